Source: an optimization exercise on an open RTL-to-GDS flow (aim: small area). Production flows keep margins and buffers that such runs may drop. RTL that was checked went through simulation tests only; none was proved equivalent to the original. Order is by start time. A run may have started before the one above it ended, and the first run may already hold edits. Not every run is shown, and edits may drop behaviour that the tests do not exercise. No functional check of the RTL was part of runs 1, 4 and 5. Power and IR drop assume default switching activity.

==> flow/constraint.sdc <==
create_clock -name core_clock -period 20.0 [get_ports {clk}]
set_input_delay 4.0000 -clock core_clock [delete_from_list [all_inputs] [get_ports {clk}]]
set_output_delay 4.0000 -clock core_clock [all_outputs]
set_load 0.01 [all_outputs]
==> flow/run.sh <==
#!/bin/bash
# synth_recipe.tcl (not shown) runs the flow's synth.tcl, then flattens the netlist and writes it again
# the make line also repeats each setting of config.mk as NAME=value (left out here)
make -C /OpenROAD-flow-scripts/flow DESIGN_CONFIG=/design/flow/config.mk WORK_HOME=/design/flow/orfs CLKGATE_MAP_FILE= SYNTH_SCRIPT=/design/flow/synth_recipe.tcl finish
==> flow/config.mk <==
export PLATFORM = sky130hd
export DESIGN_NAME = tt_um_enieman
export DESIGN_NICKNAME = tt_um_enieman
export VERILOG_FILES = /design/flow/design.v
export SDC_FILE = /design/flow/constraint.sdc
export NUM_CORES = 4
export LEC_CHECK = 0
export CAP_MARGIN = 20
export CORE_MARGIN = 2
export CORE_UTILIZATION = 30
export SLEW_MARGIN = 20
==> flow/design.v <==
module synchronizer (
   input  wire clk,     
   input  wire async,   
   output wire sync);  
   reg [1:0] buff;
   always_ff @ (posedge clk) 
      buff <= {buff[0], async};
   assign sync = buff[1];
endmodule
module pos_edge_detector (
   input  wire clk,
   input  wire rst,
   input  wire signal_in,
   output wire edge_detected);
   reg register;
   always @(posedge clk) begin
      if (rst) register <= 1;
      else register <= signal_in;
   end
   assign edge_detected = ~register & signal_in;
endmodule
module neg_edge_detector (
   input  wire clk,
   input  wire rst,
   input  wire signal_in,
   output wire edge_detected);
   reg register;
   always @(posedge clk) begin
      if (rst) register <= 1;
      else register <= signal_in;
   end
   assign edge_detected = register & ~signal_in;
endmodule
module shift_register #(
   parameter NUM_BITS = 8,
   parameter RST_VALUE = 0)
(
   input  wire clk,
   input  wire rst,
   input  wire serial_in,
   input  wire shift_enable,
   input  wire [NUM_BITS-1:0] parallel_in,
   input  wire load_enable,
   output wire serial_out,
   output wire [NUM_BITS-1:0] parallel_out);
   reg [NUM_BITS-1:0] register;
   always @(posedge clk) begin
      if (rst) register <= RST_VALUE[NUM_BITS-1:0];
      else if (load_enable) register <= parallel_in;
      else if (shift_enable) begin
         for (integer unsigned i = 0; i < NUM_BITS-1; i++) register[i] <= register[i+1];
         register[NUM_BITS-1] <= serial_in;
      end
   end
   assign parallel_out = register;
   assign serial_out = register[0];
endmodule
module uart_rx #(
   parameter COUNTER_WIDTH = 24)
(
   input  wire clk,
   input  wire rst,
   input  wire uart_rx_in,
   output wire [7:0] data,                          
   output reg  [COUNTER_WIDTH-1:0] cycles_per_bit,  
   output wire ready);                              
   localparam STATE_IDLE  = 4'h0;
   localparam STATE_START = 4'h1;
   localparam STATE_D0    = 4'h2;
   localparam STATE_D1    = 4'h3;
   localparam STATE_D2    = 4'h4;
   localparam STATE_D3    = 4'h5;
   localparam STATE_D4    = 4'h6;
   localparam STATE_D5    = 4'h7;
   localparam STATE_D6    = 4'h8;
   localparam STATE_D7    = 4'h9;
   localparam STATE_STOP  = 4'hA;
   reg baud_rate_known;
   reg [COUNTER_WIDTH-1:0] counter_val;
   reg [3:0] state;
   wire uart_rx_in_synced, start_detected, rising_edge, timer_rst, half_bit, full_bit, shift_en;
   always @(posedge clk) begin
      if (rst) baud_rate_known <= 1'b0;
      else if ((state == STATE_STOP) && (start_detected || full_bit)) baud_rate_known <= 1'b1;
   end
   synchronizer uart_rx_in_synchronizer(
      .clk(clk),
      .async(uart_rx_in),
      .sync(uart_rx_in_synced));
   neg_edge_detector start_detector(
      .clk(clk),
      .rst(rst),
      .signal_in(uart_rx_in_synced),
      .edge_detected(start_detected));
   pos_edge_detector rising_edge_detector(
      .clk(clk),
      .rst(rst),
      .signal_in(uart_rx_in_synced),
      .edge_detected(rising_edge));
   assign shift_en = ((state > STATE_START) && (state < STATE_STOP) && half_bit && baud_rate_known) ? 1'b1:1'b0;
   shift_register #(
      .NUM_BITS(8),
      .RST_VALUE(0))
   shift_reg(
      .clk(clk),
      .rst(rst),
      .serial_in(uart_rx_in_synced),
      .shift_enable(shift_en),
      .parallel_in(8'h0),
      .load_enable(1'b0),
      .serial_out(),
      .parallel_out(data));
   assign timer_rst = ((state == STATE_IDLE) || (state == STATE_STOP && start_detected) || full_bit || rst) ? 1'b1:1'b0;
   assign half_bit = counter_val == cycles_per_bit >> 1 ? 1'b1 : 1'b0;
   assign full_bit = (counter_val >= cycles_per_bit) || (state == STATE_START && !baud_rate_known && rising_edge) ? 1'b1 : 1'b0;
   always @(posedge clk) begin
      if (rst) cycles_per_bit <= {COUNTER_WIDTH{1'b1}};
      else if (state == STATE_START && rising_edge) cycles_per_bit <= counter_val;
   end
   always @(posedge clk) begin
      if (timer_rst) counter_val <= '0;
      else counter_val <= counter_val + 1;
   end
   always @(posedge clk) begin
      if (rst || (state > STATE_STOP)) state <= STATE_IDLE;
      else if (start_detected && (state == STATE_IDLE || state == STATE_STOP)) state <= STATE_START;
      else if (full_bit)
         case (state)
            STATE_START:    state <= STATE_D0;
            STATE_D0:       state <= STATE_D1;
            STATE_D1:       state <= STATE_D2;
            STATE_D2:       state <= STATE_D3;
            STATE_D3:       state <= STATE_D4;
            STATE_D4:       state <= STATE_D5;
            STATE_D5:       state <= STATE_D6;
            STATE_D6:       state <= STATE_D7;
            STATE_D7:       state <= STATE_STOP;
            STATE_STOP:     state <= STATE_IDLE;
            default:        state <= state;
         endcase
   end
   assign ready = (state == STATE_STOP && baud_rate_known) ? 1'b1:1'b0;
endmodule
module uart_tx #(
   parameter COUNTER_WIDTH = 24)
(
   input  wire clk,
   input  wire rst,
   output wire uart_tx_out,
   input  wire [7:0] data,
   input  wire req,
   input  wire [COUNTER_WIDTH-1:0] cycles_per_bit,
   output wire empty,
   output wire error);
   localparam STATE_IDLE  = 4'h0;
   localparam STATE_START = 4'h1;
   localparam STATE_D0    = 4'h2;
   localparam STATE_D1    = 4'h3;
   localparam STATE_D2    = 4'h4;
   localparam STATE_D3    = 4'h5;
   localparam STATE_D4    = 4'h6;
   localparam STATE_D5    = 4'h7;
   localparam STATE_D6    = 4'h8;
   localparam STATE_D7    = 4'h9;
   localparam STATE_STOP  = 4'hA;
   wire full_bit, idle_state;
   reg [COUNTER_WIDTH-1:0] counter_val;
   reg [3:0] state;
   assign idle_state = (state == STATE_IDLE) ? 1'b1:1'b0;
   shift_register #(
      .NUM_BITS(9),
      .RST_VALUE(1))
   shift_reg(
      .clk(clk),
      .rst(rst),
      .serial_in(1'b1),
      .shift_enable(full_bit),
      .parallel_in({data, 1'b0}),
      .load_enable(idle_state & req),
      .serial_out(uart_tx_out),
      .parallel_out());
   assign full_bit = (counter_val >= cycles_per_bit) ? 1'b1 : 1'b0;
   always @(posedge clk) begin
      if (full_bit || idle_state || rst) counter_val <= '0;
      else counter_val <= counter_val + 1;
   end
   always @(posedge clk) begin
      if (rst || (state > STATE_STOP)) state <= STATE_IDLE;
      else if (idle_state & req) state <= STATE_START;
      else if (full_bit)
         case (state)
            STATE_START:    state <= STATE_D0;
            STATE_D0:       state <= STATE_D1;
            STATE_D1:       state <= STATE_D2;
            STATE_D2:       state <= STATE_D3;
            STATE_D3:       state <= STATE_D4;
            STATE_D4:       state <= STATE_D5;
            STATE_D5:       state <= STATE_D6;
            STATE_D6:       state <= STATE_D7;
            STATE_D7:       state <= STATE_STOP;
            STATE_STOP:     state <= STATE_IDLE;
            default:        state <= STATE_IDLE;
         endcase
   end
   assign empty = idle_state;
   assign error = ~idle_state & req;
endmodule
module uart_ctrl #(
   parameter IMEM_BYTE_ADDR_WIDTH = 6,  
   parameter DMEM_BYTE_ADDR_WIDTH = 6)  
(
   input  wire clk,
   input  wire rst,
   input  wire rx_ready,
   input  wire tx_empty,
   input  wire tx_error,
   output wire cpu_rst,
   output reg  tx_req,
   output wire imem_ctrl,
   output wire imem_wr_en,
   output reg  [IMEM_BYTE_ADDR_WIDTH-1:0] imem_addr,
   output wire dmem_ctrl,
   output wire dmem_rd_en,
   output reg  [DMEM_BYTE_ADDR_WIDTH-1:0] dmem_addr);
   localparam NUM_IMEM_BYTES = 2**IMEM_BYTE_ADDR_WIDTH;
   localparam NUM_DMEM_BYTES = 2**DMEM_BYTE_ADDR_WIDTH;
   localparam STATE_RESET = 2'b00;
   localparam STATE_DATA_WRITE = 2'b01;
   localparam STATE_IDLE = 2'b10;
   localparam STATE_DATA_READ = 2'b11;
   wire rd_complete, wr_data_ready, all_imem_written, tx_ready;
   reg [1:0] state;
   /*verilator lint_off WIDTHEXPAND*/
   assign rd_complete = ((state == STATE_DATA_READ) && (dmem_addr == NUM_DMEM_BYTES-1) && dmem_rd_en) ? 1'b1 : 1'b0;
   assign all_imem_written = ((state == STATE_DATA_WRITE) && (imem_addr == NUM_IMEM_BYTES-1) && imem_wr_en) ? 1'b1 : 1'b0;
   /*verilator lint_on WIDTHEXPAND*/
   pos_edge_detector wr_data_ready_detect (
      .clk(clk),
      .rst(rst),
      .signal_in(rx_ready),
      .edge_detected(wr_data_ready));
   pos_edge_detector tx_ready_detect (
      .clk(clk),
      .rst(rst),
      .signal_in((state == STATE_DATA_READ) & tx_empty),
      .edge_detected(tx_ready));
   always @(posedge clk) begin
      if (rst) state <= STATE_RESET;
      else begin
         case (state)
            STATE_RESET:      if (!rst)             state <= STATE_DATA_WRITE;
            STATE_DATA_WRITE: if (all_imem_written) state <= STATE_IDLE;
            STATE_IDLE:       if (wr_data_ready)    state <= STATE_DATA_READ;
            STATE_DATA_READ:  if (rd_complete)      state <= STATE_IDLE;
         endcase
      end  
   end  
   always @(posedge clk) begin
      if (rst) imem_addr <= '0;
      else if (state == STATE_RESET) imem_addr <= '0;
      else if (state == STATE_IDLE)  imem_addr <= '0;
      else if (state == STATE_DATA_WRITE && imem_wr_en) imem_addr <= imem_addr + 1;
   end  
   always @(posedge clk) begin
      if (rst) dmem_addr <= '0;
      else if (state == STATE_RESET) dmem_addr <= '0;
      else if (state == STATE_IDLE)  dmem_addr <= '0;
      else if (state == STATE_DATA_READ && tx_req) dmem_addr <= dmem_addr + 1;
   end  
   always @(posedge clk) begin
      if (rst) tx_req <= 1'b0;
      else tx_req <= dmem_rd_en;
   end
   assign cpu_rst    = (state == STATE_RESET || state == STATE_DATA_WRITE || rst) ? 1'b1 : 1'b0;
   assign imem_ctrl  = cpu_rst;
   assign dmem_ctrl  = cpu_rst;
   assign dmem_rd_en = (state == STATE_DATA_READ && tx_ready) ? 1'b1 : 1'b0;
   assign imem_wr_en = (state == STATE_DATA_WRITE && wr_data_ready) ? 1'b1 : 1'b0;
endmodule
module byte_to_word #(
   parameter BYTE_ADDR_WIDTH = 6)  
(
   input  wire [BYTE_ADDR_WIDTH-1:0] byte_addr_in,
   input  wire [7:0]                 byte_data_in,
   output reg  [BYTE_ADDR_WIDTH-3:0] word_addr_out,
   output reg  [3:0]                 word_byte_en_out,
   output reg  [31:0]                word_data_out);
   always @(*) begin
      word_addr_out = byte_addr_in[BYTE_ADDR_WIDTH-1:2];
      case (byte_addr_in[1:0])
         2'b00: begin
                word_byte_en_out = 4'b0001;
                word_data_out = {24'h00_0000, byte_data_in};
                end
         2'b01: begin
                word_byte_en_out = 4'b0010;
                word_data_out = {16'h0000, byte_data_in, 8'h00};
                end
         2'b10: begin
                word_byte_en_out = 4'b0100;
                word_data_out = {8'h00, byte_data_in, 16'h0000};
                end
         2'b11: begin
                word_byte_en_out = 4'b1000;
                word_data_out = {byte_data_in, 24'h00_0000};
                end
      endcase
   end
endmodule
module word_to_byte #(
   parameter BYTE_ADDR_WIDTH = 6)  
(
   input  wire [BYTE_ADDR_WIDTH-1:0] byte_addr_in,
   output reg  [7:0]                 byte_data_out,
   output reg  [BYTE_ADDR_WIDTH-3:0] word_addr_out,
   input  wire [31:0]                word_data_in);
   always @(*) begin
      word_addr_out = byte_addr_in[BYTE_ADDR_WIDTH-1:2];
      case (byte_addr_in[1:0])
         2'b00: byte_data_out = word_data_in[7:0];
         2'b01: byte_data_out = word_data_in[15:8];
         2'b10: byte_data_out = word_data_in[23:16];
         2'b11: byte_data_out = word_data_in[31:24];
      endcase
   end
endmodule
module uart_top #(
   parameter COUNTER_WIDTH = 24,        
   parameter IMEM_BYTE_ADDR_WIDTH = 6,  
   parameter DMEM_BYTE_ADDR_WIDTH = 6)  
(
   input  wire clk,
   input  wire rst,
   input  wire rx_in,
   output wire tx_out,
   output wire cpu_rst,
   output wire imem_ctrl,
   output wire imem_wr_en,
   output wire [IMEM_BYTE_ADDR_WIDTH-3:0] imem_addr,
   output wire [3:0] imem_byte_en,
   output wire [31:0] imem_wr_data,
   output wire dmem_ctrl,
   output wire dmem_rd_en,
   output wire [DMEM_BYTE_ADDR_WIDTH-3:0] dmem_addr,
   input  wire [31:0] dmem_rd_data);
   wire rx_ready, tx_empty, tx_error, tx_req;
   wire [IMEM_BYTE_ADDR_WIDTH-1:0] imem_byte_addr;
   wire [DMEM_BYTE_ADDR_WIDTH-1:0] dmem_byte_addr;
   wire [7:0] rx_data, tx_data;
   wire [COUNTER_WIDTH-1:0] cycles_per_bit;
   uart_rx #(
      .COUNTER_WIDTH(COUNTER_WIDTH))
   uart_rx0 (
      .clk(clk),
      .rst(rst),
      .uart_rx_in(rx_in),
      .data(rx_data),
      .cycles_per_bit(cycles_per_bit),
      .ready(rx_ready));
   uart_tx #(
      .COUNTER_WIDTH(COUNTER_WIDTH))
   uart_tx0 (
      .clk(clk),
      .rst(rst),
      .uart_tx_out(tx_out),
      .data(tx_data),
      .req(tx_req),
      .cycles_per_bit(cycles_per_bit),
      .empty(tx_empty),
      .error(tx_error));
   uart_ctrl #(
      .IMEM_BYTE_ADDR_WIDTH(IMEM_BYTE_ADDR_WIDTH),
      .DMEM_BYTE_ADDR_WIDTH(DMEM_BYTE_ADDR_WIDTH))
   uart_ctrl0 (
      .clk(clk),
      .rst(rst),
      .rx_ready(rx_ready),
      .tx_empty(tx_empty),
      .tx_error(tx_error),
      .cpu_rst(cpu_rst),
      .tx_req(tx_req),
      .imem_ctrl(imem_ctrl),
      .imem_wr_en(imem_wr_en),
      .imem_addr(imem_byte_addr),
      .dmem_ctrl(dmem_ctrl),
      .dmem_rd_en(dmem_rd_en),
      .dmem_addr(dmem_byte_addr));
   byte_to_word #(
      .BYTE_ADDR_WIDTH(IMEM_BYTE_ADDR_WIDTH))
   byte_to_word0 (
      .byte_addr_in(imem_byte_addr),
      .byte_data_in(rx_data),
      .word_addr_out(imem_addr),
      .word_byte_en_out(imem_byte_en),
      .word_data_out(imem_wr_data));
   word_to_byte #(
      .BYTE_ADDR_WIDTH(DMEM_BYTE_ADDR_WIDTH))
   word_to_byte0 (
      .byte_addr_in(dmem_byte_addr),
      .byte_data_out(tx_data),
      .word_addr_out(dmem_addr),
      .word_data_in(dmem_rd_data));
endmodule
module reg_file #(
   parameter BYTE_ADDR_WIDTH = 6,  
   localparam NUM_BYTES = 2**BYTE_ADDR_WIDTH)
(
   input  wire clk,
   input  wire rst,
   input  wire rd_en0,
   input  wire [BYTE_ADDR_WIDTH-3:0] rd_addr0,
   output reg  [31:0] rd_data0,
   input  wire rd_en1,
   input  wire [BYTE_ADDR_WIDTH-3:0] rd_addr1,
   output reg  [31:0] rd_data1,
   input  wire wr_en,
   input  wire [BYTE_ADDR_WIDTH-3:0] wr_addr,
   input  wire [3:0] byte_en,
   input  wire [31:0] wr_data);
   reg [7:0] register [NUM_BYTES];
   always @(posedge clk) begin
      if (rst)
         for (integer unsigned i = 0; i < NUM_BYTES; i++)
            register[i] = 8'h00;
      else if (wr_en) begin
         if (byte_en[3]) register[{wr_addr, 2'b11}] <= wr_data[31:24];
         if (byte_en[2]) register[{wr_addr, 2'b10}] <= wr_data[23:16];
         if (byte_en[1]) register[{wr_addr, 2'b01}] <= wr_data[15:8];
         if (byte_en[0]) register[{wr_addr, 2'b00}] <= wr_data[7:0];
      end
   end
   always @(posedge clk) begin
      if (rst) begin
         rd_data0 <= 32'h0000_0000;
         rd_data1 <= 32'h0000_0000;
      end
      else begin
         if (rd_en0) rd_data0 <= {
            register[{rd_addr0, 2'b11}],
            register[{rd_addr0, 2'b10}],
            register[{rd_addr0, 2'b01}],
            register[{rd_addr0, 2'b00}]};
         if (rd_en1) rd_data1 <= {
            register[{rd_addr1, 2'b11}],
            register[{rd_addr1, 2'b10}],
            register[{rd_addr1, 2'b01}],
            register[{rd_addr1, 2'b00}]};
      end
   end
endmodule
module tt_um_enieman (
    input  wire [7:0] ui_in,     
    output wire [7:0] uo_out,    
    input  wire [7:0] uio_in,    
    output wire [7:0] uio_out,   
    output wire [7:0] uio_oe,    
    input  wire       ena,       
    input  wire       clk,       
    input  wire       rst_n      
);
   localparam COUNTER_WIDTH = 16;        
   localparam IMEM_BYTE_ADDR_WIDTH = 4 + 2;  
   localparam DMEM_BYTE_ADDR_WIDTH = 2 + 2;  
   wire reset;
   wire rst = ! rst_n | ui_in[7];  
   wire rx_in = ui_in[2];          
   wire tx_out;
   assign uo_out[7] = rst;         
   assign uo_out[6] = reset;       
   assign uo_out[5] = ~rx_in;      
   assign uo_out[4] = ~tx_out;     
   assign uo_out[3] = 1'b0;        
   assign uo_out[2] = tx_out;      
   assign uo_out[1] = 1'b0;        
   assign uo_out[0] = 1'b0;        
   wire uart_imem_ctrl;
   wire imem_rd_en, uart_imem_wr_en;
   wire [IMEM_BYTE_ADDR_WIDTH-3:0] imem_rd_addr, uart_imem_addr;
   wire [3:0] uart_imem_byte_en;
   wire [31:0] imem_rd_data, uart_imem_wr_data;
   wire dmem_rd_en, dmem_wr_en, uart_dmem_rd_en;
   wire [DMEM_BYTE_ADDR_WIDTH-3:0] dmem_addr, uart_dmem_addr;
   wire [3:0] dmem_wr_byte_en;
   wire [31:0] dmem_wr_data, dmem_rd_data, uart_dmem_rd_data;
   uart_top #(
      .COUNTER_WIDTH(COUNTER_WIDTH),
      .IMEM_BYTE_ADDR_WIDTH(IMEM_BYTE_ADDR_WIDTH),
      .DMEM_BYTE_ADDR_WIDTH(DMEM_BYTE_ADDR_WIDTH))
   uart_top0 (
      .clk(clk),
      .rst(rst),
      .rx_in(rx_in),
      .tx_out(tx_out),
      .cpu_rst(reset),
      .imem_ctrl(uart_imem_ctrl),
      .imem_wr_en(uart_imem_wr_en),
      .imem_addr(uart_imem_addr),
      .imem_byte_en(uart_imem_byte_en),
      .imem_wr_data(uart_imem_wr_data),
      .dmem_ctrl(),
      .dmem_rd_en(uart_dmem_rd_en),
      .dmem_addr(uart_dmem_addr),
      .dmem_rd_data(uart_dmem_rd_data));
   reg_file #(
      .BYTE_ADDR_WIDTH(IMEM_BYTE_ADDR_WIDTH))
   imem0 (
      .clk(clk),
      .rst(rst),
      .rd_en0(uart_imem_ctrl ? 1'b0 : imem_rd_en),
      .rd_addr0(uart_imem_ctrl ? {(IMEM_BYTE_ADDR_WIDTH-2){1'b0}} : imem_rd_addr),
      .rd_data0(imem_rd_data),
      .rd_en1(1'b0),
      .rd_addr1({(IMEM_BYTE_ADDR_WIDTH-2){1'b0}}),
      .rd_data1(),
      .wr_en(uart_imem_ctrl ? uart_imem_wr_en : 1'b0),
      .wr_addr(uart_imem_ctrl ? uart_imem_addr : {(IMEM_BYTE_ADDR_WIDTH-2){1'b0}}),
      .byte_en(uart_imem_ctrl ? uart_imem_byte_en : 4'h0),
      .wr_data(uart_imem_ctrl ? uart_imem_wr_data : 32'h0));
   reg_file #(
      .BYTE_ADDR_WIDTH(DMEM_BYTE_ADDR_WIDTH))
   dmem0 (
      .clk(clk),
      .rst(rst),
      .rd_en0(dmem_rd_en),
      .rd_addr0(dmem_addr),
      .rd_data0(dmem_rd_data),
      .rd_en1(uart_dmem_rd_en),
      .rd_addr1(uart_dmem_addr),
      .rd_data1(uart_dmem_rd_data),
      .wr_en(dmem_wr_en),
      .wr_addr(dmem_addr),
      .byte_en(dmem_wr_byte_en),
      .wr_data(dmem_wr_data));
genvar digit, input_label, leds, switch, xreg;
wire [7:0] L0_slideswitch_a0;
wire L0_sseg_decimal_point_n_a0;
wire [7:0] L0_sseg_digit_n_a0;
wire [6:0] L0_sseg_segment_n_a0;
wire [31:0] FpgaPins_Fpga_CPU_alu_op1_a2;
reg  [31:0] FpgaPins_Fpga_CPU_alu_op1_a3;
wire [31:0] FpgaPins_Fpga_CPU_alu_op2_a2;
reg  [31:0] FpgaPins_Fpga_CPU_alu_op2_a3;
wire [2:0] FpgaPins_Fpga_CPU_funct3_a1;
wire [6:0] FpgaPins_Fpga_CPU_funct7_a1;
wire [31:0] FpgaPins_Fpga_CPU_imm_a1;
reg  [31:0] FpgaPins_Fpga_CPU_imm_a2;
wire [31:0] FpgaPins_Fpga_CPU_inc_pc_a1;
reg  [31:0] FpgaPins_Fpga_CPU_inc_pc_a2,
            FpgaPins_Fpga_CPU_inc_pc_a3;
wire [31:0] FpgaPins_Fpga_CPU_instr_a1;
wire FpgaPins_Fpga_CPU_is_add_a1;
wire FpgaPins_Fpga_CPU_is_add_op_a1;
reg  FpgaPins_Fpga_CPU_is_add_op_a2,
     FpgaPins_Fpga_CPU_is_add_op_a3;
wire FpgaPins_Fpga_CPU_is_addi_a1;
wire FpgaPins_Fpga_CPU_is_and_a1;
wire FpgaPins_Fpga_CPU_is_and_op_a1;
reg  FpgaPins_Fpga_CPU_is_and_op_a2,
     FpgaPins_Fpga_CPU_is_and_op_a3;
wire FpgaPins_Fpga_CPU_is_andi_a1;
wire FpgaPins_Fpga_CPU_is_auipc_a1;
reg  FpgaPins_Fpga_CPU_is_auipc_a2;
wire FpgaPins_Fpga_CPU_is_b_instr_a1;
reg  FpgaPins_Fpga_CPU_is_b_instr_a2;
wire FpgaPins_Fpga_CPU_is_beq_a1;
reg  FpgaPins_Fpga_CPU_is_beq_a2,
     FpgaPins_Fpga_CPU_is_beq_a3;
wire FpgaPins_Fpga_CPU_is_bge_a1;
reg  FpgaPins_Fpga_CPU_is_bge_a2,
     FpgaPins_Fpga_CPU_is_bge_a3;
wire FpgaPins_Fpga_CPU_is_bgeu_a1;
reg  FpgaPins_Fpga_CPU_is_bgeu_a2,
     FpgaPins_Fpga_CPU_is_bgeu_a3;
wire FpgaPins_Fpga_CPU_is_blt_a1;
reg  FpgaPins_Fpga_CPU_is_blt_a2,
     FpgaPins_Fpga_CPU_is_blt_a3;
wire FpgaPins_Fpga_CPU_is_bltu_a1;
reg  FpgaPins_Fpga_CPU_is_bltu_a2,
     FpgaPins_Fpga_CPU_is_bltu_a3;
wire FpgaPins_Fpga_CPU_is_bne_a1;
reg  FpgaPins_Fpga_CPU_is_bne_a2,
     FpgaPins_Fpga_CPU_is_bne_a3;
wire FpgaPins_Fpga_CPU_is_i_instr_a1;
wire FpgaPins_Fpga_CPU_is_j_instr_a1;
wire FpgaPins_Fpga_CPU_is_jal_a1;
wire FpgaPins_Fpga_CPU_is_jalr_a1;
reg  FpgaPins_Fpga_CPU_is_jalr_a2;
wire FpgaPins_Fpga_CPU_is_jump_a1;
reg  FpgaPins_Fpga_CPU_is_jump_a2,
     FpgaPins_Fpga_CPU_is_jump_a3;
wire FpgaPins_Fpga_CPU_is_lb_a1;
wire FpgaPins_Fpga_CPU_is_lbu_a1;
wire FpgaPins_Fpga_CPU_is_lh_a1;
wire FpgaPins_Fpga_CPU_is_lhu_a1;
wire FpgaPins_Fpga_CPU_is_load_a1;
reg  FpgaPins_Fpga_CPU_is_load_a2,
     FpgaPins_Fpga_CPU_is_load_a3;
wire FpgaPins_Fpga_CPU_is_lui_a1;
reg  FpgaPins_Fpga_CPU_is_lui_a2,
     FpgaPins_Fpga_CPU_is_lui_a3;
wire FpgaPins_Fpga_CPU_is_lw_a1;
wire FpgaPins_Fpga_CPU_is_or_a1;
wire FpgaPins_Fpga_CPU_is_or_op_a1;
reg  FpgaPins_Fpga_CPU_is_or_op_a2,
     FpgaPins_Fpga_CPU_is_or_op_a3;
wire FpgaPins_Fpga_CPU_is_ori_a1;
wire FpgaPins_Fpga_CPU_is_r_instr_a1;
reg  FpgaPins_Fpga_CPU_is_r_instr_a2;
wire FpgaPins_Fpga_CPU_is_s_instr_a1;
wire FpgaPins_Fpga_CPU_is_sb_a1;
wire FpgaPins_Fpga_CPU_is_sh_a1;
wire FpgaPins_Fpga_CPU_is_sll_a1;
wire FpgaPins_Fpga_CPU_is_sll_op_a1;
reg  FpgaPins_Fpga_CPU_is_sll_op_a2,
     FpgaPins_Fpga_CPU_is_sll_op_a3;
wire FpgaPins_Fpga_CPU_is_slli_a1;
wire FpgaPins_Fpga_CPU_is_slt_a1;
wire FpgaPins_Fpga_CPU_is_slt_op_a1;
reg  FpgaPins_Fpga_CPU_is_slt_op_a2,
     FpgaPins_Fpga_CPU_is_slt_op_a3;
wire FpgaPins_Fpga_CPU_is_slti_a1;
wire FpgaPins_Fpga_CPU_is_sltiu_a1;
wire FpgaPins_Fpga_CPU_is_sltu_a1;
wire FpgaPins_Fpga_CPU_is_sltu_op_a1;
reg  FpgaPins_Fpga_CPU_is_sltu_op_a2,
     FpgaPins_Fpga_CPU_is_sltu_op_a3;
wire FpgaPins_Fpga_CPU_is_sra_a1;
wire FpgaPins_Fpga_CPU_is_sra_op_a1;
reg  FpgaPins_Fpga_CPU_is_sra_op_a2,
     FpgaPins_Fpga_CPU_is_sra_op_a3;
wire FpgaPins_Fpga_CPU_is_srai_a1;
wire FpgaPins_Fpga_CPU_is_srl_a1;
wire FpgaPins_Fpga_CPU_is_srl_op_a1;
reg  FpgaPins_Fpga_CPU_is_srl_op_a2,
     FpgaPins_Fpga_CPU_is_srl_op_a3;
wire FpgaPins_Fpga_CPU_is_srli_a1;
wire FpgaPins_Fpga_CPU_is_store_a1;
reg  FpgaPins_Fpga_CPU_is_store_a2,
     FpgaPins_Fpga_CPU_is_store_a3;
wire FpgaPins_Fpga_CPU_is_sub_a1;
reg  FpgaPins_Fpga_CPU_is_sub_a2,
     FpgaPins_Fpga_CPU_is_sub_a3;
wire FpgaPins_Fpga_CPU_is_sw_a1;
wire FpgaPins_Fpga_CPU_is_u_instr_a1;
wire FpgaPins_Fpga_CPU_is_xor_a1;
wire FpgaPins_Fpga_CPU_is_xor_op_a1;
reg  FpgaPins_Fpga_CPU_is_xor_op_a2,
     FpgaPins_Fpga_CPU_is_xor_op_a3;
wire FpgaPins_Fpga_CPU_is_xori_a1;
wire [31:0] FpgaPins_Fpga_CPU_ld_data_a5;
wire [6:0] FpgaPins_Fpga_CPU_opcode_a1;
wire [31:0] FpgaPins_Fpga_CPU_pc_a0;
reg  [31:0] FpgaPins_Fpga_CPU_pc_a1,
            FpgaPins_Fpga_CPU_pc_a2;
wire [4:0] FpgaPins_Fpga_CPU_rd_a1;
reg  [4:0] FpgaPins_Fpga_CPU_rd_a2,
           FpgaPins_Fpga_CPU_rd_a3,
           FpgaPins_Fpga_CPU_rd_a4,
           FpgaPins_Fpga_CPU_rd_a5;
wire FpgaPins_Fpga_CPU_rd_valid_a1;
reg  FpgaPins_Fpga_CPU_rd_valid_a2,
     FpgaPins_Fpga_CPU_rd_valid_a3;
wire FpgaPins_Fpga_CPU_reset_a0;
reg  FpgaPins_Fpga_CPU_reset_a1,
     FpgaPins_Fpga_CPU_reset_a2,
     FpgaPins_Fpga_CPU_reset_a3;
wire [31:0] FpgaPins_Fpga_CPU_result_a3;
reg  [3:2] FpgaPins_Fpga_CPU_result_a4;
wire [31:0] FpgaPins_Fpga_CPU_rf_rd_data1_a2;
wire [31:0] FpgaPins_Fpga_CPU_rf_rd_data2_a2;
wire FpgaPins_Fpga_CPU_rf_rd_en1_a2;
wire FpgaPins_Fpga_CPU_rf_rd_en2_a2;
wire [4:0] FpgaPins_Fpga_CPU_rf_rd_index1_a2;
wire [4:0] FpgaPins_Fpga_CPU_rf_rd_index2_a2;
wire [31:0] FpgaPins_Fpga_CPU_rf_wr_data_a3;
wire FpgaPins_Fpga_CPU_rf_wr_en_a3;
wire [4:0] FpgaPins_Fpga_CPU_rf_wr_index_a3;
wire [4:0] FpgaPins_Fpga_CPU_rs1_a1;
reg  [4:0] FpgaPins_Fpga_CPU_rs1_a2;
wire FpgaPins_Fpga_CPU_rs1_valid_a1;
reg  FpgaPins_Fpga_CPU_rs1_valid_a2;
wire [4:0] FpgaPins_Fpga_CPU_rs2_a1;
reg  [4:0] FpgaPins_Fpga_CPU_rs2_a2;
wire FpgaPins_Fpga_CPU_rs2_valid_a1;
reg  FpgaPins_Fpga_CPU_rs2_valid_a2;
wire [31:0] FpgaPins_Fpga_CPU_sltu_result_a3;
wire [63:0] FpgaPins_Fpga_CPU_sra_result_a3;
wire [31:0] FpgaPins_Fpga_CPU_src1_value_a2;
wire [31:0] FpgaPins_Fpga_CPU_src2_value_a2;
reg  [31:0] FpgaPins_Fpga_CPU_src2_value_a3,
            FpgaPins_Fpga_CPU_src2_value_a4;
wire [31:0] FpgaPins_Fpga_CPU_tgt_pc_a3;
wire [31:0] FpgaPins_Fpga_CPU_tgt_pc_op1_a2;
reg  [31:0] FpgaPins_Fpga_CPU_tgt_pc_op1_a3;
wire [31:0] FpgaPins_Fpga_CPU_tgt_pc_op2_a2;
reg  [31:0] FpgaPins_Fpga_CPU_tgt_pc_op2_a3;
wire FpgaPins_Fpga_CPU_valid_a3;
wire FpgaPins_Fpga_CPU_valid_jump_a3;
reg  FpgaPins_Fpga_CPU_valid_jump_a4,
     FpgaPins_Fpga_CPU_valid_jump_a5;
wire FpgaPins_Fpga_CPU_valid_load_a3;
reg  FpgaPins_Fpga_CPU_valid_load_a4,
     FpgaPins_Fpga_CPU_valid_load_a5;
wire FpgaPins_Fpga_CPU_valid_store_a3;
reg  FpgaPins_Fpga_CPU_valid_store_a4;
wire FpgaPins_Fpga_CPU_valid_taken_br_a3;
reg  FpgaPins_Fpga_CPU_valid_taken_br_a4,
     FpgaPins_Fpga_CPU_valid_taken_br_a5;
wire FpgaPins_Fpga_CPU_valid_tgt_pc_a3;
wire [31:0] FpgaPins_Fpga_CPU_Xreg_value_a3 [15:0];
reg  [31:0] FpgaPins_Fpga_CPU_Xreg_value_a4 [15:0];
            always @(posedge clk) FpgaPins_Fpga_CPU_alu_op1_a3[31:0] <= FpgaPins_Fpga_CPU_alu_op1_a2[31:0];
            always @(posedge clk) FpgaPins_Fpga_CPU_alu_op2_a3[31:0] <= FpgaPins_Fpga_CPU_alu_op2_a2[31:0];
            always @(posedge clk) FpgaPins_Fpga_CPU_imm_a2[31:0] <= FpgaPins_Fpga_CPU_imm_a1[31:0];
            always @(posedge clk) FpgaPins_Fpga_CPU_inc_pc_a2[31:0] <= FpgaPins_Fpga_CPU_inc_pc_a1[31:0];
            always @(posedge clk) FpgaPins_Fpga_CPU_inc_pc_a3[31:0] <= FpgaPins_Fpga_CPU_inc_pc_a2[31:0];
            always @(posedge clk) FpgaPins_Fpga_CPU_is_add_op_a2 <= FpgaPins_Fpga_CPU_is_add_op_a1;
            always @(posedge clk) FpgaPins_Fpga_CPU_is_add_op_a3 <= FpgaPins_Fpga_CPU_is_add_op_a2;
            always @(posedge clk) FpgaPins_Fpga_CPU_is_and_op_a2 <= FpgaPins_Fpga_CPU_is_and_op_a1;
            always @(posedge clk) FpgaPins_Fpga_CPU_is_and_op_a3 <= FpgaPins_Fpga_CPU_is_and_op_a2;
            always @(posedge clk) FpgaPins_Fpga_CPU_is_auipc_a2 <= FpgaPins_Fpga_CPU_is_auipc_a1;
            always @(posedge clk) FpgaPins_Fpga_CPU_is_b_instr_a2 <= FpgaPins_Fpga_CPU_is_b_instr_a1;
            always @(posedge clk) FpgaPins_Fpga_CPU_is_beq_a2 <= FpgaPins_Fpga_CPU_is_beq_a1;
            always @(posedge clk) FpgaPins_Fpga_CPU_is_beq_a3 <= FpgaPins_Fpga_CPU_is_beq_a2;
            always @(posedge clk) FpgaPins_Fpga_CPU_is_bge_a2 <= FpgaPins_Fpga_CPU_is_bge_a1;
            always @(posedge clk) FpgaPins_Fpga_CPU_is_bge_a3 <= FpgaPins_Fpga_CPU_is_bge_a2;
            always @(posedge clk) FpgaPins_Fpga_CPU_is_bgeu_a2 <= FpgaPins_Fpga_CPU_is_bgeu_a1;
            always @(posedge clk) FpgaPins_Fpga_CPU_is_bgeu_a3 <= FpgaPins_Fpga_CPU_is_bgeu_a2;
            always @(posedge clk) FpgaPins_Fpga_CPU_is_blt_a2 <= FpgaPins_Fpga_CPU_is_blt_a1;
            always @(posedge clk) FpgaPins_Fpga_CPU_is_blt_a3 <= FpgaPins_Fpga_CPU_is_blt_a2;
            always @(posedge clk) FpgaPins_Fpga_CPU_is_bltu_a2 <= FpgaPins_Fpga_CPU_is_bltu_a1;
            always @(posedge clk) FpgaPins_Fpga_CPU_is_bltu_a3 <= FpgaPins_Fpga_CPU_is_bltu_a2;
            always @(posedge clk) FpgaPins_Fpga_CPU_is_bne_a2 <= FpgaPins_Fpga_CPU_is_bne_a1;
            always @(posedge clk) FpgaPins_Fpga_CPU_is_bne_a3 <= FpgaPins_Fpga_CPU_is_bne_a2;
            always @(posedge clk) FpgaPins_Fpga_CPU_is_jalr_a2 <= FpgaPins_Fpga_CPU_is_jalr_a1;
            always @(posedge clk) FpgaPins_Fpga_CPU_is_jump_a2 <= FpgaPins_Fpga_CPU_is_jump_a1;
            always @(posedge clk) FpgaPins_Fpga_CPU_is_jump_a3 <= FpgaPins_Fpga_CPU_is_jump_a2;
            always @(posedge clk) FpgaPins_Fpga_CPU_is_load_a2 <= FpgaPins_Fpga_CPU_is_load_a1;
            always @(posedge clk) FpgaPins_Fpga_CPU_is_load_a3 <= FpgaPins_Fpga_CPU_is_load_a2;
            always @(posedge clk) FpgaPins_Fpga_CPU_is_lui_a2 <= FpgaPins_Fpga_CPU_is_lui_a1;
            always @(posedge clk) FpgaPins_Fpga_CPU_is_lui_a3 <= FpgaPins_Fpga_CPU_is_lui_a2;
            always @(posedge clk) FpgaPins_Fpga_CPU_is_or_op_a2 <= FpgaPins_Fpga_CPU_is_or_op_a1;
            always @(posedge clk) FpgaPins_Fpga_CPU_is_or_op_a3 <= FpgaPins_Fpga_CPU_is_or_op_a2;
            always @(posedge clk) FpgaPins_Fpga_CPU_is_r_instr_a2 <= FpgaPins_Fpga_CPU_is_r_instr_a1;
            always @(posedge clk) FpgaPins_Fpga_CPU_is_sll_op_a2 <= FpgaPins_Fpga_CPU_is_sll_op_a1;
            always @(posedge clk) FpgaPins_Fpga_CPU_is_sll_op_a3 <= FpgaPins_Fpga_CPU_is_sll_op_a2;
            always @(posedge clk) FpgaPins_Fpga_CPU_is_slt_op_a2 <= FpgaPins_Fpga_CPU_is_slt_op_a1;
            always @(posedge clk) FpgaPins_Fpga_CPU_is_slt_op_a3 <= FpgaPins_Fpga_CPU_is_slt_op_a2;
            always @(posedge clk) FpgaPins_Fpga_CPU_is_sltu_op_a2 <= FpgaPins_Fpga_CPU_is_sltu_op_a1;
            always @(posedge clk) FpgaPins_Fpga_CPU_is_sltu_op_a3 <= FpgaPins_Fpga_CPU_is_sltu_op_a2;
            always @(posedge clk) FpgaPins_Fpga_CPU_is_sra_op_a2 <= FpgaPins_Fpga_CPU_is_sra_op_a1;
            always @(posedge clk) FpgaPins_Fpga_CPU_is_sra_op_a3 <= FpgaPins_Fpga_CPU_is_sra_op_a2;
            always @(posedge clk) FpgaPins_Fpga_CPU_is_srl_op_a2 <= FpgaPins_Fpga_CPU_is_srl_op_a1;
            always @(posedge clk) FpgaPins_Fpga_CPU_is_srl_op_a3 <= FpgaPins_Fpga_CPU_is_srl_op_a2;
            always @(posedge clk) FpgaPins_Fpga_CPU_is_store_a2 <= FpgaPins_Fpga_CPU_is_store_a1;
            always @(posedge clk) FpgaPins_Fpga_CPU_is_store_a3 <= FpgaPins_Fpga_CPU_is_store_a2;
            always @(posedge clk) FpgaPins_Fpga_CPU_is_sub_a2 <= FpgaPins_Fpga_CPU_is_sub_a1;
            always @(posedge clk) FpgaPins_Fpga_CPU_is_sub_a3 <= FpgaPins_Fpga_CPU_is_sub_a2;
            always @(posedge clk) FpgaPins_Fpga_CPU_is_xor_op_a2 <= FpgaPins_Fpga_CPU_is_xor_op_a1;
            always @(posedge clk) FpgaPins_Fpga_CPU_is_xor_op_a3 <= FpgaPins_Fpga_CPU_is_xor_op_a2;
            always @(posedge clk) FpgaPins_Fpga_CPU_pc_a1[31:0] <= FpgaPins_Fpga_CPU_pc_a0[31:0];
            always @(posedge clk) FpgaPins_Fpga_CPU_pc_a2[31:0] <= FpgaPins_Fpga_CPU_pc_a1[31:0];
            always @(posedge clk) FpgaPins_Fpga_CPU_rd_a2[4:0] <= FpgaPins_Fpga_CPU_rd_a1[4:0];
            always @(posedge clk) FpgaPins_Fpga_CPU_rd_a3[4:0] <= FpgaPins_Fpga_CPU_rd_a2[4:0];
            always @(posedge clk) FpgaPins_Fpga_CPU_rd_a4[4:0] <= FpgaPins_Fpga_CPU_rd_a3[4:0];
            always @(posedge clk) FpgaPins_Fpga_CPU_rd_a5[4:0] <= FpgaPins_Fpga_CPU_rd_a4[4:0];
            always @(posedge clk) FpgaPins_Fpga_CPU_rd_valid_a2 <= FpgaPins_Fpga_CPU_rd_valid_a1;
            always @(posedge clk) FpgaPins_Fpga_CPU_rd_valid_a3 <= FpgaPins_Fpga_CPU_rd_valid_a2;
            always @(posedge clk) FpgaPins_Fpga_CPU_reset_a1 <= FpgaPins_Fpga_CPU_reset_a0;
            always @(posedge clk) FpgaPins_Fpga_CPU_reset_a2 <= FpgaPins_Fpga_CPU_reset_a1;
            always @(posedge clk) FpgaPins_Fpga_CPU_reset_a3 <= FpgaPins_Fpga_CPU_reset_a2;
            always @(posedge clk) FpgaPins_Fpga_CPU_result_a4[3:2] <= FpgaPins_Fpga_CPU_result_a3[3:2];
            always @(posedge clk) FpgaPins_Fpga_CPU_rs1_a2[4:0] <= FpgaPins_Fpga_CPU_rs1_a1[4:0];
            always @(posedge clk) FpgaPins_Fpga_CPU_rs1_valid_a2 <= FpgaPins_Fpga_CPU_rs1_valid_a1;
            always @(posedge clk) FpgaPins_Fpga_CPU_rs2_a2[4:0] <= FpgaPins_Fpga_CPU_rs2_a1[4:0];
            always @(posedge clk) FpgaPins_Fpga_CPU_rs2_valid_a2 <= FpgaPins_Fpga_CPU_rs2_valid_a1;
            always @(posedge clk) FpgaPins_Fpga_CPU_src2_value_a3[31:0] <= FpgaPins_Fpga_CPU_src2_value_a2[31:0];
            always @(posedge clk) FpgaPins_Fpga_CPU_src2_value_a4[31:0] <= FpgaPins_Fpga_CPU_src2_value_a3[31:0];
            always @(posedge clk) FpgaPins_Fpga_CPU_tgt_pc_op1_a3[31:0] <= FpgaPins_Fpga_CPU_tgt_pc_op1_a2[31:0];
            always @(posedge clk) FpgaPins_Fpga_CPU_tgt_pc_op2_a3[31:0] <= FpgaPins_Fpga_CPU_tgt_pc_op2_a2[31:0];
            always @(posedge clk) FpgaPins_Fpga_CPU_valid_jump_a4 <= FpgaPins_Fpga_CPU_valid_jump_a3;
            always @(posedge clk) FpgaPins_Fpga_CPU_valid_jump_a5 <= FpgaPins_Fpga_CPU_valid_jump_a4;
            always @(posedge clk) FpgaPins_Fpga_CPU_valid_load_a4 <= FpgaPins_Fpga_CPU_valid_load_a3;
            always @(posedge clk) FpgaPins_Fpga_CPU_valid_load_a5 <= FpgaPins_Fpga_CPU_valid_load_a4;
            always @(posedge clk) FpgaPins_Fpga_CPU_valid_store_a4 <= FpgaPins_Fpga_CPU_valid_store_a3;
            always @(posedge clk) FpgaPins_Fpga_CPU_valid_taken_br_a4 <= FpgaPins_Fpga_CPU_valid_taken_br_a3;
            always @(posedge clk) FpgaPins_Fpga_CPU_valid_taken_br_a5 <= FpgaPins_Fpga_CPU_valid_taken_br_a4;
            generate for (xreg = 0; xreg <= 15; xreg=xreg+1) begin : L1gen_FpgaPins_Fpga_CPU_Xreg
               always @(posedge clk) FpgaPins_Fpga_CPU_Xreg_value_a4[xreg][31:0] <= FpgaPins_Fpga_CPU_Xreg_value_a3[xreg][31:0];
            end endgenerate
   /*verilator lint_off UNOPTFLAT*/
      assign L0_slideswitch_a0[7:0] = ui_in;
      assign L0_sseg_segment_n_a0[6:0] = ~ uo_out[6:0];
      assign L0_sseg_decimal_point_n_a0 = ~ uo_out[7];
      assign L0_sseg_digit_n_a0[7:0] = 8'b11111110;
                        assign FpgaPins_Fpga_CPU_reset_a0 = reset;
                        assign FpgaPins_Fpga_CPU_pc_a0[31:0] =
                           FpgaPins_Fpga_CPU_reset_a0             ? 32'h0000_0000 :
                           FpgaPins_Fpga_CPU_reset_a1          ? 32'h0000_0000 :
                           FpgaPins_Fpga_CPU_valid_tgt_pc_a3   ? FpgaPins_Fpga_CPU_tgt_pc_a3 :
                           FpgaPins_Fpga_CPU_valid_load_a3     ? FpgaPins_Fpga_CPU_inc_pc_a3 :
                                                FpgaPins_Fpga_CPU_inc_pc_a1;
                        assign imem_rd_en = ! (FpgaPins_Fpga_CPU_reset_a0);
                        assign imem_rd_addr[3:0] = FpgaPins_Fpga_CPU_pc_a0[5:2];
                        assign FpgaPins_Fpga_CPU_instr_a1[31:0] = imem_rd_data[31:0];
                        assign FpgaPins_Fpga_CPU_inc_pc_a1[31:0] = FpgaPins_Fpga_CPU_pc_a1 + 32'h4;
                        assign FpgaPins_Fpga_CPU_opcode_a1[6:0] = FpgaPins_Fpga_CPU_instr_a1[6:0];
                        assign FpgaPins_Fpga_CPU_funct3_a1[2:0] = FpgaPins_Fpga_CPU_instr_a1[14:12];
                        assign FpgaPins_Fpga_CPU_funct7_a1[6:0] = FpgaPins_Fpga_CPU_instr_a1[31:25];
                        assign FpgaPins_Fpga_CPU_rd_a1[4:0] = FpgaPins_Fpga_CPU_instr_a1[11:7];
                        assign FpgaPins_Fpga_CPU_rs1_a1[4:0] = FpgaPins_Fpga_CPU_instr_a1[19:15];
                        assign FpgaPins_Fpga_CPU_rs2_a1[4:0] = FpgaPins_Fpga_CPU_instr_a1[24:20];
                        assign FpgaPins_Fpga_CPU_imm_a1[31:0] =
                           FpgaPins_Fpga_CPU_is_s_instr_a1 ? {{21{FpgaPins_Fpga_CPU_instr_a1[31]}}, FpgaPins_Fpga_CPU_instr_a1[30:25], FpgaPins_Fpga_CPU_instr_a1[11:7]} :
                           FpgaPins_Fpga_CPU_is_b_instr_a1 ? {{20{FpgaPins_Fpga_CPU_instr_a1[31]}}, FpgaPins_Fpga_CPU_instr_a1[7], FpgaPins_Fpga_CPU_instr_a1[30:25], FpgaPins_Fpga_CPU_instr_a1[11:8], 1'b0} :
                           FpgaPins_Fpga_CPU_is_u_instr_a1 ? {FpgaPins_Fpga_CPU_instr_a1[31:12], {12{1'b0}}} :
                           FpgaPins_Fpga_CPU_is_j_instr_a1 ? {{12{FpgaPins_Fpga_CPU_instr_a1[31]}}, FpgaPins_Fpga_CPU_instr_a1[19:12], FpgaPins_Fpga_CPU_instr_a1[20], FpgaPins_Fpga_CPU_instr_a1[30:25], FpgaPins_Fpga_CPU_instr_a1[24:21], 1'b0} :
                                         {{21{FpgaPins_Fpga_CPU_instr_a1[31]}}, FpgaPins_Fpga_CPU_instr_a1[30:20]};
                        assign FpgaPins_Fpga_CPU_is_lui_a1   = FpgaPins_Fpga_CPU_opcode_a1 == 7'b0110111;
                        assign FpgaPins_Fpga_CPU_is_auipc_a1 = FpgaPins_Fpga_CPU_opcode_a1 == 7'b0010111;
                        assign FpgaPins_Fpga_CPU_is_jal_a1   = FpgaPins_Fpga_CPU_opcode_a1 == 7'b1101111;
                        assign FpgaPins_Fpga_CPU_is_jalr_a1  = {FpgaPins_Fpga_CPU_funct3_a1, FpgaPins_Fpga_CPU_opcode_a1} == 10'b000_1100111;
                        assign FpgaPins_Fpga_CPU_is_beq_a1   = {FpgaPins_Fpga_CPU_funct3_a1, FpgaPins_Fpga_CPU_opcode_a1} == 10'b000_1100011;
                        assign FpgaPins_Fpga_CPU_is_bne_a1   = {FpgaPins_Fpga_CPU_funct3_a1, FpgaPins_Fpga_CPU_opcode_a1} == 10'b001_1100011;
                        assign FpgaPins_Fpga_CPU_is_blt_a1   = {FpgaPins_Fpga_CPU_funct3_a1, FpgaPins_Fpga_CPU_opcode_a1} == 10'b100_1100011;
                        assign FpgaPins_Fpga_CPU_is_bge_a1   = {FpgaPins_Fpga_CPU_funct3_a1, FpgaPins_Fpga_CPU_opcode_a1} == 10'b101_1100011;
                        assign FpgaPins_Fpga_CPU_is_bltu_a1  = {FpgaPins_Fpga_CPU_funct3_a1, FpgaPins_Fpga_CPU_opcode_a1} == 10'b110_1100011;
                        assign FpgaPins_Fpga_CPU_is_bgeu_a1  = {FpgaPins_Fpga_CPU_funct3_a1, FpgaPins_Fpga_CPU_opcode_a1} == 10'b111_1100011;
                        assign FpgaPins_Fpga_CPU_is_lb_a1    = {FpgaPins_Fpga_CPU_funct3_a1, FpgaPins_Fpga_CPU_opcode_a1} == 10'b000_0000011;
                        assign FpgaPins_Fpga_CPU_is_lh_a1    = {FpgaPins_Fpga_CPU_funct3_a1, FpgaPins_Fpga_CPU_opcode_a1} == 10'b001_0000011;
                        assign FpgaPins_Fpga_CPU_is_lw_a1    = {FpgaPins_Fpga_CPU_funct3_a1, FpgaPins_Fpga_CPU_opcode_a1} == 10'b010_0000011;
                        assign FpgaPins_Fpga_CPU_is_lbu_a1   = {FpgaPins_Fpga_CPU_funct3_a1, FpgaPins_Fpga_CPU_opcode_a1} == 10'b100_0000011;
                        assign FpgaPins_Fpga_CPU_is_lhu_a1   = {FpgaPins_Fpga_CPU_funct3_a1, FpgaPins_Fpga_CPU_opcode_a1} == 10'b101_0000011;
                        assign FpgaPins_Fpga_CPU_is_sb_a1    = {FpgaPins_Fpga_CPU_funct3_a1, FpgaPins_Fpga_CPU_opcode_a1} == 10'b000_0100011;
                        assign FpgaPins_Fpga_CPU_is_sh_a1    = {FpgaPins_Fpga_CPU_funct3_a1, FpgaPins_Fpga_CPU_opcode_a1} == 10'b001_0100011;
                        assign FpgaPins_Fpga_CPU_is_sw_a1    = {FpgaPins_Fpga_CPU_funct3_a1, FpgaPins_Fpga_CPU_opcode_a1} == 10'b010_0100011;
                        assign FpgaPins_Fpga_CPU_is_addi_a1  = {FpgaPins_Fpga_CPU_funct3_a1, FpgaPins_Fpga_CPU_opcode_a1} == 10'b000_0010011;
                        assign FpgaPins_Fpga_CPU_is_slti_a1  = {FpgaPins_Fpga_CPU_funct3_a1, FpgaPins_Fpga_CPU_opcode_a1} == 10'b010_0010011;
                        assign FpgaPins_Fpga_CPU_is_sltiu_a1 = {FpgaPins_Fpga_CPU_funct3_a1, FpgaPins_Fpga_CPU_opcode_a1} == 10'b011_0010011;
                        assign FpgaPins_Fpga_CPU_is_xori_a1  = {FpgaPins_Fpga_CPU_funct3_a1, FpgaPins_Fpga_CPU_opcode_a1} == 10'b100_0010011;
                        assign FpgaPins_Fpga_CPU_is_ori_a1   = {FpgaPins_Fpga_CPU_funct3_a1, FpgaPins_Fpga_CPU_opcode_a1} == 10'b110_0010011;
                        assign FpgaPins_Fpga_CPU_is_andi_a1  = {FpgaPins_Fpga_CPU_funct3_a1, FpgaPins_Fpga_CPU_opcode_a1} == 10'b111_0010011;
                        assign FpgaPins_Fpga_CPU_is_slli_a1  = {FpgaPins_Fpga_CPU_funct7_a1, FpgaPins_Fpga_CPU_funct3_a1, FpgaPins_Fpga_CPU_opcode_a1} == 17'b0000000_001_0010011;
                        assign FpgaPins_Fpga_CPU_is_srli_a1  = {FpgaPins_Fpga_CPU_funct7_a1, FpgaPins_Fpga_CPU_funct3_a1, FpgaPins_Fpga_CPU_opcode_a1} == 17'b0000000_101_0010011;
                        assign FpgaPins_Fpga_CPU_is_srai_a1  = {FpgaPins_Fpga_CPU_funct7_a1, FpgaPins_Fpga_CPU_funct3_a1, FpgaPins_Fpga_CPU_opcode_a1} == 17'b0100000_101_0010011;
                        assign FpgaPins_Fpga_CPU_is_add_a1   = {FpgaPins_Fpga_CPU_funct7_a1, FpgaPins_Fpga_CPU_funct3_a1, FpgaPins_Fpga_CPU_opcode_a1} == 17'b0000000_000_0110011;
                        assign FpgaPins_Fpga_CPU_is_sub_a1   = {FpgaPins_Fpga_CPU_funct7_a1, FpgaPins_Fpga_CPU_funct3_a1, FpgaPins_Fpga_CPU_opcode_a1} == 17'b0100000_000_0110011;
                        assign FpgaPins_Fpga_CPU_is_sll_a1   = {FpgaPins_Fpga_CPU_funct7_a1, FpgaPins_Fpga_CPU_funct3_a1, FpgaPins_Fpga_CPU_opcode_a1} == 17'b0000000_001_0110011;
                        assign FpgaPins_Fpga_CPU_is_slt_a1   = {FpgaPins_Fpga_CPU_funct7_a1, FpgaPins_Fpga_CPU_funct3_a1, FpgaPins_Fpga_CPU_opcode_a1} == 17'b0000000_010_0110011;
                        assign FpgaPins_Fpga_CPU_is_sltu_a1  = {FpgaPins_Fpga_CPU_funct7_a1, FpgaPins_Fpga_CPU_funct3_a1, FpgaPins_Fpga_CPU_opcode_a1} == 17'b0000000_011_0110011;
                        assign FpgaPins_Fpga_CPU_is_xor_a1   = {FpgaPins_Fpga_CPU_funct7_a1, FpgaPins_Fpga_CPU_funct3_a1, FpgaPins_Fpga_CPU_opcode_a1} == 17'b0000000_100_0110011;
                        assign FpgaPins_Fpga_CPU_is_srl_a1   = {FpgaPins_Fpga_CPU_funct7_a1, FpgaPins_Fpga_CPU_funct3_a1, FpgaPins_Fpga_CPU_opcode_a1} == 17'b0000000_101_0110011;
                        assign FpgaPins_Fpga_CPU_is_sra_a1   = {FpgaPins_Fpga_CPU_funct7_a1, FpgaPins_Fpga_CPU_funct3_a1, FpgaPins_Fpga_CPU_opcode_a1} == 17'b0100000_101_0110011;
                        assign FpgaPins_Fpga_CPU_is_or_a1    = {FpgaPins_Fpga_CPU_funct7_a1, FpgaPins_Fpga_CPU_funct3_a1, FpgaPins_Fpga_CPU_opcode_a1} == 17'b0000000_110_0110011;
                        assign FpgaPins_Fpga_CPU_is_and_a1   = {FpgaPins_Fpga_CPU_funct7_a1, FpgaPins_Fpga_CPU_funct3_a1, FpgaPins_Fpga_CPU_opcode_a1} == 17'b0000000_111_0110011;
                        assign FpgaPins_Fpga_CPU_is_load_a1    = FpgaPins_Fpga_CPU_is_lb_a1 | FpgaPins_Fpga_CPU_is_lh_a1 | FpgaPins_Fpga_CPU_is_lw_a1 | FpgaPins_Fpga_CPU_is_lbu_a1 | FpgaPins_Fpga_CPU_is_lhu_a1;
                        assign FpgaPins_Fpga_CPU_is_store_a1   = FpgaPins_Fpga_CPU_is_sb_a1 | FpgaPins_Fpga_CPU_is_sh_a1 | FpgaPins_Fpga_CPU_is_sw_a1;
                        assign FpgaPins_Fpga_CPU_is_jump_a1    = FpgaPins_Fpga_CPU_is_jal_a1  | FpgaPins_Fpga_CPU_is_jalr_a1;
                        assign FpgaPins_Fpga_CPU_is_add_op_a1  = FpgaPins_Fpga_CPU_is_add_a1  | FpgaPins_Fpga_CPU_is_addi_a1 | FpgaPins_Fpga_CPU_is_auipc_a1 | FpgaPins_Fpga_CPU_is_jump_a1 | FpgaPins_Fpga_CPU_is_load_a1 | FpgaPins_Fpga_CPU_is_store_a1;
                        assign FpgaPins_Fpga_CPU_is_and_op_a1  = FpgaPins_Fpga_CPU_is_and_a1  | FpgaPins_Fpga_CPU_is_andi_a1;
                        assign FpgaPins_Fpga_CPU_is_or_op_a1   = FpgaPins_Fpga_CPU_is_or_a1   | FpgaPins_Fpga_CPU_is_ori_a1;
                        assign FpgaPins_Fpga_CPU_is_sll_op_a1  = FpgaPins_Fpga_CPU_is_sll_a1  | FpgaPins_Fpga_CPU_is_slli_a1;
                        assign FpgaPins_Fpga_CPU_is_slt_op_a1  = FpgaPins_Fpga_CPU_is_slt_a1  | FpgaPins_Fpga_CPU_is_slti_a1  | FpgaPins_Fpga_CPU_is_blt_a1  | FpgaPins_Fpga_CPU_is_bge_a1;
                        assign FpgaPins_Fpga_CPU_is_sltu_op_a1 = FpgaPins_Fpga_CPU_is_sltu_a1 | FpgaPins_Fpga_CPU_is_sltiu_a1 | FpgaPins_Fpga_CPU_is_bltu_a1 | FpgaPins_Fpga_CPU_is_bgeu_a1;
                        assign FpgaPins_Fpga_CPU_is_sra_op_a1  = FpgaPins_Fpga_CPU_is_sra_a1  | FpgaPins_Fpga_CPU_is_srai_a1;
                        assign FpgaPins_Fpga_CPU_is_srl_op_a1  = FpgaPins_Fpga_CPU_is_srl_a1  | FpgaPins_Fpga_CPU_is_srli_a1;
                        assign FpgaPins_Fpga_CPU_is_xor_op_a1  = FpgaPins_Fpga_CPU_is_xor_a1  | FpgaPins_Fpga_CPU_is_xori_a1;
                        assign FpgaPins_Fpga_CPU_is_r_instr_a1 = FpgaPins_Fpga_CPU_is_add_a1 | FpgaPins_Fpga_CPU_is_sub_a1 | FpgaPins_Fpga_CPU_is_sll_a1 | FpgaPins_Fpga_CPU_is_slt_a1 | FpgaPins_Fpga_CPU_is_sltu_a1 | FpgaPins_Fpga_CPU_is_xor_a1 | FpgaPins_Fpga_CPU_is_srl_a1 | FpgaPins_Fpga_CPU_is_sra_a1 | FpgaPins_Fpga_CPU_is_or_a1 | FpgaPins_Fpga_CPU_is_and_a1;
                        assign FpgaPins_Fpga_CPU_is_i_instr_a1 = FpgaPins_Fpga_CPU_is_jalr_a1 | FpgaPins_Fpga_CPU_is_load_a1 | FpgaPins_Fpga_CPU_is_addi_a1 | FpgaPins_Fpga_CPU_is_slti_a1 | FpgaPins_Fpga_CPU_is_sltiu_a1 | FpgaPins_Fpga_CPU_is_xori_a1 | FpgaPins_Fpga_CPU_is_ori_a1 | FpgaPins_Fpga_CPU_is_andi_a1 | FpgaPins_Fpga_CPU_is_slli_a1 | FpgaPins_Fpga_CPU_is_srli_a1 | FpgaPins_Fpga_CPU_is_srai_a1;
                        assign FpgaPins_Fpga_CPU_is_s_instr_a1 = FpgaPins_Fpga_CPU_is_store_a1;
                        assign FpgaPins_Fpga_CPU_is_b_instr_a1 = FpgaPins_Fpga_CPU_is_beq_a1 | FpgaPins_Fpga_CPU_is_bne_a1 | FpgaPins_Fpga_CPU_is_blt_a1 | FpgaPins_Fpga_CPU_is_bge_a1 | FpgaPins_Fpga_CPU_is_bltu_a1 | FpgaPins_Fpga_CPU_is_bgeu_a1;
                        assign FpgaPins_Fpga_CPU_is_u_instr_a1 = FpgaPins_Fpga_CPU_is_lui_a1 | FpgaPins_Fpga_CPU_is_auipc_a1;
                        assign FpgaPins_Fpga_CPU_is_j_instr_a1 = FpgaPins_Fpga_CPU_is_jal_a1;
                        assign FpgaPins_Fpga_CPU_rd_valid_a1    = !FpgaPins_Fpga_CPU_reset_a1 & (FpgaPins_Fpga_CPU_is_r_instr_a1 | FpgaPins_Fpga_CPU_is_i_instr_a1 | FpgaPins_Fpga_CPU_is_u_instr_a1 | FpgaPins_Fpga_CPU_is_j_instr_a1);
                        assign FpgaPins_Fpga_CPU_rs1_valid_a1   = !FpgaPins_Fpga_CPU_reset_a1 & (FpgaPins_Fpga_CPU_is_r_instr_a1 | FpgaPins_Fpga_CPU_is_i_instr_a1 | FpgaPins_Fpga_CPU_is_s_instr_a1 | FpgaPins_Fpga_CPU_is_b_instr_a1);
                        assign FpgaPins_Fpga_CPU_rs2_valid_a1   = !FpgaPins_Fpga_CPU_reset_a1 & (FpgaPins_Fpga_CPU_is_r_instr_a1 | FpgaPins_Fpga_CPU_is_s_instr_a1 | FpgaPins_Fpga_CPU_is_b_instr_a1);
                        assign FpgaPins_Fpga_CPU_rf_rd_en1_a2 = FpgaPins_Fpga_CPU_rs1_valid_a2;
                        assign FpgaPins_Fpga_CPU_rf_rd_en2_a2 = FpgaPins_Fpga_CPU_rs2_valid_a2;
                        assign FpgaPins_Fpga_CPU_rf_rd_index1_a2[4:0] = FpgaPins_Fpga_CPU_rs1_a2;
                        assign FpgaPins_Fpga_CPU_rf_rd_index2_a2[4:0] = FpgaPins_Fpga_CPU_rs2_a2;
                        assign FpgaPins_Fpga_CPU_src1_value_a2[31:0] = (FpgaPins_Fpga_CPU_rf_wr_en_a3 && (FpgaPins_Fpga_CPU_rf_wr_index_a3 == FpgaPins_Fpga_CPU_rf_rd_index1_a2)) ? FpgaPins_Fpga_CPU_rf_wr_data_a3 : FpgaPins_Fpga_CPU_rf_rd_data1_a2;
                        assign FpgaPins_Fpga_CPU_src2_value_a2[31:0] = (FpgaPins_Fpga_CPU_rf_wr_en_a3 && (FpgaPins_Fpga_CPU_rf_wr_index_a3 == FpgaPins_Fpga_CPU_rf_rd_index2_a2)) ? FpgaPins_Fpga_CPU_rf_wr_data_a3 : FpgaPins_Fpga_CPU_rf_rd_data2_a2;
                        assign FpgaPins_Fpga_CPU_alu_op1_a2[31:0] =
                           FpgaPins_Fpga_CPU_is_auipc_a2 | FpgaPins_Fpga_CPU_is_jump_a2 ? FpgaPins_Fpga_CPU_pc_a2 :
                                                  FpgaPins_Fpga_CPU_src1_value_a2;
                        assign FpgaPins_Fpga_CPU_alu_op2_a2[31:0] =
                           FpgaPins_Fpga_CPU_is_r_instr_a2 || FpgaPins_Fpga_CPU_is_b_instr_a2 ? FpgaPins_Fpga_CPU_src2_value_a2 :
                           FpgaPins_Fpga_CPU_is_jump_a2                   ? 32'h0000_0004 :
                                                        FpgaPins_Fpga_CPU_imm_a2;
                        assign FpgaPins_Fpga_CPU_tgt_pc_op1_a2[31:0] = FpgaPins_Fpga_CPU_is_jalr_a2 ? FpgaPins_Fpga_CPU_src1_value_a2 : FpgaPins_Fpga_CPU_pc_a2;
                        assign FpgaPins_Fpga_CPU_tgt_pc_op2_a2[31:0] = FpgaPins_Fpga_CPU_imm_a2;
                        assign FpgaPins_Fpga_CPU_valid_a3 = !FpgaPins_Fpga_CPU_reset_a3 && !(FpgaPins_Fpga_CPU_valid_taken_br_a4 || FpgaPins_Fpga_CPU_valid_taken_br_a5 || FpgaPins_Fpga_CPU_valid_load_a4 || FpgaPins_Fpga_CPU_valid_load_a5 || FpgaPins_Fpga_CPU_valid_jump_a4 || FpgaPins_Fpga_CPU_valid_jump_a5);
                        assign FpgaPins_Fpga_CPU_valid_load_a3  = FpgaPins_Fpga_CPU_is_load_a3  && FpgaPins_Fpga_CPU_valid_a3;
                        assign FpgaPins_Fpga_CPU_valid_store_a3 = FpgaPins_Fpga_CPU_is_store_a3 && FpgaPins_Fpga_CPU_valid_a3;
                        assign FpgaPins_Fpga_CPU_valid_jump_a3  = FpgaPins_Fpga_CPU_is_jump_a3  && FpgaPins_Fpga_CPU_valid_a3;
                        assign FpgaPins_Fpga_CPU_valid_taken_br_a3 =
                           !FpgaPins_Fpga_CPU_valid_a3  ? 1'b0 :
                           FpgaPins_Fpga_CPU_is_beq_a3  ? FpgaPins_Fpga_CPU_alu_op1_a3 == FpgaPins_Fpga_CPU_alu_op2_a3 :
                           FpgaPins_Fpga_CPU_is_bne_a3  ? FpgaPins_Fpga_CPU_alu_op1_a3 != FpgaPins_Fpga_CPU_alu_op2_a3 :
                           FpgaPins_Fpga_CPU_is_bltu_a3 ? FpgaPins_Fpga_CPU_result_a3[0] :
                           FpgaPins_Fpga_CPU_is_bgeu_a3 ? !FpgaPins_Fpga_CPU_result_a3[0] :
                           FpgaPins_Fpga_CPU_is_blt_a3  ? FpgaPins_Fpga_CPU_result_a3[0] :
                           FpgaPins_Fpga_CPU_is_bge_a3  ? !FpgaPins_Fpga_CPU_result_a3[0] :
                                      1'b0;
                        assign FpgaPins_Fpga_CPU_valid_tgt_pc_a3 = FpgaPins_Fpga_CPU_valid_taken_br_a3 | FpgaPins_Fpga_CPU_valid_jump_a3;
                        assign FpgaPins_Fpga_CPU_tgt_pc_a3[31:0] = FpgaPins_Fpga_CPU_tgt_pc_op1_a3 + FpgaPins_Fpga_CPU_tgt_pc_op2_a3;
                        assign FpgaPins_Fpga_CPU_sra_result_a3[63:0] = { {32{FpgaPins_Fpga_CPU_alu_op1_a3[31]}}, FpgaPins_Fpga_CPU_alu_op1_a3} >> FpgaPins_Fpga_CPU_alu_op2_a3[4:0];
                        assign FpgaPins_Fpga_CPU_sltu_result_a3[31:0] = FpgaPins_Fpga_CPU_alu_op1_a3 < FpgaPins_Fpga_CPU_alu_op2_a3 ? 32'h0000_0001 : 32'h0000_0000;
                        assign FpgaPins_Fpga_CPU_result_a3[31:0] =
                           FpgaPins_Fpga_CPU_is_add_op_a3  ? FpgaPins_Fpga_CPU_alu_op1_a3 + FpgaPins_Fpga_CPU_alu_op2_a3 :
                           FpgaPins_Fpga_CPU_is_and_op_a3  ? FpgaPins_Fpga_CPU_alu_op1_a3 & FpgaPins_Fpga_CPU_alu_op2_a3 :
                           FpgaPins_Fpga_CPU_is_lui_a3     ? {FpgaPins_Fpga_CPU_alu_op2_a3[31:12], 12'h000} :
                           FpgaPins_Fpga_CPU_is_or_op_a3   ? FpgaPins_Fpga_CPU_alu_op1_a3 | FpgaPins_Fpga_CPU_alu_op2_a3 :
                           FpgaPins_Fpga_CPU_is_sll_op_a3  ? FpgaPins_Fpga_CPU_alu_op1_a3 << FpgaPins_Fpga_CPU_alu_op2_a3[4:0] :
                           FpgaPins_Fpga_CPU_is_slt_op_a3  ? ((FpgaPins_Fpga_CPU_alu_op1_a3[31] == FpgaPins_Fpga_CPU_alu_op2_a3[31]) ? FpgaPins_Fpga_CPU_sltu_result_a3 : (FpgaPins_Fpga_CPU_alu_op1_a3[31] == 1'b1 ? 32'h0000_0001 : 32'h0000_0000)) :
                           FpgaPins_Fpga_CPU_is_sltu_op_a3 ? FpgaPins_Fpga_CPU_sltu_result_a3 :
                           FpgaPins_Fpga_CPU_is_sra_op_a3  ? FpgaPins_Fpga_CPU_sra_result_a3[31:0] :
                           FpgaPins_Fpga_CPU_is_srl_op_a3  ? FpgaPins_Fpga_CPU_alu_op1_a3 >> FpgaPins_Fpga_CPU_alu_op2_a3[4:0] :
                           FpgaPins_Fpga_CPU_is_sub_a3     ? FpgaPins_Fpga_CPU_alu_op1_a3 - FpgaPins_Fpga_CPU_alu_op2_a3 :
                           FpgaPins_Fpga_CPU_is_xor_op_a3  ? FpgaPins_Fpga_CPU_alu_op1_a3 ^ FpgaPins_Fpga_CPU_alu_op2_a3 :
                                         32'h0000_0000;
                        assign FpgaPins_Fpga_CPU_rf_wr_en_a3 = (FpgaPins_Fpga_CPU_valid_a3 && FpgaPins_Fpga_CPU_rd_valid_a3 && (FpgaPins_Fpga_CPU_rd_a3 != 5'h00) && !FpgaPins_Fpga_CPU_valid_load_a3) || FpgaPins_Fpga_CPU_valid_load_a5;
                        assign FpgaPins_Fpga_CPU_rf_wr_index_a3[4:0] = FpgaPins_Fpga_CPU_valid_a3 ? FpgaPins_Fpga_CPU_rd_a3 : FpgaPins_Fpga_CPU_rd_a5;
                        assign FpgaPins_Fpga_CPU_rf_wr_data_a3[31:0] = FpgaPins_Fpga_CPU_valid_a3 ? FpgaPins_Fpga_CPU_result_a3 : FpgaPins_Fpga_CPU_ld_data_a5;
                        assign dmem_rd_en = FpgaPins_Fpga_CPU_valid_load_a4;
                        assign dmem_wr_en = FpgaPins_Fpga_CPU_valid_store_a4;
                        assign dmem_addr[1:0] = FpgaPins_Fpga_CPU_result_a4[3:2];
                        assign dmem_wr_byte_en[3:0] = 4'b1111;  
                        assign dmem_wr_data[31:0] = FpgaPins_Fpga_CPU_src2_value_a4;
                        assign FpgaPins_Fpga_CPU_ld_data_a5[31:0] = dmem_rd_data[31:0];
               assign uio_out = 8'b0;
               assign uio_oe = 8'b0;
                        generate for (xreg = 0; xreg <= 15; xreg=xreg+1) begin : L1_FpgaPins_Fpga_CPU_Xreg  
                           wire L1_wr_a3;
                           assign L1_wr_a3 = FpgaPins_Fpga_CPU_rf_wr_en_a3 && (FpgaPins_Fpga_CPU_rf_wr_index_a3 != 5'b0) && (FpgaPins_Fpga_CPU_rf_wr_index_a3 == xreg);
                           assign FpgaPins_Fpga_CPU_Xreg_value_a3[xreg][31:0] = FpgaPins_Fpga_CPU_reset_a3 ?   xreg           :
                                          L1_wr_a3        ?   FpgaPins_Fpga_CPU_rf_wr_data_a3 :
                                                         FpgaPins_Fpga_CPU_Xreg_value_a4[xreg][31:0];
                        end endgenerate
                           assign FpgaPins_Fpga_CPU_rf_rd_data1_a2[31:0] = FpgaPins_Fpga_CPU_Xreg_value_a4[FpgaPins_Fpga_CPU_rf_rd_index1_a2[3:0]];
                           assign FpgaPins_Fpga_CPU_rf_rd_data2_a2[31:0] = FpgaPins_Fpga_CPU_Xreg_value_a4[FpgaPins_Fpga_CPU_rf_rd_index2_a2[3:0]];
         generate for (digit = 0; digit <= 0; digit=digit+1) begin : L1_Digit  
            for (leds = 0; leds <= 7; leds=leds+1) begin : L2_Leds  
               wire L2_viz_lit_a0;
               assign L2_viz_lit_a0 = (! L0_sseg_digit_n_a0[digit]) && ! ((leds == 7) ? L0_sseg_decimal_point_n_a0 : L0_sseg_segment_n_a0[leds % 7]);
            end
         end endgenerate
         generate for (switch = 0; switch <= 7; switch=switch+1) begin : L1_Switch  
            wire L1_viz_switch_a0;
            assign L1_viz_switch_a0 = L0_slideswitch_a0[switch];
         end endgenerate
      generate for (input_label = 0; input_label <= 7; input_label=input_label+1) begin : L1_InputLabel  
      end endgenerate
endmodule
==> impl_metrics.json, run 1 <==
{
  "outcome": "complete, no violations",
  "dominantRegCellSynth": "dfxtp_1",
  "io_buffers": 8,
  "path_clk_slew_ns": 0.07,
  "ys_warn_count": 14,
  "fin_util": 0.338,
  "dieArea_sq_um": 289000,
  "synth.top_cell.area_share": 0.267,
  "grt_overflow": 0,
  "fin_nets": 8836,
  "core_sq_um": 283000,
  "grt_max_degree": 250,
  "cts_buffers": 185,
  "slew_headroom": 0.136,
  "htreeDepth": 4,
  "clkSinkCount": 1778,
  "grt_pass1_vias": 69800,
  "row_count": 195,
  "routabilityCongestion": 0.968,
  "synthSimpleGateAreaFrac": 0.177,
  "grt.total_usage": 0.218,
  "crit_arrival_ns": 7.09,
  "startpoint_type": "primary input",
  "postCtsResizedCells": 0,
  "cp_slowest_stage_delay_ns": 0.69,
  "antenna_found_initial": 12,
  "drt_wl_total_mm": 326,
  "finalHoldViolCount": 0,
  "insertion_delay_ns": 0.87,
  "firstDrtPassIters": 9,
  "ant_nets": 0,
  "fp.dieW_um": 538,
  "cts_tree": "built",
  "via_count": 73100,
  "crit_chain": "clkdlybuf4s50_1 > nor2b_4 > buf_4 > clkinv_2 > clkdlybuf4s50_1",
  "post_synth_num_cell_types": 103,
  "cp_slowest_cell": "clkinv_2",
  "clock_path_buffers": 3,
  "hold_buffers": 0,
  "drc": 0,
  "syn_inst": 9001,
  "pin_count": 43,
  "synth_top_family_by_area": "compound AO/OA/AOI/OAI gates",
  "setup-violations-final": 0,
  "rsz0062_at_grt": "no",
  "drv_cap": 0,
  "drive_gt1_frac": 0.0962,
  "clock-root-buffer": "clkbuf_16",
  "synth.top_cells.by_area": "dfxtp_1 27%, edfxtp_1 22%, nor2_1 6.3%, nand2_1 3.6%, mux4_2 3.3%",
  "setup_tns_ns": 0,
  "initial_utilization": 0.302,
  "required_ns": 16.00,
  "dp_hpwl_mm": 204,
  "syn_avg_cell_area_sq_um": 9.49,
  "synth_most_common_cell": "nor2_1",
  "report.final.slew_viol_count": 0,
  "worstSetupPathType": "in2out",
  "syn_area_sq_um": 85500,
  "yosys.area.top_type": "dfxtp_1",
  "synth_compound_area_frac": 0.186,
  "hold_path.class": "reg2reg",
  "fp.dieH_um": 538,
  "min_period_over_period": 0.555,
  "syn_to_final_growth_pct": 11.8,
  "grt_pass1_wl_mm": 473,
  "drtIter0Drc": 10100,
  "wl_per_cell_um": 26.0,
  "period_minus_slack_ns": 11.09,
  "cp-end-kind": "primary output",
  "critPathMostFrequentCell": "clkdlybuf4s50_1",
  "post_cts_buffers": 0,
  "ys_top_cells_by_count": "1442 x nor2_1, 1138 x dfxtp_1, 831 x nand2_1",
  "critPathBufInv": 4,
  "synthMuxAreaShare": 0.0605,
  "clock_skew_ns": 0.0677,
  "fmax_ghz": 0.0901,
  "viasPerCell": 5.83,
  "async_flop_share": 0,
  "critPathMaxFanout": 47,
  "seq_area_frac_synth": 0.491,
  "worst_slew_pin_slew_ns": 1.30,
  "crit_family": "buffers and inverters",
  "synth_xor_xnor_area_share": 0.0143,
  "synth_edf_count": 640,
  "synth_fa_ha_area_frac": 0.0266,
  "synth_seq_cells": 1778
}
-- sequential cells by signal, indices dropped and copies added (netlist names), 32 cells and up, named ones only --
register / flops
dmem0.register: 128
FpgaPins_Fpga_CPU_src2_value_a4: 32
imem0.rd_data0: 32
dmem0.rd_data1: 32
FpgaPins_Fpga_CPU_tgt_pc_op1_a3: 32
FpgaPins_Fpga_CPU_inc_pc_a3: 32
FpgaPins_Fpga_CPU_tgt_pc_op2_a3: 32
imem0.register: 512
dmem0.rd_data0: 32
FpgaPins_Fpga_CPU_alu_op1_a3: 32
FpgaPins_Fpga_CPU_Xreg_value_a4: 512
FpgaPins_Fpga_CPU_imm_a2: 32
FpgaPins_Fpga_CPU_inc_pc_a2: 32
FpgaPins_Fpga_CPU_src2_value_a3: 32
FpgaPins_Fpga_CPU_alu_op2_a3: 32
-- layer usage --
layer  vias to the layer above  share of wire  global-route usage
met5                         -              0                   0
met4                         0          0.059               0.112
met3                      1053           0.11              0.0509
met2                      4396           0.43               0.331
met1                     35500           0.40               0.288
li1                      32200              -                   -
-- final timing paths --
check	from	endpoint	slack (ns)	cells past startpoint
worst min register to register	FpgaPins_Fpga_CPU_src2_value_a3[20]$_DFF_P_	FpgaPins_Fpga_CPU_src2_value_a4[20]$_DFF_P_	0.28	0
worst max register to register	FpgaPins_Fpga_CPU_alu_op2_a3[2]$_DFF_P_	imem0.rd_data0[28]$_SDFFE_PP0P_	11.81	17
worst max-delay path	rst_n	uo_out[7]	8.91	5
worst min-delay path	FpgaPins_Fpga_CPU_src2_value_a3[20]$_DFF_P_	FpgaPins_Fpga_CPU_src2_value_a4[20]$_DFF_P_	0.28	0
-- per-stage QoR --
| step | setup slack (ns) | instance area [sq um] | instances | hold WS [ns] |
|---|---|---|---|---|
| 2_1_floorplan | 11.01 | 85500 | 9019 | 0.310 |
| 3_5_place_dp | 9.00 | 89200 | 12200 | 0.312 |
| 5_1_grt | 8.81 | 95600 | 12500 | 0.286 |
| 4_1_cts | 9.00 | 95500 | 12500 | 0.270 |
| 3_3_place_gp | 9.02 | 89100 | 12200 | 0.310 |
| 6_report | 8.91 | 95600 | 12500 | 0.277 |
-- layout make-up --
type | instances | area, sq um
Tap cell | 3743 | 4680
Antenna cell | 6 | 15.0
Clock inverter | 77 | 1010
Sequential cell | 1778 | 42000
Fill cell | 28300 | 187000
Inverter | 172 | 649
Multi-Input combinational cell | 6304 | 40300
Timing Repair Buffer | 196 | 1530
Clock buffer | 268 | 5350
-- layout by cell type (no fill, tap or decap), types with 33 or more instances in the layout --
master,Yosys,final
edfxtp_1,640,640
xor2_1,54,54
nor2_1,1442,1407
nand3_1,125,122
a21oi_1,508,505
nor3_1,169,155
o21ai_0,197,195
xnor2_1,86,86
o21ai_1,35,35
a221oi_1,84,83
a31oi_1,38,33
nand2b_1,53,49
o22ai_1,63,62
a22o_1,64,64
a211o_1,40,40
nor2b_1,59,58
a211oi_1,293,293
nor4_1,62,58
and2_1,156,154
a21o_1,83,83
a2111oi_0,150,149
mux4_2,127,127
buf_4,38,185
inv_1,167,165
a22oi_1,320,320
and3_1,255,253
ha_1,177,177
o211ai_1,77,77
dfxtp_1,1138,1125
nand4_1,96,96
mux2i_1,156,154
mux2_2,65,65
clkbuf_1,607,47
nand2_1,831,826
clkbuf_16,0,189
-- kinds of logic after synthesis --
kind of cell	Yosys count
buffers and inverters	937
adders and majority gates	180
other	1
and+or+nand+nor	3366
DFF	1778
muxes	349
xor gates and xnor gates	140
AOI/OAI and AO/OA	2250
Power of run 1 is not shown: the default activity estimate is doubtful for this run.
==> run 2, diff against run 1 <==
==> flow/design.v (replaced) <==
module tt_um_enieman (
    input  wire [7:0] ui_in,
    output wire [7:0] uo_out,
    input  wire [7:0] uio_in,
    output wire [7:0] uio_out,
    output wire [7:0] uio_oe,
    input  wire       ena,
    input  wire       clk,
    input  wire       rst_n
);
   wire rst = ~rst_n | ui_in[7];
   wire rx  = ui_in[2];
   integer i;
   reg [2:0] ph;
   always @(posedge clk) ph <= rst ? 3'd0 : ph + 3'd1;
   reg        prog;      
   reg        cal;       
   reg        act;       
   reg        txm;       
   reg        rxp;       
   reg        txo;       
   reg [3:0]  bitidx;    
   reg [11:0] cnt;       
   reg [11:0] pm1;       
   reg [8:0]  wptr;      
   reg [3:0]  tsr;       
   wire fall    = rxp & ~rx;
   wire meas    = cal & (bitidx == 4'd0);
   wire wrap    = act & (meas ? rx : (cnt == pm1));
   wire databit = (bitidx != 4'd0) & (bitidx != 4'd9);
   wire endrx   = act & ~txm & (bitidx == 4'd9);
   wire early   = (cnt[11:3] == 9'd0);
   wire iwr = act & ~txm & prog & ~cal & databit & early & (ph == wptr[4:2]);
   wire [3:0] dmd;       
   always @(posedge clk) begin
      rxp <= rx;
      cnt <= (~act | wrap | endrx) ? 12'd0 : cnt + 12'd1;
      if (rst) begin
         prog <= 1'b1;
         cal  <= 1'b1;
         act  <= 1'b0;
         txm  <= 1'b0;
         txo  <= 1'b1;
         wptr <= 9'd0;
      end else if (~act) begin
         if (fall) begin
            act    <= 1'b1;
            bitidx <= 4'd0;
         end
      end else if (~txm) begin
         if (wrap) begin
            bitidx <= bitidx + 4'd1;
            if (meas) pm1 <= cnt;
            if (databit & prog & ~cal) wptr <= wptr + 9'd1;
         end
         if (bitidx == 4'd9) begin
            cal <= 1'b0;
            if (prog) begin
               if (~cal && wptr == 9'd0) prog <= 1'b0;
               act <= 1'b0;
            end else begin
               txm    <= 1'b1;
               bitidx <= 4'd0;
               txo    <= 1'b0;
            end
         end
      end else begin
         if (wrap) begin
            bitidx <= bitidx + 4'd1;
            if (databit) wptr <= wptr + 9'd1;
            if (bitidx == 4'd9) begin
               if (wptr[6:0] == 7'd0) begin
                  act <= 1'b0;
                  txm <= 1'b0;
                  txo <= 1'b1;
               end else begin
                  bitidx <= 4'd0;
                  txo    <= 1'b0;
               end
            end else if (bitidx == 4'd8) begin
               txo <= 1'b1;
            end else begin
               txo <= tsr[0];
            end
         end
      end
   end
   always @(posedge clk) begin
      if (txm & wrap)
         tsr <= {1'b0, tsr[3:1]};
      else if (txm & (((bitidx == 4'd0) & (ph == {wptr[4:3], 1'b0})) |
                      ((bitidx == 4'd4) & (ph == {wptr[4:3], 1'b1}))))
         tsr <= dmd;
   end
   assign uo_out  = {rst, prog | rst, ~rx, ~txo, 1'b0, txo, 2'b00};
   assign uio_out = 8'h00;
   assign uio_oe  = 8'h00;
   reg [511:0] imv;      
   reg [479:0] rfv;      
   reg [127:0] dmv;      
   reg [31:0]  tv;       
   reg        pass;      
   reg [3:0]  pc;        
   reg [31:2] ir;
   reg        c;         
   reg        eqf;       
   reg [3:0]  maddr;     
   reg [3:0]  rd_s;      
   reg        pend;      
   reg        dslt;      
   reg        ltf;       
   reg        sleft;     
   reg        fill;      
   reg [4:0]  shamt;
   wire init = prog;
   wire exec = pass;
   wire [4:0] op = ir[6:2];
   wire [2:0] f3 = ir[14:12];
   wire is_alu    = ~op[4] & op[2] & ~op[0];             
   wire is_op     = is_alu & op[3];
   wire is_u      = ~op[4] & op[2] & op[0];              
   wire is_lui    = is_u & op[3];
   wire is_load   = ~op[4] & ~op[2] & ~op[3];
   wire is_store  = ~op[4] & ~op[2] & op[3];
   wire is_branch = op[4] & ~op[0];
   wire is_jalr   = op[4] & op[0] & ~op[1];
   wire is_jal    = op[4] & op[1];
   wire is_jump   = op[4] & op[0];
   wire is_shift  = is_alu & ~f3[1] & f3[0];
   wire is_slt    = is_alu & ~f3[2] & f3[1];
   wire is_logic  = is_alu & f3[2] & ~(~f3[1] & f3[0]);
   wire is_sub    = is_op & (f3 == 3'd0) & ir[30];
   wire inv       = is_sub | is_slt | is_branch;
   wire [31:0] imm =
      is_u     ? {ir[31:12], 12'h000} :
      is_store ? {{20{ir[31]}}, ir[31:25], ir[11:7]} :
                 {{20{ir[31]}}, ir[31:20]};
   wire [3:0] immd = imm[4*ph +: 4];
   wire [63:0] rfh;
   genvar g;
   generate
      for (g = 1; g < 16; g = g + 1) begin : g_rfh
         assign rfh[4*g +: 4] = rfv[32*(g-1) +: 4];
      end
   endgenerate
   assign rfh[3:0] = 4'd0;
   wire [3:0] a_rf = rfh[4*ir[18:15] +: 4];
   wire [3:0] b_rf = rfh[4*ir[23:20] +: 4];
   wire [3:0] pcd = (ph == 3'd0) ? {pc[1:0], 2'b00} :
                    (ph == 3'd1) ? {2'b00, pc[3:2]} : 4'd0;
   wire [3:0] A = is_u ? (is_lui ? 4'd0 : pcd) : a_rf;
   wire [3:0] B = (is_op | is_branch) ? b_rf : immd;
   wire [4:0] sum = A + (B ^ {4{inv}}) + ((ph == 3'd0) ? inv : c);
   wire eq  = (A == B) & ((ph == 3'd0) | eqf);
   wire ltu = ~sum[4];
   wire lts = (A[3] ^ B[3]) ? A[3] : sum[3];
   wire cond  = f3[2] ? (f3[1] ? ltu : lts) : eq;
   wire taken = cond ^ f3[0];
   wire [1:0] dsel = txm ? wptr[6:5] : ((ph == 3'd0) ? sum[3:2] : maddr[1:0]);
   wire [15:0] dmh = {dmv[96 +: 4], dmv[64 +: 4], dmv[32 +: 4], dmv[0 +: 4]};
   assign dmd = dmh[4*dsel +: 4];
   wire [4:0] pc1 = {1'b0, pc} + 5'd1;
   wire [3:0] lnk = (ph == 3'd0) ? {pc1[1:0], 2'b00} :
                    (ph == 3'd1) ? {1'b0, pc1[4:2]} : 4'd0;
   wire [3:0] lgc = f3[1] ? (f3[0] ? (A & B) : (A | B)) : (A ^ B);
   wire [3:0] eres = is_jump  ? lnk :
                     is_load  ? dmd :
                     is_logic ? lgc : sum[3:0];
   wire ewen = is_jump | is_load | is_u | (is_alu & ~is_shift & ~is_slt);
   wire [4:0] rr = sleft ? (5'd0 - shamt) : shamt;
   wire [63:0] tt = {tv, tv};
   wire [7:0] twin = tt[4*rr[4:2] +: 8];
   wire [3:0] sraw = twin[rr[1:0] +: 4];
   wire [5:0] th = sleft ? {1'b0, shamt} : (6'd32 - {1'b0, shamt});
   reg  [3:0] sres;
   always @* begin
      for (i = 0; i < 4; i = i + 1)
         sres[i] = ((({1'b0, ph, 2'b00} + i) >= th) ^ ~sleft) ? sraw[i] : fill;
   end
   wire [3:0] fres = dslt ? ((ph == 3'd0) ? {3'b000, ltf} : 4'd0) : sres;
   wire [3:0] wdata = exec ? eres : fres;
   wire       wact  = exec ? ewen : pend;
   wire [3:0] wd1 = init ? {4{ph == 3'd0}} : wdata;    
   wire [3:0] wd0 = init ? 4'd0 : wdata;               
   always @(posedge clk) begin
      for (i = 1; i < 16; i = i + 1) begin
         rfv[32*(i-1) +: 28] <= rfv[32*(i-1) + 4 +: 28];
         if (init | (wact & (rd_s == i)))
            rfv[32*(i-1) + 28 +: 4] <= {i[3] ? wd1[3] : wd0[3], i[2] ? wd1[2] : wd0[2],
                                        i[1] ? wd1[1] : wd0[1], i[0] ? wd1[0] : wd0[0]};
         else
            rfv[32*(i-1) + 28 +: 4] <= rfv[32*(i-1) +: 4];
      end
   end
   wire [3:0] dwd = init ? 4'd0 : b_rf;
   always @(posedge clk) begin
      for (i = 0; i < 4; i = i + 1) begin
         dmv[32*i +: 28] <= dmv[32*i + 4 +: 28];
         if (init | (exec & is_store & (dsel == i)))
            dmv[32*i + 28 +: 4] <= dwd;
         else
            dmv[32*i + 28 +: 4] <= dmv[32*i +: 4];
      end
   end
   always @(posedge clk) begin
      for (i = 0; i < 16; i = i + 1) begin
         imv[32*i +: 28] <= imv[32*i + 4 +: 28];
         imv[32*i + 28 +: 4] <= imv[32*i +: 4];
         if (iwr && wptr[8:5] == i)
            imv[32*i + 28 + wptr[1:0]] <= rx;
      end
   end
   always @(posedge clk) tv <= {exec ? A : tv[3:0], tv[31:4]};
   wire [63:0] imh;
   generate
      for (g = 0; g < 16; g = g + 1) begin : g_imh
         assign imh[4*g +: 4] = imv[32*g +: 4];
      end
   endgenerate
   wire [3:0] imd = imh[4*pc +: 4];
   always @(posedge clk) begin
      if (~exec) begin
         case (ph)
            3'd0: ir[3:2]   <= imd[3:2];
            3'd1: ir[7:4]   <= imd;
            3'd2: ir[11:8]  <= imd;
            3'd3: ir[15:12] <= imd;
            3'd4: ir[19:16] <= imd;
            3'd5: ir[23:20] <= imd;
            3'd6: ir[27:24] <= imd;
            3'd7: ir[31:28] <= imd;
         endcase
      end
   end
   wire [3:0] imm52 = is_jal ? ir[25:22] : {ir[25], ir[11:9]};
   wire [3:0] npc = is_jalr ? maddr :
                    (is_jal | (is_branch & taken)) ? pc + imm52 : pc1[3:0];
   always @(posedge clk) begin
      if (rst | prog) begin
         pass <= 1'b0;
         pc   <= 4'd0;
         pend <= 1'b0;
      end else if (ph == 3'd7) begin
         pass <= ~pass;
         if (exec) begin
            pc   <= npc;
            pend <= is_shift | is_slt;
         end
      end
   end
   always @(posedge clk) begin
      c   <= sum[4];
      eqf <= eq;
      if (exec) begin
         if (ph == 3'd0) begin
            maddr[1:0] <= sum[3:2];
            shamt[3:0] <= B;
         end
         if (ph == 3'd1) begin
            maddr[3:2] <= sum[1:0];
            shamt[4]   <= B[0];
         end
         if (ph == 3'd7) begin
            dslt  <= is_slt;
            ltf   <= f3[0] ? ltu : lts;
            sleft <= ~f3[2];
            fill  <= ir[30] & f3[2] & A[3];
         end
      end else if (ph == 3'd7) begin
         rd_s <= ir[10:7];
      end
   end
endmodule
==> run 2 against run 1 <==
Effect of this change: still clean on timing, DRC and antenna; clock-buffer cell count shrank 124; utilization is 1.1 points higher; routed wire length down 79%; flip-flop and latch count shrank 521; hold slack about the same; synthesized cell count fell by 70%; global-route usage shrank 11 points; sequential share of layout area rose by 20 points.
==> impl_metrics.json, run 2 <==
{
  "syn_to_final_growth_pct": 15.6,
  "path_clk_slew_ns": 0.06,
  "internal-power_uw": 3820,
  "dp_hpwl_mm": 44.5,
  "synth_top_family_by_area": "simple AND/OR/NAND/NOR gates",
  "required_ns": 16.00,
  "dp_slack_ns": 9.74,
  "synthMuxAreaShare": 0.0576,
  "routabilityCongestion": 0.833,
  "largestRegisters": "imv (512), rfv (480), dmv (128)",
  "initial_utilization": 0.302,
  "synth_compound_area_frac": 0.0773,
  "synth_fa_ha_area_frac": 0.0153,
  "post_synth_num_cell_types": 82,
  "ant_nets": 0,
  "synth_edf_count": 66,
  "drc": 0,
  "seqPwrFrac": 0.538,
  "synth_xor_xnor_area_share": 0.0130,
  "hold_start": "imv[48]$_DFF_P_",
  "clock_skew_ns": 0.0637,
  "rr_worst_depth": 16,
  "row_count": 125,
  "grt_pass1_wl_mm": 105,
  "clock_path_buffers": 3,
  "insertion_delay_ns": 0.72,
  "crit_arrival_ns": 6.17,
  "outcome": "complete, no violations",
  "core_sq_um": 116000,
  "seq_area_frac_synth": 0.738,
  "power.leakage_uw": 0.0151,
  "fin_nets": 2769,
  "critPathMaxFanout": 13,
  "min_period_over_period": 0.508,
  "setup-violations-final": 0,
  "layout_common_cells": "1190 x dfxtp_1, 231 x nand2_1, 206 x o21ai_0, 168 x nor2_1, 108 x clkbuf_16",
  "worstReg2RegEnd": "rfv[349]$_DFF_P_",
  "via_count": 19000,
  "report.final.slew_viol_count": 0,
  "postCtsResizedCells": 0,
  "slew_headroom": 0.276,
  "crit_family": "buffers and inverters",
  "finalHoldViolCount": 0,
  "synth_most_common_cell": "dfxtp_1",
  "syn_area_sq_um": 35000,
  "clkSinkCount": 1257,
  "hold_buffers": 0,
  "yosys.area.top_type": "dfxtp_1",
  "rsz0062_at_grt": "no",
  "startpoint_type": "primary input",
  "drt_wl_total_mm": 67.7,
  "hold_path_end": "imv[44]$_DFF_P_",
  "hold_depth": 0,
  "critPathBufInv": 5,
  "p_per_area_nw_per_um2": 119,
  "p_sw_uw": 995,
  "final_common_cell": "dfxtp_1",
  "ff2ff_setup_slack_ns": 13.75,
  "top_register": "imv",
  "grt_pass1_vias": 18000,
  "grt_overflow": 0,
  "grt_max_degree": 48,
  "clockPowerShare": 0.447,
  "crit_chain": "clkdlybuf4s50_1 > nor2b_1 > buf_4 > inv_1 > nor2_1 > inv_1 > clkdlybuf4s50_1",
  "r2r-start": "ph[1]$_SDFF_PP0_",
  "post_cts_buffers": 0,
  "synth.top_cell.area_share": 0.681,
  "peakVddDrop_v": 0.0000856,
  "wl_per_cell_um": 15.7,
  "ys_top_cells_by_count": "1191 x dfxtp_1, 231 x nand2_1, 206 x o21ai_0",
  "largest_reg_flops": 512,
  "worst_slew_pin_slew_ns": 1.08,
  "async_flop_share": 0,
  "fp.dieH_um": 346,
  "pwr-share-comb": 0.015,
  "pin_count": 43,
  "fmax_ghz": 0.0984,
  "firstDrtPassIters": 6,
  "synth.top_cells.by_area": "dfxtp_1 68%, edfxtp_1 5.7%, mux4_2 3.7%, o21ai_0 2.9%, nand2_1 2.5%",
  "period_minus_slack_ns": 10.17,
  "cp_slowest_stage_delay_ns": 0.54,
  "io_buffers": 8,
  "htreeDepth": 3,
  "drtIter0Drc": 1240,
  "diodes": 0,
  "cts_buffers": 107,
  "grt.total_usage": 0.111,
  "syn_avg_cell_area_sq_um": 13.1,
  "setup_tns_ns": 0,
  "antenna_found_initial": 0,
  "switching_share": 0.207,
  "fp.dieW_um": 346,
  "cts_tree": "built",
  "worst_slack_ns": 9.83,
  "clock-root-buffer": "clkbuf_16",
  "ys_warn_count": 1,
  "synth_seq_cells": 1257,
  "power_uw": 4810,
  "worstSetupPathType": "in2out",
  "drive_gt1_frac": 0.111,
  "viasPerCell": 4.40,
  "dominantRegCellSynth": "dfxtp_1",
  "syn_inst": 2671,
  "cp-end-kind": "primary output",
  "hold_path.class": "reg2reg",
  "synthSimpleGateAreaFrac": 0.0789,
  "dieArea_sq_um": 119000,
  "drv_cap": 0,
  "cp_slowest_cell": "clkdlybuf4s50_1"
}
run 2: changes by cell type after synthesis, sizes merged, moves of 115 or more:
cell,change
ha,-139
nor3,-143
nor2,-1272
inv,-132
and2,-150
a21oi,-444
edfxtp,-574
nand2,-600
a2111oi,-144
a211oi,-261
buf,-115
clkbuf,-538
and3,-242
a22oi,-318
run 2: cells by family (layout without fill, tap and decap cells):
family,count (synthesis),in the layout
fa+ha+maj,41,41
flops,1257,1257
compound gates,436,436
other cells,1,19
xor+xnor,52,52
buf+inv,154,265
simple gates,604,604
mux,126,126
run 2: final cells by class:
class / count / area (sq um)
clock buffers: 144 / 3080
clock inverters: 56 / 743
fillers: 11100 / 75400
inverters: 43 / 161
multi-input cells: 1278 / 8570
flip-flops and latches: 1257 / 25800
well taps: 1524 / 1910
repair buffers: 22 / 185
run 2: power groups by stage:
stage / registers [uW] / logic (uW) / clock network (uW)
final: 2590 / 73.1 / 2150
after global routing: 2590 / 79.5 / 2310
after CTS: 2590 / 72.4 / 2200
after detailed placement: 2650 / 71.8 / 0
after global placement: 2640 / 71.5 / 0
after floorplan: 2640 / 54.2 / 0
run 2: layer usage:
metal / up-vias / global-route usage / wire length, um
met4: 0 / 0.0405 / 1550
met2: 545 / 0.171 / 29600
met3: 109 / 0.0186 / 3820
met5: - / 0 / 0
met1: 9145 / 0.157 / 32800
li1: 9225 / - / -
run 2: worst max-delay path by stage:
stage | start | end | slack (ns) | cells past startpoint
6_report | rst_n | uo_out[6] | 9.83 | 7
5_1_grt | rst_n | uo_out[6] | 9.56 | 7
4_1_cts | rst_n | uo_out[6] | 9.72 | 7
3_5_place_dp | rst_n | uo_out[6] | 9.74 | 7
3_3_place_gp | rst_n | uo_out[6] | 9.71 | 7
2_1_floorplan | rst_n | uo_out[7] | 11.22 | 4
run 2: per-stage QoR:
step                      cell area [sq um]  utilization  hold WS, ns  std cells
after floorplan                       35100            -        0.310       2689
after global placement                36600        0.316        0.309       4124
after detailed placement              36600        0.316        0.312       4124
after CTS                             40500        0.349        0.270       4324
after global routing                  40500        0.349        0.261       4324
final                                 40500        0.349        0.277       4324
==> run 3, diff against run 2 <==
--- a/flow/config.mk
+++ b/flow/config.mk
@@ -8,4 +8,6 @@
 export CAP_MARGIN = 20
 export CORE_MARGIN = 2
-export CORE_UTILIZATION = 30
+export CORE_UTILIZATION = 50
+export CTS_BUF_LIST = sky130_fd_sc_hd__clkbuf_4 sky130_fd_sc_hd__clkbuf_8
+export CTS_CLUSTER_SIZE = 24
 export SLEW_MARGIN = 20
==> run 3 against run 2 <==
Effect of this change: register-to-register slack improved by 0.04 ns; global-route usage up 8.5 points; non-clock buffer count increased by 1; critical path depth is 1 lower; cell count shrank 11%; setup slack got worse by 0.24 ns; synthesized cell count did not move; total power is 0.40% lower.
==> impl_metrics.json, run 3 <==
{
  "clock-root-buffer": "clkbuf_8",
  "grt_pass1_vias": 19500,
  "crit_arrival_ns": 6.41,
  "dp_hpwl_mm": 45.2,
  "fin_util": 0.579,
  "fmax_ghz": 0.0961,
  "synth_edf_count": 66,
  "insertion_delay_ns": 0.84,
  "top_usage_layer": "met2",
  "clock_path_buffers": 3,
  "post_synth_num_cell_types": 82,
  "hold_path.class": "reg2reg",
  "pin_count": 43,
  "routabilityCongestion": 0.874,
  "io_buffers": 8,
  "cts_tree": "built",
  "synth.top_cell.area_share": 0.681,
  "worstSetupPathType": "in2out",
  "setup_tns_ns": 0,
  "rsz0062_at_grt": "no",
  "drt_wl_total_mm": 69.4,
  "syn_inst": 2671,
  "syn_area_sq_um": 35000,
  "drc": 0,
  "pwr-share-comb": 0.015,
  "top_register": "imv",
  "power.leakage_uw": 0.0154,
  "startpoint_type": "primary input",
  "clkSinkCount": 1257,
  "cp-end-kind": "primary output",
  "grt_overflow": 0,
  "fin_cells": 3862,
  "period_minus_slack_ns": 10.41,
  "syn_to_final_growth_pct": 14.0,
  "fin_nets": 2844,
  "firstDrtPassIters": 5,
  "p_per_area_nw_per_um2": 120,
  "synth_most_common_cell": "dfxtp_1",
  "cts_buffers": 181,
  "report.final.slew_viol_count": 0,
  "hold_ws_ns": 0.310,
  "drv_cap": 0,
  "htreeDepth": 4,
  "globalRouteMet3Util": 0.0447,
  "peakVddDrop_v": 0.0000771,
  "worst_slew_pin_slew_ns": 1.15,
  "largestRegisters": "imv (512), rfv (480), dmv (128)",
  "grt_pass1_wl_mm": 108,
  "ys_warn_count": 1,
  "hold_buffers": 0,
  "seq_area_frac_synth": 0.738,
  "yosys.area.top_type": "dfxtp_1",
  "internal-power_uw": 3790,
  "via_count": 19600,
  "synth.top_cells.by_area": "dfxtp_1 68%, edfxtp_1 5.7%, mux4_2 3.7%, o21ai_0 2.9%, nand2_1 2.5%",
  "dp_cells": 3532,
  "antenna_found_initial": 2,
  "postCtsResizedCells": 0,
  "dieArea_sq_um": 72100,
  "path_clk_slew_ns": 0.06,
  "outcome": "complete, no violations",
  "drtIter0Drc": 1554,
  "critPathMaxFanout": 13,
  "syn_avg_cell_area_sq_um": 13.1,
  "met2_usage": 0.310,
  "synth_seq_cells": 1257,
  "required_ns": 16.00,
  "fp.dieH_um": 269,
  "ys_top_cells_by_count": "1191 x dfxtp_1, 231 x nand2_1, 206 x o21ai_0",
  "fillers": 5641,
  "fp.dieW_um": 269,
  "grt_max_degree": 48,
  "core_sq_um": 68900,
  "final_common_cell": "dfxtp_1",
  "dominantRegCellSynth": "dfxtp_1",
  "layout_common_cells": "1190 x dfxtp_1, 231 x nand2_1, 225 x clkbuf_8, 206 x o21ai_0, 169 x nor2_1",
  "row_count": 96,
  "use_met1": 0.262,
  "wl_per_cell_um": 18.0,
  "ant_nets": 0,
  "clockPowerShare": 0.444,
  "grt.total_usage": 0.196,
  "setup-violations-final": 0,
  "async_flop_share": 0,
  "initial_utilization": 0.508,
  "post_cts_buffers": 0,
  "p_sw_uw": 1000,
  "viasPerCell": 5.07,
  "switching_share": 0.209,
  "seqPwrFrac": 0.541,
  "largest_reg_flops": 512,
  "slew_headroom": 0.230,
  "drive_gt1_frac": 0.154,
  "min_period_over_period": 0.520,
  "finalHoldViolCount": 0,
  "clock_skew_ns": 0.0448
}
[run 3: logic make-up after synthesis]
| logic type | Yosys count | share of synthesized area |
|---|---|---|
| other | 1 | 0.000107 |
| AND/OR/NAND/NOR | 604 | 0.0789 |
| buffers and inverters | 154 | 0.0198 |
| AO/OA/AOI/OAI | 436 | 0.0773 |
| adder cells (fa/ha/maj) | 41 | 0.0153 |
| multiplexers | 126 | 0.0576 |
| XOR/XNOR | 52 | 0.0130 |
| flip-flops | 1257 | 0.738 |
[run 3: routing by layer]
metal | share of wire | routed length, um
met1 | 0.46 | 31700
met2 | 0.46 | 31800
met3 | 0.057 | 3980
met4 | 0.027 | 1870
met5 | 0 | 0
[run 3: layout make-up]
| cell class | instances | area, sq um | area share |
|---|---|---|---|
| inverter | 43 | 161 | 0.00405 |
| clock buffer | 282 | 3520 | 0.0883 |
| multi-input combinational | 1278 | 8560 | 0.214 |
| timing repair buffer | 23 | 193 | 0.00483 |
| clock inverter | 47 | 472 | 0.0118 |
| antenna | 1 | 2.50 | 0.0000627 |
| sequential | 1257 | 25800 | 0.647 |
| tap | 931 | 1160 | 0.0292 |
[run 3: final timing paths]
kind | end | startpoint | slack, ns | depth (start not counted)
worst min register to register | imv[429]$_DFF_P_ | imv[433]$_DFF_P_ | 0.31 | 0
worst max-delay path | uo_out[6] | rst_n | 9.59 | 6
worst max register to register | rfv[189]$_DFF_P_ | ir[22]$_DFFE_PP_ | 13.79 | 14
worst min-delay path | imv[429]$_DFF_P_ | imv[433]$_DFF_P_ | 0.31 | 0
[run 3: metrics by stage]
step | setup slack, ns | power [uW] | area (sq um)
floorplan | 11.22 | 2690 | 35100
global placement | 9.57 | 2710 | 35900
detailed placement | 9.52 | 2720 | 35900
CTS | 9.49 | 4850 | 39900
global route | 9.38 | 4980 | 39900
finish | 9.59 | 4790 | 39900
[run 3: worst max-delay path: stages]
cell	delay, ns
clkdlybuf4s50_1	0.45
nor2b_1	0.47
inv_1	0.36
nor2_1	0.32
inv_1	0.17
clkdlybuf4s50_1	0.63
[run 3: power by group through the flow]
stage	combinational (uW)	clock (uW)	sequential [uW]
after floorplan	54.2	0	2640
after global placement	70.0	0	2640
after detailed placement	70.7	0	2650
after CTS	71.6	2190	2590
after global routing	79.2	2300	2590
final	72.1	2130	2590
==> run 4, diff against run 3 <==
--- a/flow/design.v
+++ b/flow/design.v
@@ -31,5 +31,6 @@
    wire endrx   = act & ~txm & (bitidx == 4'd9);
    wire early   = (cnt[11:3] == 9'd0);
-   wire iwr = act & ~txm & prog & ~cal & databit & early & (ph == wptr[4:2]);
+   wire iwr = act & ~txm & prog & ~cal & databit & early & (wptr[1:0] == 2'd3) &
+              (ph == wptr[4:2]);
    wire [3:0] dmd;       
    always @(posedge clk) begin
@@ -87,6 +88,6 @@
    end
    always @(posedge clk) begin
-      if (txm & wrap)
-         tsr <= {1'b0, tsr[3:1]};
+      if (wrap)
+         tsr <= {rx, tsr[3:1]};
       else if (txm & (((bitidx == 4'd0) & (ph == {wptr[4:3], 1'b0})) |
                       ((bitidx == 4'd4) & (ph == {wptr[4:3], 1'b1}))))
@@ -206,7 +207,8 @@
       for (i = 0; i < 16; i = i + 1) begin
          imv[32*i +: 28] <= imv[32*i + 4 +: 28];
-         imv[32*i + 28 +: 4] <= imv[32*i +: 4];
          if (iwr && wptr[8:5] == i)
-            imv[32*i + 28 + wptr[1:0]] <= rx;
+            imv[32*i + 28 +: 4] <= tsr;
+         else
+            imv[32*i + 28 +: 4] <= imv[32*i +: 4];
       end
    end
--- a/flow/config.mk
+++ b/flow/config.mk
@@ -9,5 +9,6 @@
 export CORE_MARGIN = 2
 export CORE_UTILIZATION = 50
-export CTS_BUF_LIST = sky130_fd_sc_hd__clkbuf_4 sky130_fd_sc_hd__clkbuf_8
-export CTS_CLUSTER_SIZE = 24
+export CTS_BUF_LIST = sky130_fd_sc_hd__clkbuf_16
+export CTS_CLUSTER_DIAMETER = 100
+export CTS_CLUSTER_SIZE = 30
 export SLEW_MARGIN = 20
==> run 4 against run 3 <==
Effect of this change: design area fell by 9.0%; clock-buffer cell count decreased by 233; sequential power about the same; hold slack improved by 0.0095 ns; critical path depth is 1 higher; via count fell by 16%; still clean on timing, DRC and antenna; sequential share of layout area rose by 6.4 points; register-to-register slack worse by 0.42 ns; flip-flop and latch count is the same; combinational power is 5.4% lower; utilization down 3.9 points; largest power group unchanged; clock power is 45% lower.
==> impl_metrics.json, run 4 <==
{
  "ant_nets": 0,
  "setup-violations-final": 0,
  "synth_seq_cells": 1257,
  "ys_top_cells_by_count": "1190 x dfxtp_1, 107 x nor2_1, 88 x nand2_1",
  "dieArea_sq_um": 70200,
  "grt.total_usage": 0.172,
  "postCtsResizedCells": 0,
  "drv_cap": 0,
  "clock-root-buffer": "clkbuf_16",
  "peakVddDrop_v": 0.0000878,
  "async_flop_share": 0,
  "required_ns": 16.00,
  "clock_skew_ns": 0.0352,
  "grt_max_degree": 66,
  "dp_hpwl_mm": 40.3,
  "clockPowerShare": 0.307,
  "slew_headroom": 0.196,
  "viasPerCell": 5.12,
  "internal-power_uw": 3050,
  "yosys.area.top_type": "dfxtp_1",
  "wl_per_cell_um": 18.6,
  "top_register": "imv",
  "worst_slack_ns": 9.77,
  "rsz0062_at_grt": "no",
  "place_area_sq_um": 34900,
  "cp-end-kind": "primary output",
  "crit_arrival_ns": 6.23,
  "p_per_area_nw_per_um2": 105,
  "ys_warn_count": 1,
  "synth_most_common_cell": "dfxtp_1",
  "pwr-share-comb": 0.018,
  "core_sq_um": 67300,
  "cts_buffers": 49,
  "grt_pass1_wl_mm": 94.0,
  "clock_path_buffers": 3,
  "switching_share": 0.202,
  "period_minus_slack_ns": 10.23,
  "finalHoldViolCount": 0,
  "post_cts_buffers": 0,
  "grt_pass1_vias": 16400,
  "layout_common_cells": "1188 x dfxtp_1, 105 x nor2_1, 88 x nand2_1, 74 x mux2i_1, 69 x mux2_2",
  "largest_reg_flops": 512,
  "row_count": 95,
  "min_period_over_period": 0.511,
  "seq_area_frac_synth": 0.758,
  "fp.dieH_um": 265,
  "firstDrtPassIters": 5,
  "cts_tree": "built",
  "antenna_found_initial": 0,
  "clkSinkCount": 1257,
  "hold_buffers": 0,
  "final_common_cell": "dfxtp_1",
  "outcome": "complete, no violations",
  "dp_cells": 3166,
  "post_synth_num_cell_types": 78,
  "hold_path.class": "reg2reg",
  "synth_edf_count": 67,
  "worstSetupPathType": "in2out",
  "syn_avg_cell_area_sq_um": 14.4,
  "drive_gt1_frac": 0.0951,
  "fin_nets": 2399,
  "fp.dieW_um": 265,
  "syn_area_sq_um": 34100,
  "drt_wl_total_mm": 59.9,
  "critPathMaxFanout": 14,
  "via_count": 16500,
  "syn_inst": 2358,
  "path_clk_slew_ns": 0.11,
  "initial_utilization": 0.506,
  "drtIter0Drc": 1385,
  "seqPwrFrac": 0.675,
  "report.final.slew_viol_count": 0,
  "power.leakage_uw": 0.0139,
  "fmax_ghz": 0.0978,
  "startpoint_type": "primary input",
  "synth.top_cell.area_share": 0.699,
  "syn_to_final_growth_pct": 6.62,
  "p_sw_uw": 773,
  "insertion_delay_ns": 0.64,
  "fin_cells": 3229,
  "htreeDepth": 2,
  "grt_overflow": 0,
  "io_buffers": 8,
  "dp_slack_ns": 9.77,
  "setup_tns_ns": 0,
  "drc": 0,
  "fin_area_sq_um": 36300,
  "dominantRegCellSynth": "dfxtp_1",
  "synth.top_cells.by_area": "dfxtp_1 70%, edfxtp_1 5.9%, mux4_2 3.8%, mux2_2 2.3%, mux2i_1 2.2%",
  "worst_slew_pin_slew_ns": 1.20,
  "pin_count": 43,
  "largestRegisters": "imv (512), rfv (480), dmv (128)",
  "routabilityCongestion": 0.872
}
-- run 4: cell count changes in the layout (fill, tap and decap cells not counted), sizes merged, moves of 9 or more --
cell    delta
clkbuf   -233
o21ai    -145
nand2    -143
nor2      -62
mux2      +46
clkinv    -32
mux2i     +29
a31oi     +16
nand4     -14
o41ai     +11
a21oi      -9
a32oi      -9
nor3b      +9
-- run 4: layout make-up --
cell class                 count  area (sq um)
clock inverter                13           156
sequential                  1257         25800
fill                        5494         31000
antenna                        1          2.50
timing repair buffer          22           185
clock buffer                  49          1230
tap                          873          1090
inverter                      45           169
multi-input combinational    969          7650
-- run 4: path summary, 6_finish.rpt --
kind / startpoint / to / slack, ns / cells past startpoint
hold / removal: imv[171]$_DFF_P_ / imv[167]$_DFF_P_ / 0.32 / 0
setup reg to reg: ir[6]$_DFFE_PP_ / rfv[414]$_DFF_P_ / 13.37 / 18
setup / recovery: rst_n / uo_out[6] / 9.77 / 7
hold reg to reg: imv[171]$_DFF_P_ / imv[167]$_DFF_P_ / 0.32 / 0
-- run 4: critical path, cell delays in order --
cell and delay [ns]:
clkdlybuf4s50_1 0.45, nor2b_1 0.30, buf_4 0.24, inv_1 0.24
nor2_1 0.31, inv_1 0.14, clkdlybuf4s50_1 0.54
-- run 4: cells by family (layout without fill, tap and decap cells) --
logic type | after synthesis | in the layout | synth area share
flip-flops | 1257 | 1257 | 0.758
buffers and inverters | 150 | 129 | 0.0196
multiplexers | 200 | 200 | 0.0822
adder cells (fa/ha/maj) | 36 | 36 | 0.0139
other | 1 | 20 | 0.000110
AO/OA/AOI/OAI | 286 | 286 | 0.0569
AND/OR/NAND/NOR | 374 | 374 | 0.0541
XOR/XNOR | 54 | 54 | 0.0147
-- run 4: per-layer routing --
metal  track usage  routed length (um)  up-vias
met5             0                   0        -
met4        0.0551                1770        0
met3        0.0223                2260      116
met2         0.277               27300      339
met1         0.242               28600     8080
li1              -                   -     8000
-- run 4: metrics by stage --
stage	hold slack, ns	util	total power (uW)
5_1_grt	0.326	0.540	3960
6_report	0.320	0.540	3830
2_1_floorplan	0.310	-	2690
3_3_place_gp	0.310	0.519	2710
3_5_place_dp	0.312	0.519	2710
4_1_cts	0.312	0.540	3870
-- run 4: power groups by stage --
stage / Combinational, uW / Sequential, uW / Clock [uW]
finish: 68.2 / 2580 / 1170
global route: 75.0 / 2590 / 1300
CTS: 68.1 / 2590 / 1210
detailed placement: 67.7 / 2640 / 0
global placement: 66.9 / 2640 / 0
floorplan: 53.0 / 2630 / 0
==> run 5, diff against run 4 <==
--- a/flow/config.mk
+++ b/flow/config.mk
@@ -9,6 +9,6 @@
 export CORE_MARGIN = 2
 export CORE_UTILIZATION = 50
-export CTS_BUF_LIST = sky130_fd_sc_hd__clkbuf_16
-export CTS_CLUSTER_DIAMETER = 100
-export CTS_CLUSTER_SIZE = 30
+export CTS_BUF_LIST = sky130_fd_sc_hd__clkbuf_8
+export CTS_CLUSTER_DIAMETER = 60
+export CTS_CLUSTER_SIZE = 18
 export SLEW_MARGIN = 20
==> run 5 against run 4 <==
Effect of this change: clock-buffer cell count rose by 39; first-iteration DRC count fell by 4.5%; clock skew fell by 0.0010 ns; still clean on timing, DRC and antenna; fmax fell by 0.38%; setup slack got worse by 0.039 ns; global-route usage rose by 0.30 points; flip-flop and latch count did not move; synthesized cell count did not move; design area barely moved; sequential share of layout area barely moved; largest power group unchanged.
==> impl_metrics.json, run 5 <==
{
  "outcome": "complete, no violations",
  "largestRegisters": "imv (512), rfv (480), dmv (128)",
  "period_minus_slack_ns": 10.27,
  "drtIter0Drc": 1323,
  "setup-violations-final": 0,
  "finalHoldViolCount": 0,
  "p_per_area_nw_per_um2": 105,
  "slew_headroom": 0.214,
  "fin_nets": 2433,
  "drive_gt1_frac": 0.112,
  "crit_arrival_ns": 6.27,
  "startpoint_type": "primary input",
  "grt_overflow": 0,
  "synthSimpleGateAreaFrac": 0.0541,
  "row_count": 95,
  "path_clk_slew_ns": 0.11,
  "final_common_cell": "dfxtp_1",
  "grt.total_usage": 0.175,
  "seq_area_frac_synth": 0.758,
  "synth_compound_area_frac": 0.0569,
  "synth_most_common_cell": "dfxtp_1",
  "synthMuxAreaShare": 0.0822,
  "io_buffers": 8,
  "grt_pass1_wl_mm": 95.1,
  "synth_xor_xnor_area_share": 0.0147,
  "seqCellArea_sq_um": 25800,
  "multi_input_area_sq_um": 7650,
  "clkSinkCount": 1257,
  "grt_pass1_vias": 16700,
  "drv_cap": 0,
  "async_flop_share": 0,
  "synth.top_cells.by_area": "dfxtp_1 70%, edfxtp_1 5.9%, mux4_2 3.8%, mux2_2 2.3%, mux2i_1 2.2%",
  "worstSetupPathType": "in2out",
  "syn_inst": 2358,
  "synth.top_cell.area_share": 0.699,
  "dominantRegCellSynth": "dfxtp_1",
  "drt_wl_total_mm": 60.5,
  "fp.dieH_um": 265,
  "synth_top_family_by_area": "multiplexers",
  "fp.dieW_um": 265,
  "antenna_found_initial": 2,
  "cts_buffers": 83,
  "worst_slew_pin_slew_ns": 1.18,
  "ys_top_cells_by_count": "1190 x dfxtp_1, 107 x nor2_1, 88 x nand2_1",
  "top_register": "imv",
  "ant_nets": 0,
  "hold_buffers": 0,
  "dieArea_sq_um": 70200,
  "synth_edf_count": 67,
  "wl_per_cell_um": 18.5,
  "hold_path.class": "reg2reg",
  "synth_seq_cells": 1257,
  "clock-root-buffer": "clkbuf_8",
  "pin_count": 43,
  "dp_slack_ns": 9.77,
  "rsz0062_at_grt": "no",
  "fin_util": 0.540,
  "syn_to_final_growth_pct": 6.69,
  "syn_area_sq_um": 34100,
  "clock_skew_ns": 0.0342,
  "fillers": 5540,
  "routabilityCongestion": 0.872,
  "grt_max_degree": 66,
  "core_sq_um": 67300,
  "drc": 0,
  "report.final.slew_viol_count": 0,
  "insertion_delay_ns": 0.71,
  "htreeDepth": 3,
  "worst_slack_ns": 9.73,
  "via_count": 16800,
  "post_synth_num_cell_types": 78,
  "yosys.area.top_type": "dfxtp_1",
  "fmax_ghz": 0.0974,
  "clock_path_buffers": 3,
  "layout_common_cells": "1188 x dfxtp_1, 105 x nor2_1, 88 x nand2_1, 88 x clkbuf_8, 74 x mux2i_1",
  "ff2ff_setup_slack_ns": 13.36,
  "largest_reg_flops": 512,
  "initial_utilization": 0.506,
  "viasPerCell": 5.11,
  "setup_tns_ns": 0,
  "peakVddDrop_v": 0.0000759,
  "power_uw": 3810,
  "syn_avg_cell_area_sq_um": 14.4,
  "required_ns": 16.00,
  "min_period_over_period": 0.513,
  "ys_warn_count": 1,
  "cts_tree": "built",
  "dp_hpwl_mm": 40.3,
  "cp-end-kind": "primary output",
  "critPathMaxFanout": 14,
  "firstDrtPassIters": 5,
  "place_area_sq_um": 34900,
  "post_cts_buffers": 0,
  "power.leakage_uw": 0.0139,
  "synth_fa_ha_area_frac": 0.0139,
  "postCtsResizedCells": 0,
  "fin_area_sq_um": 36300
}
run 5: cells by family (layout without fill, tap and decap cells):
kind of cell | count (synthesis) | after routing
DFF | 1257 | 1257
and+or+nand+nor | 374 | 374
AOI/OAI and AO/OA | 286 | 286
muxes | 200 | 200
buffers and inverters | 150 | 176
xor gates and xnor gates | 54 | 54
adders and majority gates | 36 | 36
other | 1 | 20
run 5: cell type report:
class	instances	share of cell area
timing repair buffer	22	0.00510
inverter	45	0.00465
sequential	1257	0.711
clock buffer	88	0.0333
antenna	1	0.0000689
multi-input combinational	969	0.211
tap	873	0.0301
clock inverter	21	0.00530
run 5: worst max-delay path, stage by stage:
cell and delay, ns:
clkdlybuf4s50_1 0.45, nor2b_1 0.32, buf_4 0.24, inv_1 0.25, nor2_1 0.31, inv_1 0.15
clkdlybuf4s50_1 0.54
run 5: worst paths after layout:
| path | start | to | depth (start not counted) |
|---|---|---|---|
| worst min-delay path | rfv[421]$_DFF_P_ | rfv[417]$_DFF_P_ | 0 |
| worst max-delay path | rst_n | uo_out[6] | 7 |
| worst max register to register | ir[6]$_DFFE_PP_ | rfv[92]$_DFF_P_ | 18 |
| worst min register to register | rfv[421]$_DFF_P_ | rfv[417]$_DFF_P_ | 0 |
run 5: routing by layer:
| layer | wire length (um) | GRT usage | share of wire |
|---|---|---|---|
| met1 | 28500 | 0.242 | 0.47 |
| met2 | 27400 | 0.276 | 0.45 |
| met3 | 2620 | 0.0332 | 0.043 |
| met4 | 2030 | 0.0629 | 0.034 |
| met5 | 0 | 0 | 0 |
run 5: per-stage QoR:
step	hold slack [ns]	std cells
final	0.314	3276
after global routing	0.325	3276
after CTS	0.318	3275
after detailed placement	0.312	3166
after global placement	0.310	3166
after floorplan	0.310	2376
run 5: power breakdown:
part / total [uW] / switching (uW) / leakage, uW / internal, uW
Sequential: 2580 / 16.8 / 0.0103 / 2570
Clock: 1160 / 732 / 0.000740 / 425
Combinational: 68.0 / 40.7 / 0.00293 / 27.3
==> run 6, diff against run 5 <==
--- a/flow/design.v
+++ b/flow/design.v
@@ -23,14 +23,13 @@
    reg [11:0] cnt;       
    reg [11:0] pm1;       
-   reg [8:0]  wptr;      
+   reg [5:0]  bcnt;      
    reg [3:0]  tsr;       
    wire fall    = rxp & ~rx;
    wire meas    = cal & (bitidx == 4'd0);
    wire wrap    = act & (meas ? rx : (cnt == pm1));
-   wire databit = (bitidx != 4'd0) & (bitidx != 4'd9);
    wire endrx   = act & ~txm & (bitidx == 4'd9);
    wire early   = (cnt[11:3] == 9'd0);
-   wire iwr = act & ~txm & prog & ~cal & databit & early & (wptr[1:0] == 2'd3) &
-              (ph == wptr[4:2]);
+   wire iwr = act & ~txm & prog & ~cal & early & ((bitidx == 4'd4) | (bitidx == 4'd8)) &
+              (ph == {bcnt[1:0], bitidx[3]});
    wire [3:0] dmd;       
    always @(posedge clk) begin
@@ -43,5 +42,5 @@
          txm  <= 1'b0;
          txo  <= 1'b1;
-         wptr <= 9'd0;
+         bcnt <= 6'd0;
       end else if (~act) begin
          if (fall) begin
@@ -53,10 +52,10 @@
             bitidx <= bitidx + 4'd1;
             if (meas) pm1 <= cnt;
-            if (databit & prog & ~cal) wptr <= wptr + 9'd1;
+            if ((bitidx == 4'd8) & prog & ~cal) bcnt <= bcnt + 6'd1;
          end
          if (bitidx == 4'd9) begin
             cal <= 1'b0;
             if (prog) begin
-               if (~cal && wptr == 9'd0) prog <= 1'b0;
+               if (~cal && bcnt == 6'd0) prog <= 1'b0;
                act <= 1'b0;
             end else begin
@@ -69,7 +68,7 @@
          if (wrap) begin
             bitidx <= bitidx + 4'd1;
-            if (databit) wptr <= wptr + 9'd1;
+            if (bitidx == 4'd8) bcnt <= bcnt + 6'd1;
             if (bitidx == 4'd9) begin
-               if (wptr[6:0] == 7'd0) begin
+               if (bcnt[3:0] == 4'd0) begin
                   act <= 1'b0;
                   txm <= 1'b0;
@@ -90,6 +89,6 @@
       if (wrap)
          tsr <= {rx, tsr[3:1]};
-      else if (txm & (((bitidx == 4'd0) & (ph == {wptr[4:3], 1'b0})) |
-                      ((bitidx == 4'd4) & (ph == {wptr[4:3], 1'b1}))))
+      else if (txm & (((bitidx == 4'd0) & (ph == {bcnt[1:0], 1'b0})) |
+                      ((bitidx == 4'd4) & (ph == {bcnt[1:0], 1'b1}))))
          tsr <= dmd;
    end
@@ -158,5 +157,5 @@
    wire cond  = f3[2] ? (f3[1] ? ltu : lts) : eq;
    wire taken = cond ^ f3[0];
-   wire [1:0] dsel = txm ? wptr[6:5] : ((ph == 3'd0) ? sum[3:2] : maddr[1:0]);
+   wire [1:0] dsel = txm ? bcnt[3:2] : ((ph == 3'd0) ? sum[3:2] : maddr[1:0]);
    wire [15:0] dmh = {dmv[96 +: 4], dmv[64 +: 4], dmv[32 +: 4], dmv[0 +: 4]};
    assign dmd = dmh[4*dsel +: 4];
@@ -207,5 +206,5 @@
       for (i = 0; i < 16; i = i + 1) begin
          imv[32*i +: 28] <= imv[32*i + 4 +: 28];
-         if (iwr && wptr[8:5] == i)
+         if (iwr && bcnt[5:2] == i)
             imv[32*i + 28 +: 4] <= tsr;
          else
--- a/flow/config.mk
+++ b/flow/config.mk
@@ -8,7 +8,8 @@
 export CAP_MARGIN = 20
 export CORE_MARGIN = 2
-export CORE_UTILIZATION = 50
-export CTS_BUF_LIST = sky130_fd_sc_hd__clkbuf_8
-export CTS_CLUSTER_DIAMETER = 60
-export CTS_CLUSTER_SIZE = 18
+export CORE_UTILIZATION = 70
+export CTS_BUF_LIST = sky130_fd_sc_hd__clkbuf_16
+export CTS_CLUSTER_DIAMETER = 50
+export CTS_CLUSTER_SIZE = 36
+export PLACE_DENSITY = 0.8
 export SLEW_MARGIN = 20
==> run 6 against run 5 <==
Effect of this change: register-to-register slack worse by 0.82 ns; routed wire length up 4.6%; global-route usage up 8.3 points; clock-buffer cell count down 19; synthesized cell count down 2.1%; via count up 0.20%; clock power up 42%; critical path type unchanged; largest power group unchanged.
==> impl_metrics.json, run 6 <==
{
  "synth_seq_cells": 1254,
  "drc": 0,
  "wl_per_cell_um": 21.1,
  "required_ns": 16.00,
  "insertion_delay_ns": 0.64,
  "path_clk_slew_ns": 0.11,
  "fin_nets": 2382,
  "ys_top_cells_by_count": "1187 x dfxtp_1, 94 x nor2_1, 89 x nand2_1",
  "critPathMaxFanout": 14,
  "worst_slew_pin_slew_ns": 1.13,
  "synth.top_cell.area_share": 0.703,
  "antenna_found_initial": 1,
  "power.leakage_uw": 0.0145,
  "outcome": "complete, no violations",
  "cp-end-kind": "primary output",
  "top_register": "imv",
  "core_sq_um": 47600,
  "slew_headroom": 0.250,
  "async_flop_share": 0,
  "hold_buffers": 0,
  "grt_overflow": 0,
  "crit_arrival_ns": 6.22,
  "fp.dieH_um": 224,
  "hold_path.class": "reg2reg",
  "clock_path_buffers": 3,
  "ant_nets": 0,
  "post_cts_buffers": 0,
  "pin_count": 43,
  "diodes": 0,
  "setup_tns_ns": 0,
  "cts_buffers": 67,
  "synth_compound_area_frac": 0.0539,
  "drive_gt1_frac": 0.123,
  "fp.dieW_um": 224,
  "syn_area_sq_um": 33800,
  "report.final.slew_viol_count": 0,
  "largest_reg_flops": 512,
  "routabilityCongestion": 0.910,
  "multi_input_area_sq_um": 7470,
  "grt_max_degree": 61,
  "synth_top_family_by_area": "multiplexers",
  "setup-violations-final": 0,
  "firstDrtPassIters": 7,
  "period_minus_slack_ns": 10.22,
  "initial_utilization": 0.709,
  "grt_pass1_wl_mm": 98.2,
  "syn_to_final_growth_pct": 9.18,
  "clock_skew_ns": 0.0449,
  "peakVddDrop_v": 0.000115,
  "dominantRegCellSynth": "dfxtp_1",
  "clkSinkCount": 1254,
  "row_count": 80,
  "synth.top_cells.by_area": "dfxtp_1 70%, edfxtp_1 6.0%, mux4_2 3.8%, mux2_2 2.7%, mux2i_1 1.8%",
  "grt_pass1_vias": 17100,
  "drt_wl_total_mm": 63.2,
  "seq_area_frac_synth": 0.763,
  "largestRegisters": "imv (512), rfv (480), dmv (128)",
  "min_period_over_period": 0.511,
  "via_count": 16800,
  "drv_cap": 0,
  "synth_xor_xnor_area_share": 0.0132,
  "cts_tree": "built",
  "startpoint_type": "primary input",
  "drtIter0Drc": 1523,
  "synthMuxAreaShare": 0.0878,
  "rsz0062_at_grt": "no",
  "seqCellArea_sq_um": 25800,
  "final_common_cell": "dfxtp_1",
  "synth_edf_count": 67,
  "viasPerCell": 5.60,
  "grt.total_usage": 0.258,
  "dieArea_sq_um": 50000,
  "synthSimpleGateAreaFrac": 0.0497,
  "postCtsResizedCells": 0,
  "clock-root-buffer": "clkbuf_16",
  "fin_util": 0.774,
  "post_synth_num_cell_types": 77,
  "fillers": 2592,
  "dp_hpwl_mm": 39.7,
  "yosys.area.top_type": "dfxtp_1",
  "syn_avg_cell_area_sq_um": 14.6,
  "synth_most_common_cell": "dfxtp_1",
  "p_per_area_nw_per_um2": 116,
  "ys_warn_count": 1,
  "syn_inst": 2308,
  "io_buffers": 8,
  "worstSetupPathType": "in2out",
  "layout_common_cells": "1186 x dfxtp_1, 94 x nor2_1, 89 x nand2_1, 80 x mux2_2, 75 x a21oi_1",
  "htreeDepth": 3,
  "fmax_ghz": 0.0979,
  "finalHoldViolCount": 0,
  "synth_fa_ha_area_frac": 0.0144
}
run 6: cell count changes after synthesis, moves of 13 or more:
cell	before	now
a21oi_1	55	75
mux2i_1	74	61
clkbuf_1	69	52
nand3_1	41	17
nor2_1	107	94
a211oi_1	25	11
run 6: per-layer routing:
layer  part of all wire  up-vias  GRT usage
li1                   -     7923          -
met2               0.48      575      0.425
met1               0.43     8122      0.343
met4              0.041        2      0.108
met5            0.00032        -          0
met3              0.050      163     0.0430
run 6: kinds of logic (layout without fill, tap and decap cells):
group           Yosys count  count (layout)
simple gates            340             340
other cells               1              19
buf+inv                 131             185
xor+xnor                 50              50
flops                  1254            1254
compound gates          290             290
fa+ha+maj                37              37
mux                     205             205
run 6: path summary, 6_finish.rpt:
| kind | from | to | slack [ns] | cells after the start |
|---|---|---|---|---|
| max | rst_n | uo_out[6] | 9.78 | 6 |
| min reg2reg | rfv[297]$_DFF_P_ | rfv[293]$_DFF_P_ | 0.30 | 0 |
| max reg2reg | ir[6]$_DFFE_PP_ | rfv[383]$_DFF_P_ | 12.54 | 17 |
| min | rfv[297]$_DFF_P_ | rfv[293]$_DFF_P_ | 0.30 | 0 |
run 6: final cells by class:
cell class,instances,share of cell area
repair buffers,20,0.00461
inverters,42,0.00427
flip-flops and latches,1254,0.699
well taps,615,0.0209
clock inverters,54,0.0222
multi-input cells,941,0.202
clock buffers,69,0.0468
run 6: per-stage QoR:
| step | instances | setup WS [ns] | hold WS [ns] | power (uW) | instance area, sq um |
|---|---|---|---|---|---|
| finish | 2995 | 9.78 | 0.302 | 4290 | 36900 |
| global route | 2995 | 9.68 | 0.313 | 4410 | 36900 |
| CTS | 2995 | 9.82 | 0.303 | 4310 | 36900 |
| detailed placement | 2872 | 9.82 | 0.312 | 2700 | 34300 |
| global placement | 2872 | 9.90 | 0.310 | 2690 | 34300 |
| floorplan | 2326 | 11.31 | 0.310 | 2680 | 33900 |
run 6: power by group:
| part | internal, uW | switching, uW | total (uW) | leakage, uW |
|---|---|---|---|---|
| Sequential | 2560 | 19.5 | 2580 | 0.0103 |
| Combinational | 23.8 | 37.2 | 61.0 | 0.00299 |
| Clock | 737 | 909 | 1650 | 0.00121 |
| Total | 3330 | 966 | 4290 | 0.0145 |
run 6: worst max-delay path, cell delays in order:
cell and delay [ns]:
clkdlybuf4s50_1 0.45, nor2b_1 0.34, inv_1 0.33, nor2_1 0.39, inv_1 0.19, clkdlybuf4s50_1 0.51
==> run 7, diff against run 6 <==
--- a/flow/config.mk
+++ b/flow/config.mk
@@ -10,6 +10,5 @@
 export CORE_UTILIZATION = 70
 export CTS_BUF_LIST = sky130_fd_sc_hd__clkbuf_16
-export CTS_CLUSTER_DIAMETER = 50
-export CTS_CLUSTER_SIZE = 36
-export PLACE_DENSITY = 0.8
+export CTS_CLUSTER_DIAMETER = 60
+export CTS_CLUSTER_SIZE = 30
 export SLEW_MARGIN = 20
==> run 7 against run 6 <==
Effect of this change: setup slack improved by 0.037 ns; combinational power shrank 2%; critical path depth did not move; hold slack better by 0.0017 ns; sequential power about the same; clock skew shrank 0.016 ns; die area unchanged; flip-flop and latch count is the same; synthesized area unchanged; non-clock buffer count is 2 higher; clock power fell by about 20%; highest routed layer is now met4.
==> impl_metrics.json, run 7 <==
{
  "synth.top_cell.area_share": 0.703,
  "report.final.slew_viol_count": 0,
  "insertion_delay_ns": 0.66,
  "fin_nets": 2372,
  "yosys.area.top_type": "dfxtp_1",
  "core_sq_um": 47600,
  "synth_most_common_cell": "dfxtp_1",
  "drtIter0Drc": 1116,
  "finalHoldViolCount": 0,
  "synth.top_cells.by_area": "dfxtp_1 70%, edfxtp_1 6.0%, mux4_2 3.8%, mux2_2 2.7%, mux2i_1 1.8%",
  "synth_seq_cells": 1254,
  "hold_buffers": 0,
  "dominantRegCellSynth": "dfxtp_1",
  "fillers": 2808,
  "fmax_ghz": 0.0982,
  "antenna_found_initial": 1,
  "p_per_area_nw_per_um2": 110,
  "cp_slowest_stage_delay_ns": 0.53,
  "postCtsResizedCells": 0,
  "largest_reg_flops": 512,
  "switching_share": 0.210,
  "clock_skew_ns": 0.0287,
  "cts_tree": "built",
  "syn_avg_cell_area_sq_um": 14.6,
  "dieArea_sq_um": 50000,
  "required_ns": 16.00,
  "ys_top_cells_by_count": "1187 x dfxtp_1, 94 x nor2_1, 89 x nand2_1",
  "grt_pass1_vias": 16200,
  "worst_slew_pin_slew_ns": 1.12,
  "crit_arrival_ns": 6.18,
  "hold_start": "dmv[124]$_DFF_P_",
  "pwr-share-comb": 0.015,
  "pin_count": 43,
  "clock_path_buffers": 3,
  "grt_pass1_wl_mm": 92.0,
  "ys_warn_count": 1,
  "fp.dieH_um": 224,
  "async_flop_share": 0,
  "firstDrtPassIters": 6,
  "initial_utilization": 0.709,
  "final_common_cell": "dfxtp_1",
  "top_register": "imv",
  "cts_buffers": 55,
  "setup_tns_ns": 0,
  "hold_path.class": "reg2reg",
  "dp_hpwl_mm": 38.6,
  "htreeDepth": 2,
  "diodes": 0,
  "drt_wl_total_mm": 59.3,
  "fp.dieW_um": 224,
  "grt_overflow": 0,
  "internal-power_uw": 3130,
  "syn_area_sq_um": 33800,
  "r2r-start": "ir[6]$_DFFE_PP_",
  "setup-violations-final": 0,
  "wl_per_cell_um": 20.1,
  "cp_slowest_cell": "clkdlybuf4s50_1",
  "layout_common_cells": "1186 x dfxtp_1, 94 x nor2_1, 89 x nand2_1, 80 x mux2_2, 75 x a21oi_1",
  "post_synth_num_cell_types": 77,
  "outcome": "complete, no violations",
  "seq_area_frac_synth": 0.763,
  "io_buffers": 8,
  "row_count": 80,
  "worstSetupPathType": "in2out",
  "crit_chain": "clkdlybuf4s50_1 > nor2b_1 > inv_1 > nor2_1 > inv_1 > clkdlybuf4s50_1",
  "drive_gt1_frac": 0.106,
  "clockPowerShare": 0.333,
  "critPathMaxFanout": 14,
  "path_clk_slew_ns": 0.10,
  "cp-end-kind": "primary output",
  "p_sw_uw": 833,
  "peakVddDrop_v": 0.000107,
  "grt.total_usage": 0.240,
  "via_count": 16200,
  "fin_util": 0.758,
  "drc": 0,
  "slew_headroom": 0.249,
  "clock-root-buffer": "clkbuf_16",
  "min_period_over_period": 0.509,
  "ant_nets": 0,
  "post_cts_buffers": 0,
  "startpoint": "rst_n",
  "rsz0062_at_grt": "no",
  "synth_edf_count": 67,
  "grt_max_degree": 59,
  "viasPerCell": 5.49,
  "drv_cap": 0,
  "routabilityCongestion": 0.905,
  "seqPwrFrac": 0.652,
  "period_minus_slack_ns": 10.18,
  "startpoint_type": "primary input",
  "clkSinkCount": 1254,
  "power.leakage_uw": 0.0141,
  "syn_inst": 2308,
  "syn_to_final_growth_pct": 6.91,
  "largestRegisters": "imv (512), rfv (480), dmv (128)"
}
## run 7: cell count changes in the layout (fill, tap and decap cells not counted), sizes merged
cell,delta
clkinv,-12
clkinvlp,-4
inv,-13
bufinv,-2
buf,+2
clkbuf,-13
## run 7: final cells by class
class,instances,area (sq um),share of cell area
clock buffers,56,1400,0.0388
clock inverters,23,360,0.00998
inverters,42,158,0.00436
multi-input cells,941,7470,0.207
flip-flops and latches,1254,25800,0.714
well taps,615,769,0.0213
repair buffers,22,185,0.00513
## run 7: power groups by stage
| stage | clock (uW) | combinational [uW] | sequential, uW |
|---|---|---|---|
| floorplan | 0 | 46.4 | 2630 |
| global placement | 0 | 57.6 | 2640 |
| detailed placement | 0 | 58.4 | 2640 |
| CTS | 1350 | 59.1 | 2580 |
| global route | 1430 | 66.0 | 2590 |
| finish | 1320 | 59.8 | 2580 |
## run 7: kinds of logic after synthesis
group,Yosys count,synth area share
compound gates,290,0.0539
mux,205,0.0878
simple gates,340,0.0497
buf+inv,131,0.0180
fa+ha+maj,37,0.0144
xor+xnor,50,0.0132
other cells,1,0.000111
flops,1254,0.763
## run 7: path summary, 6_finish.rpt
path	cells after the start	slack, ns	endpoint
max	6	9.82	uo_out[6]
min	0	0.30	dmv[120]$_DFF_P_
max reg2reg	17	12.66	rfv[319]$_DFF_P_
min reg2reg	0	0.30	dmv[120]$_DFF_P_
## run 7: worst max-delay path, delay by kind of cell
kind	cells	cell delay, ns
AND/OR/NAND/NOR	2	0.74
buffers and inverters	4	1.43
## run 7: metal layers
metal / routed length, um / up-vias / GRT usage
met2: 27700 / 345 / 0.390
met1: 27400 / 7883 / 0.335
met5: 0 / - / 0
met3: 2180 / 108 / 0.0310
li1: - / 7862 / -
met4: 1980 / 0 / 0.0918
## run 7: through the flow
| stage | hold slack, ns | cells | setup WS (ns) | total power (uW) | instance area (sq um) |
|---|---|---|---|---|---|
| 6_report | 0.304 | 2953 | 9.82 | 3960 | 36100 |
| 3_5_place_dp | 0.312 | 2874 | 9.78 | 2700 | 34400 |
| 4_1_cts | 0.313 | 2953 | 9.78 | 3990 | 36100 |
| 5_1_grt | 0.305 | 2953 | 9.61 | 4080 | 36100 |
| 3_3_place_gp | 0.309 | 2874 | 9.86 | 2690 | 34400 |
| 2_1_floorplan | 0.310 | 2326 | 11.31 | 2680 | 33900 |
==> run 8, diff against run 7 <==
--- a/flow/config.mk
+++ b/flow/config.mk
@@ -8,7 +8,7 @@
 export CAP_MARGIN = 20
 export CORE_MARGIN = 2
-export CORE_UTILIZATION = 70
-export CTS_BUF_LIST = sky130_fd_sc_hd__clkbuf_16
+export CORE_UTILIZATION = 50
+export CTS_BUF_LIST = sky130_fd_sc_hd__clkbuf_8
 export CTS_CLUSTER_DIAMETER = 60
-export CTS_CLUSTER_SIZE = 30
+export CTS_CLUSTER_SIZE = 18
 export SLEW_MARGIN = 20
==> run 8 against run 7 <==
Effect of this change: flip-flop and latch count is the same; via count is 0.19% higher; cell count grew 9.8%; fmax up 1.2%; utilization decreased by 22 points; largest cell class unchanged; sequential share of layout area is 0.057 points lower; still clean; total power shrank 3.6%; global-route usage down 7.0 points; clock skew rose by 0.019 ns; hold slack worse by 0.0015 ns; routed wire length down 0.92%; clock power decreased by 11%.
==> impl_metrics.json, run 8 <==
{
  "fmax_ghz": 0.0994,
  "drc": 0,
  "grt.total_usage": 0.170,
  "crit_arrival_ns": 6.06,
  "path_clk_slew_ns": 0.11,
  "largestRegisters": "imv (512), rfv (480), dmv (128)",
  "syn_avg_cell_area_sq_um": 14.6,
  "cts_buffers": 84,
  "initial_utilization": 0.504,
  "htreeDepth": 3,
  "synth_seq_cells": 1254,
  "drt_wl_total_mm": 58.7,
  "synth.top_cell.area_share": 0.703,
  "top_register": "imv",
  "fin_area_sq_um": 36100,
  "slew_headroom": 0.279,
  "pin_count": 43,
  "drive_gt1_frac": 0.118,
  "viasPerCell": 5.00,
  "cts_tree": "built",
  "fp.dieH_um": 264,
  "firstDrtPassIters": 5,
  "drtIter0Drc": 932,
  "peakVddDrop_v": 0.0000807,
  "hold_buffers": 0,
  "post_synth_num_cell_types": 77,
  "worst_slew_pin_slew_ns": 1.07,
  "yosys.area.top_type": "dfxtp_1",
  "seq_area_frac_synth": 0.763,
  "grt_pass1_wl_mm": 91.6,
  "layout_common_cells": "1186 x dfxtp_1, 94 x nor2_1, 89 x nand2_1, 86 x clkbuf_8, 80 x mux2_2",
  "p_per_area_nw_per_um2": 106,
  "row_count": 95,
  "required_ns": 16.00,
  "dominantRegCellSynth": "dfxtp_1",
  "final_common_cell": "dfxtp_1",
  "setup_tns_ns": 0,
  "antenna_found_initial": 1,
  "hold_ws_ns": 0.302,
  "clock_path_buffers": 3,
  "fin_cells": 3243,
  "synth_edf_count": 67,
  "dp_hpwl_mm": 39.5,
  "clock-root-buffer": "clkbuf_8",
  "dp_slack_ns": 9.93,
  "syn_area_sq_um": 33800,
  "rsz0062_at_grt": "no",
  "ant_nets": 0,
  "hold_path.class": "reg2reg",
  "clock_skew_ns": 0.0473,
  "syn_to_final_growth_pct": 7.00,
  "synth_most_common_cell": "dfxtp_1",
  "clkSinkCount": 1254,
  "dieArea_sq_um": 69700,
  "period_minus_slack_ns": 10.06,
  "grt_max_degree": 61,
  "ys_top_cells_by_count": "1187 x dfxtp_1, 94 x nor2_1, 89 x nand2_1",
  "worstSetupPathType": "in2out",
  "critPathMaxFanout": 14,
  "wl_per_cell_um": 18.1,
  "grt_pass1_vias": 16100,
  "via_count": 16200,
  "report.final.slew_viol_count": 0,
  "startpoint_type": "primary input",
  "insertion_delay_ns": 0.71,
  "cp-end-kind": "primary output",
  "synth.top_cells.by_area": "dfxtp_1 70%, edfxtp_1 6.0%, mux4_2 3.8%, mux2_2 2.7%, mux2i_1 1.8%",
  "ff2ff_setup_slack_ns": 12.98,
  "routabilityCongestion": 0.923,
  "finalHoldViolCount": 0,
  "largest_reg_flops": 512,
  "worst_slack_ns": 9.94,
  "setup-violations-final": 0,
  "drv_cap": 0,
  "ys_warn_count": 1,
  "syn_inst": 2308,
  "io_buffers": 8,
  "outcome": "complete, no violations",
  "min_period_over_period": 0.503,
  "postCtsResizedCells": 0,
  "place_area_sq_um": 34700,
  "power.leakage_uw": 0.0140,
  "post_cts_buffers": 0,
  "core_sq_um": 67000,
  "grt_overflow": 0,
  "fp.dieW_um": 264,
  "async_flop_share": 0,
  "dp_cells": 3132,
  "fin_nets": 2402
}
run 8: cell counts after synthesis:
Identical to the previous run, type by type.
run 8: logic make-up after synthesis:
| family | Yosys count | synth area share |
|---|---|---|
| XOR/XNOR | 50 | 0.0132 |
| other | 1 | 0.000111 |
| flip-flops | 1254 | 0.763 |
| AO/OA/AOI/OAI | 290 | 0.0539 |
| multiplexers | 205 | 0.0878 |
| adder cells (fa/ha/maj) | 37 | 0.0144 |
| AND/OR/NAND/NOR | 340 | 0.0497 |
| buffers and inverters | 131 | 0.0180 |
run 8: report_power, final:
| part | internal [uW] | switching [uW] |
|---|---|---|
| combinational | 23.7 | 36.5 |
| sequential | 2560 | 17.2 |
| clock | 445 | 735 |
run 8: layout make-up:
| cell class | count | area, sq um |
|---|---|---|
| Clock inverter | 23 | 274 |
| Multi-Input combinational cell | 941 | 7470 |
| Timing Repair Buffer | 23 | 193 |
| Sequential cell | 1254 | 25800 |
| Tap cell | 873 | 1090 |
| Antenna cell | 1 | 2.50 |
| Fill cell | 5534 | 30900 |
| Clock buffer | 86 | 1180 |
| Inverter | 42 | 158 |
run 8: worst paths after layout:
kind,start,to,cells past startpoint
worst min register to register,dmv[54]$_DFF_P_,dmv[50]$_DFF_P_,0
worst max-delay path,rst_n,uo_out[6],6
worst max register to register,ir[22]$_DFFE_PP_,rfv[447]$_DFF_P_,15
worst min-delay path,dmv[54]$_DFF_P_,dmv[50]$_DFF_P_,0
run 8: critical path, stage by stage:
cell             delay [ns]
clkdlybuf4s50_1        0.44
nor2b_1                0.26
inv_1                  0.30
nor2_1                 0.39
inv_1                  0.15
clkdlybuf4s50_1        0.51
run 8: metrics by stage:
stage / utilization / total power [uW]
finish: 0.539 / 3820
global route: 0.539 / 3960
CTS: 0.539 / 3860
floorplan: - / 2680
global placement: 0.517 / 2700
detailed placement: 0.517 / 2700
run 8: routing by layer:
metal	track usage	part of all wire	routed length, um
met3	0.0294	0.045	2650
met4	0.0722	0.037	2190
met2	0.259	0.44	25600
met1	0.241	0.48	28300
met5	0	0	0
==> run 9, diff against run 8 <==
--- a/flow/config.mk
+++ b/flow/config.mk
@@ -9,6 +9,6 @@
 export CORE_MARGIN = 2
 export CORE_UTILIZATION = 50
-export CTS_BUF_LIST = sky130_fd_sc_hd__clkbuf_8
-export CTS_CLUSTER_DIAMETER = 60
-export CTS_CLUSTER_SIZE = 18
+export CTS_BUF_LIST = sky130_fd_sc_hd__clkbuf_16
+export CTS_CLUSTER_DIAMETER = 80
+export CTS_CLUSTER_SIZE = 26
 export SLEW_MARGIN = 20
==> run 9 against run 8 <==
Effect of this change: fmax is 0.14% higher; still clean; combinational power barely moved; register-to-register slack gained 0.09 ns; global-route usage fell by 0.19 points; flip-flop and latch count unchanged; routed wire length decreased by 0.54%; via count decreased by 0.71%; first-iteration DRC count increased by 17%; design area rose by 0.26%.
==> impl_metrics.json, run 9 <==
{
  "viasPerCell": 5.03,
  "syn_avg_cell_area_sq_um": 14.6,
  "outcome": "complete, no violations",
  "synth.top_cell.area_share": 0.703,
  "cts_buffers": 56,
  "hold_buffers": 0,
  "finalHoldViolCount": 0,
  "grt_pass1_vias": 15900,
  "crit_arrival_ns": 6.04,
  "wl_per_cell_um": 18.2,
  "final_common_cell": "dfxtp_1",
  "r2r-start": "ir[22]$_DFFE_PP_",
  "required_ns": 16.00,
  "power.leakage_uw": 0.0141,
  "io_buffers": 8,
  "fp.dieW_um": 264,
  "cp-endpoint": "uo_out[6]",
  "top_register": "imv",
  "clock_skew_ns": 0.0321,
  "critPathMaxFanout": 14,
  "synth_most_common_cell": "dfxtp_1",
  "htreeDepth": 2,
  "syn_area_sq_um": 33800,
  "drc": 0,
  "dp_hpwl_mm": 39.5,
  "fin_nets": 2374,
  "row_count": 95,
  "startpoint": "rst_n",
  "hold_ws_ns": 0.311,
  "worst_slew_pin_slew_ns": 1.07,
  "diodes": 0,
  "synth_edf_count": 67,
  "cts_tree": "built",
  "fillers": 5519,
  "drv_cap": 0,
  "synth_seq_cells": 1254,
  "insertion_delay_ns": 0.64,
  "synth.top_cells.by_area": "dfxtp_1 70%, edfxtp_1 6.0%, mux4_2 3.8%, mux2_2 2.7%, mux2i_1 1.8%",
  "via_count": 16100,
  "hold_path.class": "reg2reg",
  "async_flop_share": 0,
  "path_clk_slew_ns": 0.09,
  "ys_top_cells_by_count": "1187 x dfxtp_1, 94 x nor2_1, 89 x nand2_1",
  "pin_count": 43,
  "routabilityCongestion": 0.923,
  "core_sq_um": 67000,
  "drtIter0Drc": 1088,
  "drt_wl_total_mm": 58.4,
  "drive_gt1_frac": 0.103,
  "layout_common_cells": "1186 x dfxtp_1, 94 x nor2_1, 89 x nand2_1, 80 x mux2_2, 75 x a21oi_1",
  "setup_tns_ns": 0,
  "post_synth_num_cell_types": 77,
  "clkSinkCount": 1254,
  "power_uw": 3890,
  "seq_area_frac_synth": 0.763,
  "fmax_ghz": 0.0996,
  "syn_inst": 2308,
  "p_per_area_nw_per_um2": 107,
  "yosys.area.top_type": "dfxtp_1",
  "largest_reg_flops": 512,
  "rsz0062_at_grt": "no",
  "ff2ff_setup_slack_ns": 13.07,
  "period_minus_slack_ns": 10.04,
  "rr_worst_depth": 15,
  "worstSetupPathType": "in2out",
  "fp.dieH_um": 264,
  "initial_utilization": 0.504,
  "grt_pass1_wl_mm": 91.1,
  "grt_max_degree": 61,
  "report.final.slew_viol_count": 0,
  "worstReg2RegEnd": "rfv[447]$_DFF_P_",
  "clock-root-buffer": "clkbuf_16",
  "dieArea_sq_um": 69700,
  "ant_nets": 0,
  "antenna_found_initial": 0,
  "ys_warn_count": 1,
  "startpoint_type": "primary input",
  "peakVddDrop_v": 0.0000835,
  "postCtsResizedCells": 0,
  "largestRegisters": "imv (512), rfv (480), dmv (128)",
  "dominantRegCellSynth": "dfxtp_1",
  "firstDrtPassIters": 5,
  "min_period_over_period": 0.502,
  "cp-end-kind": "primary output",
  "grt.total_usage": 0.168,
  "syn_to_final_growth_pct": 7.27,
  "clock_path_buffers": 3,
  "setup-violations-final": 0,
  "post_cts_buffers": 0,
  "slew_headroom": 0.279,
  "grt_overflow": 0
}
## run 9: cell counts after synthesis
No cell type changed its count.
## run 9: critical path: stages
cell and delay [ns]:
clkdlybuf4s50_1 0.44, nor2b_1 0.26, inv_1 0.29, nor2_1 0.38, inv_1 0.15, clkdlybuf4s50_1 0.51
## run 9: where the power goes
part / internal [uW] / total, uW / switching [uW]
clock: 517 / 1240 / 727
sequential: 2560 / 2580 / 17.2
combinational: 23.7 / 60.2 / 36.5
total: 3100 / 3890 / 781
## run 9: routing by layer
layer  wire length (um)  up-vias  global-route usage
met2              25700      364               0.261
met3               2550      109              0.0246
li1                   -     7849                   -
met1              28300     7790               0.242
met5                  0        -                   0
met4               1810        0              0.0587
## run 9: through the flow
stage          cells  area [sq um]   util  setup WS [ns]
2_1_floorplan   2326         33900      -          11.31
3_3_place_gp    3132         34700  0.517           9.97
3_5_place_dp    3132         34700  0.517           9.93
4_1_cts         3204         36200  0.540           9.93
5_1_grt         3205         36200  0.541           9.82
6_report        3205         36200  0.541           9.96
## run 9: kinds of logic after synthesis
group	after synthesis	share of synthesized area
flops	1254	0.763
fa+ha+maj	37	0.0144
other cells	1	0.000111
compound gates	290	0.0539
xor+xnor	50	0.0132
simple gates	340	0.0497
buf+inv	131	0.0180
mux	205	0.0878
## run 9: area by class of cell
class / count / area [sq um] / share of cell area
flip-flops and latches: 1254 / 25800 / 0.711
multi-input cells: 941 / 7470 / 0.206
clock buffers: 56 / 1400 / 0.0387
well taps: 873 / 1090 / 0.0301
repair buffers: 23 / 193 / 0.00532
inverters: 42 / 158 / 0.00435
clock inverters: 16 / 153 / 0.00421
## run 9: how the worst min path moves through the flow
stage | to | startpoint | depth (start not counted)
after floorplan | dmv[0]$_DFF_P_ | dmv[4]$_DFF_P_ | 0
after CTS | imv[32]$_DFF_P_ | imv[36]$_DFF_P_ | 0
final | imv[32]$_DFF_P_ | imv[36]$_DFF_P_ | 0
after global routing | imv[32]$_DFF_P_ | imv[36]$_DFF_P_ | 0
after global placement | imv[450]$_DFF_P_ | imv[454]$_DFF_P_ | 0
after detailed placement | rfv[131]$_DFF_P_ | rfv[135]$_DFF_P_ | 0

==> separate check: timing with driven ports <==
No port has a modelled driver above. Below, the same layouts with a new extraction and two added sets of constraints. Step 1: set_driving_cell puts a clkbuf_16 on clk and a buf_2 on each other input, an assumption about the parent block. Step 2, shift: input delay + t, output delay - t, t = (earliest + latest rising clock arrival at the registers) / 2. This alone moves slack from input paths to output paths. Slacks: ideal / step 1 / step 2; pairs: ideal / step 1.
run | t, ns | setup slack, ns | latest minus earliest clock arrival (ns) | worst slew at a driven data input, ns
run 1 | 0.934 | 8.905 / 8.877 / 8.877 | 0.079 / 0.079 | 0.03
run 2 | 0.753 | 9.835 / 9.812 / 9.812 | 0.063 / 0.064 | 0.03
run 3 | 0.869 | 9.592 / 9.566 / 9.566 | 0.045 / 0.045 | 0.03
run 4 | 0.685 | 9.771 / 9.750 / 9.750 | 0.040 / 0.040 | 0.04
run 5 | 0.744 | 9.732 / 9.711 / 9.711 | 0.038 / 0.038 | 0.04
run 6 | 0.679 | 9.783 / 9.751 / 9.751 | 0.047 / 0.046 | 0.03
run 7 | 0.705 | 9.820 / 9.796 / 9.796 | 0.032 / 0.032 | 0.03
run 8 | 0.740 | 9.944 / 9.919 / 9.919 | 0.047 / 0.047 | 0.03
run 9 | 0.683 | 9.959 / 9.934 / 9.934 | 0.037 / 0.037 | 0.03
After both steps setup and hold are still met in every run listed. For run 6, which loses most, drivers alone change the setup slack by -0.032 ns; drivers and shift together by -0.032 ns.
